What follows belongs to an exercise in optimizing a design on an open flow for small area; a production flow would make more cautious choices. The RTL was checked by simulation tests, not by an equivalence proof against the original design. The runs stand in the order in which they began. Some may have run side by side, so a run need not build on the results above it, and the first need not be the original design. Not every run is shown, and edits may drop behaviour that the tests do not exercise. The clock cells of runs 16 to 19 come from the design's own scripts or RTL, not from TritonCTS. No driver is modelled on the clock port, so clock power and skew are understated where the tree is cut down; a real chip needs a root buffer or a tree. No activity file was given, so power comes from the tool's default toggle rates.

`flow/config.mk`:
```
export PLATFORM = sky130hd
export DESIGN_NAME = calculator
export DESIGN_NICKNAME = calculator
export VERILOG_FILES = /design/flow/design.v
export SDC_FILE = /design/flow/constraint.sdc
export NUM_CORES = 4
export LEC_CHECK = 0
export CAP_MARGIN = 20
export CORE_MARGIN = 2
export CORE_UTILIZATION = 40
export SLEW_MARGIN = 20
```
`flow/constraint.sdc`:
```
create_clock -name core_clock -period 10.0 [get_ports {clk}]
set_input_delay 2.0000 -clock core_clock [delete_from_list [all_inputs] [get_ports {clk}]]
set_output_delay 2.0000 -clock core_clock [all_outputs]
set_load 0.01 [all_outputs]
```
`flow/design.v`:
```
module hex2seg (
   input [3:0] number,            
   output reg [6:0] pattern );    
   always @ (number)
      case(number)
         4'h0:  pattern = 7'b0000001;   
         4'h1:  pattern = 7'b1001111;   
         4'h2:  pattern = 7'b0010010;
         4'h3:  pattern = 7'b0000110;
         4'h4:  pattern = 7'b1001100;
         4'h5:  pattern = 7'b0100100;
         4'h6:  pattern = 7'b0100000;
         4'h7:  pattern = 7'b0001111;
         4'h8:  pattern = 7'b0000000;
         4'h9:  pattern = 7'b0000100;
         4'hA:  pattern = 7'b0001000;
         4'hB:  pattern = 7'b1100000;
         4'hC:  pattern = 7'b0110001;
         4'hD:  pattern = 7'b1000010;
         4'hE:  pattern = 7'b0110000;
         4'hF:  pattern = 7'b0111000;   
      endcase   
endmodule 
module displayInterface (
    input clock,  
    input reset,  
    input [23:0] value,
    input [5:0] dots,
    output reg [7:0] digit,  
    output [7:0] segment     
);
    reg [2:0] count;  
    reg [3:0] hexNumber;  
    reg dot;  
    wire [6:0] pattern;  
    reg clock_slow;  
    reg [10:0] slowedCounter;  
    hex2seg hex2segModule (
        .number (hexNumber),
        .pattern (pattern)
    );
    always @ (posedge clock) begin
        if ( reset == 1'b1 ) begin  
            clock_slow <= 0;
            slowedCounter <= 0;
        end
        else begin
            slowedCounter <= slowedCounter + 11'd1;
            if (slowedCounter == 11'd1000) begin
                slowedCounter <= 0;
                clock_slow <= ~clock_slow;  
            end
        end
    end
    wire slow_tick = (slowedCounter == 11'd1000) && (clock_slow == 1'b0);
    always @ (posedge clock or posedge reset) begin
        if ( reset == 1'b1 ) begin
            count <= 3'd0;
        end
        else if (slow_tick) begin  
            count <= count + 3'd1;
            if (count == 3'd5) begin
                count <= 3'd0;
            end
        end
    end
    always @ (count, value, dots) begin
        case (count)
            3'd0 : begin
                digit <= 8'b11111110;
                hexNumber <= value[3:0];
                dot <= ~dots[0];
            end
            3'd1 : begin
                digit <= 8'b11111101;
                hexNumber <= value[7:4];
                dot <= ~dots[1];
            end
            3'd2 : begin
                digit <= 8'b11111011;
                hexNumber <= value[11:8];
                dot <= ~dots[2];
            end
            3'd3 : begin
                digit <= 8'b11110111;
                hexNumber <= value[15:12];
                dot <= ~dots[3];
            end
            3'd4 : begin
                digit <= 8'b11101111;
                hexNumber <= value[19:16];
                dot <= ~dots[4];
            end
            3'd5 : begin
                digit <= 8'b11011111;
                hexNumber <= value[23:20];
                dot <= ~dots[5];
            end
            default: begin  
                digit <= 8'b11111111;
                hexNumber <= 4'h0;
                dot <= 1'b1;
            end
        endcase
    end
    assign segment = {pattern, dot};  
endmodule
module InputProcessor (
    input new_key,  
    input [4: 0] key_code,  
    output [3: 0] code,  
    output new_value,  
    output new_op,  
    output equal_pressed  
);
localparam [4: 0] EQUAL_CODE = 5'b00001;
wire select;
wire is_op;
assign equal_pressed = (key_code == EQUAL_CODE) ? new_key : 1'b0;
assign select = (key_code[4] == 1'b1);
assign {new_value, is_op} = select ? {new_key, 1'b0} : {1'b0, new_key};
assign new_op = is_op & ~equal_pressed;
assign code = key_code[3: 0];
endmodule
module DisplayUpdate (
    input clock,
    input reset,  
    input load,  
    input [23: 0] load_val,  
    input new_digit,  
    input [3: 0] code,  
    input new_op,
    output reg [23: 0] X,  
    output reg [2: 0] digit_count  
);
wire [23: 0] new_X;
wire [23: 0] shifted_X;
wire [23: 0] proc_X;
reg [2: 0] new_digit_count;
wire max_digits;
wire value_to_add;
always @ (posedge clock or posedge reset) begin
    if (reset == 1'b1)
        X <= 0;
    else
        X <= new_X;
end
assign shifted_X = {X[19: 0], code};
assign proc_X = (new_digit == 1'b1 && max_digits == 1'b0) ? shifted_X : X;
assign new_X = (new_op == 1'b1) ? 24'd0 : (load == 1'b1) ? load_val : proc_X;
always @ (posedge clock or posedge reset) begin
    if (reset == 1'b1)
        digit_count <= 0;
    else
        digit_count <= new_digit_count;
end
always @ (load, value_to_add, digit_count) begin
    if (load == 1'b1) begin
        new_digit_count = 3'd0;
    end
    else begin
        new_digit_count = digit_count + value_to_add;
    end
end
assign max_digits = (digit_count == 3'd6);
assign value_to_add = (new_digit == 1'b1) ? (max_digits == 1'b1 ? 1'b0 : 1'b1) : 0;
endmodule
module Y_Update (
    input wire clk,              
    input wire reset,            
    input wire load,  
  input wire [23:0] X,  
  output reg [23:0] Y  
);
    always @(posedge clk or posedge reset) begin
        if (reset) begin
            Y <= 24'b0;  
        end else if (load) begin
            Y <= X;  
        end
    end
endmodule
module Operation_Update (
    input wire clk,       
    input wire reset,         
    input wire new_op,  
  input wire [3:0] code, 
  output reg [3:0] OP  
);
  wire [3:0] selected_op; 
    assign selected_op = (new_op) ? code : OP;
    always @(posedge clk or posedge reset) begin
        if (reset) begin
          OP <= 4'b00;  
        end else begin
            OP <= selected_op;  
        end
    end
endmodule
module Arithmetic_Block (
    input wire clk,    
    input wire reset,  
  input wire [23:0] X,  
  input wire [23:0] Y, 
  input wire [3:0] OP, 
  output reg [23:0] result,  
    output wire overflow  
);
  localparam [3: 0] MULTIPLY_CODE = 4'b0010;
  localparam [3: 0] PLUS_CODE = 4'b1010;
  wire [23:0] add_result, mul_result;  
  wire [23:0] selected_result; 
    assign add_result = X + Y;
    assign mul_result = X * Y;
    assign selected_result = (OP == PLUS_CODE) ? add_result : 
                             (OP == MULTIPLY_CODE) ? mul_result : 
                             24'b0;  
    always @(posedge clk or posedge reset) begin
        if (reset) begin
            result <= 24'b0;  
        end else begin
            result <= selected_result;  
        end
    end
    assign overflow = (selected_result > 24'hFFFFFF);
endmodule
module calculator (
    input         clk,       
    input         reset,     
    input         newkey,    
    input  [4:0]  keycode,   
    output [23:0] value,     
    output [7:0]  digit,     
    output [7:0]  segment    
);
    wire [3:0] code, OP;
    wire new_value, new_op, equal_pressed;
    wire [23:0] X, Y, R;
    assign value = X;
    InputProcessor inputProc (
        .new_key(newkey),
        .key_code(keycode),
        .code(code),
        .new_value(new_value),
        .new_op(new_op),
        .equal_pressed(equal_pressed)
    );
    DisplayUpdate dispUp (
        .clock(clk),
        .reset(reset),
        .load(equal_pressed),
        .load_val(R),
        .new_digit(new_value),
        .code(code),
        .new_op(new_op),
        .X(X),
        .digit_count()
    );
    Y_Update YReg (
        .clk(clk),
        .reset(reset),
        .load(new_op),
        .X(X),
        .Y(Y)
    );
    Operation_Update OpReg (
        .clk(clk),
        .reset(reset),
        .new_op(new_op),
        .code(code),
        .OP(OP)
    );
    Arithmetic_Block arithmetic (
        .clk(clk),
        .reset(reset),
        .X(X),
        .Y(Y),
        .OP(OP),
        .result(R),
        .overflow()
    );
    displayInterface disp (
        .clock(clk),
        .reset(reset),
        .value(X),
        .dots(6'b0),
        .digit(digit),
        .segment(segment)
    );
endmodule
```
`flow/run.sh`:
```
#!/bin/bash
# synth_recipe.tcl (not shown) runs the flow's synth.tcl, then flattens the netlist and writes it again
# the make line also repeats each setting of config.mk as NAME=value (left out here)
make -C /OpenROAD-flow-scripts/flow DESIGN_CONFIG=/design/flow/config.mk WORK_HOME=/design/flow/orfs CLKGATE_MAP_FILE= SYNTH_SCRIPT=/design/flow/synth_recipe.tcl finish
```
==> results.json, run 1 <==
{
  "outcome": "no timing/DRC/antenna violations",
  "layout_common_cells": "305 x sky130_fd_sc_hd__inv_1, 248 x sky130_fd_sc_hd__nand2_1, 214 x sky130_fd_sc_hd__fa_1, 166 x sky130_fd_sc_hd__and2_1, 121 x sky130_fd_sc_hd__ha_1",
  "critical_path_class": "reg2reg",
  "ys.warnings.count": 6,
  "worstPathArrival_ps": 7440,
  "die-height_um": 194,
  "core-area_um2": 35700,
  "cell_breakdown_of_the_critical_path": "ha_1 > inv_1 > fa_1 > inv_1 > fa_1 > inv_1 > fa_1 > inv_1 > ha_1 > fa_1 > fa_1 > inv_1 > fa_1 > inv_1 > ha_1 > a21o_1 > a21oi_1 > nor3b_1 > a31oi_1 > a21o_1 > o21ba_2 > xor2_1 > o21ai_0 > a21oi_1",
  "num-nets-final": 2029,
  "cp-start-kind": "flip-flop",
  "ys_ff_latch": 94,
  "floorplan.initialDensity_pct": 40.6,
  "cts.root.buffer_cell": "sky130_fd_sc_hd__clkbuf_16",
  "slew_viol_final": 0,
  "tns_ps": 0,
  "antenna-diode-count": 0,
  "dr.pass1.iters": 5,
  "clock.fmax_ghz": 0.139,
  "numCtsBuffers": 9,
  "slowest_delay_ps": 1070,
  "number_of_global_route_vias_before_repair": 11800,
  "gp_routability_congestion": 0.863,
  "async_flop_share_pct": 87.2,
  "netlist_area_um2": 14500,
  "path_delay_family": "adder cells",
  "finalHoldViolations": 0,
  "crit-reg2reg-launch": "dispUp.X[5]",
  "grt_pass1_wl_um": 66000,
  "clk_latency_ps": 360,
  "largest_driver_fanout_on_the_critical_path": 24,
  "crit_start": "dispUp.X[5]",
  "clk_slew_on_worst_s_h_paths_ps": 80,
  "ys_dominant_reg_cell": "sky130_fd_sc_hd__dfrtp_1",
  "worst-path-buf-inv": 6,
  "antenna_found_initial": 1,
  "fp-row-count": 69,
  "finalSetupViolations": 0,
  "ys_seq_area_share_pct": 15.8,
  "end_kind": "flip-flop",
  "holdCritPathClass": "reg2reg",
  "max_cap_viols": 0,
  "areaGrowthSynthToFinish_pct": 8.27,
  "antenna_violating_nets_post_route": 0,
  "drt_wl_total_um": 41000,
  "layout_commonest_cell": "sky130_fd_sc_hd__inv_1",
  "fraction_of_final_layout_cells_sized_beyond_drive_strength_1_pct": 3.78,
  "overall_global_routing_resource_usage_pct": 22.6,
  "grt_max_degree": 75,
  "synth_area_leaders": "sky130_fd_sc_hd__fa_1 30%, sky130_fd_sc_hd__dfrtp_1 14%, sky130_fd_sc_hd__ha_1 10%",
  "tritoncts_num_sinks": 94,
  "synth_edf_count": 0,
  "drcViolationCount": 0,
  "cts_htree_levels": 3,
  "postSynthCellCount": 1687,
  "worst_path_max_delay_cell": "sky130_fd_sc_hd__dfrtp_1",
  "port_buffers": 44,
  "grt_setup_unrepaired": "false",
  "dr_total_vias": 11300,
  "detail_route.iter0.violations": 921,
  "viasPerCell": 5.23,
  "synthDominantCellAreaShare_pct": 29.6,
  "ioPinCount": 48,
  "dp.final_hpwl_um": 30500,
  "worstPathRequired_ps": 10220,
  "yosys.cell_types.count": 69,
  "die_w_um": 194,
  "post_cts.repair.setup_buffers": 0,
  "cts_hold_repair.buffers": 0,
  "min_period_over_period_pct": 72.2,
  "timing.slew.headroom_pct": 27.1,
  "launch_instance_of_the_worst_min_delay_path": "arithmetic.result[1]",
  "design.die.area_um2": 37800,
  "cts_repair_resize_count": 0,
  "grt-ovfl-total": 0,
  "worst_clock_skew_ps": 8.10,
  "wire_per_inst_um": 19.0,
  "worst_pin_slew_ps": 1090,
  "timing.final.crit_period_ps": 7220,
  "clock_tree_from_tritoncts": "built",
  "post_synth.cell_area_avg_um2": 8.59,
  "max-clock-path-buffers": 2,
  "synth_area_leader_cell": "sky130_fd_sc_hd__fa_1"
}
-- routing by layer --
layer  vias up  GRT usage, %  part of all wire [%]
met3        76          2.48                   7.0
met1      5585          31.9                    44
li1       5151             -                     -
met4         0          6.55                   2.6
met5         -             0                     0
met2       446          36.7                    46
-- metrics by stage --
| step | util (%) | cell area, um^2 | worst slack (ps) | instances | hold slack, ps |
|---|---|---|---|---|---|
| final | 44.0 | 15700 | 2780 | 2152 | 485 |
| after detailed placement | 43.1 | 15400 | 2830 | 2135 | 473 |
| after floorplan | - | 14500 | 3620 | 1689 | 426 |
| after CTS | 44.0 | 15700 | 2800 | 2151 | 495 |
| after global placement | 43.1 | 15400 | 3010 | 2135 | 464 |
| after global routing | 44.0 | 15700 | 2460 | 2152 | 499 |
-- cells by family (layout without fill, tap and decap cells) --
kind of cell / after synthesis / after routing / share of synthesized area [%]
buf+inv: 387 / 389 / 10.1
other cells: 1 / 3 / 0.0259
compound gates: 196 / 196 / 8.72
mux: 15 / 15 / 1.16
fa+ha+maj: 335 / 335 / 40.0
flops: 94 / 94 / 15.8
simple gates: 569 / 569 / 18.4
xor+xnor: 90 / 90 / 5.69
-- cells in the mapped netlist (12+ instances only) --
cell / n
sky130_fd_sc_hd__fa_1: 214
sky130_fd_sc_hd__nand2_1: 248
sky130_fd_sc_hd__xnor2_1: 62
sky130_fd_sc_hd__o21ai_0: 47
sky130_fd_sc_hd__inv_1: 306
sky130_fd_sc_hd__a21oi_1: 61
sky130_fd_sc_hd__dfrtp_1: 82
sky130_fd_sc_hd__nor2_1: 103
sky130_fd_sc_hd__ha_1: 121
sky130_fd_sc_hd__and2_1: 166
sky130_fd_sc_hd__xor2_1: 24
sky130_fd_sc_hd__dfxtp_1: 12
sky130_fd_sc_hd__clkbuf_1: 71
-- area by class of cell --
cell class                 instances  area (um^2)
clock buffer                       9          225
clock inverter                     7         86.3
fill                            3489        20000
inverter                         306         1150
multi-input combinational       1208        10700
sequential                        94         2290
tap                              461          577
timing repair buffer              67          611
-- registers in the layout, indices dropped and copies added (netlist names) --
name and count:
arithmetic.result 24, dispUp.digit_count 3, disp.slowedCounter 11, disp.clock_slow 1
YReg.Y 24, OpReg.OP 4, disp.count 3, dispUp.X 24
-- worst reg2reg max path: stages (launching register included) --
cell                      delay [ps]
sky130_fd_sc_hd__dfrtp_1        1070
sky130_fd_sc_hd__ha_1            370
sky130_fd_sc_hd__inv_1            80
sky130_fd_sc_hd__fa_1            500
sky130_fd_sc_hd__inv_1            50
sky130_fd_sc_hd__fa_1            470
sky130_fd_sc_hd__inv_1            60
sky130_fd_sc_hd__fa_1            420
sky130_fd_sc_hd__inv_1            70
sky130_fd_sc_hd__ha_1            150
sky130_fd_sc_hd__fa_1            440
sky130_fd_sc_hd__fa_1            540
sky130_fd_sc_hd__inv_1            50
sky130_fd_sc_hd__fa_1            480
sky130_fd_sc_hd__inv_1            50
sky130_fd_sc_hd__ha_1            320
sky130_fd_sc_hd__a21o_1          190
sky130_fd_sc_hd__a21oi_1         280
sky130_fd_sc_hd__nor3b_1         460
sky130_fd_sc_hd__a31oi_1         220
sky130_fd_sc_hd__a21o_1          240
sky130_fd_sc_hd__o21ba_2         200
sky130_fd_sc_hd__xor2_1          140
sky130_fd_sc_hd__o21ai_0         170
sky130_fd_sc_hd__a21oi_1          60
-- final timing paths --
path                                               to  slack (ps)  cells past startpoint
worst min register to register            dispUp.X[1]         480                      2
worst max-delay path            arithmetic.result[22]        2780                     24
worst max register to register  arithmetic.result[22]        2780                     24
worst min-delay path                      dispUp.X[1]         480                      2
min in group asynchronous                  YReg.Y[21]        1890                      2
max in group asynchronous                dispUp.X[11]        6930                      3
Power of run 1 is not shown: default switching activity piles up to over one toggle a cycle in this logic, so the estimate is an artifact.
==> run 2: changes to the inputs <==
==> flow/design.v (replaced) <==
module hex2seg (
   input [3:0] number,            
   output reg [6:0] pattern );    
   always @ (number)
      case(number)
         4'h0:  pattern = 7'b0000001;   
         4'h1:  pattern = 7'b1001111;   
         4'h2:  pattern = 7'b0010010;
         4'h3:  pattern = 7'b0000110;
         4'h4:  pattern = 7'b1001100;
         4'h5:  pattern = 7'b0100100;
         4'h6:  pattern = 7'b0100000;
         4'h7:  pattern = 7'b0001111;
         4'h8:  pattern = 7'b0000000;
         4'h9:  pattern = 7'b0000100;
         4'hA:  pattern = 7'b0001000;
         4'hB:  pattern = 7'b1100000;
         4'hC:  pattern = 7'b0110001;
         4'hD:  pattern = 7'b1000010;
         4'hE:  pattern = 7'b0110000;
         4'hF:  pattern = 7'b0111000;   
      endcase   
endmodule 
module calculator (
    input         clk,       
    input         reset,     
    input         newkey,    
    input  [4:0]  keycode,   
    output [23:0] value,     
    output [7:0]  digit,     
    output [7:0]  segment    
);
    wire key_digit = newkey & keycode[4];
    wire key_eq    = newkey & (keycode == 5'h01);
    wire key_op    = newkey & ~keycode[4] & (keycode[3:0] != 4'h1);
    reg [23:0] X;        
    reg [23:0] Y;        
    reg [23:0] R;        
    reg        op_add;   
    reg        op_mul;   
    reg [2:0]  dcnt;     
    reg [4:0]  step;     
    assign value = X;
    wire full = (dcnt == 3'd6);
    always @(posedge clk or posedge reset) begin
        if (reset)
            X <= 24'd0;
        else if (key_op)
            X <= 24'd0;
        else if (key_eq)
            X <= R;
        else if (key_digit & ~full)
            X <= {X[19:0], keycode[3:0]};
    end
    always @(posedge clk or posedge reset) begin
        if (reset)
            dcnt <= 3'd0;
        else if (key_eq)
            dcnt <= 3'd0;
        else if (key_digit & ~full)
            dcnt <= dcnt + 3'd1;
    end
    always @(posedge clk or posedge reset) begin
        if (reset) begin
            op_add <= 1'b0;
            op_mul <= 1'b0;
        end else if (key_op) begin
            op_add <= (keycode[3:0] == 4'hA);
            op_mul <= (keycode[3:0] == 4'h2);
        end
    end
    always @(posedge clk)
        if (key_op)
            Y <= X;
    wire run = ~(step[4] & step[3]);
    always @(posedge clk or posedge reset) begin
        if (reset)
            step <= 5'd0;
        else if (newkey)
            step <= 5'd0;
        else if (run)
            step <= step + 5'd1;
    end
    wire ybit = Y[5'd23 - step];
    wire [23:0] opa = op_add ? Y : {R[22:0], 1'b0};
    wire [23:0] opb = (op_add | (op_mul & ybit)) ? X : 24'd0;
    always @(posedge clk)
        if (run)
            R <= opa + opb;
    reg [10:0] div;      
    reg [2:0]  dsel;     
    wire tick = (div == 11'd1000);
    always @(posedge clk or posedge reset) begin
        if (reset)
            div <= 11'd0;
        else if (div == 11'd2001)
            div <= 11'd0;
        else
            div <= div + 11'd1;
    end
    always @(posedge clk or posedge reset) begin
        if (reset)
            dsel <= 3'd0;
        else if (tick)
            dsel <= (dsel == 3'd5) ? 3'd0 : dsel + 3'd1;
    end
    reg [3:0] nib;
    reg [7:0] dig;
    always @* begin
        case (dsel)
            3'd0: begin dig = 8'b11111110; nib = X[3:0];   end
            3'd1: begin dig = 8'b11111101; nib = X[7:4];   end
            3'd2: begin dig = 8'b11111011; nib = X[11:8];  end
            3'd3: begin dig = 8'b11110111; nib = X[15:12]; end
            3'd4: begin dig = 8'b11101111; nib = X[19:16]; end
            3'd5: begin dig = 8'b11011111; nib = X[23:20]; end
            default: begin dig = 8'b11111111; nib = 4'h0; end
        endcase
    end
    assign digit = dig;
    wire [6:0] pattern;
    hex2seg h2s (.number(nib), .pattern(pattern));
    assign segment = {pattern, 1'b1};
endmodule
==> run 2 against run 1 <==
Effect of this change: largest cell class unchanged; area after synthesis is 58% lower; synthesized cell count is 67% lower; wire length is 61% lower; count of clock-buffer cells in the layout is 3 higher; setup slack better by 1700 ps.
==> results.json, run 2 <==
{
  "outcome": "no timing/DRC/antenna violations",
  "synthDominantCellAreaShare_pct": 23.8,
  "cp-start-kind": "flip-flop",
  "postSynthCellCount": 563,
  "timing.slew.headroom_pct": 26.7,
  "post_synth.cell_area_avg_um2": 10.8,
  "fill_cells": 1349,
  "clk_latency_ps": 350,
  "grt-ovfl-total": 0,
  "max-clock-path-buffers": 2,
  "dr_total_vias": 4587,
  "ys_seq_area_share_pct": 43.6,
  "yosys.cell_types.count": 69,
  "number_of_global_route_vias_before_repair": 4540,
  "core-area_um2": 14600,
  "dr.pass1.iters": 8,
  "ys_ff_latch": 96,
  "worstPathRequired_ps": 8000,
  "finalSetupViolations": 0,
  "timing.final.ws_setup_ps": 4480,
  "clk_slew_on_worst_s_h_paths_ps": 70,
  "timing.final.crit_period_ps": 5520,
  "dp.final_hpwl_um": 11100,
  "pre_cts_ws_ps": 4840,
  "biggest_regs": "R: 24 flops, X: 24 flops, Y: 24 flops",
  "areaGrowthSynthToFinish_pct": 14.4,
  "layout_common_cells": "48 x sky130_fd_sc_hd__edfxtp_1, 48 x sky130_fd_sc_hd__dfrtp_1, 44 x sky130_fd_sc_hd__clkdlybuf4s50_1, 39 x sky130_fd_sc_hd__inv_1, 37 x sky130_fd_sc_hd__ha_1",
  "slew_viol_final": 0,
  "cts_repair_resize_count": 0,
  "clock_tree_from_tritoncts": "built",
  "ioPinCount": 48,
  "hold_path_end": "X[23]",
  "design.die.area_um2": 16100,
  "drt_wl_total_um": 15900,
  "gp_routability_congestion": 0.893,
  "antenna-diode-count": 0,
  "max_cap_viols": 0,
  "holdCritPathClass": "reg2reg",
  "cts.root.buffer_cell": "sky130_fd_sc_hd__clkbuf_16",
  "reg2reg_setup_slack_ps": 5300,
  "overall_global_routing_resource_usage_pct": 20.3,
  "worst_clock_skew_ps": 8.11,
  "synth_edf_count": 48,
  "cts_htree_levels": 3,
  "design_power_total_mw": 1.31,
  "die_w_um": 127,
  "critical_path_class": "reg2out",
  "worstPathArrival_ps": 3520,
  "viasPerCell": 5.84,
  "antenna_violating_nets_post_route": 0,
  "numCtsBuffers": 9,
  "cts_hold_repair.buffers": 0,
  "min_period_over_period_pct": 55.2,
  "end_kind": "output port",
  "tns_ps": 0,
  "async_flop_share_pct": 50.0,
  "port_buffers": 44,
  "largest_driver_fanout_on_the_critical_path": 14,
  "netlist_area_um2": 6060,
  "ys_dominant_reg_cell": "sky130_fd_sc_hd__edfxtp_1",
  "fraction_of_final_layout_cells_sized_beyond_drive_strength_1_pct": 13.1,
  "floorplan.initialDensity_pct": 41.4,
  "finalHoldViolations": 0,
  "yosys-top-cells-count": "48 x sky130_fd_sc_hd__dfrtp_1, 48 x sky130_fd_sc_hd__edfxtp_1, 42 x sky130_fd_sc_hd__inv_1",
  "drcViolationCount": 0,
  "synth_area_leader_cell": "sky130_fd_sc_hd__edfxtp_1",
  "hold_depth": 2,
  "post_cts.repair.setup_buffers": 0,
  "p_leak_nw": 3.06,
  "peakVddDrop_mv": 0.112,
  "fp-row-count": 44,
  "wire_per_inst_um": 20.2,
  "dpl_cell_area_um2": 6620,
  "antenna_found_initial": 0,
  "worst_r2r_path_depth": 14,
  "power_density_nw_per_um2": 190,
  "launch_instance_of_the_worst_min_delay_path": "R[23]",
  "detail_route.iter0.violations": 415,
  "stdcell_area_um2": 6930,
  "clock.fmax_ghz": 0.181,
  "capture_instance_of_the_worst_register_to_register_path": "R[20]",
  "ys.warnings.count": 2,
  "grt_pass1_wl_um": 25200,
  "grt_setup_unrepaired": "false",
  "grt_max_degree": 49,
  "num-nets-final": 643,
  "synth_area_leaders": "sky130_fd_sc_hd__edfxtp_1 24%, sky130_fd_sc_hd__dfrtp_1 20%, sky130_fd_sc_hd__ha_1 7.6%",
  "tritoncts_num_sinks": 96,
  "die-height_um": 127,
  "crit-reg2reg-launch": "step[0]",
  "worst_pin_slew_ps": 1100
}
-- run 2: cell types whose count changed in the layout (fill, tap and decap cells not counted), sizes merged, moves of 34 or more --
cell	delta
inv	-267
xnor2	-52
fa	-213
and2	-139
dfrtp	-34
nand2	-221
edfxtp	+48
ha	-84
a21oi	-35
nor2	-69
-- run 2: cell families (layout without fill, tap and decap cells) --
group                      after synthesis  count (layout)  synth area share (%)
other                                    1               3                0.0619
and+or+nand+nor                        154             154                  14.0
muxes                                   39              39                  8.33
AOI/OAI and AO/OA                      137             137                  16.7
adders and majority gates               38              38                  7.98
buffers and inverters                   68             105                  5.00
DFF                                     96              96                  43.6
xor gates and xnor gates                30              30                  4.34
-- run 2: final cells by class --
type / count / area [um^2] / share of cell area (%)
inverters: 42 / 160 / 2.31
multi-input cells: 401 / 3120 / 45.1
well taps: 184 / 230 / 3.32
flip-flops and latches: 96 / 2640 / 38.2
repair buffers: 47 / 463 / 6.68
clock inverters: 4 / 51.3 / 0.741
clock buffers: 12 / 256 / 3.70
-- run 2: routing by layer --
metal	up-vias	share of wire [%]	GRT usage, %
met1	2273	46	28.7
met5	-	0	0
met2	144	46	31.5
met4	0	1.7	5.95
li1	2145	-	-
met3	25	6.1	4.36
-- run 2: worst max path at each step --
stage	start	depth (start not counted)	to	slack [ps]
floorplan	dsel[1]	11	segment[2]	5530
global placement	dsel[0]	10	segment[2]	4970
detailed placement	dsel[0]	10	segment[2]	4840
CTS	dsel[0]	10	segment[2]	4440
global route	dsel[0]	10	segment[1]	4150
finish	dsel[0]	10	segment[2]	4480
-- run 2: report_power, final --
group	switching [mW]	total, mW	internal [mW]
logic	0.198	0.383	0.185
registers	0.0732	0.574	0.501
clock network	0.149	0.357	0.208
total	0.420	1.31	0.894
-- run 2: per-stage QoR --
stage          instances  hold WS (ps)  utilization (%)
6_report             786           494             47.3
5_1_grt              786           514             47.3
4_1_cts              786           493             47.3
3_5_place_dp         770           471             45.2
3_3_place_gp         770           473             45.2
2_1_floorplan        565           457                -
-- run 2: critical path: stages, from the launching register on --
cell and delay [ps]:
sky130_fd_sc_hd__dfrtp_1 540, sky130_fd_sc_hd__and2_1 220, sky130_fd_sc_hd__ha_1 270, sky130_fd_sc_hd__a22o_1 260, sky130_fd_sc_hd__a211oi_1 560, sky130_fd_sc_hd__inv_1 180, sky130_fd_sc_hd__ha_1 250, sky130_fd_sc_hd__nand2b_1 110
sky130_fd_sc_hd__a21boi_0 180, sky130_fd_sc_hd__o22ai_1 100, sky130_fd_sc_hd__clkdlybuf4s50_1 490
==> run 3: changes to the inputs <==
--- a/flow/design.v
+++ b/flow/design.v
@@ -73,5 +73,14 @@
         if (key_op)
             Y <= X;
-    wire run = ~(step[4] & step[3]);
+    wire done  = step[4] & step[3];
+    wire first = (step == 5'd0);
+    wire [23:0] yrev;
+    genvar gr;
+    generate
+        for (gr = 0; gr < 24; gr = gr + 1) begin : rev
+            assign yrev[gr] = Y[23 - gr];
+        end
+    endgenerate
+    wire ybit  = yrev[step];
     always @(posedge clk or posedge reset) begin
         if (reset)
@@ -79,29 +88,41 @@
         else if (newkey)
             step <= 5'd0;
-        else if (run)
+        else if (~done)
             step <= step + 5'd1;
     end
-    wire ybit = Y[5'd23 - step];
-    wire [23:0] opa = op_add ? Y : {R[22:0], 1'b0};
-    wire [23:0] opb = (op_add | (op_mul & ybit)) ? X : 24'd0;
+    wire a_sh = ~op_add & ~first & ~done;         
+    wire a_hd = op_add ? ~first : done;           
+    wire b_x  = op_add ? first : (~done & op_mul & ybit);
+    wire b_y  = op_add & (step == 5'd1);
+    wire [23:0] opa = ({24{a_sh}} & {R[22:0], 1'b0}) | ({24{a_hd}} & R);
+    wire [23:0] opb = ({24{b_x}} & X) | ({24{b_y}} & Y);
+    wire [23:0] sum;
+    wire [24:0] cy;
+    assign cy[0] = 1'b0;
+    genvar gi;
+    generate
+        for (gi = 0; gi < 24; gi = gi + 1) begin : rca
+            assign sum[gi]  = opa[gi] ^ opb[gi] ^ cy[gi];
+            assign cy[gi+1] = (opa[gi] & opb[gi]) | (cy[gi] & (opa[gi] ^ opb[gi]));
+        end
+    endgenerate
     always @(posedge clk)
-        if (run)
-            R <= opa + opb;
-    reg [10:0] div;      
+        R <= sum;
+    localparam [10:0] DIV_RESET = 11'd298;
+    localparam [10:0] DIV_TICK  = 11'd438;
+    reg [10:0] div;
     reg [2:0]  dsel;     
-    wire tick = (div == 11'd1000);
+    wire tick = (div == DIV_TICK);
     always @(posedge clk or posedge reset) begin
         if (reset)
-            div <= 11'd0;
-        else if (div == 11'd2001)
-            div <= 11'd0;
+            div <= DIV_RESET;
         else
-            div <= div + 11'd1;
+            div <= {div[9:0], ~(div[10] ^ div[1] ^ tick)};
     end
     always @(posedge clk or posedge reset) begin
         if (reset)
-            dsel <= 3'd0;
+            dsel <= 3'b000;
         else if (tick)
-            dsel <= (dsel == 3'd5) ? 3'd0 : dsel + 3'd1;
+            dsel <= {dsel[1:0], ~dsel[2]};
     end
     reg [3:0] nib;
@@ -109,10 +130,10 @@
     always @* begin
         case (dsel)
-            3'd0: begin dig = 8'b11111110; nib = X[3:0];   end
-            3'd1: begin dig = 8'b11111101; nib = X[7:4];   end
-            3'd2: begin dig = 8'b11111011; nib = X[11:8];  end
-            3'd3: begin dig = 8'b11110111; nib = X[15:12]; end
-            3'd4: begin dig = 8'b11101111; nib = X[19:16]; end
-            3'd5: begin dig = 8'b11011111; nib = X[23:20]; end
+            3'b000: begin dig = 8'b11111110; nib = X[3:0];   end
+            3'b001: begin dig = 8'b11111101; nib = X[7:4];   end
+            3'b011: begin dig = 8'b11111011; nib = X[11:8];  end
+            3'b111: begin dig = 8'b11110111; nib = X[15:12]; end
+            3'b110: begin dig = 8'b11101111; nib = X[19:16]; end
+            3'b100: begin dig = 8'b11011111; nib = X[23:20]; end
             default: begin dig = 8'b11111111; nib = 4'h0; end
         endcase
==> run 3 against run 2 <==
Effect of this change: now fails the layout checks on negative setup slack; combinational power down 14%; die area down 12%; global-route usage up 0.30 points; cell count down 11%; power down 6.0%; maximum frequency down 45%; count of clock-buffer cells in the layout unchanged; wire length down 13%; largest power group unchanged; highest routed layer unchanged.
==> results.json, run 3 <==
{
  "outcome": "complete, but fails checks",
  "layout.failed_checks": "negative setup slack",
  "post_synth_mux_area_share_pct": 6.39,
  "met1_length_um": 6050,
  "hold_depth": 0,
  "worst-path-buf-inv": 2,
  "basic_gate_share_of_the_synthesized_area_counting_and_or_nand_and_nor_cells_pct": 7.89,
  "worst_pin_slew_ps": 990,
  "antenna_violating_nets_post_route": 0,
  "design_power_total_mw": 1.24,
  "reg2reg_setup_slack_ps": -60,
  "tritoncts_num_sinks": 96,
  "met2WireLength_um": 6980,
  "dp.final_hpwl_um": 9820,
  "cp-start-kind": "flip-flop",
  "highest-signal-layer": "met4",
  "largest_driver_fanout_on_the_critical_path": 5,
  "post_synth_fa_ha_maj_area_fraction_pct": 11.1,
  "layout_common_cells": "44 x sky130_fd_sc_hd__clkdlybuf4s50_1, 43 x sky130_fd_sc_hd__dfrtp_1, 35 x sky130_fd_sc_hd__inv_1, 30 x sky130_fd_sc_hd__a21oi_1, 29 x sky130_fd_sc_hd__buf_4",
  "drt_wl_total_um": 13900,
  "cts_htree_levels": 3,
  "biggest_regs": "R: 24 flops, X: 24 flops, Y: 24 flops",
  "antenna-diode-count": 0,
  "num-nets-final": 563,
  "number_of_global_route_vias_before_repair": 4008,
  "clk_slew_on_worst_s_h_paths_ps": 70,
  "p_leak_nw": 2.59,
  "yosys.cell_types.count": 57,
  "post_synth.cell_area_avg_um2": 11.3,
  "postSynthCellCount": 470,
  "cts.root.buffer_cell": "sky130_fd_sc_hd__clkbuf_16",
  "power_density_nw_per_um2": 193,
  "viasPerCell": 5.66,
  "port_buffers": 44,
  "timing.final.crit_period_ps": 10060,
  "detail_route.iter0.violations": 324,
  "max-clock-path-buffers": 2,
  "worst_path_max_delay_cell": "sky130_fd_sc_hd__mux4_2",
  "fraction_of_final_layout_cells_sized_beyond_drive_strength_1_pct": 21.1,
  "ys_ff_latch": 96,
  "layoutNonFillerInstCount": 702,
  "synth_compound_gate_area_share_pct": 21.8,
  "antenna_found_initial": 0,
  "finalHoldViolations": 0,
  "min_period_over_period_pct": 101,
  "ys_dominant_reg_cell": "sky130_fd_sc_hd__dfrtp_1",
  "max_cap_viols": 0,
  "worstPathArrival_ps": 10280,
  "worstPathRequired_ps": 10220,
  "ioPinCount": 48,
  "path_delay_family": "adder cells",
  "cp.depth": 30,
  "layout_commonest_cell": "sky130_fd_sc_hd__clkdlybuf4s50_1",
  "netlist_area_um2": 5330,
  "synthMostInstantiatedCell": "sky130_fd_sc_hd__dfrtp_1",
  "fp-row-count": 42,
  "grt_pass1_wl_um": 22700,
  "tns_ps": -61.6,
  "grt-ovfl-total": 0,
  "synth_area_leader_cell": "sky130_fd_sc_hd__dfrtp_1",
  "drcViolationCount": 0,
  "main_combinational_cell_family_by_area_after_synthesis": "compound AO/OA/AOI/OAI gates",
  "detailroute.wirelength.met3_um": 645,
  "areaGrowthSynthToFinish_pct": 20.2,
  "design.die.area_um2": 14300,
  "gp_routability_congestion": 0.887,
  "post-place-cells": 681,
  "die_w_um": 119,
  "timing.slew.headroom_pct": 33.6,
  "synthDominantCellAreaShare_pct": 20.7,
  "critical_path_class": "reg2reg",
  "clk_latency_ps": 340,
  "layout.core_utilization_pct": 48.7,
  "grt_setup_unrepaired": "true",
  "synth_area_leaders": "sky130_fd_sc_hd__dfrtp_1 21%, sky130_fd_sc_hd__edfxtp_1 14%, sky130_fd_sc_hd__dfxtp_1 9.0%",
  "clock.fmax_ghz": 0.0994,
  "clock_tree_from_tritoncts": "built",
  "dr.pass1.iters": 5,
  "slew_viol_final": 0,
  "synth_edf_count": 24,
  "numCtsBuffers": 9,
  "finalSetupViolations": 1,
  "yosys-top-cells-count": "44 x sky130_fd_sc_hd__dfrtp_1, 36 x sky130_fd_sc_hd__inv_1, 30 x sky130_fd_sc_hd__a21oi_1",
  "dr_total_vias": 3973,
  "worst_clock_skew_ps": 8.35,
  "core-area_um2": 13100,
  "dpl_cell_area_um2": 6050,
  "worst_r2r_path_depth": 30,
  "synth_xor_area_share_pct": 1.15,
  "stdcell_area_um2": 6400,
  "die-height_um": 119,
  "end_kind": "flip-flop",
  "slowest_delay_ps": 480,
  "overall_global_routing_resource_usage_pct": 20.6,
  "path_common_cell": "sky130_fd_sc_hd__fa_2",
  "holdCritPathClass": "reg2reg",
  "fill_cells": 1181,
  "ys_seq_area_share_pct": 45.2,
  "ys.warnings.count": 2,
  "timing.final.ws_setup_ps": -61.6,
  "async_flop_share_pct": 50.0,
  "grt_max_degree": 49,
  "peakVddDrop_mv": 0.101,
  "wire_per_inst_um": 19.7,
  "floorplan.initialDensity_pct": 40.5
}
run 3: changes by cell type after synthesis, sizes merged, moves of 18 or more:
cell and delta:
edfxtp -24, ha -25, a22oi +20, mux2 -18
and2 -24, a222oi -22, a22o +18, dfxtp +24
fa +21, a221oi +19, nor2 -25
run 3: final cells by class:
class / instances / area, um^2 / area share [%]
Timing Repair Buffer: 75 / 689 / 10.8
Clock buffer: 12 / 236 / 3.69
Tap cell: 176 / 220 / 3.44
Inverter: 36 / 135 / 2.11
Multi-Input combinational cell: 303 / 2670 / 41.7
Sequential cell: 96 / 2410 / 37.6
Clock inverter: 4 / 45.0 / 0.704
run 3: per-layer routing:
metal  up-vias  global-route usage, %
met1      2011                   27.7
met3        12                   3.30
met4         0                   5.59
met2       110                   34.6
met5         -                      0
li1       1840                      -
run 3: final timing paths:
check,startpoint,to
setup / recovery,step[0],R[23]
hold / removal,div[7],div[8]
setup reg to reg,step[0],R[23]
hold reg to reg,div[7],div[8]
max in group asynchronous,reset,step[0]
min in group asynchronous,reset,div[6]
run 3: what timing repair did:
action / CTS / global route
resized for setup: 6 / 2
buffers inserted: 1 / 4
pin swaps: 2 / 2
setup endpoints to repair: 2 / 2
gates cloned: 0 / 0
hold buffers: 0 / 0
hold endpoints to repair: 0 / 0
run 3: logic make-up (layout without fill, tap and decap cells):
logic type,Yosys count,after routing
AO/OA/AOI/OAI,154,154
XOR/XNOR,7,7
adder cells (fa/ha/maj),34,34
buffers and inverters,73,127
flip-flops,96,96
multiplexers,29,29
other,1,3
AND/OR/NAND/NOR,76,76
run 3: per-stage QoR:
stage | hold WS (ps) | setup WS [ps]
4_1_cts | 377 | -21.7
3_3_place_gp | 358 | -53.3
3_5_place_dp | 366 | -141
6_report | 375 | -61.6
5_1_grt | 386 | -249
2_1_floorplan | 347 | 24.3
run 3: report_power, final:
group	switching [mW]	leakage [nW]	internal, mW	total, mW
Sequential	0.0976	0.999	0.474	0.572
Clock	0.141	0.132	0.193	0.333
Combinational	0.165	1.46	0.165	0.330
==> run 4: changes to the inputs <==
--- a/flow/design.v
+++ b/flow/design.v
@@ -1,25 +1,12 @@
-module hex2seg (
-   input [3:0] number,            
-   output reg [6:0] pattern );    
-   always @ (number)
-      case(number)
-         4'h0:  pattern = 7'b0000001;   
-         4'h1:  pattern = 7'b1001111;   
-         4'h2:  pattern = 7'b0010010;
-         4'h3:  pattern = 7'b0000110;
-         4'h4:  pattern = 7'b1001100;
-         4'h5:  pattern = 7'b0100100;
-         4'h6:  pattern = 7'b0100000;
-         4'h7:  pattern = 7'b0001111;
-         4'h8:  pattern = 7'b0000000;
-         4'h9:  pattern = 7'b0000100;
-         4'hA:  pattern = 7'b0001000;
-         4'hB:  pattern = 7'b1100000;
-         4'hC:  pattern = 7'b0110001;
-         4'hD:  pattern = 7'b1000010;
-         4'hE:  pattern = 7'b0110000;
-         4'hF:  pattern = 7'b0111000;   
-      endcase   
-endmodule 
+module hex2seg (input [3:0] number, output [6:0] pattern);
+    wire [3:0] n = number;
+    assign pattern[6] = (n[0]&~n[1]&~n[2]&~n[3]) | (~n[0]&~n[1]&n[2]&~n[3]) | (n[0]&n[1]&~n[2]&n[3]) | (n[0]&~n[1]&n[2]&n[3]);
+    assign pattern[5] = (n[0]&~n[1]&n[2]&~n[3]) | (~n[0]&n[1]&n[2]&~n[3]) | (n[0]&n[1]&~n[2]&n[3]) | (~n[0]&~n[1]&n[2]&n[3]) | (~n[0]&n[1]&n[2]&n[3]) | (n[0]&n[1]&n[2]&n[3]);
+    assign pattern[4] = (~n[0]&n[1]&~n[2]&~n[3]) | (~n[0]&~n[1]&n[2]&n[3]) | (~n[0]&n[1]&n[2]&n[3]) | (n[0]&n[1]&n[2]&n[3]);
+    assign pattern[3] = (n[0]&~n[1]&~n[2]&~n[3]) | (~n[0]&~n[1]&n[2]&~n[3]) | (n[0]&n[1]&n[2]&~n[3]) | (~n[0]&n[1]&~n[2]&n[3]) | (n[0]&n[1]&n[2]&n[3]);
+    assign pattern[2] = (n[0]&~n[1]&~n[2]&~n[3]) | (n[0]&n[1]&~n[2]&~n[3]) | (~n[0]&~n[1]&n[2]&~n[3]) | (n[0]&~n[1]&n[2]&~n[3]) | (n[0]&n[1]&n[2]&~n[3]) | (n[0]&~n[1]&~n[2]&n[3]);
+    assign pattern[1] = (n[0]&~n[1]&~n[2]&~n[3]) | (~n[0]&n[1]&~n[2]&~n[3]) | (n[0]&n[1]&~n[2]&~n[3]) | (n[0]&n[1]&n[2]&~n[3]) | (n[0]&~n[1]&n[2]&n[3]);
+    assign pattern[0] = (~n[0]&~n[1]&~n[2]&~n[3]) | (n[0]&~n[1]&~n[2]&~n[3]) | (n[0]&n[1]&n[2]&~n[3]) | (~n[0]&~n[1]&n[2]&n[3]);
+endmodule
 module calculator (
     input         clk,       
@@ -40,5 +27,4 @@
     reg        op_mul;   
     reg [2:0]  dcnt;     
-    reg [4:0]  step;     
     assign value = X;
     wire full = (dcnt == 3'd6);
@@ -73,4 +59,6 @@
         if (key_op)
             Y <= X;
+    reg  [4:0] step;
+    reg        a_sh, a_hd, b_x, b_y;
     wire done  = step[4] & step[3];
     wire first = (step == 5'd0);
@@ -91,8 +79,10 @@
             step <= step + 5'd1;
     end
-    wire a_sh = ~op_add & ~first & ~done;         
-    wire a_hd = op_add ? ~first : done;           
-    wire b_x  = op_add ? first : (~done & op_mul & ybit);
-    wire b_y  = op_add & (step == 5'd1);
+    always @(posedge clk) begin
+        a_sh <= ~op_add & ~first & ~done;
+        a_hd <= op_add ? ~first : done;
+        b_x  <= op_add ? first : (~done & op_mul & ybit);
+        b_y  <= op_add & (step == 5'd1);
+    end
     wire [23:0] opa = ({24{a_sh}} & {R[22:0], 1'b0}) | ({24{a_hd}} & R);
     wire [23:0] opb = ({24{b_x}} & X) | ({24{b_y}} & Y);
==> run 4 against run 3 <==
Effect of this change: now clean on timing, DRC and antenna; final area down 8.0%; non-clock buffer count down 21; critical path depth down 4; setup slack better by 350 ps; sequential share of layout area up 4.6 points; first-iteration DRC count down 33%; largest cell class is now sequential cells; largest power group unchanged; highest routed layer unchanged.
==> results.json, run 4 <==
{
  "outcome": "no timing/DRC/antenna violations",
  "yosys-top-cells-count": "47 x sky130_fd_sc_hd__a22o_1, 44 x sky130_fd_sc_hd__dfrtp_1, 42 x sky130_fd_sc_hd__nand2_1",
  "port_buffers": 44,
  "cts.root.buffer_cell": "sky130_fd_sc_hd__clkbuf_16",
  "clk_latency_ps": 350,
  "tns_ps": 0,
  "dpl_cell_area_um2": 5560,
  "slew_viol_final": 0,
  "end_kind": "flip-flop",
  "drcViolationCount": 0,
  "power.share.combinational_pct": 18.9,
  "viasPerCell": 5.56,
  "postSynthCellCount": 424,
  "ioPinCount": 48,
  "drt_wl_total_um": 12600,
  "hold_depth": 0,
  "cts_hold_repair.buffers": 0,
  "cell_internal_pwr_mw": 0.736,
  "worstPathRequired_ps": 10240,
  "synth_area_leaders": "sky130_fd_sc_hd__dfrtp_1 22%, sky130_fd_sc_hd__edfxtp_1 14%, sky130_fd_sc_hd__dfxtp_1 11%",
  "worst_pin_slew_ps": 1080,
  "ys_dominant_reg_cell": "sky130_fd_sc_hd__dfrtp_1",
  "dr.pass1.iters": 4,
  "stdcell_area_um2": 5890,
  "core-area_um2": 12100,
  "timing.slew.headroom_pct": 27.8,
  "ys_seq_area_share_pct": 49.8,
  "netlist_area_um2": 4990,
  "num-nets-final": 496,
  "finalSetupViolations": 0,
  "clock.fmax_ghz": 0.103,
  "path_common_cell": "sky130_fd_sc_hd__fa_1",
  "critical_path_class": "reg2reg",
  "worst-path-buf-inv": 0,
  "dp.final_hpwl_um": 8600,
  "design.die.area_um2": 13400,
  "cts_htree_levels": 3,
  "finalHoldViolations": 0,
  "timing.final.crit_period_ps": 9720,
  "antenna_found_initial": 0,
  "worst_path_max_delay_cell": "sky130_fd_sc_hd__edfxtp_1",
  "synth_area_leader_cell": "sky130_fd_sc_hd__dfrtp_1",
  "post_synth.cell_area_avg_um2": 11.8,
  "die_w_um": 116,
  "seq_power_share_pct": 48.3,
  "fp-row-count": 40,
  "worstPathArrival_ps": 9960,
  "post_cts.repair.setup_buffers": 0,
  "number_of_global_route_vias_before_repair": 3790,
  "antenna_violating_nets_post_route": 0,
  "layout_commonest_cell": "sky130_fd_sc_hd__a22o_1",
  "grt-ovfl-total": 0,
  "sw_frac_of_total_pct": 31.1,
  "p_leak_nw": 2.32,
  "min_period_over_period_pct": 97.2,
  "gp_routability_congestion": 0.801,
  "layout_common_cells": "47 x sky130_fd_sc_hd__a22o_1, 44 x sky130_fd_sc_hd__dfrtp_1, 44 x sky130_fd_sc_hd__clkdlybuf4s50_1, 42 x sky130_fd_sc_hd__nand2_1, 28 x sky130_fd_sc_hd__dfxtp_1",
  "ys.warnings.count": 1,
  "synthDominantCellAreaShare_pct": 22.1,
  "synthMostInstantiatedCell": "sky130_fd_sc_hd__a22o_1",
  "cp.depth": 26,
  "slowest_delay_ps": 400,
  "worst_clock_skew_ps": 5.29,
  "dr_total_vias": 3522,
  "detail_route.iter0.violations": 217,
  "path_delay_family": "adder cells",
  "wire_per_inst_um": 19.9,
  "power.share.clock_pct": 32.9,
  "biggest_regs": "R: 24 flops, X: 24 flops, Y: 24 flops",
  "die-height_um": 116,
  "fraction_of_final_layout_cells_sized_beyond_drive_strength_1_pct": 11.4,
  "clock_tree_from_tritoncts": "built",
  "power_density_nw_per_um2": 181,
  "areaGrowthSynthToFinish_pct": 18.0,
  "floorplan.initialDensity_pct": 41.2,
  "tritoncts_num_sinks": 100,
  "worst_r2r_path_depth": 26,
  "grt_pass1_wl_um": 21100,
  "holdCritPathClass": "reg2reg",
  "largest_driver_fanout_on_the_critical_path": 2,
  "overall_global_routing_resource_usage_pct": 20.9,
  "peakVddDrop_mv": 0.0916,
  "yosys.cell_types.count": 59,
  "ys_ff_latch": 100,
  "cp-start-kind": "flip-flop",
  "max_cap_viols": 0,
  "power.switching_mw": 0.332,
  "antenna-diode-count": 0,
  "async_flop_share_pct": 48.0,
  "max-clock-path-buffers": 2,
  "clk_slew_on_worst_s_h_paths_ps": 70,
  "numCtsBuffers": 9,
  "grt_setup_unrepaired": "false",
  "synth_edf_count": 24,
  "grt_max_degree": 49
}
-- run 4: changes by cell type after synthesis, moves of 6 or more --
cell | previous run | this run
sky130_fd_sc_hd__o21ai_2 | 20 | 0
sky130_fd_sc_hd__a221oi_1 | 21 | 0
sky130_fd_sc_hd__inv_1 | 36 | 10
sky130_fd_sc_hd__a21oi_1 | 30 | 10
sky130_fd_sc_hd__mux2i_1 | 19 | 13
sky130_fd_sc_hd__nand3_1 | 15 | 8
sky130_fd_sc_hd__nand2_1 | 17 | 42
sky130_fd_sc_hd__o21ai_0 | 11 | 26
sky130_fd_sc_hd__buf_2 | 16 | 5
sky130_fd_sc_hd__ha_1 | 12 | 6
sky130_fd_sc_hd__clkbuf_1 | 12 | 19
sky130_fd_sc_hd__a22o_1 | 24 | 47
-- run 4: path summary, 6_finish.rpt --
kind | from | endpoint | slack, ps
worst max-delay path | Y[0] | R[23] | 280
worst min-delay path | div[7] | div[8] | 390
worst max register to register | Y[0] | R[23] | 280
worst min register to register | div[7] | div[8] | 390
max in group asynchronous | reset | X[11] | 7340
min in group asynchronous | reset | div[4] | 2130
-- run 4: worst register-to-register path: stages (launching register included) --
cell and delay (ps):
sky130_fd_sc_hd__edfxtp_1 400, sky130_fd_sc_hd__a22o_1 220, sky130_fd_sc_hd__ha_1 200, sky130_fd_sc_hd__fa_1 390
sky130_fd_sc_hd__fa_1 400, sky130_fd_sc_hd__fa_1 390, sky130_fd_sc_hd__fa_1 390, sky130_fd_sc_hd__fa_1 390
sky130_fd_sc_hd__fa_1 380, sky130_fd_sc_hd__fa_1 380, sky130_fd_sc_hd__fa_1 390, sky130_fd_sc_hd__fa_1 400
sky130_fd_sc_hd__fa_2 350, sky130_fd_sc_hd__fa_1 400, sky130_fd_sc_hd__fa_1 400, sky130_fd_sc_hd__fa_1 400
sky130_fd_sc_hd__fa_1 400, sky130_fd_sc_hd__fa_2 350, sky130_fd_sc_hd__fa_1 390, sky130_fd_sc_hd__fa_1 390
sky130_fd_sc_hd__fa_1 400, sky130_fd_sc_hd__fa_2 370, sky130_fd_sc_hd__fa_1 390, sky130_fd_sc_hd__fa_1 400
sky130_fd_sc_hd__fa_2 360, sky130_fd_sc_hd__xnor2_2 140, sky130_fd_sc_hd__xnor2_1 130
-- run 4: what timing repair did --
item / CTS / global route
hold endpoints to repair: 0 / 0
setup endpoints to repair: 0 / 1
resized for setup: 0 / 5
-- run 4: cell families (layout without fill, tap and decap cells) --
logic type               after synthesis  after routing  share of synthesized area, %
adder cells (fa/ha/maj)               29             29                          10.6
AO/OA/AOI/OAI                        133            133                          20.2
XOR/XNOR                               7              7                          1.23
AND/OR/NAND/NOR                       92             92                          8.98
buffers and inverters                 42             81                          4.04
flip-flops                           100            100                          49.8
multiplexers                          20             20                          5.09
other                                  1              3                        0.0752
-- run 4: area by class of cell --
| cell class | instances | area, um^2 |
|---|---|---|
| fillers | 1110 | 6220 |
| flip-flops and latches | 100 | 2490 |
| multi-input cells | 284 | 2330 |
| repair buffers | 54 | 515 |
| clock buffers | 9 | 225 |
| well taps | 168 | 210 |
| clock inverters | 7 | 80.1 |
| inverters | 11 | 42.5 |
-- run 4: through the flow --
| stage | cells | power, mW | worst slack, ps | hold WS, ps | utilization [%] |
|---|---|---|---|---|---|
| floorplan | 426 | 0.619 | 336 | 347 | - |
| global placement | 617 | 0.721 | 311 | 361 | 45.9 |
| detailed placement | 617 | 0.725 | 137 | 362 | 45.9 |
| CTS | 633 | 1.08 | 103 | 388 | 48.5 |
| global route | 633 | 1.12 | 33.3 | 398 | 48.6 |
| finish | 633 | 1.07 | 284 | 387 | 48.6 |
-- run 4: routing by layer --
metal  wire (um)  global-route usage (%)  vias to the layer above
met5           0                       0                        -
met4         182                    4.60                        0
met3         725                    6.12                       15
met2        6030                    33.9                       96
met1        5690                    28.0                     1771
li1            -                       -                     1640
-- run 4: power by group through the flow --
stage | sequential [mW] | clock, mW | combinational [mW]
floorplan | 0.508 | 0 | 0.111
global placement | 0.523 | 0 | 0.198
detailed placement | 0.523 | 0 | 0.202
CTS | 0.516 | 0.360 | 0.204
global route | 0.522 | 0.374 | 0.222
finish | 0.515 | 0.351 | 0.201
==> run 5: changes to the inputs <==
--- a/flow/config.mk
+++ b/flow/config.mk
@@ -9,3 +9,4 @@
 export CORE_MARGIN = 2
 export CORE_UTILIZATION = 40
+export CTS_BUF_LIST = sky130_fd_sc_hd__clkbuf_8
 export SLEW_MARGIN = 20
==> run 5 against run 4 <==
Effect of this change: largest power group unchanged; highest routed layer unchanged; non-clock buffer count did not move; still clean; critical path depth did not move; setup slack worse by 0.96 ps; first-iteration DRC count increased by 1.8%; sequential power barely moved; via count up 0.14%.
==> results.json, run 5 <==
{
  "post_cts.repair.setup_buffers": 0,
  "cp-start-kind": "flip-flop",
  "capture_instance_of_the_worst_register_to_register_path": "R[23]",
  "cts_htree_levels": 3,
  "viasPerCell": 5.57,
  "areaGrowthSynthToFinish_pct": 15.9,
  "overall_global_routing_resource_usage_pct": 20.9,
  "timing.slew.headroom_pct": 27.8,
  "die-height_um": 116,
  "peakVddDrop_mv": 0.0842,
  "synth_area_leader_cell": "sky130_fd_sc_hd__dfrtp_1",
  "clock.fmax_ghz": 0.103,
  "ys.warnings.count": 1,
  "finalSetupViolations": 0,
  "slew_viol_final": 0,
  "finalHoldViolations": 0,
  "ys_dominant_reg_cell": "sky130_fd_sc_hd__dfrtp_1",
  "min_period_over_period_pct": 97.2,
  "launch_instance_of_the_worst_min_delay_path": "div[7]",
  "detail_route.iter0.violations": 221,
  "synth_area_leaders": "sky130_fd_sc_hd__dfrtp_1 22%, sky130_fd_sc_hd__edfxtp_1 14%, sky130_fd_sc_hd__dfxtp_1 11%",
  "dpl_cell_area_um2": 5560,
  "max_cap_viols": 0,
  "dr.pass1.iters": 4,
  "synthMostInstantiatedCell": "sky130_fd_sc_hd__a22o_1",
  "drcViolationCount": 0,
  "clock_tree_from_tritoncts": "built",
  "antenna_found_initial": 0,
  "crit-reg2reg-launch": "Y[0]",
  "slowest_delay_ps": 410,
  "netlist_area_um2": 4990,
  "power.switching_mw": 0.320,
  "number_of_global_route_vias_before_repair": 3788,
  "port_buffers": 44,
  "biggest_regs": "R: 24 flops, X: 24 flops, Y: 24 flops",
  "pre_cts_ws_ps": 137,
  "end_kind": "flip-flop",
  "worst_pin_slew_ps": 1080,
  "fraction_of_final_layout_cells_sized_beyond_drive_strength_1_pct": 11.4,
  "ioPinCount": 48,
  "design_power_total_mw": 0.977,
  "worst_clock_skew_ps": 11.6,
  "core-area_um2": 12100,
  "reg2reg_setup_slack_ps": 280,
  "seq_power_share_pct": 52.7,
  "worst_r2r_path_depth": 26,
  "tns_ps": 0,
  "dp.final_hpwl_um": 8600,
  "ys_ff_latch": 100,
  "hold_depth": 0,
  "power.share.combinational_pct": 20.6,
  "dr_total_vias": 3527,
  "die_w_um": 116,
  "power.share.clock_pct": 26.7,
  "cell_internal_pwr_mw": 0.657,
  "num-nets-final": 496,
  "cts.root.buffer_cell": "sky130_fd_sc_hd__clkbuf_8",
  "yosys-top-cells-count": "47 x sky130_fd_sc_hd__a22o_1, 44 x sky130_fd_sc_hd__dfrtp_1, 42 x sky130_fd_sc_hd__nand2_1",
  "post-place-cells": 617,
  "critical_path_class": "reg2reg",
  "clk_latency_ps": 380,
  "stdcell_area_um2": 5790,
  "post_synth.cell_area_avg_um2": 11.8,
  "outcome": "no timing/DRC/antenna violations",
  "design.die.area_um2": 13400,
  "largest_driver_fanout_on_the_critical_path": 2,
  "postSynthCellCount": 424,
  "timing.final.ws_setup_ps": 283,
  "ys_seq_area_share_pct": 49.8,
  "numCtsBuffers": 9,
  "grt_pass1_wl_um": 21200,
  "worstPathArrival_ps": 9990,
  "grt-ovfl-total": 0,
  "hold_slack_ps": 393,
  "gp_routability_congestion": 0.801,
  "timing.final.crit_period_ps": 9720,
  "holdCritPathClass": "reg2reg",
  "layoutNonFillerInstCount": 633,
  "power_density_nw_per_um2": 169,
  "layout_commonest_cell": "sky130_fd_sc_hd__a22o_1",
  "max-clock-path-buffers": 2,
  "wire_per_inst_um": 19.8,
  "grt_setup_unrepaired": "false",
  "hold_path_end": "div[8]",
  "path_common_cell": "sky130_fd_sc_hd__fa_1",
  "tritoncts_num_sinks": 100,
  "clk_slew_on_worst_s_h_paths_ps": 100,
  "grt_max_degree": 49,
  "sw_frac_of_total_pct": 32.7,
  "antenna-diode-count": 0,
  "synthDominantCellAreaShare_pct": 22.1,
  "synth_edf_count": 24,
  "fp-row-count": 40,
  "async_flop_share_pct": 48.0,
  "layout.core_utilization_pct": 47.8,
  "worst_path_max_delay_cell": "sky130_fd_sc_hd__edfxtp_1",
  "floorplan.initialDensity_pct": 41.2,
  "layout_common_cells": "47 x sky130_fd_sc_hd__a22o_1, 44 x sky130_fd_sc_hd__dfrtp_1, 44 x sky130_fd_sc_hd__clkdlybuf4s50_1, 42 x sky130_fd_sc_hd__nand2_1, 28 x sky130_fd_sc_hd__dfxtp_1",
  "worstPathRequired_ps": 10270,
  "antenna_violating_nets_post_route": 0,
  "p_leak_nw": 2.28,
  "drt_wl_total_um": 12600,
  "yosys.cell_types.count": 59
}
## run 5: worst max-delay path, delay by kind of cell, from the launching register on
kind,cells,cell delay (ps)
flip-flops,1,410
AO/OA/AOI/OAI,1,220
adder cells (fa/ha/maj),23,8700
XOR/XNOR,2,270
## run 5: cell type report
cell class                      instances  area (um^2)
Tap cell                              168          210
Multi-Input combinational cell        284         2330
Fill cell                            1124         6330
Clock buffer                            9          124
Inverter                               11         42.5
Timing Repair Buffer                   54          515
Clock inverter                          7         80.1
Sequential cell                       100         2490
## run 5: routing by layer
layer	GRT usage, %	up-vias	share of wire, %
li1	-	1639	-
met1	28.0	1786	46
met2	33.8	94	48
met3	5.91	8	5.3
met4	5.00	0	0.92
met5	0	-	0
## run 5: worst max path at each step
stage / slack, ps / start / cells after the start / to
3_5_place_dp: 140 / Y[0] / 26 / R[23]
5_1_grt: 30 / Y[0] / 26 / R[23]
6_report: 280 / Y[0] / 26 / R[23]
4_1_cts: 100 / Y[0] / 26 / R[23]
3_3_place_gp: 310 / Y[0] / 26 / R[23]
2_1_floorplan: 340 / b_x / 27 / R[23]
## run 5: power by group through the flow
stage / combinational [mW] / clock (mW) / sequential [mW]
floorplan: 0.111 / 0 / 0.508
global placement: 0.198 / 0 / 0.523
detailed placement: 0.202 / 0 / 0.523
CTS: 0.204 / 0.270 / 0.516
global route: 0.222 / 0.284 / 0.522
finish: 0.201 / 0.260 / 0.515
## run 5: cell families after synthesis
family                     count (synthesis)  share of synthesized area (%)
other                                      1                         0.0752
muxes                                     20                           5.09
xor gates and xnor gates                   7                           1.23
buffers and inverters                     42                           4.04
AOI/OAI and AO/OA                        133                           20.2
adders and majority gates                 29                           10.6
and+or+nand+nor                           92                           8.98
DFF                                      100                           49.8
## run 5: what timing repair did
action	4_1_cts	5_1_grt
resized for setup	0	5
setup endpoints to repair	0	1
hold buffers	0	0
==> run 6: changes to the inputs <==
==> flow/flow/run.sh (new file) <==
#!/bin/bash
cp standard.sh standard_copy.log
export BUFFER_PORTS_ARGS="-buffer_cell sky130_fd_sc_hd__buf_1"
export RECOVER_POWER=100
bash standard.sh > standard.log 2>&1
==> flow/standard.sh (new file) <==
#!/bin/bash
# synth_recipe.tcl (not shown) runs the flow's synth.tcl, then flattens the netlist and writes it again
# the make line also repeats each setting of config.mk as NAME=value (left out here)
make -C /OpenROAD-flow-scripts/flow DESIGN_CONFIG=/design/flow/config.mk WORK_HOME=/design/flow/orfs CLKGATE_MAP_FILE= SYNTH_SCRIPT=/design/flow/synth_recipe.tcl "${@:-finish}"
removed: flow/run.sh
==> run 6 against run 5 <==
Effect of this change: wire length is 4.4% lower; combinational power is 19% lower; power is 2.4% lower; clock power is 6% higher; the layout now fails its checks (max-capacitance violations, max-slew violations).
==> results.json, run 6 <==
{
  "slowest_delay_ps": 410,
  "hold_path_end": "div[7]",
  "grt_pass1_wl_um": 19400,
  "overall_global_routing_resource_usage_pct": 19.2,
  "worstPathRequired_ps": 10270,
  "reg2reg_setup_slack_ps": 250,
  "worst-path-buf-inv": 0,
  "cts_hold_repair.buffers": 0,
  "ys_dominant_reg_cell": "sky130_fd_sc_hd__dfrtp_1",
  "hold_depth": 0,
  "floorplan.initialDensity_pct": 41.2,
  "power_density_nw_per_um2": 174,
  "max_cap_viols": 2,
  "die_w_um": 116,
  "finalSetupViolations": 0,
  "die-height_um": 116,
  "postSynthCellCount": 424,
  "fp-row-count": 40,
  "clk_slew_on_worst_s_h_paths_ps": 100,
  "netlist_area_um2": 4990,
  "ioPinCount": 48,
  "synth_area_leader_cell": "sky130_fd_sc_hd__dfrtp_1",
  "viasPerCell": 5.63,
  "launch_instance_of_the_worst_min_delay_path": "div[6]",
  "multi_input_area_um2": 2290,
  "clk_latency_ps": 370,
  "cts_repair_resize_count": 0,
  "end_kind": "flip-flop",
  "path_common_cell": "sky130_fd_sc_hd__fa_1",
  "core-area_um2": 12100,
  "worst_pin_slew_ps": 2210,
  "critical_path_class": "reg2reg",
  "drt_wl_total_um": 12000,
  "numCtsBuffers": 9,
  "post_synth.cell_area_avg_um2": 11.8,
  "capture_instance_of_the_worst_register_to_register_path": "R[23]",
  "worst_r2r_path_depth": 26,
  "num-nets-final": 496,
  "clock.fmax_ghz": 0.103,
  "synthDominantCellAreaShare_pct": 22.1,
  "port_buffers": 44,
  "holdCritPathClass": "reg2reg",
  "timing.slew.headroom_pct": -48.0,
  "wire_per_inst_um": 19.0,
  "worstPathArrival_ps": 10020,
  "antenna-diode-count": 0,
  "worst_clock_skew_ps": 11.2,
  "dr_total_vias": 3564,
  "cts_htree_levels": 3,
  "max-clock-path-buffers": 2,
  "dr.pass1.iters": 6,
  "fraction_of_final_layout_cells_sized_beyond_drive_strength_1_pct": 8.82,
  "drcViolationCount": 0,
  "yosys.cell_types.count": 59,
  "layout_commonest_cell": "sky130_fd_sc_hd__a22o_1",
  "finalHoldViolations": 0,
  "grt_setup_unrepaired": "false",
  "yosys-top-cells-count": "47 x sky130_fd_sc_hd__a22o_1, 44 x sky130_fd_sc_hd__dfrtp_1, 42 x sky130_fd_sc_hd__nand2_1",
  "timing.final.crit_period_ps": 9750,
  "synth_area_leaders": "sky130_fd_sc_hd__dfrtp_1 22%, sky130_fd_sc_hd__edfxtp_1 14%, sky130_fd_sc_hd__dfxtp_1 11%",
  "grt_max_degree": 49,
  "outcome": "complete, but fails checks",
  "grt-ovfl-total": 0,
  "largest_driver_fanout_on_the_critical_path": 2,
  "slew_viol_final": 78,
  "peakVddDrop_mv": 0.0759,
  "detail_route.iter0.violations": 239,
  "p_leak_nw": 2.15,
  "design.die.area_um2": 13400,
  "dp.final_hpwl_um": 8360,
  "fill_cells": 1172,
  "antenna_violating_nets_post_route": 0,
  "cts.root.buffer_cell": "sky130_fd_sc_hd__clkbuf_8",
  "areaGrowthSynthToFinish_pct": 9.98,
  "ys.warnings.count": 1,
  "design_power_total_mw": 0.953,
  "tritoncts_num_sinks": 100,
  "layout.failed_checks": "max-capacitance violations, max-slew violations",
  "ys_seq_area_share_pct": 49.8,
  "antenna_found_initial": 0,
  "ff_latch_area_um2": 2490,
  "async_flop_share_pct": 48.0,
  "biggest_regs": "R: 24 flops, X: 24 flops, Y: 24 flops",
  "number_of_global_route_vias_before_repair": 3536,
  "worst_path_max_delay_cell": "sky130_fd_sc_hd__edfxtp_1",
  "ys_ff_latch": 100,
  "crit-reg2reg-launch": "Y[0]",
  "path_delay_family": "adder cells",
  "post_cts.repair.setup_buffers": 0,
  "gp_routability_congestion": 0.818,
  "tns_ps": 0,
  "cp-start-kind": "flip-flop",
  "min_period_over_period_pct": 97.5,
  "layout_common_cells": "47 x sky130_fd_sc_hd__a22o_1, 44 x sky130_fd_sc_hd__dfrtp_1, 43 x sky130_fd_sc_hd__buf_1, 42 x sky130_fd_sc_hd__nand2_1, 30 x sky130_fd_sc_hd__o21ai_0",
  "synth_edf_count": 24,
  "clock_tree_from_tritoncts": "built",
  "synthMostInstantiatedCell": "sky130_fd_sc_hd__a22o_1"
}
run 6: area by class of cell:
| type | instances | share of cell area (%) |
|---|---|---|
| Sequential cell | 100 | 45.3 |
| Multi-Input combinational cell | 284 | 41.8 |
| Timing Repair Buffer | 54 | 4.31 |
| Tap cell | 168 | 3.83 |
| Clock buffer | 9 | 2.26 |
| Clock inverter | 7 | 1.69 |
| Inverter | 11 | 0.775 |
run 6: worst reg2reg max path: stages (launching register included):
cell	delay (ps)
sky130_fd_sc_hd__edfxtp_1	410
sky130_fd_sc_hd__a22o_1	220
sky130_fd_sc_hd__ha_1	210
sky130_fd_sc_hd__fa_1	390
sky130_fd_sc_hd__fa_1	400
sky130_fd_sc_hd__fa_1	390
sky130_fd_sc_hd__fa_1	390
sky130_fd_sc_hd__fa_1	390
sky130_fd_sc_hd__fa_1	380
sky130_fd_sc_hd__fa_1	390
sky130_fd_sc_hd__fa_1	380
sky130_fd_sc_hd__fa_1	400
sky130_fd_sc_hd__fa_1	400
sky130_fd_sc_hd__fa_1	390
sky130_fd_sc_hd__fa_1	390
sky130_fd_sc_hd__fa_2	360
sky130_fd_sc_hd__fa_2	350
sky130_fd_sc_hd__fa_1	390
sky130_fd_sc_hd__fa_1	390
sky130_fd_sc_hd__fa_1	390
sky130_fd_sc_hd__fa_1	410
sky130_fd_sc_hd__fa_1	390
sky130_fd_sc_hd__fa_1	390
sky130_fd_sc_hd__fa_1	390
sky130_fd_sc_hd__fa_1	390
sky130_fd_sc_hd__xnor2_1	150
sky130_fd_sc_hd__xnor2_1	130
run 6: cells by family (layout without fill, tap and decap cells):
group	after synthesis	count (layout)	share of synthesized area (%)
and+or+nand+nor	92	92	8.98
AOI/OAI and AO/OA	133	133	20.2
adders and majority gates	29	29	10.6
xor gates and xnor gates	7	7	1.23
DFF	100	100	49.8
other	1	3	0.0752
muxes	20	20	5.09
buffers and inverters	42	81	4.04
run 6: where the power goes:
group	leakage (nW)	internal, mW	switching (mW)	total, mW
logic	0.960	0.0636	0.0998	0.163
registers	1.08	0.460	0.0555	0.515
clock network	0.109	0.123	0.152	0.275
total	2.15	0.646	0.307	0.953
run 6: how the worst max path moves through the flow:
stage               slack [ps]     to  start  depth (start not counted)
floorplan                  340  R[23]    b_x                         27
global placement           280  R[23]    b_x                         26
detailed placement         170  R[23]   Y[0]                         26
CTS                        150  R[23]   Y[0]                         26
global route                 9  R[23]    b_x                         26
finish                     250  R[23]   Y[0]                         26
run 6: metrics by stage:
step / utilization (%) / hold slack (ps) / cells / instance area [um^2] / worst slack, ps
after floorplan: - / 347 / 426 / 5000 / 336
after global placement: 43.6 / 359 / 616 / 5280 / 284
after detailed placement: 43.6 / 357 / 616 / 5280 / 170
after CTS: 45.4 / 389 / 632 / 5500 / 154
after global routing: 45.3 / 402 / 633 / 5490 / 9.30
final: 45.3 / 390 / 633 / 5490 / 248
run 6: layer usage:
metal / wire length, um / track usage (%) / vias up / share of wire (%)
met3: 575 / 3.87 / 14 / 4.8
met1: 5430 / 26.3 / 1797 / 45
li1: - / - / 1639 / -
met5: 0 / 0 / - / 0
met4: 193 / 6.03 / 0 / 1.6
met2: 5800 / 30.8 / 114 / 48
==> run 7: changes to the inputs <==
==> flow/flow/run.sh (replaced) <==
#!/bin/bash
cp standard.sh standard_copy.log
export BUFFER_PORTS_ARGS="-buffer_cell sky130_fd_sc_hd__buf_1"
bash standard.sh > standard.log 2>&1
==> run 7 against run 6 <==
Effect of this change: now clean on timing, DRC and antenna; count of clock-buffer cells in the layout stayed put; first-iteration DRC count is 18% higher; final area rose by 0.55%; global-route usage is the same; critical path depth did not move; worst hold slack worse by 2.5 ps; setup slack is essentially flat; sequential power hardly changed; maximum frequency about the same; critical endpoint unchanged; highest routed layer unchanged.
==> results.json, run 7 <==
{
  "outcome": "no timing/DRC/antenna violations",
  "design.die.area_um2": 13400,
  "synth_edf_count": 24,
  "finalHoldViolations": 0,
  "tns_ps": 0,
  "antenna-diode-count": 0,
  "hold_depth": 0,
  "worst_r2r_path_depth": 26,
  "cts.root.buffer_cell": "sky130_fd_sc_hd__clkbuf_8",
  "clock.fmax_ghz": 0.103,
  "ys_ff_latch": 100,
  "slew_viol_final": 0,
  "peakVddDrop_mv": 0.0758,
  "clk_latency_ps": 370,
  "dr_total_vias": 3577,
  "yosys-top-cells-count": "47 x sky130_fd_sc_hd__a22o_1, 44 x sky130_fd_sc_hd__dfrtp_1, 42 x sky130_fd_sc_hd__nand2_1",
  "dp.final_hpwl_um": 8360,
  "viasPerCell": 5.65,
  "timing.final.ws_setup_ps": 248,
  "dr.pass1.iters": 5,
  "layout_common_cells": "47 x sky130_fd_sc_hd__a22o_1, 44 x sky130_fd_sc_hd__dfrtp_1, 44 x sky130_fd_sc_hd__buf_1, 42 x sky130_fd_sc_hd__nand2_1, 28 x sky130_fd_sc_hd__dfxtp_1",
  "antenna_violating_nets_post_route": 0,
  "capture_instance_of_the_worst_register_to_register_path": "R[23]",
  "grt-ovfl-total": 0,
  "clock_tree_from_tritoncts": "built",
  "layout_commonest_cell": "sky130_fd_sc_hd__a22o_1",
  "worst_clock_skew_ps": 10.8,
  "holdCritPathClass": "reg2reg",
  "pre_cts_ws_ps": 170,
  "ioPinCount": 48,
  "hold_path_end": "div[1]",
  "yosys.cell_types.count": 59,
  "largest_driver_fanout_on_the_critical_path": 2,
  "overall_global_routing_resource_usage_pct": 19.2,
  "layout.core_utilization_pct": 45.6,
  "antenna_found_initial": 0,
  "launch_instance_of_the_worst_min_delay_path": "div[0]",
  "crit-reg2reg-launch": "Y[0]",
  "worstPathArrival_ps": 10020,
  "worst_pin_slew_ps": 1030,
  "number_of_global_route_vias_before_repair": 3536,
  "clk_slew_on_worst_s_h_paths_ps": 100,
  "synth_area_leader_cell": "sky130_fd_sc_hd__dfrtp_1",
  "tritoncts_num_sinks": 100,
  "max_cap_viols": 0,
  "timing.slew.headroom_pct": 31.3,
  "die-height_um": 116,
  "port_buffers": 44,
  "ys.warnings.count": 1,
  "die_w_um": 116,
  "grt_setup_unrepaired": "false",
  "gp_routability_congestion": 0.818,
  "worstPathRequired_ps": 10270,
  "fraction_of_final_layout_cells_sized_beyond_drive_strength_1_pct": 10.8,
  "multi_input_area_um2": 2310,
  "wire_per_inst_um": 19.0,
  "synthDominantCellAreaShare_pct": 22.1,
  "fp-row-count": 40,
  "cp-start-kind": "flip-flop",
  "ys_dominant_reg_cell": "sky130_fd_sc_hd__dfrtp_1",
  "reg2reg_setup_slack_ps": 250,
  "drt_wl_total_um": 12000,
  "synthMostInstantiatedCell": "sky130_fd_sc_hd__a22o_1",
  "critical_path_class": "reg2reg",
  "num-nets-final": 496,
  "fill_cells": 1164,
  "grt_pass1_wl_um": 19400,
  "detail_route.iter0.violations": 282,
  "postSynthCellCount": 424,
  "floorplan.initialDensity_pct": 41.2,
  "timing.final.crit_period_ps": 9750,
  "dpl_cell_area_um2": 5280,
  "max-clock-path-buffers": 2,
  "finalSetupViolations": 0,
  "ys_seq_area_share_pct": 49.8,
  "design_power_total_mw": 0.957,
  "numCtsBuffers": 9,
  "core-area_um2": 12100,
  "async_flop_share_pct": 48.0,
  "stdcell_area_um2": 5520,
  "power_density_nw_per_um2": 173,
  "end_kind": "flip-flop",
  "post_synth.cell_area_avg_um2": 11.8,
  "grt_max_degree": 49,
  "p_leak_nw": 2.18,
  "biggest_regs": "R: 24 flops, X: 24 flops, Y: 24 flops",
  "areaGrowthSynthToFinish_pct": 10.6,
  "drcViolationCount": 0,
  "netlist_area_um2": 4990,
  "synth_area_leaders": "sky130_fd_sc_hd__dfrtp_1 22%, sky130_fd_sc_hd__edfxtp_1 14%, sky130_fd_sc_hd__dfxtp_1 11%",
  "min_period_over_period_pct": 97.5,
  "ff_latch_area_um2": 2490,
  "cts_htree_levels": 3
}
-- run 7: cell counts after synthesis --
Identical to the previous run, type by type.
-- run 7: how the worst max path moves through the flow --
stage,from,depth (start not counted),end,slack (ps)
final,Y[0],26,R[23],250
after global routing,b_x,26,R[23],9
after CTS,Y[0],26,R[23],150
after detailed placement,Y[0],26,R[23],170
after global placement,b_x,26,R[23],280
after floorplan,b_x,27,R[23],340
-- run 7: critical path: stages (launching register included) --
cell                       delay (ps)
sky130_fd_sc_hd__edfxtp_1         410
sky130_fd_sc_hd__a22o_1           220
sky130_fd_sc_hd__ha_1             200
sky130_fd_sc_hd__fa_1             390
sky130_fd_sc_hd__fa_1             400
sky130_fd_sc_hd__fa_1             390
sky130_fd_sc_hd__fa_1             390
sky130_fd_sc_hd__fa_1             390
sky130_fd_sc_hd__fa_1             380
sky130_fd_sc_hd__fa_1             390
sky130_fd_sc_hd__fa_1             380
sky130_fd_sc_hd__fa_1             400
sky130_fd_sc_hd__fa_1             400
sky130_fd_sc_hd__fa_1             390
sky130_fd_sc_hd__fa_1             390
sky130_fd_sc_hd__fa_2             360
sky130_fd_sc_hd__fa_2             350
sky130_fd_sc_hd__fa_1             390
sky130_fd_sc_hd__fa_1             390
sky130_fd_sc_hd__fa_1             390
sky130_fd_sc_hd__fa_1             410
sky130_fd_sc_hd__fa_1             390
sky130_fd_sc_hd__fa_1             390
sky130_fd_sc_hd__fa_1             390
sky130_fd_sc_hd__fa_1             390
sky130_fd_sc_hd__xnor2_1          150
sky130_fd_sc_hd__xnor2_1          130
-- run 7: final cells by class --
type / instances / share of cell area (%)
Clock buffer: 9 / 2.24
Timing Repair Buffer: 54 / 4.49
Sequential cell: 100 / 45.1
Tap cell: 168 / 3.81
Multi-Input combinational cell: 284 / 41.9
Inverter: 11 / 0.771
Clock inverter: 7 / 1.68
-- run 7: cells by family after synthesis --
| logic type | share of synthesized area [%] |
|---|---|
| buf+inv | 4.04 |
| fa+ha+maj | 10.6 |
| simple gates | 8.98 |
| mux | 5.09 |
| other cells | 0.0752 |
| xor+xnor | 1.23 |
| flops | 49.8 |
| compound gates | 20.2 |
-- run 7: layer usage --
layer	wire [um]	vias to the layer above	GRT usage [%]
met5	0	-	0
met4	195	0	6.03
met3	574	14	3.87
met2	5750	113	30.8
met1	5470	1812	26.3
li1	-	1638	-
-- run 7: power breakdown --
group	switching [mW]	leakage [nW]	total, mW	internal [mW]
Clock	0.152	0.109	0.275	0.123
Combinational	0.100	0.986	0.167	0.0667
Sequential	0.0556	1.08	0.515	0.460
-- run 7: per-stage QoR --
step                      hold slack, ps  std cells
after floorplan                      347        426
after global placement               359        616
after detailed placement             357        616
after CTS                            389        632
after global routing                 401        633
final                                387        633
-- run 7: timing repair --
| action | CTS | global route |
|---|---|---|
| hold buffers | 0 | 0 |
| setup endpoints to repair | 0 | 1 |
| gates resized for setup | 0 | 2 |
| setup buffers | 0 | 0 |
==> run 8: changes to the inputs <==
==> flow/flow/run.sh (replaced) <==
#!/bin/bash
cp standard.sh standard_copy.log
export BUFFER_PORTS_ARGS="-buffer_cell sky130_fd_sc_hd__buf_1"
export CTS_ARGS="-sink_clustering_enable -repair_clock_nets -buf_list sky130_fd_sc_hd__clkbuf_8 -dont_use_dummy_load"
bash standard.sh > standard.log 2>&1
==> run 8 against run 7 <==
Effect of this change: still clean; clock skew is 21 ps higher; utilization shrank 0.70 points; first-iteration DRC count shrank 11%; global-route usage about the same; power fell by 7.7%; maximum frequency rose by 0.20%; via count is 0.59% lower; worst hold slack unchanged; critical path depth stayed put; cell count down 0.95%; largest power group unchanged.
==> results.json, run 8 <==
{
  "ys.warnings.count": 1,
  "detailroute.wirelength.met3_um": 718,
  "post_synth.cell_area_avg_um2": 11.8,
  "power.share.combinational_pct": 18.9,
  "clock.fmax_ghz": 0.103,
  "timing.final.ws_setup_ps": 268,
  "timing.final.crit_period_ps": 9730,
  "yosys.cell_types.count": 59,
  "layout_common_cells": "47 x sky130_fd_sc_hd__a22o_1, 44 x sky130_fd_sc_hd__dfrtp_1, 44 x sky130_fd_sc_hd__buf_1, 42 x sky130_fd_sc_hd__nand2_1, 28 x sky130_fd_sc_hd__dfxtp_1",
  "ioPinCount": 48,
  "drt_wl_total_um": 12000,
  "crit_start": "b_x",
  "slew_viol_final": 0,
  "hold_depth": 0,
  "synth_area_leaders": "sky130_fd_sc_hd__dfrtp_1 22%, sky130_fd_sc_hd__edfxtp_1 14%, sky130_fd_sc_hd__dfxtp_1 11%",
  "worst_pin_slew_ps": 1000,
  "core-area_um2": 12100,
  "stdcell_area_um2": 5430,
  "fill_cells": 1175,
  "antenna-diode-count": 0,
  "holdCritPathClass": "reg2reg",
  "die_w_um": 116,
  "areaGrowthSynthToFinish_pct": 8.88,
  "min_period_over_period_pct": 97.3,
  "p_leak_nw": 2.14,
  "clk_latency_ps": 370,
  "finalSetupViolations": 0,
  "wire_per_inst_um": 19.1,
  "dpl_cell_area_um2": 5280,
  "yosys-top-cells-count": "47 x sky130_fd_sc_hd__a22o_1, 44 x sky130_fd_sc_hd__dfrtp_1, 42 x sky130_fd_sc_hd__nand2_1",
  "tritoncts_num_sinks": 100,
  "reg2reg_setup_slack_ps": 270,
  "end_kind": "flip-flop",
  "finalHoldViolations": 0,
  "ys_seq_area_share_pct": 49.8,
  "cts_hold_repair.buffers": 0,
  "overall_global_routing_resource_usage_pct": 19.1,
  "antenna_violating_nets_post_route": 0,
  "grt_max_degree": 49,
  "design.die.area_um2": 13400,
  "detail_route.iter0.violations": 250,
  "fp-row-count": 40,
  "crit-reg2reg-launch": "b_x",
  "numCtsBuffers": 9,
  "outcome": "no timing/DRC/antenna violations",
  "worst_r2r_path_depth": 26,
  "tns_ps": 0,
  "path_common_cell": "sky130_fd_sc_hd__fa_1",
  "floorplan.initialDensity_pct": 41.2,
  "cell_internal_pwr_mw": 0.608,
  "met2WireLength_um": 5760,
  "dp.final_hpwl_um": 8360,
  "clk_slew_on_worst_s_h_paths_ps": 100,
  "worst_clock_skew_ps": 31.7,
  "max_cap_viols": 0,
  "timing.slew.headroom_pct": 33.3,
  "biggest_regs": "R: 24 flops, X: 24 flops, Y: 24 flops",
  "power.switching_mw": 0.276,
  "grt_setup_unrepaired": "false",
  "synthDominantCellAreaShare_pct": 22.1,
  "ys_dominant_reg_cell": "sky130_fd_sc_hd__dfrtp_1",
  "cp-start-kind": "flip-flop",
  "grt_pass1_wl_um": 19400,
  "port_buffers": 44,
  "cts.root.buffer_cell": "sky130_fd_sc_hd__clkbuf_8",
  "power_density_nw_per_um2": 163,
  "synth_area_leader_cell": "sky130_fd_sc_hd__dfrtp_1",
  "viasPerCell": 5.67,
  "dr.pass1.iters": 4,
  "largest_driver_fanout_on_the_critical_path": 15,
  "synthMostInstantiatedCell": "sky130_fd_sc_hd__a22o_1",
  "peakVddDrop_mv": 0.0758,
  "antenna_found_initial": 0,
  "slowest_delay_ps": 410,
  "pre_cts_ws_ps": 170,
  "postSynthCellCount": 424,
  "async_flop_share_pct": 48.0,
  "worstPathRequired_ps": 10250,
  "grt-ovfl-total": 0,
  "dr_total_vias": 3556,
  "drcViolationCount": 0,
  "layout_commonest_cell": "sky130_fd_sc_hd__a22o_1",
  "worstPathArrival_ps": 9980,
  "max-clock-path-buffers": 2,
  "layout.core_utilization_pct": 44.9,
  "seq_power_share_pct": 58.3,
  "met1_length_um": 5300,
  "cts_htree_levels": 3,
  "clock_tree_from_tritoncts": "built",
  "num-nets-final": 497,
  "launch_instance_of_the_worst_min_delay_path": "div[0]",
  "fraction_of_final_layout_cells_sized_beyond_drive_strength_1_pct": 9.59,
  "worst_path_max_delay_cell": "sky130_fd_sc_hd__fa_1",
  "gp_routability_congestion": 0.818,
  "ys_ff_latch": 100,
  "die-height_um": 116,
  "netlist_area_um2": 4990,
  "synth_edf_count": 24,
  "number_of_global_route_vias_before_repair": 3522,
  "power.share.clock_pct": 22.8,
  "sw_frac_of_total_pct": 31.2,
  "critical_path_class": "reg2reg",
  "highest-signal-layer": "met4"
}
==> run 8: changes by cell type in the layout (fill, tap and decap cells not counted) <==
cell	change
sky130_fd_sc_hd__clkinv_8	-1
sky130_fd_sc_hd__inv_6	-3
sky130_fd_sc_hd__inv_8	-1
sky130_fd_sc_hd__clkinv_4	-1
sky130_fd_sc_hd__buf_4	+1
sky130_fd_sc_hd__bufinv_16	-1
==> run 8: per-layer routing <==
metal  global-route usage, %  vias to the layer above
li1                        -                     1632
met1                    26.2                     1799
met2                    30.9                      112
met3                    3.87                       13
met4                    6.03                        0
met5                       0                        -
==> run 8: final timing paths <==
| kind | endpoint |
|---|---|
| worst max-delay path | R[23] |
| worst min-delay path | div[1] |
| worst max register to register | R[23] |
| worst min register to register | div[1] |
| max in group asynchronous | X[10] |
| min in group asynchronous | div[10] |
==> run 8: cell families after synthesis <==
| family | after synthesis | share of synthesized area (%) |
|---|---|---|
| AOI/OAI and AO/OA | 133 | 20.2 |
| xor gates and xnor gates | 7 | 1.23 |
| adders and majority gates | 29 | 10.6 |
| buffers and inverters | 42 | 4.04 |
| DFF | 100 | 49.8 |
| muxes | 20 | 5.09 |
| other | 1 | 0.0752 |
| and+or+nand+nor | 92 | 8.98 |
==> run 8: stage by stage <==
| step | total power, mW | hold WS, ps | instances |
|---|---|---|---|
| after floorplan | 0.619 | 347 | 426 |
| after global placement | 0.687 | 359 | 616 |
| after detailed placement | 0.691 | 357 | 616 |
| after CTS | 0.894 | 389 | 625 |
| after global routing | 0.935 | 401 | 627 |
| final | 0.883 | 387 | 627 |
==> run 8: cell type report <==
class,count,area [um^2],share of cell area [%]
well taps,168,210,3.87
flip-flops and latches,100,2490,45.8
repair buffers,55,255,4.70
clock buffers,9,124,2.28
inverters,11,42.5,0.783
multi-input cells,284,2310,42.6
==> run 8: timing repair <==
action,4_1_cts,5_1_grt
setup buffers,0,1
endpoints found under the setup margin,0,1
gates resized for setup,0,2
==> run 8: power groups by stage <==
stage / clock network (mW) / registers, mW / logic, mW
CTS: 0.210 / 0.516 / 0.168
floorplan: 0 / 0.508 / 0.111
finish: 0.201 / 0.515 / 0.167
global route: 0.224 / 0.523 / 0.188
global placement: 0 / 0.524 / 0.164
detailed placement: 0 / 0.524 / 0.168
==> run 8: critical path, delay by kind of cell (launching register included) <==
kind	cells	cell delay (ps)
fa+ha+maj	22	8560
flops	1	330
xor+xnor	2	280
compound gates	1	260
buf+inv	1	190
==> run 9: changes to the inputs <==
--- a/flow/design.v
+++ b/flow/design.v
@@ -60,7 +60,6 @@
             Y <= X;
     reg  [4:0] step;
-    reg        a_sh, a_hd, b_x, b_y;
+    reg        a_sh, inj, b_x;
     wire done  = step[4] & step[3];
-    wire first = (step == 5'd0);
     wire [23:0] yrev;
     genvar gr;
@@ -70,5 +69,5 @@
         end
     endgenerate
-    wire ybit  = yrev[step];
+    wire yb = yrev[step];
     always @(posedge clk or posedge reset) begin
         if (reset)
@@ -80,11 +79,10 @@
     end
     always @(posedge clk) begin
-        a_sh <= ~op_add & ~first & ~done;
-        a_hd <= op_add ? ~first : done;
-        b_x  <= op_add ? first : (~done & op_mul & ybit);
-        b_y  <= op_add & (step == 5'd1);
+        a_sh <= ~done;
+        inj  <= ~done & op_add & yb;
+        b_x  <= ~done & (op_mul ? yb : (op_add & (step == 5'd23)));
     end
-    wire [23:0] opa = ({24{a_sh}} & {R[22:0], 1'b0}) | ({24{a_hd}} & R);
-    wire [23:0] opb = ({24{b_x}} & X) | ({24{b_y}} & Y);
+    wire [23:0] opa = ({24{a_sh}} & {R[22:0], inj}) | ({24{~a_sh}} & R);
+    wire [23:0] opb = {24{b_x}} & X;
     wire [23:0] sum;
     wire [24:0] cy;
==> run 9 against run 8 <==
Effect of this change: count of clock-buffer cells in the layout is the same; worst hold slack lost 11 ps; synthesized cell count shrank 7.3%; register-to-register slack is essentially flat; power grew 1.0%; global-route usage shrank 1.1 points; die area shrank 3.6%; via count shrank 9.5%; sequential power is essentially flat; utilization shrank 0.52 points; non-clock buffer count shrank 4.
==> results.json, run 9 <==
{
  "fraction_of_final_layout_cells_sized_beyond_drive_strength_1_pct": 15.3,
  "areaGrowthSynthToFinish_pct": 9.48,
  "clock_tree_from_tritoncts": "built",
  "cts.root.buffer_cell": "sky130_fd_sc_hd__clkbuf_8",
  "timing.final.crit_period_ps": 9720,
  "detail_route.iter0.violations": 279,
  "finalSetupViolations": 0,
  "cts_hold_repair.buffers": 0,
  "async_flop_share_pct": 48.5,
  "slowest_delay_ps": 400,
  "worst-path-buf-inv": 0,
  "worst_clock_skew_ps": 17.7,
  "largest_driver_fanout_on_the_critical_path": 3,
  "min_period_over_period_pct": 97.2,
  "dp.final_hpwl_um": 7410,
  "antenna_violating_nets_post_route": 0,
  "worstPathRequired_ps": 10240,
  "power.share.clock_pct": 22.6,
  "num-nets-final": 468,
  "ys_seq_area_share_pct": 51.4,
  "antenna-diode-count": 0,
  "number_of_global_route_vias_before_repair": 3290,
  "peakVddDrop_mv": 0.0818,
  "die-height_um": 114,
  "floorplan.initialDensity_pct": 40.5,
  "slew_viol_final": 0,
  "worst_r2r_path_depth": 26,
  "grt_max_degree": 49,
  "grt-ovfl-total": 0,
  "dr.pass1.iters": 5,
  "worst_pin_slew_ps": 1000,
  "critical_path_class": "reg2reg",
  "path_common_cell": "sky130_fd_sc_hd__fa_1",
  "hold_path_end": "div[7]",
  "max-clock-path-buffers": 2,
  "power.switching_mw": 0.272,
  "worst_path_max_delay_cell": "sky130_fd_sc_hd__fa_1",
  "yosys-top-cells-count": "44 x sky130_fd_sc_hd__dfrtp_1, 28 x sky130_fd_sc_hd__inv_1, 28 x sky130_fd_sc_hd__mux2_2",
  "capture_instance_of_the_worst_register_to_register_path": "R[23]",
  "layout.core_utilization_pct": 44.3,
  "fill_cells": 1123,
  "p_leak_nw": 2.32,
  "launch_instance_of_the_worst_min_delay_path": "div[6]",
  "post_synth.cell_area_avg_um2": 12.2,
  "clk_latency_ps": 360,
  "gp_routability_congestion": 0.767,
  "synthMostInstantiatedCell": "sky130_fd_sc_hd__dfrtp_1",
  "max_cap_viols": 0,
  "synth_area_leaders": "sky130_fd_sc_hd__dfrtp_1 23%, sky130_fd_sc_hd__edfxtp_1 15%, sky130_fd_sc_hd__dfxtp_1 11%",
  "antenna_found_initial": 0,
  "dr_total_vias": 3217,
  "crit-reg2reg-launch": "a_sh",
  "holdCritPathClass": "reg2reg",
  "numCtsBuffers": 9,
  "worstPathArrival_ps": 9960,
  "ioPinCount": 48,
  "viasPerCell": 5.56,
  "layout_common_cells": "44 x sky130_fd_sc_hd__dfrtp_1, 44 x sky130_fd_sc_hd__buf_1, 28 x sky130_fd_sc_hd__mux2_2, 27 x sky130_fd_sc_hd__inv_1",
  "clock.fmax_ghz": 0.103,
  "synth_edf_count": 24,
  "sw_frac_of_total_pct": 30.5,
  "yosys.cell_types.count": 58,
  "postSynthCellCount": 393,
  "cp-start-kind": "flip-flop",
  "power_density_nw_per_um2": 170,
  "design.die.area_um2": 12900,
  "grt_pass1_wl_um": 17900,
  "drcViolationCount": 0,
  "cts_htree_levels": 3,
  "seq_power_share_pct": 57.3,
  "netlist_area_um2": 4800,
  "ys_dominant_reg_cell": "sky130_fd_sc_hd__dfrtp_1",
  "tns_ps": 0,
  "hold_depth": 0,
  "core-area_um2": 11900,
  "outcome": "no timing/DRC/antenna violations",
  "clk_slew_on_worst_s_h_paths_ps": 70,
  "cell_internal_pwr_mw": 0.621,
  "ys_ff_latch": 99,
  "finalHoldViolations": 0,
  "biggest_regs": "R: 24 flops, X: 24 flops, Y: 24 flops",
  "end_kind": "flip-flop",
  "drt_wl_total_um": 10900,
  "wire_per_inst_um": 18.7,
  "overall_global_routing_resource_usage_pct": 18.0,
  "design_power_total_mw": 0.893,
  "die_w_um": 114,
  "tritoncts_num_sinks": 99,
  "port_buffers": 44,
  "timing.slew.headroom_pct": 33.1,
  "ys.warnings.count": 1,
  "path_delay_family": "adder cells",
  "power.share.combinational_pct": 20.1,
  "reg2reg_setup_slack_ps": 280,
  "synthDominantCellAreaShare_pct": 22.9,
  "synth_area_leader_cell": "sky130_fd_sc_hd__dfrtp_1",
  "grt_setup_unrepaired": "false",
  "fp-row-count": 40
}
==> run 9: cell types whose count changed in the layout (fill, tap and decap cells not counted), sizes merged, moves of 16 or more <==
cell	previous run	this run
inv	10	27
a22o	47	1
o21ai	30	7
and2	4	26
a222oi	0	21
a22oi	23	5
mux2	3	29
nand2	42	26
==> run 9: power by group through the flow <==
stage / clock [mW] / sequential [mW] / combinational (mW)
2_1_floorplan: 0 / 0.505 / 0.124
3_3_place_gp: 0 / 0.519 / 0.175
3_5_place_dp: 0 / 0.521 / 0.179
4_1_cts: 0.208 / 0.512 / 0.180
5_1_grt: 0.224 / 0.519 / 0.202
6_report: 0.201 / 0.512 / 0.179
==> run 9: cell families after synthesis <==
kind of cell | after synthesis | share of synthesized area, %
AO/OA/AOI/OAI | 65 | 10.7
AND/OR/NAND/NOR | 95 | 10.3
other | 1 | 0.0781
adder cells (fa/ha/maj) | 27 | 10.4
XOR/XNOR | 7 | 1.28
multiplexers | 48 | 11.4
buffers and inverters | 51 | 4.51
flip-flops | 99 | 51.4
==> run 9: layout make-up <==
class	instances	area, um^2	area share, %
flip-flops and latches	99	2470	46.9
multi-input cells	245	2160	41.0
repair buffers	51	218	4.14
well taps	147	184	3.50
clock buffers	9	124	2.36
inverters	28	106	2.02
==> run 9: stage by stage <==
step           setup slack, ps  instance area [um^2]  hold WS [ps]  cells
2_1_floorplan             95.6                  4820           345    395
3_3_place_gp               112                  5100           350    570
3_5_place_dp             -8.81                  5110           360    570
4_1_cts                   13.7                  5240           376    579
5_1_grt                   28.5                  5260           390    579
6_report                   276                  5260           376    579
==> run 9: routing by layer <==
layer | global-route usage, % | part of all wire, % | vias up | wire length (um)
li1 | - | - | 1486 | -
met4 | 5.12 | 1.3 | 0 | 138
met3 | 3.88 | 4.8 | 10 | 521
met2 | 28.9 | 49 | 86 | 5320
met1 | 24.9 | 45 | 1635 | 4880
met5 | 0 | 0 | - | 0
==> run 9: timing repair <==
action / CTS / global route
endpoints found under the setup margin: 1 / 2
pin swaps: 1 / 0
setup buffers: 0 / 0
gates resized for setup: 1 / 7
hold endpoints to repair: 0 / 0
==> run 9: how the worst max path moves through the flow <==
stage                        to  depth (start not counted)  from  slack, ps
after floorplan           R[23]                         28  a_sh        100
final                     R[23]                         26  a_sh        280
after CTS                 R[23]                         26  a_sh         10
after detailed placement  R[23]                         26  a_sh         -9
after global routing      R[23]                         26  a_sh         30
after global placement    R[23]                         26  a_sh        110
==> run 10: changes to the inputs <==
--- a/flow/design.v
+++ b/flow/design.v
@@ -60,6 +60,7 @@
             Y <= X;
     reg  [4:0] step;
-    reg        a_sh, inj, b_x;
+    reg        a_sh, a_hd, b_x, b_y;
     wire done  = step[4] & step[3];
+    wire first = (step == 5'd0);
     wire [23:0] yrev;
     genvar gr;
@@ -69,5 +70,5 @@
         end
     endgenerate
-    wire yb = yrev[step];
+    wire ybit  = yrev[step];
     always @(posedge clk or posedge reset) begin
         if (reset)
@@ -79,10 +80,11 @@
     end
     always @(posedge clk) begin
-        a_sh <= ~done;
-        inj  <= ~done & op_add & yb;
-        b_x  <= ~done & (op_mul ? yb : (op_add & (step == 5'd23)));
+        a_sh <= ~op_add & ~first & ~done;
+        a_hd <= op_add ? ~first : done;
+        b_x  <= op_add ? first : (~done & op_mul & ybit);
+        b_y  <= op_add & (step == 5'd1);
     end
-    wire [23:0] opa = ({24{a_sh}} & {R[22:0], inj}) | ({24{~a_sh}} & R);
-    wire [23:0] opb = {24{b_x}} & X;
+    wire [23:0] opa = ({24{a_sh}} & {R[22:0], 1'b0}) | ({24{a_hd}} & R);
+    wire [23:0] opb = ({24{b_x}} & X) | ({24{b_y}} & Y);
     wire [23:0] sum;
     wire [24:0] cy;
==> flow/flow/run.sh (replaced) <==
#!/bin/bash
cp standard.sh standard_copy.log
export BUFFER_PORTS_ARGS="-buffer_cell sky130_fd_sc_hd__buf_1"
export CTS_ARGS="-sink_clustering_enable -repair_clock_nets -buf_list sky130_fd_sc_hd__clkbuf_8 -dont_use_dummy_load -sink_clustering_size 32 -sink_clustering_max_diameter 120"
bash standard.sh > standard.log 2>&1
==> run 10 against run 9 <==
Effect of this change: utilization grew 0.52 points; final area up 3.3%; wire length up 10%; critical endpoint unchanged; highest routed layer unchanged.
==> results.json, run 10 <==
{
  "drcViolationCount": 0,
  "drt_wl_total_um": 12000,
  "postSynthCellCount": 424,
  "met1_length_um": 5300,
  "hold_path_end": "div[1]",
  "capture_instance_of_the_worst_register_to_register_path": "R[23]",
  "synthMostInstantiatedCell": "sky130_fd_sc_hd__a22o_1",
  "ff_latch_area_um2": 2490,
  "clock_tree_from_tritoncts": "built",
  "synth_area_leaders": "sky130_fd_sc_hd__dfrtp_1 22%, sky130_fd_sc_hd__edfxtp_1 14%, sky130_fd_sc_hd__dfxtp_1 11%",
  "floorplan.initialDensity_pct": 41.2,
  "antenna-diode-count": 0,
  "dr_total_vias": 3556,
  "tns_ps": 0,
  "biggest_regs": "R: 24 flops, X: 24 flops, Y: 24 flops",
  "fill_cells": 1175,
  "fraction_of_final_layout_cells_sized_beyond_drive_strength_1_pct": 9.59,
  "gp_routability_congestion": 0.818,
  "antenna_found_initial": 0,
  "post_synth.cell_area_avg_um2": 11.8,
  "ys.warnings.count": 1,
  "multi_input_area_um2": 2310,
  "holdCritPathClass": "reg2reg",
  "met2WireLength_um": 5760,
  "stdcell_area_um2": 5430,
  "yosys.cell_types.count": 59,
  "wire_per_inst_um": 19.1,
  "die-height_um": 116,
  "clk_slew_on_worst_s_h_paths_ps": 100,
  "design.die.area_um2": 13400,
  "layout_commonest_cell": "sky130_fd_sc_hd__a22o_1",
  "power_density_nw_per_um2": 163,
  "layoutNonFillerInstCount": 627,
  "yosys-top-cells-count": "47 x sky130_fd_sc_hd__a22o_1, 44 x sky130_fd_sc_hd__dfrtp_1, 42 x sky130_fd_sc_hd__nand2_1",
  "grt-ovfl-total": 0,
  "largest_driver_fanout_on_the_critical_path": 15,
  "crit-reg2reg-launch": "b_x",
  "number_of_global_route_vias_before_repair": 3522,
  "grt_pass1_wl_um": 19400,
  "outcome": "no timing/DRC/antenna violations",
  "min_period_over_period_pct": 97.3,
  "layout_common_cells": "47 x sky130_fd_sc_hd__a22o_1, 44 x sky130_fd_sc_hd__dfrtp_1, 44 x sky130_fd_sc_hd__buf_1, 42 x sky130_fd_sc_hd__nand2_1, 28 x sky130_fd_sc_hd__dfxtp_1",
  "clk_latency_ps": 370,
  "dr.pass1.iters": 4,
  "max_cap_viols": 0,
  "cp-start-kind": "flip-flop",
  "fp-row-count": 40,
  "dpl_cell_area_um2": 5280,
  "worst_r2r_path_depth": 26,
  "post-place-cells": 616,
  "synth_edf_count": 24,
  "die_w_um": 116,
  "worst_clock_skew_ps": 31.7,
  "antenna_violating_nets_post_route": 0,
  "overall_global_routing_resource_usage_pct": 19.1,
  "dp.final_hpwl_um": 8360,
  "reg2reg_setup_slack_ps": 270,
  "end_kind": "flip-flop",
  "worst_pin_slew_ps": 1000,
  "viasPerCell": 5.67,
  "ioPinCount": 48,
  "detail_route.iter0.violations": 250,
  "critical_path_class": "reg2reg",
  "tritoncts_num_sinks": 100,
  "hold_depth": 0,
  "synth_area_leader_cell": "sky130_fd_sc_hd__dfrtp_1",
  "ys_seq_area_share_pct": 49.8,
  "ys_dominant_reg_cell": "sky130_fd_sc_hd__dfrtp_1",
  "areaGrowthSynthToFinish_pct": 8.88,
  "slew_viol_final": 0,
  "core-area_um2": 12100,
  "port_buffers": 44,
  "detailroute.wirelength.met3_um": 718,
  "finalSetupViolations": 0,
  "worstPathRequired_ps": 10250,
  "num-nets-final": 497,
  "grt_setup_unrepaired": "false",
  "worstPathArrival_ps": 9980,
  "launch_instance_of_the_worst_min_delay_path": "div[0]",
  "async_flop_share_pct": 48.0,
  "max-clock-path-buffers": 2,
  "netlist_area_um2": 4990,
  "clock.fmax_ghz": 0.103,
  "timing.slew.headroom_pct": 33.3,
  "cts.root.buffer_cell": "sky130_fd_sc_hd__clkbuf_8",
  "p_leak_nw": 2.14,
  "cts_htree_levels": 3,
  "ys_ff_latch": 100,
  "grt_max_degree": 49,
  "cts_hold_repair.buffers": 0,
  "synthDominantCellAreaShare_pct": 22.1,
  "timing.final.crit_period_ps": 9730,
  "numCtsBuffers": 9,
  "finalHoldViolations": 0,
  "peakVddDrop_mv": 0.0758,
  "highest-signal-layer": "met4"
}
[run 10: changes by cell type after synthesis, moves of 4 or more]
cell,previous run,this run
sky130_fd_sc_hd__clkbuf_1,14,19
sky130_fd_sc_hd__mux2_2,28,3
sky130_fd_sc_hd__a22oi_1,5,23
sky130_fd_sc_hd__and2_1,25,2
sky130_fd_sc_hd__mux2i_1,17,13
sky130_fd_sc_hd__inv_1,28,10
sky130_fd_sc_hd__o21ai_0,6,26
sky130_fd_sc_hd__nand2_1,26,42
sky130_fd_sc_hd__a22o_1,1,47
sky130_fd_sc_hd__a222oi_1,21,0
[run 10: worst max path at each step]
| stage | start | to | cells after the start |
|---|---|---|---|
| CTS | Y[0] | R[23] | 26 |
| global placement | b_x | R[23] | 26 |
| finish | b_x | R[23] | 26 |
| detailed placement | Y[0] | R[23] | 26 |
| floorplan | b_x | R[23] | 27 |
| global route | Y[0] | R[23] | 26 |
[run 10: cell families after synthesis]
| kind of cell | Yosys count | synth area share (%) |
|---|---|---|
| fa+ha+maj | 29 | 10.6 |
| buf+inv | 42 | 4.04 |
| compound gates | 133 | 20.2 |
| flops | 100 | 49.8 |
| xor+xnor | 7 | 1.23 |
| simple gates | 92 | 8.98 |
| mux | 20 | 5.09 |
| other cells | 1 | 0.0752 |
[run 10: timing repair]
action / 4_1_cts / 5_1_grt
buffers inserted: 0 / 1
hold endpoints to repair: 0 / 0
endpoints found under the setup margin: 0 / 1
gates resized for setup: 0 / 2
[run 10: metrics by stage]
| step | util, % | total power, mW | hold slack [ps] | worst slack [ps] |
|---|---|---|---|---|
| after CTS | 44.6 | 0.894 | 389 | 163 |
| after global routing | 44.9 | 0.935 | 401 | 19.6 |
| after global placement | 43.6 | 0.687 | 359 | 284 |
| after detailed placement | 43.6 | 0.691 | 357 | 170 |
| after floorplan | - | 0.619 | 347 | 336 |
| final | 44.9 | 0.883 | 387 | 268 |
[run 10: final cells by class]
cell class | instances | area share (%)
clock buffer | 9 | 2.28
timing repair buffer | 55 | 4.70
sequential | 100 | 45.8
tap | 168 | 3.87
multi-input combinational | 284 | 42.6
inverter | 11 | 0.783
[run 10: power by group]
group | internal (mW) | total, mW | switching (mW)
clock network | 0.0810 | 0.201 | 0.120
logic | 0.0670 | 0.167 | 0.100
registers | 0.460 | 0.515 | 0.0552
[run 10: metal layers]
layer	up-vias	track usage, %
li1	1632	-
met1	1799	26.2
met2	112	30.9
met3	13	3.87
met4	0	6.03
met5	-	0
[run 10: critical path: stages (launching register included)]
cell and delay (ps):
sky130_fd_sc_hd__dfxtp_1 330, sky130_fd_sc_hd__buf_4 190, sky130_fd_sc_hd__a22o_1 260, sky130_fd_sc_hd__fa_1 410, sky130_fd_sc_hd__fa_1 390, sky130_fd_sc_hd__fa_1 390
sky130_fd_sc_hd__fa_1 390, sky130_fd_sc_hd__fa_1 390, sky130_fd_sc_hd__fa_1 390, sky130_fd_sc_hd__fa_1 390, sky130_fd_sc_hd__fa_1 380, sky130_fd_sc_hd__fa_1 400
sky130_fd_sc_hd__fa_1 400, sky130_fd_sc_hd__fa_1 390, sky130_fd_sc_hd__fa_1 390, sky130_fd_sc_hd__fa_2 360, sky130_fd_sc_hd__fa_2 350, sky130_fd_sc_hd__fa_1 390
sky130_fd_sc_hd__fa_1 390, sky130_fd_sc_hd__fa_1 390, sky130_fd_sc_hd__fa_1 410, sky130_fd_sc_hd__fa_1 390, sky130_fd_sc_hd__fa_1 390, sky130_fd_sc_hd__fa_1 390
sky130_fd_sc_hd__fa_1 390, sky130_fd_sc_hd__xnor2_1 150, sky130_fd_sc_hd__xnor2_1 130
==> run 11: changes to the inputs <==
--- a/flow/design.v
+++ b/flow/design.v
@@ -60,7 +60,6 @@
             Y <= X;
     reg  [4:0] step;
-    reg        a_sh, a_hd, b_x, b_y;
+    reg        a_sh, inj, b_x;
     wire done  = step[4] & step[3];
-    wire first = (step == 5'd0);
     wire [23:0] yrev;
     genvar gr;
@@ -70,5 +69,5 @@
         end
     endgenerate
-    wire ybit  = yrev[step];
+    wire yb = yrev[step];
     always @(posedge clk or posedge reset) begin
         if (reset)
@@ -80,11 +79,10 @@
     end
     always @(posedge clk) begin
-        a_sh <= ~op_add & ~first & ~done;
-        a_hd <= op_add ? ~first : done;
-        b_x  <= op_add ? first : (~done & op_mul & ybit);
-        b_y  <= op_add & (step == 5'd1);
+        a_sh <= ~done;
+        inj  <= ~done & op_add & yb;
+        b_x  <= ~done & (op_mul ? yb : (op_add & (step == 5'd23)));
     end
-    wire [23:0] opa = ({24{a_sh}} & {R[22:0], 1'b0}) | ({24{a_hd}} & R);
-    wire [23:0] opb = ({24{b_x}} & X) | ({24{b_y}} & Y);
+    wire [23:0] opa = ({24{a_sh}} & {R[22:0], inj}) | ({24{~a_sh}} & R);
+    wire [23:0] opb = {24{b_x}} & X;
     wire [23:0] sum;
     wire [24:0] cy;
==> flow/flow/run.sh (replaced) <==
#!/bin/bash
# The standard layout with three changes:
#  - synthesis maps the logic with an area-oriented ABC script (flow/area.abc)
#    instead of ORFS's speed script; everything else in synthesis, including
#    the flip-flop mapping, is the standard synthesis unchanged;
#  - the port buffers are made from the smallest buffer cell;
#  - the clock tree is built from clkbuf_8 without dummy balancing loads.
set -euo pipefail
here=$PWD
# ORFS synth.tcl with only the ABC script replaced
sed "s#^source \$::env(SCRIPTS_DIR)/synth_preamble.tcl#&\nset abc_args [lreplace \$abc_args 1 1 $here/flow/area.abc]#" \
    "$FLOW_HOME/scripts/synth.tcl" > "$here/area_synth.tcl"
grep -q "area.abc" "$here/area_synth.tcl"
# The standard flow's synthesis wrapper, sourcing it
sed "s#^source \$::env(SCRIPTS_DIR)/synth.tcl#source $here/area_synth.tcl#" \
    "$here/synth_recipe.tcl" > "$here/area_synth_recipe.tcl"
grep -q "area_synth.tcl" "$here/area_synth_recipe.tcl"
sed "s#SYNTH_SCRIPT=[^ ]*#SYNTH_SCRIPT=$here/area_synth_recipe.tcl#" "$here/standard.sh" > "$here/area_standard.sh"
grep -q "area_synth_recipe.tcl" "$here/area_standard.sh"
export BUFFER_PORTS_ARGS="-buffer_cell sky130_fd_sc_hd__buf_1"
export CTS_ARGS="-sink_clustering_enable -repair_clock_nets -buf_list sky130_fd_sc_hd__clkbuf_8 -dont_use_dummy_load"
bash "$here/area_standard.sh" > "$here/flow.log" 2>&1
==> flow/flow/area.abc (new file) <==
strash
&get -n
&st
&syn2
&synch2
&dch -f
&put
amap
--- a/flow/config.mk
+++ b/flow/config.mk
@@ -9,4 +9,3 @@
 export CORE_MARGIN = 2
 export CORE_UTILIZATION = 40
-export CTS_BUF_LIST = sky130_fd_sc_hd__clkbuf_8
 export SLEW_MARGIN = 20
==> run 11 against run 10 <==
Effect of this change: wire length is 7.3% lower; count of clock-buffer cells in the layout stayed put; utilization is 1.5 points higher; synthesized cell count is 3.3% lower; sequential cell count is 1 lower; non-clock buffer count is 6 lower; power is 3.6% lower; sequential share of layout area is 2.9 points higher; cell count is 3.2% lower; highest routed layer unchanged.
==> results.json, run 11 <==
{
  "cts_hold_repair.buffers": 0,
  "synth_edf_count": 24,
  "grt_max_degree": 49,
  "floorplan.initialDensity_pct": 41.5,
  "design.die.area_um2": 12200,
  "gp_routability_congestion": 0.876,
  "ys_seq_area_share_pct": 54.3,
  "clk_latency_ps": 370,
  "antenna-diode-count": 0,
  "path_delay_family": "adder cells",
  "worst_clock_skew_ps": 19.7,
  "die-height_um": 111,
  "min_period_over_period_pct": 97.1,
  "capture_instance_of_the_worst_register_to_register_path": "R[23]",
  "ioPinCount": 48,
  "ys_ff_latch": 99,
  "synth_area_leaders": "sky130_fd_sc_hd__dfrtp_1 24%, sky130_fd_sc_hd__edfxtp_1 16%, sky130_fd_sc_hd__dfxtp_1 12%",
  "outcome": "no timing/DRC/antenna violations",
  "holdCritPathClass": "reg2reg",
  "cts_repair_resize_count": 0,
  "antenna_found_initial": 0,
  "cp-start-kind": "flip-flop",
  "cts.root.buffer_cell": "sky130_fd_sc_hd__clkbuf_8",
  "slew_viol_final": 0,
  "worstPathRequired_ps": 10260,
  "power_density_nw_per_um2": 168,
  "tritoncts_num_sinks": 99,
  "port_buffers": 44,
  "critical_path_class": "reg2reg",
  "synthDominantCellAreaShare_pct": 24.2,
  "worst-path-buf-inv": 1,
  "layout_commonest_cell": "sky130_fd_sc_hd__nor2_1",
  "slowest_delay_ps": 410,
  "dr.pass1.iters": 5,
  "max_cap_viols": 0,
  "die_w_um": 111,
  "synthMostInstantiatedCell": "sky130_fd_sc_hd__nor2_1",
  "clock.fmax_ghz": 0.103,
  "fp-row-count": 38,
  "crit_start": "a_sh",
  "timing.final.crit_period_ps": 9710,
  "yosys.cell_types.count": 38,
  "viasPerCell": 5.67,
  "peakVddDrop_mv": 0.0803,
  "largest_driver_fanout_on_the_critical_path": 4,
  "layout_common_cells": "73 x sky130_fd_sc_hd__nor2_1, 49 x sky130_fd_sc_hd__clkinv_1, 44 x sky130_fd_sc_hd__dfrtp_1, 44 x sky130_fd_sc_hd__buf_1, 26 x sky130_fd_sc_hd__dfxtp_1",
  "tns_ps": 0,
  "endpoint": "R[23]",
  "worst_r2r_path_depth": 29,
  "design_power_total_mw": 0.851,
  "yosys-top-cells-count": "73 x sky130_fd_sc_hd__nor2_1, 51 x sky130_fd_sc_hd__clkinv_1, 44 x sky130_fd_sc_hd__dfrtp_1",
  "end_kind": "flip-flop",
  "grt_pass1_wl_um": 18300,
  "async_flop_share_pct": 48.5,
  "ys_dominant_reg_cell": "sky130_fd_sc_hd__dfrtp_1",
  "max-clock-path-buffers": 2,
  "clock_tree_from_tritoncts": "built",
  "fraction_of_final_layout_cells_sized_beyond_drive_strength_1_pct": 6.00,
  "reg2reg_setup_slack_ps": 290,
  "post_synth.cell_area_avg_um2": 11.1,
  "post_cts.repair.setup_buffers": 0,
  "hold_depth": 0,
  "antenna_violating_nets_post_route": 0,
  "worst_pin_slew_ps": 985,
  "drcViolationCount": 0,
  "finalHoldViolations": 0,
  "grt_setup_unrepaired": "false",
  "worstPathArrival_ps": 9960,
  "overall_global_routing_resource_usage_pct": 18.9,
  "biggest_regs": "R: 24 flops, X: 24 flops, Y: 24 flops",
  "synth_area_leader_cell": "sky130_fd_sc_hd__dfrtp_1",
  "ys.warnings.count": 1,
  "finalSetupViolations": 0,
  "core-area_um2": 10900,
  "grt-ovfl-total": 0,
  "drt_wl_total_um": 11100,
  "dp.final_hpwl_um": 8380,
  "dr_total_vias": 3442,
  "postSynthCellCount": 410,
  "netlist_area_um2": 4540,
  "wire_per_inst_um": 18.3,
  "crit-reg2reg-launch": "a_sh",
  "timing.slew.headroom_pct": 34.2,
  "detail_route.iter0.violations": 200,
  "path_common_cell": "sky130_fd_sc_hd__fa_1",
  "cts_htree_levels": 3,
  "numCtsBuffers": 9,
  "areaGrowthSynthToFinish_pct": 11.7,
  "clk_slew_on_worst_s_h_paths_ps": 80,
  "num-nets-final": 503,
  "number_of_global_route_vias_before_repair": 3495,
  "cp.depth": 29,
  "p_leak_nw": 1.96,
  "worst_path_max_delay_cell": "sky130_fd_sc_hd__fa_1"
}
## run 11: area by class of cell
type	count	area, um^2
clock buffer	9	124
fill	1060	5860
inverter	51	198
multi-input combinational	259	1900
sequential	99	2470
tap	140	175
timing repair buffer	49	203
## run 11: worst register-to-register path, delay by kind of cell (launching register included)
family          cells  cell delay [ps]
simple gates        1               50
flops               1              380
buf+inv             1               60
fa+ha+maj          23             8690
compound gates      4              410
## run 11: logic make-up (layout without fill, tap and decap cells)
| group | count (synthesis) | in the layout | share of synthesized area (%) |
|---|---|---|---|
| AOI/OAI and AO/OA | 124 | 124 | 20.3 |
| adders and majority gates | 26 | 26 | 10.8 |
| buffers and inverters | 54 | 109 | 4.71 |
| DFF | 99 | 99 | 54.3 |
| other | 1 | 3 | 0.0826 |
| and+or+nand+nor | 106 | 106 | 9.73 |
## run 11: metrics by stage
step	worst slack (ps)	cells	util [%]	hold slack (ps)	instance area (um^2)
finish	293	607	46.4	375	5070
detailed placement	71.0	598	45.0	355	4920
global placement	228	598	45.0	355	4920
global route	9.21	607	46.4	396	5070
floorplan	64.0	412	-	346	4550
CTS	54.4	607	46.1	376	5040
## run 11: how the worst min path moves through the flow
| stage | slack, ps | end | start |
|---|---|---|---|
| 3_5_place_dp | 360 | div[10] | div[9] |
| 6_report | 380 | div[10] | div[9] |
| 4_1_cts | 380 | div[10] | div[9] |
| 2_1_floorplan | 350 | div[7] | div[6] |
| 5_1_grt | 400 | div[8] | div[7] |
| 3_3_place_gp | 350 | div[1] | div[0] |
## run 11: report_power, final
group	internal (mW)	switching, mW	leakage [nW]
Combinational	0.0551	0.0935	0.816
Clock	0.0809	0.122	0.0647
Sequential	0.457	0.0424	1.08
Total	0.593	0.258	1.96
## run 11: metal layers
metal  vias to the layer above  global-route usage, %  share of wire (%)  wire length [um]
met2                        91                   30.1                 48              5330
met5                         -                      0                  0                 0
met4                         0                   6.25                1.3               140
met3                        12                   3.62                4.6               506
met1                      1702                   26.2                 46              5120
li1                       1637                      -                  -                 -
==> run 12: changes to the inputs <==
--- a/flow/design.v
+++ b/flow/design.v
@@ -35,5 +35,5 @@
             X <= 24'd0;
         else if (key_eq)
-            X <= R;
+            X <= (op_add | op_mul) ? R : 24'd0;
         else if (key_digit & ~full)
             X <= {X[19:0], keycode[3:0]};
@@ -70,8 +70,6 @@
     endgenerate
     wire yb = yrev[step];
-    always @(posedge clk or posedge reset) begin
-        if (reset)
-            step <= 5'd0;
-        else if (newkey)
+    always @(posedge clk) begin
+        if (newkey)
             step <= 5'd0;
         else if (~done)
@@ -83,5 +81,5 @@
         b_x  <= ~done & (op_mul ? yb : (op_add & (step == 5'd23)));
     end
-    wire [23:0] opa = ({24{a_sh}} & {R[22:0], inj}) | ({24{~a_sh}} & R);
+    wire [23:0] opa = {R[22:0], inj};
     wire [23:0] opb = {24{b_x}} & X;
     wire [23:0] sum;
@@ -96,5 +94,6 @@
     endgenerate
     always @(posedge clk)
-        R <= sum;
+        if (a_sh)
+            R <= sum;
     localparam [10:0] DIV_RESET = 11'd298;
     localparam [10:0] DIV_TICK  = 11'd438;
==> run 12 against run 11 <==
Effect of this change: die area up 0.55%; count of clock-buffer cells in the layout unchanged; power down 2.1%; critical path depth up 2; critical endpoint is now R[23].
==> results.json, run 12 <==
{
  "outcome": "no timing/DRC/antenna violations",
  "crit_start": "X[0]",
  "ys.warnings.count": 1,
  "number_of_global_route_vias_before_repair": 3329,
  "wire_per_inst_um": 19.5,
  "areaGrowthSynthToFinish_pct": 10.9,
  "floorplan.initialDensity_pct": 40.5,
  "fill_cells": 1066,
  "fp-row-count": 39,
  "clock_tree_from_tritoncts": "built",
  "num-nets-final": 467,
  "overall_global_routing_resource_usage_pct": 18.6,
  "slew_viol_final": 0,
  "ioPinCount": 48,
  "drt_wl_total_um": 11200,
  "finalHoldViolations": 0,
  "power_density_nw_per_um2": 165,
  "grt_setup_unrepaired": "false",
  "netlist_area_um2": 4570,
  "worstPathRequired_ps": 10100,
  "peakVddDrop_mv": 0.0695,
  "reg2reg_setup_slack_ps": 290,
  "synthDominantCellAreaShare_pct": 31.6,
  "timing.final.crit_period_ps": 9710,
  "synth_edf_count": 48,
  "async_flop_share_pct": 43.4,
  "ys_ff_latch": 99,
  "die-height_um": 111,
  "yosys.cell_types.count": 36,
  "min_period_over_period_pct": 97.1,
  "clk_latency_ps": 360,
  "antenna_violating_nets_post_route": 0,
  "dr_total_vias": 3384,
  "cts.root.buffer_cell": "sky130_fd_sc_hd__clkbuf_8",
  "cts_hold_repair.buffers": 0,
  "antenna-diode-count": 0,
  "cp-start-kind": "flip-flop",
  "synth_area_leaders": "sky130_fd_sc_hd__edfxtp_1 32%, sky130_fd_sc_hd__dfrtp_1 21%, sky130_fd_sc_hd__fa_1 9.6%",
  "ys_dominant_reg_cell": "sky130_fd_sc_hd__edfxtp_1",
  "design.die.area_um2": 12300,
  "worst-path-buf-inv": 3,
  "gp_routability_congestion": 0.863,
  "synth_area_leader_cell": "sky130_fd_sc_hd__edfxtp_1",
  "launch_instance_of_the_worst_min_delay_path": "div[0]",
  "post_synth.cell_area_avg_um2": 12.2,
  "tritoncts_num_sinks": 99,
  "largest_driver_fanout_on_the_critical_path": 3,
  "drcViolationCount": 0,
  "max_cap_viols": 0,
  "worst_path_max_delay_cell": "sky130_fd_sc_hd__dfrtp_1",
  "slowest_delay_ps": 420,
  "core-area_um2": 11300,
  "grt_pass1_wl_um": 17900,
  "die_w_um": 111,
  "layoutNonFillerInstCount": 574,
  "path_delay_family": "adder cells",
  "path_common_cell": "sky130_fd_sc_hd__fa_1",
  "synthMostInstantiatedCell": "sky130_fd_sc_hd__clkinv_1",
  "tns_ps": 0,
  "critical_path_class": "reg2reg",
  "crit-reg2reg-launch": "X[0]",
  "viasPerCell": 5.90,
  "dr.pass1.iters": 5,
  "dp.final_hpwl_um": 7890,
  "finalSetupViolations": 0,
  "end_kind": "flip-flop",
  "detail_route.iter0.violations": 342,
  "grt_max_degree": 44,
  "holdCritPathClass": "reg2reg",
  "clk_slew_on_worst_s_h_paths_ps": 90,
  "numCtsBuffers": 9,
  "p_leak_nw": 1.88,
  "layout_commonest_cell": "sky130_fd_sc_hd__clkinv_1",
  "clock.fmax_ghz": 0.103,
  "worstPathArrival_ps": 9810,
  "ys_seq_area_share_pct": 58.7,
  "port_buffers": 44,
  "grt-ovfl-total": 0,
  "yosys-top-cells-count": "51 x sky130_fd_sc_hd__clkinv_1, 48 x sky130_fd_sc_hd__edfxtp_1, 42 x sky130_fd_sc_hd__nor2_1",
  "timing.slew.headroom_pct": 28.7,
  "max-clock-path-buffers": 2,
  "fraction_of_final_layout_cells_sized_beyond_drive_strength_1_pct": 5.57,
  "worst_pin_slew_ps": 1070,
  "layout_common_cells": "50 x sky130_fd_sc_hd__clkinv_1, 48 x sky130_fd_sc_hd__edfxtp_1, 44 x sky130_fd_sc_hd__buf_1, 41 x sky130_fd_sc_hd__nor2_1, 39 x sky130_fd_sc_hd__dfrtp_1",
  "postSynthCellCount": 375,
  "worst_clock_skew_ps": 20.9,
  "cts_htree_levels": 3,
  "antenna_found_initial": 0,
  "post-place-cells": 564,
  "biggest_regs": "R: 24 flops, X: 24 flops, Y: 24 flops"
}
-- run 12: changes by cell type after synthesis, sizes merged, moves of 3 or more --
cell	change
nand2	+7
o32ai	-13
a31oi	+3
nor2	-31
edfxtp	+24
a32oi	+20
o22a	-20
dfrtp	-5
a211oi	-3
o21ai	-7
o22ai	+15
o221ai	-5
dfxtp	-19
-- run 12: what timing repair did --
item / in CTS / in global routing
buffers inserted: 0 / 1
endpoints found under the setup margin: 0 / 1
gates resized for setup: 0 / 4
-- run 12: cell families (layout without fill, tap and decap cells) --
kind of cell	count (synthesis)	after routing	synth area share (%)
flip-flops	99	99	58.7
other	1	3	0.0821
adder cells (fa/ha/maj)	26	26	10.7
AND/OR/NAND/NOR	81	81	7.62
buffers and inverters	54	108	4.68
AO/OA/AOI/OAI	114	114	18.1
-- run 12: area by class of cell --
| cell class | count | area [um^2] | area share, % |
|---|---|---|---|
| multi-input cells | 224 | 1690 | 33.4 |
| clock buffers | 9 | 124 | 2.45 |
| well taps | 143 | 179 | 3.53 |
| inverters | 51 | 191 | 3.78 |
| repair buffers | 48 | 195 | 3.85 |
| flip-flops and latches | 99 | 2680 | 53.0 |
-- run 12: report_power, final --
group | total [mW] | switching (mW) | internal [mW]
clock network | 0.203 | 0.122 | 0.0810
registers | 0.496 | 0.0330 | 0.463
logic | 0.134 | 0.0872 | 0.0463
total | 0.833 | 0.243 | 0.590
-- run 12: routing by layer --
| layer | global-route usage [%] | vias to the layer above | routed length, um |
|---|---|---|---|
| met1 | 26.3 | 1698 | 4980 |
| met5 | 0 | - | 0 |
| li1 | - | 1537 | - |
| met3 | 3.50 | 29 | 599 |
| met4 | 8.33 | 0 | 355 |
| met2 | 28.1 | 120 | 5240 |
-- run 12: worst register-to-register path: cells and delay by family (launching register included) --
kind | cells | cell delay (ps)
adder cells (fa/ha/maj) | 23 | 8480
flip-flops | 1 | 420
AND/OR/NAND/NOR | 3 | 250
buffers and inverters | 3 | 210
AO/OA/AOI/OAI | 2 | 110
-- run 12: path summary, 6_finish.rpt --
check / to / cells after the start
worst max-delay path: R[23] / 31
worst min-delay path: div[1] / 0
worst max register to register: R[23] / 31
worst min register to register: div[1] / 0
max in group asynchronous: div[4] / 2
min in group asynchronous: X[17] / 2
-- run 12: through the flow --
step	worst slack (ps)	hold slack, ps	cell area, um^2	utilization (%)	power [mW]
detailed placement	165	359	4920	43.7	0.635
global route	22.6	382	5060	44.9	0.876
floorplan	464	347	4570	-	0.584
finish	289	364	5060	44.9	0.833
global placement	331	354	4920	43.7	0.633
CTS	126	365	5040	44.8	0.838
==> run 13: changes to the inputs <==
==> flow/flow/area.abc (replaced) <==
strash
&get -n
&st
&deepsyn -I 20 -J 50
&dch -f
&put
amap
==> run 13 against run 12 <==
Effect of this change: setup slack better by 130 ps; sequential power down 4.0%; non-clock buffer count down 1; sequential cell count unchanged; area after synthesis down 2.1%; critical path type unchanged; largest cell class unchanged; largest power group unchanged.
==> results.json, run 13 <==
{
  "outcome": "no timing/DRC/antenna violations",
  "post-place-cells": 571,
  "grt_max_degree": 44,
  "ff_latch_area_um2": 2680,
  "viasPerCell": 5.43,
  "power.share.clock_pct": 26.0,
  "ys_ff_latch": 99,
  "dpl_cell_area_um2": 4820,
  "max-clock-path-buffers": 2,
  "port_buffers": 44,
  "synth_area_leaders": "sky130_fd_sc_hd__edfxtp_1 32%, sky130_fd_sc_hd__dfrtp_1 22%, sky130_fd_sc_hd__fa_1 9.9%",
  "worst_clock_skew_ps": 20.4,
  "numCtsBuffers": 9,
  "finalHoldViolations": 0,
  "slew_viol_final": 0,
  "postSynthCellCount": 385,
  "clk_latency_ps": 360,
  "seq_power_share_pct": 62.7,
  "slowest_delay_ps": 400,
  "dr_total_vias": 3151,
  "fp-row-count": 38,
  "tns_ps": 0,
  "dr.pass1.iters": 5,
  "drcViolationCount": 0,
  "post_cts.repair.setup_buffers": 0,
  "die_w_um": 110,
  "die-height_um": 110,
  "ys_seq_area_share_pct": 60.0,
  "power.switching_mw": 0.196,
  "stdcell_area_um2": 4970,
  "grt_pass1_wl_um": 16400,
  "power.share.combinational_pct": 11.3,
  "biggest_regs": "R: 24 flops, X: 24 flops, Y: 24 flops",
  "layout_commonest_cell": "sky130_fd_sc_hd__clkinv_1",
  "ys.warnings.count": 1,
  "worst_pin_slew_ps": 906,
  "design.die.area_um2": 12000,
  "worst_path_max_delay_cell": "sky130_fd_sc_hd__dfrtp_1",
  "fill_cells": 1018,
  "clk_slew_on_worst_s_h_paths_ps": 90,
  "gp_routability_congestion": 0.879,
  "antenna_violating_nets_post_route": 0,
  "grt_setup_unrepaired": "false",
  "min_period_over_period_pct": 95.8,
  "synth_edf_count": 48,
  "peakVddDrop_mv": 0.0950,
  "core-area_um2": 10900,
  "clock.fmax_ghz": 0.104,
  "overall_global_routing_resource_usage_pct": 18.4,
  "number_of_global_route_vias_before_repair": 3075,
  "num-nets-final": 476,
  "tritoncts_num_sinks": 99,
  "p_leak_nw": 1.88,
  "multi_input_area_um2": 1570,
  "ys_dominant_reg_cell": "sky130_fd_sc_hd__edfxtp_1",
  "async_flop_share_pct": 43.4,
  "cell_internal_pwr_mw": 0.563,
  "end_kind": "flip-flop",
  "synthDominantCellAreaShare_pct": 32.2,
  "grt-ovfl-total": 0,
  "detail_route.iter0.violations": 261,
  "antenna_found_initial": 0,
  "layout_common_cells": "59 x sky130_fd_sc_hd__clkinv_1, 50 x sky130_fd_sc_hd__nor2_1, 48 x sky130_fd_sc_hd__edfxtp_1, 44 x sky130_fd_sc_hd__buf_1, 39 x sky130_fd_sc_hd__dfrtp_1",
  "path_common_cell": "sky130_fd_sc_hd__fa_1",
  "cts.root.buffer_cell": "sky130_fd_sc_hd__clkbuf_8",
  "floorplan.initialDensity_pct": 41.1,
  "post_synth.cell_area_avg_um2": 11.6,
  "netlist_area_um2": 4470,
  "antenna-diode-count": 0,
  "areaGrowthSynthToFinish_pct": 11.1,
  "sw_frac_of_total_pct": 25.9,
  "drt_wl_total_um": 10200,
  "ioPinCount": 48,
  "power_density_nw_per_um2": 153,
  "wire_per_inst_um": 17.7,
  "cp-start-kind": "flip-flop",
  "critical_path_class": "reg2reg",
  "finalSetupViolations": 0,
  "cts_htree_levels": 3,
  "holdCritPathClass": "reg2reg",
  "worstPathRequired_ps": 10110,
  "synth_area_leader_cell": "sky130_fd_sc_hd__edfxtp_1",
  "largest_driver_fanout_on_the_critical_path": 4,
  "yosys-top-cells-count": "60 x sky130_fd_sc_hd__clkinv_1, 50 x sky130_fd_sc_hd__nor2_1, 48 x sky130_fd_sc_hd__edfxtp_1",
  "timing.slew.headroom_pct": 39.5,
  "worstPathArrival_ps": 9690,
  "yosys.cell_types.count": 31,
  "design_power_total_mw": 0.759,
  "timing.final.crit_period_ps": 9580,
  "layoutNonFillerInstCount": 580,
  "max_cap_viols": 0,
  "dp.final_hpwl_um": 7620,
  "fraction_of_final_layout_cells_sized_beyond_drive_strength_1_pct": 5.91,
  "clock_tree_from_tritoncts": "built",
  "synthMostInstantiatedCell": "sky130_fd_sc_hd__clkinv_1"
}
==> run 13: cell types whose count changed in the layout (fill, tap and decap cells not counted), sizes merged, moves of 9 or more <==
cell,delta
o221ai,+22
a32oi,-18
nand2,+18
o22ai,-15
a221oi,-10
clkinv,+9
==> run 13: power groups by stage <==
| stage | clock network [mW] | logic (mW) | registers, mW |
|---|---|---|---|
| global route | 0.222 | 0.0962 | 0.480 |
| global placement | 0 | 0.0836 | 0.484 |
| detailed placement | 0 | 0.0847 | 0.484 |
| floorplan | 0 | 0.0550 | 0.481 |
| CTS | 0.204 | 0.0858 | 0.476 |
| finish | 0.197 | 0.0861 | 0.476 |
==> run 13: cell type report <==
class | count | share of cell area (%)
multi-input cells | 225 | 31.6
well taps | 140 | 3.53
inverters | 60 | 4.54
repair buffers | 47 | 3.78
flip-flops and latches | 99 | 54.0
clock buffers | 9 | 2.49
==> run 13: logic make-up after synthesis <==
kind of cell / after synthesis / share of synthesized area [%]
buf+inv: 63 / 5.54
fa+ha+maj: 26 / 11.0
compound gates: 79 / 12.3
flops: 99 / 60.0
other cells: 1 / 0.0839
simple gates: 117 / 11.1
==> run 13: through the flow <==
step	hold slack (ps)	setup slack, ps	utilization (%)
4_1_cts	376	112	45.4
5_1_grt	394	34.2	45.6
3_5_place_dp	361	110	44.3
3_3_place_gp	355	325	44.3
6_report	375	423	45.6
2_1_floorplan	345	464	-
==> run 13: timing repair <==
item / 4_1_cts / 5_1_grt
gates resized for setup: 0 / 8
hold buffers: 0 / 0
setup endpoints to repair: 0 / 1
==> run 13: final timing paths <==
path	startpoint	endpoint	slack [ps]	cells after the start
max	X[0]	R[23]	420	31
min	div[6]	div[7]	380	0
max reg2reg	X[0]	R[23]	420	31
min reg2reg	div[6]	div[7]	380	0
max in group asynchronous	reset	X[14]	7850	3
min in group asynchronous	reset	div[9]	1750	3
==> run 13: routing by layer <==
metal / track usage, % / share of wire [%] / vias to the layer above
met2: 28.2 / 47 / 124
met4: 4.16 / 1.7 / 0
met1: 26.7 / 46 / 1536
met5: 0 / 0 / -
met3: 4.39 / 5.8 / 20
li1: - / - / 1471
==> run 13: critical path, delay by kind of cell, from the launching register on <==
family	cells	cell delay (ps)
AND/OR/NAND/NOR	3	280
buffers and inverters	3	210
adder cells (fa/ha/maj)	23	8310
AO/OA/AOI/OAI	2	110
flip-flops	1	400
==> run 14: changes to the inputs <==
--- a/flow/design.v
+++ b/flow/design.v
@@ -59,25 +59,49 @@
         if (key_op)
             Y <= X;
+    localparam [4:0] STEP_LAST = 5'd26;     
+    localparam [4:0] STEP_DONE = 5'd20;     
     reg  [4:0] step;
     reg        a_sh, inj, b_x;
-    wire done  = step[4] & step[3];
-    wire [23:0] yrev;
-    genvar gr;
-    generate
-        for (gr = 0; gr < 24; gr = gr + 1) begin : rev
-            assign yrev[gr] = Y[23 - gr];
-        end
-    endgenerate
-    wire yb = yrev[step];
+    wire done = (step == STEP_DONE);
+    reg  yb;
+    always @* begin
+        case (step)
+            5'd0: yb = Y[23];
+            5'd1: yb = Y[22];
+            5'd3: yb = Y[21];
+            5'd7: yb = Y[20];
+            5'd14: yb = Y[19];
+            5'd28: yb = Y[18];
+            5'd25: yb = Y[17];
+            5'd18: yb = Y[16];
+            5'd4: yb = Y[15];
+            5'd8: yb = Y[14];
+            5'd17: yb = Y[13];
+            5'd2: yb = Y[12];
+            5'd5: yb = Y[11];
+            5'd10: yb = Y[10];
+            5'd21: yb = Y[9];
+            5'd11: yb = Y[8];
+            5'd23: yb = Y[7];
+            5'd15: yb = Y[6];
+            5'd30: yb = Y[5];
+            5'd29: yb = Y[4];
+            5'd27: yb = Y[3];
+            5'd22: yb = Y[2];
+            5'd13: yb = Y[1];
+            5'd26: yb = Y[0];
+            default: yb = 1'b0;
+        endcase
+    end
     always @(posedge clk) begin
         if (newkey)
             step <= 5'd0;
         else if (~done)
-            step <= step + 5'd1;
+            step <= {step[3:0], ~(step[4] ^ step[2])};
     end
     always @(posedge clk) begin
         a_sh <= ~done;
         inj  <= ~done & op_add & yb;
-        b_x  <= ~done & (op_mul ? yb : (op_add & (step == 5'd23)));
+        b_x  <= ~done & (op_mul ? yb : (op_add & (step == STEP_LAST)));
     end
     wire [23:0] opa = {R[22:0], inj};
==> run 14 against run 13 <==
Effect of this change: sequential power up 2%; largest cell class unchanged; wire length shrank 1.9%; first-iteration DRC count shrank 14%; maximum frequency shrank 0.30%; worst hold slack better by 5.5 ps; cell count decreased by 2.4%; non-clock buffer count unchanged; power increased by 4.1%; critical path depth unchanged.
==> results.json, run 14 <==
{
  "holdCritPathClass": "reg2reg",
  "slowest_delay_ps": 400,
  "floorplan.initialDensity_pct": 40.8,
  "p_leak_nw": 1.87,
  "yosys.cell_types.count": 34,
  "ys_dominant_reg_cell": "sky130_fd_sc_hd__edfxtp_1",
  "biggest_regs": "R: 24 flops, X: 24 flops, Y: 24 flops",
  "synthDominantCellAreaShare_pct": 32.6,
  "path_delay_family": "adder cells",
  "pre_cts_ws_ps": 225,
  "max_cap_viols": 0,
  "num-nets-final": 461,
  "basic_gate_share_of_the_synthesized_area_counting_and_or_nand_and_nor_cells_pct": 10.1,
  "max-clock-path-buffers": 2,
  "ys.warnings.count": 1,
  "worst_path_max_delay_cell": "sky130_fd_sc_hd__dfrtp_1",
  "dpl_cell_area_um2": 4780,
  "dr.pass1.iters": 4,
  "areaGrowthSynthToFinish_pct": 11.0,
  "worst_pin_slew_ps": 841,
  "cts_htree_levels": 3,
  "slew_viol_final": 0,
  "dp.final_hpwl_um": 7540,
  "synth_area_leader_cell": "sky130_fd_sc_hd__edfxtp_1",
  "ys_seq_area_share_pct": 60.6,
  "antenna-diode-count": 0,
  "tritoncts_num_sinks": 99,
  "grt_max_degree": 44,
  "synth_xor_area_share_pct": 0,
  "main_combinational_cell_family_by_area_after_synthesis": "compound AO/OA/AOI/OAI gates",
  "grt_setup_unrepaired": "false",
  "core-area_um2": 10800,
  "numCtsBuffers": 9,
  "overall_global_routing_resource_usage_pct": 18.2,
  "power_density_nw_per_um2": 161,
  "cts_repair_resize_count": 0,
  "clock.fmax_ghz": 0.104,
  "cts.root.buffer_cell": "sky130_fd_sc_hd__clkbuf_8",
  "finalSetupViolations": 0,
  "synthMostInstantiatedCell": "sky130_fd_sc_hd__clkinv_1",
  "detail_route.iter0.violations": 225,
  "post_cts.repair.setup_buffers": 0,
  "fill_cells": 1003,
  "design_power_total_mw": 0.791,
  "post_synth_mux_area_share_pct": 0,
  "fp-row-count": 38,
  "ioPinCount": 48,
  "layout_commonest_cell": "sky130_fd_sc_hd__clkinv_1",
  "cts_hold_repair.buffers": 0,
  "clk_latency_ps": 360,
  "min_period_over_period_pct": 96.1,
  "worst_clock_skew_ps": 18.9,
  "peakVddDrop_mv": 0.0628,
  "finalHoldViolations": 0,
  "critical_path_class": "reg2reg",
  "synth_compound_gate_area_share_pct": 13.1,
  "dr_total_vias": 3050,
  "post_synth.cell_area_avg_um2": 11.9,
  "cp-start-kind": "flip-flop",
  "drcViolationCount": 0,
  "worstPathArrival_ps": 9720,
  "number_of_global_route_vias_before_repair": 3004,
  "gp_routability_congestion": 0.825,
  "design.die.area_um2": 11900,
  "netlist_area_um2": 4430,
  "wire_per_inst_um": 17.7,
  "path_common_cell": "sky130_fd_sc_hd__fa_1",
  "post_synth_fa_ha_maj_area_fraction_pct": 10.8,
  "timing.final.crit_period_ps": 9610,
  "tns_ps": 0,
  "largest_driver_fanout_on_the_critical_path": 4,
  "layout_common_cells": "57 x sky130_fd_sc_hd__clkinv_1, 48 x sky130_fd_sc_hd__edfxtp_1, 47 x sky130_fd_sc_hd__nor2_1, 44 x sky130_fd_sc_hd__buf_1",
  "grt_pass1_wl_um": 16100,
  "antenna_violating_nets_post_route": 0,
  "worst-path-buf-inv": 3,
  "clock_tree_from_tritoncts": "built",
  "clk_slew_on_worst_s_h_paths_ps": 100,
  "grt-ovfl-total": 0,
  "port_buffers": 44,
  "layout.core_utilization_pct": 45.3,
  "synth_edf_count": 48,
  "fraction_of_final_layout_cells_sized_beyond_drive_strength_1_pct": 4.93,
  "drt_wl_total_um": 10000,
  "end_kind": "flip-flop",
  "worstPathRequired_ps": 10110,
  "timing.slew.headroom_pct": 43.8,
  "antenna_found_initial": 0,
  "ys_ff_latch": 99,
  "synth_area_leaders": "sky130_fd_sc_hd__edfxtp_1 33%, sky130_fd_sc_hd__dfrtp_1 22%, sky130_fd_sc_hd__fa_1 10%",
  "stdcell_area_um2": 4910,
  "viasPerCell": 5.39,
  "outcome": "no timing/DRC/antenna violations",
  "yosys-top-cells-count": "57 x sky130_fd_sc_hd__clkinv_1, 48 x sky130_fd_sc_hd__edfxtp_1, 47 x sky130_fd_sc_hd__nor2_1",
  "async_flop_share_pct": 43.4,
  "die-height_um": 109,
  "postSynthCellCount": 371,
  "timing.final.ws_setup_ps": 394,
  "die_w_um": 109
}
[run 14: worst register-to-register path, delay by kind of cell, from the launching register on]
family / cells / cell delay [ps]
compound gates: 2 / 100
fa+ha+maj: 23 / 8440
buf+inv: 3 / 210
flops: 1 / 400
simple gates: 3 / 260
[run 14: logic make-up after synthesis]
family                     Yosys count
adders and majority gates           25
and+or+nand+nor                    108
buffers and inverters               60
AOI/OAI and AO/OA                   78
DFF                                 99
other                                1
[run 14: path summary, 6_finish.rpt]
kind	startpoint	endpoint	slack, ps	cells after the start
worst max-delay path	X[0]	R[23]	390	31
worst min-delay path	div[6]	div[7]	380	0
worst max register to register	X[0]	R[23]	390	31
worst min register to register	div[6]	div[7]	380	0
max in group asynchronous	reset	X[3]	7850	3
min in group asynchronous	reset	div[7]	1720	3
[run 14: metal layers]
layer / vias up / track usage, % / part of all wire [%]
met5: - / 0 / 0
met4: 0 / 8.14 / 2.7
met3: 19 / 3.41 / 4.0
met2: 87 / 26.3 / 45
met1: 1506 / 26.6 / 48
li1: 1438 / - / -
[run 14: power by group]
group	total, mW	switching (mW)	internal (mW)
Sequential	0.486	0.0243	0.461
Clock	0.203	0.122	0.0810
Combinational	0.102	0.0685	0.0335
Total	0.791	0.215	0.576
[run 14: metrics by stage]
step                      instances  hold WS (ps)
after floorplan                 373           345
after global placement          557           355
after detailed placement        557           354
after CTS                       566           380
after global routing            566           394
final                           566           381
[run 14: layout make-up]
cell class                 instances  area (um^2)  area share (%)
sequential                        99         2680            54.6
tap                              140          175            3.57
inverter                          57          214            4.36
clock buffer                       9          124            2.52
multi-input combinational        214         1530            31.1
timing repair buffer              47          188            3.82
==> run 15: changes to the inputs <==
--- a/flow/design.v
+++ b/flow/design.v
@@ -56,7 +56,4 @@
         end
     end
-    always @(posedge clk)
-        if (key_op)
-            Y <= X;
     localparam [4:0] STEP_LAST = 5'd26;     
     localparam [4:0] STEP_DONE = 5'd20;     
@@ -64,34 +61,10 @@
     reg        a_sh, inj, b_x;
     wire done = (step == STEP_DONE);
-    reg  yb;
-    always @* begin
-        case (step)
-            5'd0: yb = Y[23];
-            5'd1: yb = Y[22];
-            5'd3: yb = Y[21];
-            5'd7: yb = Y[20];
-            5'd14: yb = Y[19];
-            5'd28: yb = Y[18];
-            5'd25: yb = Y[17];
-            5'd18: yb = Y[16];
-            5'd4: yb = Y[15];
-            5'd8: yb = Y[14];
-            5'd17: yb = Y[13];
-            5'd2: yb = Y[12];
-            5'd5: yb = Y[11];
-            5'd10: yb = Y[10];
-            5'd21: yb = Y[9];
-            5'd11: yb = Y[8];
-            5'd23: yb = Y[7];
-            5'd15: yb = Y[6];
-            5'd30: yb = Y[5];
-            5'd29: yb = Y[4];
-            5'd27: yb = Y[3];
-            5'd22: yb = Y[2];
-            5'd13: yb = Y[1];
-            5'd26: yb = Y[0];
-            default: yb = 1'b0;
-        endcase
-    end
+    wire yb = Y[23];
+    wire y_ld  = key_op;
+    wire y_rot = ~key_op & ~done;
+    wire y_hd  = ~key_op & done;
+    always @(posedge clk)
+        Y <= ({24{y_ld}} & X) | ({24{y_rot}} & {Y[22:0], Y[23]}) | ({24{y_hd}} & Y);
     always @(posedge clk) begin
         if (newkey)
==> run 15 against run 14 <==
Effect of this change: cell count grew 3.4%; combinational power increased by 44%; die area is 2.1% lower; power increased by 5.0%; count of clock-buffer cells in the layout unchanged; synthesized cell count rose by 5.7%; non-clock buffer count is 2 higher; area after synthesis fell by 2.1%; utilization is 1.0 points higher; global-route usage increased by 0.99 points; critical path depth decreased by 2; critical path type unchanged; largest cell class unchanged.
==> results.json, run 15 <==
{
  "critical_path_class": "reg2reg",
  "pre_cts_ws_ps": 234,
  "dr.pass1.iters": 5,
  "p_leak_nw": 1.86,
  "synth_edf_count": 24,
  "post_synth_fa_ha_maj_area_fraction_pct": 11.0,
  "gp_routability_congestion": 0.836,
  "design_power_total_mw": 0.830,
  "synth_xor_area_share_pct": 0,
  "wire_per_inst_um": 17.8,
  "viasPerCell": 5.58,
  "worstPathArrival_ps": 9780,
  "synth_compound_gate_area_share_pct": 18.2,
  "floorplan.initialDensity_pct": 41.6,
  "ys_dominant_reg_cell": "sky130_fd_sc_hd__dfrtp_1",
  "clk_slew_on_worst_s_h_paths_ps": 100,
  "hold_slack_ps": 372,
  "post_synth_mux_area_share_pct": 0,
  "areaGrowthSynthToFinish_pct": 11.4,
  "min_period_over_period_pct": 96.8,
  "clock_tree_from_tritoncts": "built",
  "postSynthCellCount": 392,
  "antenna_violating_nets_post_route": 0,
  "max_cap_viols": 0,
  "clk_latency_ps": 360,
  "async_flop_share_pct": 43.4,
  "dr_total_vias": 3263,
  "timing.final.ws_setup_ps": 322,
  "power_density_nw_per_um2": 172,
  "stdcell_area_um2": 4830,
  "end_kind": "flip-flop",
  "layout_commonest_cell": "sky130_fd_sc_hd__clkinv_1",
  "timing.slew.headroom_pct": 34.0,
  "numCtsBuffers": 9,
  "post-place-cells": 575,
  "yosys.cell_types.count": 29,
  "grt_pass1_wl_um": 16700,
  "synth_area_leaders": "sky130_fd_sc_hd__dfrtp_1 23%, sky130_fd_sc_hd__edfxtp_1 17%, sky130_fd_sc_hd__dfxtp_1 15%",
  "slew_viol_final": 0,
  "die_w_um": 108,
  "drt_wl_total_um": 10400,
  "drcViolationCount": 0,
  "overall_global_routing_resource_usage_pct": 19.2,
  "max-clock-path-buffers": 2,
  "netlist_area_um2": 4330,
  "dp.final_hpwl_um": 7350,
  "die-height_um": 108,
  "grt_max_degree": 44,
  "ys.warnings.count": 1,
  "finalHoldViolations": 0,
  "cts.root.buffer_cell": "sky130_fd_sc_hd__clkbuf_8",
  "synthMostInstantiatedCell": "sky130_fd_sc_hd__clkinv_1",
  "synth_area_leader_cell": "sky130_fd_sc_hd__dfrtp_1",
  "worst_path_max_delay_cell": "sky130_fd_sc_hd__dfrtp_1",
  "design.die.area_um2": 11700,
  "layoutNonFillerInstCount": 585,
  "worst_pin_slew_ps": 990,
  "cts_hold_repair.buffers": 0,
  "largest_driver_fanout_on_the_critical_path": 3,
  "antenna-diode-count": 0,
  "finalSetupViolations": 0,
  "peakVddDrop_mv": 0.0823,
  "timing.final.crit_period_ps": 9680,
  "main_combinational_cell_family_by_area_after_synthesis": "compound AO/OA/AOI/OAI gates",
  "layout.core_utilization_pct": 46.3,
  "grt_setup_unrepaired": "false",
  "cts_htree_levels": 3,
  "num-nets-final": 484,
  "core-area_um2": 10400,
  "port_buffers": 44,
  "yosys-top-cells-count": "65 x sky130_fd_sc_hd__clkinv_1, 42 x sky130_fd_sc_hd__nor2_1, 41 x sky130_fd_sc_hd__o21ai_0",
  "clock.fmax_ghz": 0.103,
  "cp-start-kind": "flip-flop",
  "ys_ff_latch": 99,
  "detail_route.iter0.violations": 325,
  "outcome": "no timing/DRC/antenna violations",
  "fraction_of_final_layout_cells_sized_beyond_drive_strength_1_pct": 5.57,
  "fp-row-count": 37,
  "number_of_global_route_vias_before_repair": 3125,
  "tns_ps": 0,
  "grt-ovfl-total": 0,
  "holdCritPathClass": "reg2reg",
  "ioPinCount": 48,
  "biggest_regs": "R: 24 flops, X: 24 flops, Y: 24 flops",
  "slowest_delay_ps": 420,
  "ys_seq_area_share_pct": 56.4,
  "dpl_cell_area_um2": 4680,
  "antenna_found_initial": 0,
  "worst_clock_skew_ps": 27.2,
  "layout_common_cells": "64 x sky130_fd_sc_hd__clkinv_1, 44 x sky130_fd_sc_hd__buf_1, 42 x sky130_fd_sc_hd__nor2_1, 41 x sky130_fd_sc_hd__o21ai_0, 39 x sky130_fd_sc_hd__dfrtp_1",
  "synthDominantCellAreaShare_pct": 22.5,
  "basic_gate_share_of_the_synthesized_area_counting_and_or_nand_and_nor_cells_pct": 8.12,
  "path_common_cell": "sky130_fd_sc_hd__fa_1",
  "post_synth.cell_area_avg_um2": 11.0,
  "worstPathRequired_ps": 10100,
  "tritoncts_num_sinks": 99
}
==> run 15: cell count changes in the layout (fill, tap and decap cells not counted), moves of 3 or more <==
cell and change:
sky130_fd_sc_hd__nor3_1 +5, sky130_fd_sc_hd__a311oi_1 -3, sky130_fd_sc_hd__nand2_1 -28, sky130_fd_sc_hd__dfxtp_1 +24, sky130_fd_sc_hd__a21oi_1 -6, sky130_fd_sc_hd__nor2_1 -5
sky130_fd_sc_hd__o221ai_1 -23, sky130_fd_sc_hd__a22oi_1 +33, sky130_fd_sc_hd__edfxtp_1 -24, sky130_fd_sc_hd__a222oi_1 +11, sky130_fd_sc_hd__o32ai_1 -5, sky130_fd_sc_hd__clkinv_1 +7
sky130_fd_sc_hd__o21ai_0 +37
==> run 15: metal layers <==
metal  part of all wire [%]  GRT usage [%]  vias up  wire, um
li1                       -              -     1506         -
met1                     44           26.6     1608      4620
met2                     46           29.6      139      4830
met3                    7.8           4.58       10       811
met4                    1.3           6.59        0       131
met5                      0              0        -         0
==> run 15: area by class of cell <==
class,instances,area [um^2]
clock buffer,9,124
fill,999,5590
inverter,65,244
multi-input combinational,227,1640
sequential,99,2440
tap,136,170
timing repair buffer,49,203
==> run 15: logic make-up after synthesis <==
logic type / count (synthesis)
buffers and inverters: 68
DFF: 99
and+or+nand+nor: 80
other: 1
AOI/OAI and AO/OA: 119
adders and majority gates: 25
==> run 15: worst max-delay path: cells and delay by family, from the launching register on <==
family / cells / cell delay [ps]
simple gates: 1 / 50
compound gates: 2 / 300
flops: 1 / 420
buf+inv: 3 / 220
fa+ha+maj: 23 / 8440
==> run 15: final timing paths <==
kind	startpoint	to	slack [ps]	depth (start not counted)
max	X[0]	R[23]	320	29
min	div[9]	div[10]	370	0
max reg2reg	X[0]	R[23]	320	29
min reg2reg	div[9]	div[10]	370	0
max in group asynchronous	reset	X[13]	7580	2
min in group asynchronous	reset	div[4]	1810	2
==> run 15: what timing repair did <==
| item | in CTS | in global routing |
|---|---|---|
| gates resized for setup | 0 | 5 |
| buffers inserted | 0 | 1 |
| endpoints found under the setup margin | 0 | 1 |
==> run 15: power by group <==
part	internal [mW]	total (mW)	switching, mW
logic	0.0484	0.147	0.0983
registers	0.450	0.481	0.0315
clock network	0.0810	0.202	0.121
total	0.579	0.830	0.251
==> run 16: changes to the inputs <==
--- a/flow/flow/run.sh
+++ b/flow/flow/run.sh
@@ -5,5 +5,6 @@
 #    the flip-flop mapping, is the standard synthesis unchanged;
 #  - the port buffers are made from the smallest buffer cell;
-#  - the clock tree is built from clkbuf_8 without dummy balancing loads.
+#  - the clock tree is built by flow/clock_tree.tcl: six clkbuf_8, each
+#    driving an equal share of the flip-flops, under one clkbuf_4 root.
 set -euo pipefail
 here=$PWD
@@ -19,4 +20,4 @@
 grep -q "area_synth_recipe.tcl" "$here/area_standard.sh"
 export BUFFER_PORTS_ARGS="-buffer_cell sky130_fd_sc_hd__buf_1"
-export CTS_ARGS="-sink_clustering_enable -repair_clock_nets -buf_list sky130_fd_sc_hd__clkbuf_8 -dont_use_dummy_load"
+export PRE_CTS_TCL="$here/flow/clock_tree.tcl"
 bash "$here/area_standard.sh" > "$here/flow.log" 2>&1
==> flow/flow/clock_tree.tcl (new file) <==
# Balanced manual clock tree: split the clock sinks into NCOL columns by x
# and each column into NROW groups by y, all of (nearly) equal size; one
# leaf buffer per group at its centroid, and one root buffer driving the
# leaves, placed at their centroid.
proc bal_cts { ncol nrow leafcell rootcell } {
  set block [ord::get_db_block]
  set net [$block findNet clk]
  set sinks {}
  foreach it [$net getITerms] {
    if { [$it isInputSignal] } {
      set inst [$it getInst]
      set bb [$inst getBBox]
      lappend sinks [list "[$inst getName]/[[$it getMTerm] getName]" \
        [expr ([$bb xMin] + [$bb xMax]) / 2.0] [expr ([$bb yMin] + [$bb yMax]) / 2.0]]
    }
  }
  set n [llength $sinks]
  set byx [lsort -real -index 1 $sinks]
  set groups {}
  for {set c 0} {$c < $ncol} {incr c} {
    set col [lrange $byx [expr $c * $n / $ncol] [expr ($c + 1) * $n / $ncol - 1]]
    set m [llength $col]
    set byy [lsort -real -index 2 $col]
    for {set r 0} {$r < $nrow} {incr r} {
      lappend groups [lrange $byy [expr $r * $m / $nrow] [expr ($r + 1) * $m / $nrow - 1]]
    }
  }
  set dbu [$block getDbUnitsPerMicron]
  set k 0
  set lx 0; set ly 0
  foreach g $groups {
    set sx 0; set sy 0; set pins {}
    foreach s $g { set sx [expr $sx + [lindex $s 1]]; set sy [expr $sy + [lindex $s 2]]; lappend pins [get_pins [lindex $s 0]] }
    set x [expr $sx / [llength $g] / $dbu]; set y [expr $sy / [llength $g] / $dbu]
    set lx [expr $lx + $x]; set ly [expr $ly + $y]
    insert_buffer -buffer_cell $leafcell -net clk -load_pins $pins -location [list $x $y] \
      -buffer_name clkbuf_leaf_$k -net_name clknet_leaf_$k
    incr k
  }
  if { $rootcell == "none" } { return }
  set pins {}
  foreach it [$net getITerms] {
    if { [$it isInputSignal] } { lappend pins [get_pins "[[$it getInst] getName]/[[$it getMTerm] getName]"] }
  }
  insert_buffer -buffer_cell $rootcell -net clk -load_pins $pins \
    -location [list [expr $lx / $k] [expr $ly / $k]] -buffer_name clkbuf_root -net_name clknet_root
}

# Used as ORFS's PRE_CTS_TCL hook: build the tree here, then make the
# clock_tree_synthesis call that follows in cts.tcl do nothing. The rest of
# cts.tcl (placement legalisation, timing repair) runs as usual.
bal_cts 2 3 sky130_fd_sc_hd__clkbuf_8 sky130_fd_sc_hd__clkbuf_4
set_propagated_clock [all_clocks]
proc clock_tree_synthesis { args } {
  puts "clock tree already built by [info script]"
}
==> run 16 against run 15 <==
Effect of this change: clock power down 13%; critical endpoint unchanged; sequential share of layout area is 0.33 points higher; wire length fell by 0.59%; largest cell class unchanged; first-iteration DRC count decreased by 12%; power is 3.2% lower; sequential power is essentially flat; critical path type unchanged.
==> results.json, run 16 <==
{
  "outcome": "no timing/DRC/antenna violations",
  "path_common_cell": "sky130_fd_sc_hd__fa_1",
  "number_of_global_route_vias_before_repair": 3088,
  "dp.final_hpwl_um": 7350,
  "yosys.cell_types.count": 29,
  "overall_global_routing_resource_usage_pct": 18.0,
  "cp-start-kind": "flip-flop",
  "detail_route.iter0.violations": 285,
  "dr.pass1.iters": 7,
  "ys.warnings.count": 1,
  "ys_dominant_reg_cell": "sky130_fd_sc_hd__dfrtp_1",
  "grt_pass1_wl_um": 16500,
  "min_period_over_period_pct": 96.5,
  "post-place-cells": 575,
  "timing.slew.headroom_pct": 32.4,
  "fraction_of_final_layout_cells_sized_beyond_drive_strength_1_pct": 5.15,
  "async_flop_share_pct": 43.4,
  "netlist_area_um2": 4330,
  "die_w_um": 108,
  "floorplan.initialDensity_pct": 41.6,
  "num-nets-final": 482,
  "p_leak_nw": 1.85,
  "synth_edf_count": 24,
  "design.die.area_um2": 11700,
  "holdCritPathClass": "reg2reg",
  "synthDominantCellAreaShare_pct": 22.5,
  "layout_common_cells": "64 x sky130_fd_sc_hd__clkinv_1, 44 x sky130_fd_sc_hd__buf_1, 42 x sky130_fd_sc_hd__nor2_1, 41 x sky130_fd_sc_hd__o21ai_0, 39 x sky130_fd_sc_hd__dfrtp_1",
  "clk_latency_ps": 430,
  "drt_wl_total_um": 10300,
  "grt_setup_unrepaired": "false",
  "antenna_violating_nets_post_route": 0,
  "ioPinCount": 48,
  "power_density_nw_per_um2": 167,
  "antenna_found_initial": 0,
  "tns_ps": 0,
  "crit_start": "X[0]",
  "fp-row-count": 37,
  "cts_hold_repair.buffers": 0,
  "peakVddDrop_mv": 0.0685,
  "worstPathRequired_ps": 10190,
  "crit-reg2reg-launch": "X[0]",
  "areaGrowthSynthToFinish_pct": 10.7,
  "worstPathArrival_ps": 9840,
  "grt_max_degree": 44,
  "max_cap_viols": 0,
  "synth_area_leader_cell": "sky130_fd_sc_hd__dfrtp_1",
  "finalHoldViolations": 0,
  "largest_driver_fanout_on_the_critical_path": 3,
  "grt-ovfl-total": 0,
  "clk_slew_on_worst_s_h_paths_ps": 110,
  "synth_area_leaders": "sky130_fd_sc_hd__dfrtp_1 23%, sky130_fd_sc_hd__edfxtp_1 17%, sky130_fd_sc_hd__dfxtp_1 15%",
  "worst_path_max_delay_cell": "sky130_fd_sc_hd__dfrtp_1",
  "slowest_delay_ps": 420,
  "postSynthCellCount": 392,
  "wire_per_inst_um": 17.7,
  "worst_clock_skew_ps": 13.0,
  "ys_ff_latch": 99,
  "critical_path_class": "reg2reg",
  "core-area_um2": 10400,
  "finalSetupViolations": 0,
  "design_power_total_mw": 0.803,
  "drcViolationCount": 0,
  "post_synth.cell_area_avg_um2": 11.0,
  "viasPerCell": 5.57,
  "worst_pin_slew_ps": 1010,
  "clock.fmax_ghz": 0.104,
  "port_buffers": 44,
  "ys_seq_area_share_pct": 56.4,
  "biggest_regs": "R: 24 flops, X: 24 flops, Y: 24 flops",
  "layoutNonFillerInstCount": 584,
  "dr_total_vias": 3254,
  "die-height_um": 108,
  "synthMostInstantiatedCell": "sky130_fd_sc_hd__clkinv_1",
  "yosys-top-cells-count": "65 x sky130_fd_sc_hd__clkinv_1, 42 x sky130_fd_sc_hd__nor2_1, 41 x sky130_fd_sc_hd__o21ai_0",
  "layout_commonest_cell": "sky130_fd_sc_hd__clkinv_1",
  "end_kind": "flip-flop",
  "launch_instance_of_the_worst_min_delay_path": "div[6]",
  "gp_routability_congestion": 0.836,
  "timing.final.crit_period_ps": 9650,
  "slew_viol_final": 0
}
## run 16: what timing repair did
action                     4_1_cts  5_1_grt
gates resized for setup          0        5
setup endpoints to repair        0        1
hold endpoints to repair         0        0
setup buffers                    0        1
## run 16: cell families after synthesis
family | synth area share [%]
AND/OR/NAND/NOR | 8.12
flip-flops | 56.4
AO/OA/AOI/OAI | 18.2
buffers and inverters | 6.15
other | 0.0866
adder cells (fa/ha/maj) | 11.0
## run 16: cell type report, clock buffers not listed
type                            instances  area, um^2
Antenna cell                            1        2.50
Timing Repair Buffer                   49         203
Inverter                               65         244
Tap cell                              136         170
Sequential cell                        99        2440
Multi-Input combinational cell        227        1640
Fill cell                            1005        5620
## run 16: routing by layer
metal  part of all wire (%)  track usage [%]
met5                      0                0
met4                    1.4             2.84
met3                    7.2             2.23
met2                     46             28.9
met1                     45             26.7
## run 16: worst paths after layout
kind,to,slack (ps),cells past startpoint
worst min-delay path,div[7],380,0
worst min register to register,div[7],380,0
max in group asynchronous,X[17],7660,2
worst max-delay path,R[23],350,29
min in group asynchronous,dsel[2],1750,2
worst max register to register,R[23],350,29
## run 16: critical path, delay by kind of cell (launching register included)
kind,cells,cell delay [ps]
AOI/OAI and AO/OA,2,290
buffers and inverters,3,220
adders and majority gates,23,8430
DFF,1,420
and+or+nand+nor,1,50
## run 16: report_power, final
| group | internal (mW) | switching [mW] |
|---|---|---|
| Sequential | 0.449 | 0.0319 |
| Combinational | 0.0484 | 0.0976 |
| Clock | 0.0588 | 0.117 |
## run 16: stage by stage
| stage | utilization (%) | setup slack, ps | hold WS (ps) | cell area, um^2 |
|---|---|---|---|---|
| 2_1_floorplan | - | 464 | 345 | 4340 |
| 5_1_grt | 46.0 | 44.1 | 398 | 4790 |
| 3_3_place_gp | 44.9 | 314 | 353 | 4680 |
| 3_5_place_dp | 44.9 | 234 | 360 | 4680 |
| 6_report | 46.0 | 349 | 381 | 4790 |
| 4_1_cts | 45.8 | 180 | 383 | 4770 |
==> run 17: changes to the inputs <==
--- a/flow/config.mk
+++ b/flow/config.mk
@@ -8,4 +8,4 @@
 export CAP_MARGIN = 20
 export CORE_MARGIN = 2
-export CORE_UTILIZATION = 40
+export CORE_UTILIZATION = 65
 export SLEW_MARGIN = 20
==> run 17 against run 16 <==
Effect of this change: worst hold slack lost 3.3 ps; still clean; sequential share of layout area grew 0.80 points; clock power is essentially flat; final area is 1.5% lower; critical path type unchanged; largest cell class unchanged; via count increased by 4.3%; maximum frequency decreased by 0.70%; power is 0.20% lower; combinational power is essentially flat; sequential power hardly changed.
==> results.json, run 17 <==
{
  "outcome": "no timing/DRC/antenna violations",
  "finalHoldViolations": 0,
  "dp.final_hpwl_um": 7310,
  "ys_seq_area_share_pct": 56.4,
  "wire_per_inst_um": 19.4,
  "stdcell_area_um2": 4720,
  "synth_compound_gate_area_share_pct": 18.2,
  "clk_latency_ps": 430,
  "netlist_area_um2": 4330,
  "antenna_found_initial": 0,
  "peakVddDrop_mv": 0.115,
  "finalSetupViolations": 0,
  "min_period_over_period_pct": 97.2,
  "worstPathArrival_ps": 9910,
  "main_combinational_cell_family_by_area_after_synthesis": "compound AO/OA/AOI/OAI gates",
  "launch_instance_of_the_worst_min_delay_path": "div[6]",
  "design.die.area_um2": 7330,
  "reg2reg_setup_slack_ps": 280,
  "grt_setup_unrepaired": "false",
  "crit_start": "X[0]",
  "grt_max_degree": 44,
  "grt-ovfl-total": 0,
  "die_w_um": 85.6,
  "design_power_total_mw": 0.801,
  "cts_hold_repair.buffers": 0,
  "p_leak_nw": 1.85,
  "end_kind": "flip-flop",
  "yosys.cell_types.count": 29,
  "antenna_violating_nets_post_route": 0,
  "drt_wl_total_um": 10200,
  "number_of_global_route_vias_before_repair": 3223,
  "layoutNonFillerInstCount": 525,
  "ys.warnings.count": 1,
  "worst_pin_slew_ps": 986,
  "timing.final.crit_period_ps": 9720,
  "post_synth_mux_area_share_pct": 0,
  "path_common_cell": "sky130_fd_sc_hd__fa_1",
  "biggest_regs": "R: 24 flops, X: 24 flops, Y: 24 flops",
  "clock.fmax_ghz": 0.103,
  "fraction_of_final_layout_cells_sized_beyond_drive_strength_1_pct": 4.69,
  "synth_xor_area_share_pct": 0,
  "layout_common_cells": "65 x sky130_fd_sc_hd__clkinv_1, 44 x sky130_fd_sc_hd__buf_1, 42 x sky130_fd_sc_hd__nor2_1, 41 x sky130_fd_sc_hd__o21ai_0, 39 x sky130_fd_sc_hd__dfrtp_1",
  "worst_clock_skew_ps": 15.0,
  "post_synth.cell_area_avg_um2": 11.0,
  "async_flop_share_pct": 43.4,
  "drcViolationCount": 0,
  "viasPerCell": 6.46,
  "largest_driver_fanout_on_the_critical_path": 3,
  "timing.slew.headroom_pct": 34.3,
  "antenna-diode-count": 0,
  "max_cap_viols": 0,
  "ff_latch_area_um2": 2440,
  "holdCritPathClass": "reg2reg",
  "tns_ps": 0,
  "post-place-cells": 517,
  "synthMostInstantiatedCell": "sky130_fd_sc_hd__clkinv_1",
  "fill_cells": 483,
  "areaGrowthSynthToFinish_pct": 9.01,
  "dpl_cell_area_um2": 4610,
  "ys_dominant_reg_cell": "sky130_fd_sc_hd__dfrtp_1",
  "multi_input_area_um2": 1640,
  "detail_route.iter0.violations": 353,
  "synthDominantCellAreaShare_pct": 22.5,
  "gp_routability_congestion": 0.847,
  "port_buffers": 44,
  "layout_commonest_cell": "sky130_fd_sc_hd__clkinv_1",
  "cp-start-kind": "flip-flop",
  "num-nets-final": 483,
  "post_synth_fa_ha_maj_area_fraction_pct": 11.0,
  "yosys-top-cells-count": "65 x sky130_fd_sc_hd__clkinv_1, 42 x sky130_fd_sc_hd__nor2_1, 41 x sky130_fd_sc_hd__o21ai_0",
  "synth_edf_count": 24,
  "worstPathRequired_ps": 10190,
  "overall_global_routing_resource_usage_pct": 28.8,
  "worst_path_max_delay_cell": "sky130_fd_sc_hd__fa_1",
  "synth_area_leaders": "sky130_fd_sc_hd__dfrtp_1 23%, sky130_fd_sc_hd__edfxtp_1 17%, sky130_fd_sc_hd__dfxtp_1 15%",
  "dr.pass1.iters": 5,
  "slowest_delay_ps": 410,
  "basic_gate_share_of_the_synthesized_area_counting_and_or_nand_and_nor_cells_pct": 8.12,
  "ys_ff_latch": 99,
  "critical_path_class": "reg2reg",
  "slew_viol_final": 0,
  "power_density_nw_per_um2": 170,
  "grt_pass1_wl_um": 16700,
  "synth_area_leader_cell": "sky130_fd_sc_hd__dfrtp_1",
  "ioPinCount": 48,
  "postSynthCellCount": 392,
  "path_delay_family": "adder cells",
  "dr_total_vias": 3394,
  "core-area_um2": 6390,
  "clk_slew_on_worst_s_h_paths_ps": 100,
  "worst-path-buf-inv": 3,
  "die-height_um": 85.6,
  "floorplan.initialDensity_pct": 67.8,
  "fp-row-count": 29,
  "crit-reg2reg-launch": "X[0]"
}
-- run 17: worst paths after layout --
check,end,depth (start not counted)
setup / recovery,R[23],31
hold / removal,div[7],0
setup reg to reg,R[23],31
hold reg to reg,div[7],0
max in group asynchronous,div[1],3
min in group asynchronous,X[14],3
-- run 17: timing repair --
action                                  in CTS  in global routing
resized for setup                            0                  3
buffers inserted                             0                  1
endpoints found under the setup margin       0                  1
-- run 17: layout make-up, clock buffers not listed --
type                            instances  area share (%)
Sequential cell                        99            51.8
Tap cell                               77            2.04
Multi-Input combinational cell        227            34.7
Timing Repair Buffer                   50            4.45
Inverter                               65            5.17
-- run 17: layer usage --
| metal | track usage (%) | up-vias | routed length, um |
|---|---|---|---|
| met5 | 0 | - | 0 |
| met4 | 5.48 | 0 | 227 |
| met3 | 3.56 | 24 | 849 |
| met2 | 45.2 | 180 | 4810 |
| met1 | 44.4 | 1686 | 4290 |
| li1 | - | 1504 | - |
-- run 17: through the flow --
step           worst slack, ps  hold WS, ps  utilization [%]
2_1_floorplan              464          345                -
3_3_place_gp               390          352             72.3
3_5_place_dp               171          358             72.3
4_1_cts                    167          382             73.7
5_1_grt                   41.0          390             73.9
6_report                   280          377             73.9
-- run 17: cells by family (layout without fill, tap and decap cells) --
kind of cell,count (synthesis),in the layout
other,1,3
buffers and inverters,68,122
adders and majority gates,25,25
AOI/OAI and AO/OA,119,119
and+or+nand+nor,80,80
DFF,99,99
-- run 17: where the power goes --
group	leakage [nW]	switching [mW]	internal, mW	total, mW
clock	0.0477	0.114	0.0587	0.173
combinational	0.691	0.0983	0.0489	0.147
sequential	1.11	0.0318	0.449	0.481
total	1.85	0.244	0.557	0.801
==> run 18: changes to the inputs <==
--- a/flow/design.v
+++ b/flow/design.v
@@ -39,8 +39,6 @@
             X <= {X[19:0], keycode[3:0]};
     end
-    always @(posedge clk or posedge reset) begin
-        if (reset)
-            dcnt <= 3'd0;
-        else if (key_eq)
+    always @(posedge clk) begin
+        if (reset | key_eq)
             dcnt <= 3'd0;
         else if (key_digit & ~full)
--- a/flow/config.mk
+++ b/flow/config.mk
@@ -8,4 +8,4 @@
 export CAP_MARGIN = 20
 export CORE_MARGIN = 2
-export CORE_UTILIZATION = 65
+export CORE_UTILIZATION = 40
 export SLEW_MARGIN = 20
==> run 18 against run 17 <==
Effect of this change: clock power about the same; final area rose by 1.4%; setup slack better by 78 ps; clock skew fell by 2.0 ps; area after synthesis fell by 0.26%; via count down 4.7%; combinational power decreased by 47%; cell count rose by 11%; power fell by 12%; synthesized cell count unchanged; wire length up 1.7%; sequential cell count stayed put; highest routed layer unchanged.
==> results.json, run 18 <==
{
  "drcViolationCount": 0,
  "max_cap_viols": 0,
  "synth_xor_area_share_pct": 0,
  "design_power_total_mw": 0.703,
  "design.die.area_um2": 11600,
  "biggest_regs": "R: 24 flops, X: 24 flops, Y: 24 flops",
  "overall_global_routing_resource_usage_pct": 18.3,
  "ys_seq_area_share_pct": 56.2,
  "min_period_over_period_pct": 96.4,
  "multi_input_area_um2": 1650,
  "path_common_cell": "sky130_fd_sc_hd__fa_1",
  "drt_wl_total_um": 10300,
  "grt_max_degree": 41,
  "cts_hold_repair.buffers": 0,
  "dp.final_hpwl_um": 7280,
  "fraction_of_final_layout_cells_sized_beyond_drive_strength_1_pct": 5.13,
  "gp_routability_congestion": 0.878,
  "power_density_nw_per_um2": 147,
  "async_flop_share_pct": 40.4,
  "slowest_delay_ps": 410,
  "antenna_found_initial": 0,
  "die_w_um": 108,
  "post_synth_mux_area_share_pct": 0,
  "dr_total_vias": 3233,
  "floorplan.initialDensity_pct": 41.5,
  "clk_slew_on_worst_s_h_paths_ps": 110,
  "end_kind": "flip-flop",
  "peakVddDrop_mv": 0.0809,
  "post_synth_fa_ha_maj_area_fraction_pct": 11.1,
  "yosys.cell_types.count": 28,
  "dr.pass1.iters": 6,
  "detail_route.iter0.violations": 265,
  "synthDominantCellAreaShare_pct": 20.9,
  "clk_latency_ps": 430,
  "worst-path-buf-inv": 3,
  "netlist_area_um2": 4320,
  "grt_setup_unrepaired": "false",
  "areaGrowthSynthToFinish_pct": 10.9,
  "worstPathArrival_ps": 9840,
  "worst_path_max_delay_cell": "sky130_fd_sc_hd__fa_1",
  "synth_edf_count": 24,
  "worst_clock_skew_ps": 12.9,
  "antenna_violating_nets_post_route": 0,
  "main_combinational_cell_family_by_area_after_synthesis": "compound AO/OA/AOI/OAI gates",
  "critical_path_class": "reg2reg",
  "fill_cells": 1025,
  "ys_dominant_reg_cell": "sky130_fd_sc_hd__dfrtp_1",
  "worst_pin_slew_ps": 954,
  "postSynthCellCount": 392,
  "grt_pass1_wl_um": 16900,
  "basic_gate_share_of_the_synthesized_area_counting_and_or_nand_and_nor_cells_pct": 8.20,
  "path_delay_family": "adder cells",
  "synth_area_leaders": "sky130_fd_sc_hd__dfrtp_1 21%, sky130_fd_sc_hd__edfxtp_1 17%, sky130_fd_sc_hd__dfxtp_1 16%",
  "grt-ovfl-total": 0,
  "outcome": "no timing/DRC/antenna violations",
  "timing.final.crit_period_ps": 9640,
  "layout_commonest_cell": "sky130_fd_sc_hd__clkinv_1",
  "timing.slew.headroom_pct": 36.4,
  "synth_area_leader_cell": "sky130_fd_sc_hd__dfrtp_1",
  "largest_driver_fanout_on_the_critical_path": 3,
  "finalSetupViolations": 0,
  "ioPinCount": 48,
  "finalHoldViolations": 0,
  "synthMostInstantiatedCell": "sky130_fd_sc_hd__clkinv_1",
  "die-height_um": 108,
  "wire_per_inst_um": 17.7,
  "number_of_global_route_vias_before_repair": 3177,
  "synth_compound_gate_area_share_pct": 18.3,
  "core-area_um2": 10400,
  "slew_viol_final": 0,
  "post_synth.cell_area_avg_um2": 11.0,
  "yosys-top-cells-count": "65 x sky130_fd_sc_hd__clkinv_1, 43 x sky130_fd_sc_hd__nor2_1, 40 x sky130_fd_sc_hd__o21ai_0",
  "ff_latch_area_um2": 2430,
  "num-nets-final": 483,
  "ys_ff_latch": 99,
  "clock.fmax_ghz": 0.104,
  "worstPathRequired_ps": 10190,
  "p_leak_nw": 1.84,
  "layout_common_cells": "65 x sky130_fd_sc_hd__clkinv_1, 44 x sky130_fd_sc_hd__buf_1, 43 x sky130_fd_sc_hd__nor2_1, 40 x sky130_fd_sc_hd__o21ai_0, 36 x sky130_fd_sc_hd__dfrtp_1",
  "viasPerCell": 5.54,
  "cp-start-kind": "flip-flop",
  "holdCritPathClass": "reg2reg",
  "tns_ps": 0,
  "antenna-diode-count": 0,
  "fp-row-count": 37,
  "ys.warnings.count": 1,
  "port_buffers": 44
}
[run 18: worst paths after layout]
| check | startpoint | to | slack [ps] | cells past startpoint |
|---|---|---|---|---|
| min | div[6] | div[7] | 380 | 0 |
| min reg2reg | div[6] | div[7] | 380 | 0 |
| min in group asynchronous | reset | op_mul | 1710 | 3 |
| max in group asynchronous | reset | div[8] | 7880 | 3 |
| max | X[0] | R[23] | 360 | 31 |
| max reg2reg | X[0] | R[23] | 360 | 31 |
[run 18: layout make-up, clock buffers not listed]
cell class	count	area share (%)
multi-input combinational	227	34.4
sequential	99	50.7
inverter	65	5.10
timing repair buffer	50	4.39
tap	136	3.55
[run 18: cells by family (layout without fill, tap and decap cells)]
family                   after synthesis  count (layout)
AO/OA/AOI/OAI                        118             118
other                                  1               3
adder cells (fa/ha/maj)               25              25
buffers and inverters                 68             122
AND/OR/NAND/NOR                       81              81
flip-flops                            99              99
[run 18: report_power, final]
| part | internal [mW] | total, mW | switching, mW |
|---|---|---|---|
| clock network | 0.0587 | 0.174 | 0.115 |
| registers | 0.433 | 0.451 | 0.0175 |
| logic | 0.0256 | 0.0784 | 0.0529 |
[run 18: metal layers]
layer / global-route usage, % / part of all wire, %
met5: 0 / 0
met1: 27.6 / 46
met4: 3.66 / 1.6
met2: 29.2 / 46
met3: 1.57 / 6.4
[run 18: what timing repair did]
| action | 4_1_cts | 5_1_grt |
|---|---|---|
| buffers inserted | 0 | 1 |
| endpoints found under the setup margin | 0 | 1 |
| resized for setup | 0 | 5 |
[run 18: metrics by stage]
step / instance area, um^2 / worst slack (ps) / hold WS [ps] / instances / utilization (%)
after CTS: 4770 / 81.5 / 386 / 583 / 45.8
after global routing: 4790 / 32.0 / 396 / 584 / 46.0
after floorplan: 4330 / 464 / 345 / 394 / -
after global placement: 4680 / 277 / 360 / 576 / 44.9
final: 4790 / 358 / 382 / 584 / 46.0
after detailed placement: 4680 / 95.1 / 360 / 576 / 44.9
[run 18: worst register-to-register path: cells and delay by family (launching register included)]
| family | cells | cell delay (ps) |
|---|---|---|
| AND/OR/NAND/NOR | 3 | 260 |
| buffers and inverters | 3 | 210 |
| adder cells (fa/ha/maj) | 23 | 8420 |
| flip-flops | 1 | 400 |
| AO/OA/AOI/OAI | 2 | 110 |
==> run 19: changes to the inputs <==
--- a/flow/design.v
+++ b/flow/design.v
@@ -45,5 +45,5 @@
             dcnt <= dcnt + 3'd1;
     end
-    always @(posedge clk or posedge reset) begin
+    always @(posedge clk) begin
         if (reset) begin
             op_add <= 1'b0;
@@ -96,5 +96,5 @@
     reg [2:0]  dsel;     
     wire tick = (div == DIV_TICK);
-    always @(posedge clk or posedge reset) begin
+    always @(posedge clk) begin
         if (reset)
             div <= DIV_RESET;
==> run 19 against run 18 <==
Effect of this change: global-route usage shrank 0.30 points; largest power group unchanged; final area shrank 0.37%; setup slack gained 1.5 ps; maximum frequency is essentially flat; cell count grew 2.2%; power shrank 5.3%; area after synthesis shrank 0.23%; via count grew 1.2%; critical path type unchanged.
==> results.json, run 19 <==
{
  "synth_compound_gate_area_share_pct": 17.1,
  "max_cap_viols": 0,
  "antenna_violating_nets_post_route": 0,
  "slew_viol_final": 0,
  "ys.warnings.count": 1,
  "end_kind": "flip-flop",
  "grt_max_degree": 27,
  "drcViolationCount": 0,
  "layout_common_cells": "54 x sky130_fd_sc_hd__clkinv_1, 49 x sky130_fd_sc_hd__nor2_1, 47 x sky130_fd_sc_hd__dfxtp_1, 44 x sky130_fd_sc_hd__buf_1, 29 x sky130_fd_sc_hd__nand2_1",
  "num-nets-final": 496,
  "fraction_of_final_layout_cells_sized_beyond_drive_strength_1_pct": 4.12,
  "dr_total_vias": 3273,
  "worst_pin_slew_ps": 889,
  "post_synth_mux_area_share_pct": 0,
  "ys_seq_area_share_pct": 54.7,
  "post-place-cells": 590,
  "clock.fmax_ghz": 0.104,
  "layoutNonFillerInstCount": 597,
  "worstPathArrival_ps": 9830,
  "critical_path_class": "reg2reg",
  "detail_route.iter0.violations": 224,
  "yosys.cell_types.count": 32,
  "worst_path_max_delay_cell": "sky130_fd_sc_hd__dfrtp_1",
  "antenna_found_initial": 0,
  "peakVddDrop_mv": 0.0863,
  "finalSetupViolations": 0,
  "ys_dominant_reg_cell": "sky130_fd_sc_hd__dfxtp_1",
  "overall_global_routing_resource_usage_pct": 18.0,
  "postSynthCellCount": 406,
  "grt_pass1_wl_um": 16700,
  "path_common_cell": "sky130_fd_sc_hd__fa_1",
  "main_combinational_cell_family_by_area_after_synthesis": "compound AO/OA/AOI/OAI gates",
  "finalHoldViolations": 0,
  "fill_cells": 1021,
  "post_synth.cell_area_avg_um2": 10.6,
  "power_density_nw_per_um2": 140,
  "path_delay_family": "adder cells",
  "async_flop_share_pct": 27.3,
  "wire_per_inst_um": 17.0,
  "timing.final.ws_setup_ps": 359,
  "synthDominantCellAreaShare_pct": 22.3,
  "layout_commonest_cell": "sky130_fd_sc_hd__clkinv_1",
  "antenna-diode-count": 0,
  "holdCritPathClass": "reg2reg",
  "tns_ps": 0,
  "fp-row-count": 37,
  "outcome": "no timing/DRC/antenna violations",
  "netlist_area_um2": 4310,
  "die_w_um": 108,
  "post_cts.repair.setup_buffers": 0,
  "hold_slack_ps": 426,
  "min_period_over_period_pct": 96.4,
  "core-area_um2": 10400,
  "timing.slew.headroom_pct": 40.7,
  "biggest_regs": "R: 24 flops, X: 24 flops, Y: 24 flops",
  "design.die.area_um2": 11600,
  "worstPathRequired_ps": 10190,
  "synth_area_leader_cell": "sky130_fd_sc_hd__dfxtp_1",
  "timing.final.crit_period_ps": 9640,
  "pre_cts_ws_ps": 221,
  "basic_gate_share_of_the_synthesized_area_counting_and_or_nand_and_nor_cells_pct": 11.7,
  "worst-path-buf-inv": 3,
  "p_leak_nw": 1.80,
  "slowest_delay_ps": 400,
  "areaGrowthSynthToFinish_pct": 10.7,
  "largest_driver_fanout_on_the_critical_path": 5,
  "grt-ovfl-total": 0,
  "ioPinCount": 48,
  "drt_wl_total_um": 10200,
  "yosys-top-cells-count": "55 x sky130_fd_sc_hd__clkinv_1, 49 x sky130_fd_sc_hd__nor2_1, 48 x sky130_fd_sc_hd__dfxtp_1",
  "synth_xor_area_share_pct": 0,
  "clk_latency_ps": 430,
  "dr.pass1.iters": 6,
  "viasPerCell": 5.48,
  "port_buffers": 44,
  "synthMostInstantiatedCell": "sky130_fd_sc_hd__clkinv_1",
  "post_synth_fa_ha_maj_area_fraction_pct": 11.1,
  "number_of_global_route_vias_before_repair": 3278,
  "die-height_um": 108,
  "synth_edf_count": 24,
  "grt_setup_unrepaired": "false",
  "floorplan.initialDensity_pct": 41.6,
  "synth_area_leaders": "sky130_fd_sc_hd__dfxtp_1 22%, sky130_fd_sc_hd__edfxtp_1 17%, sky130_fd_sc_hd__dfrtp_1 16%",
  "ys_ff_latch": 99,
  "dp.final_hpwl_um": 7450,
  "gp_routability_congestion": 0.902,
  "clk_slew_on_worst_s_h_paths_ps": 110,
  "worst_clock_skew_ps": 15.2,
  "cp-start-kind": "flip-flop"
}
## run 19: cell count changes in the layout (fill, tap and decap cells not counted), sizes merged, moves of 4 or more
cell / change
o221ai: +19
nand2: +18
o21ai: -14
dfxtp: +13
a222oi: -12
clkinv: -11
a22oi: -9
dfrtp: -9
or2: +8
nor2: +6
dfstp: -4
## run 19: repair_timing
| action | 4_1_cts | 5_1_grt |
|---|---|---|
| resized for setup | 0 | 6 |
| setup endpoints to repair | 0 | 1 |
| hold buffers | 0 | 0 |
| endpoints found under the hold margin | 0 | 0 |
## run 19: cells by family (layout without fill, tap and decap cells)
logic type | after synthesis | count (layout)
simple gates | 116 | 116
compound gates | 107 | 107
flops | 99 | 99
buf+inv | 58 | 111
fa+ha+maj | 25 | 25
other cells | 1 | 3
## run 19: layout make-up, clock buffers not listed
cell class | instances | area, um^2 | share of cell area (%)
inverters | 55 | 206 | 4.33
multi-input cells | 251 | 1740 | 36.5
flip-flops and latches | 99 | 2360 | 49.4
well taps | 136 | 170 | 3.57
repair buffers | 49 | 203 | 4.25
## run 19: path summary, 6_finish.rpt
check	startpoint	to	slack, ps	cells after the start
max	X[0]	R[23]	360	31
min	div[6]	div[7]	430	2
max reg2reg	X[0]	R[23]	360	31
min reg2reg	div[6]	div[7]	430	2
max in group asynchronous	reset	dsel[2]	7790	3
min in group asynchronous	reset	X[0]	1640	2
## run 19: routing by layer
metal	wire, um	global-route usage (%)	share of wire (%)
met5	0	0	0
met4	277	5.13	2.7
met1	4700	26.4	46
met2	4610	28.8	45
met3	573	1.27	5.6
## run 19: through the flow
step	utilization (%)	power, mW	area (um^2)
3_5_place_dp	45.0	0.499	4670
2_1_floorplan	-	0.478	4320
4_1_cts	45.9	0.671	4760
5_1_grt	46.0	0.694	4770
3_3_place_gp	45.0	0.498	4670
6_report	46.0	0.666	4770
## run 19: worst min-delay path: cells and delay by family, from the launching register on
kind | cells | cell delay [ps]
and+or+nand+nor | 1 | 40
DFF | 1 | 310
buffers and inverters | 1 | 50
## run 19: power breakdown
part           switching [mW]  internal [mW]
Clock                   0.117         0.0588
Combinational          0.0389         0.0172
Sequential            0.00902          0.425
Total                   0.165          0.501

==> afterwards: timing with drivers on the ports <==
No port has a modelled driver above. Below, the same layouts with a new extraction and two added sets of constraints. Step 1 assumes that a clkbuf_16 drives the clock port and a buf_2 every other input. Step 2 times the ports against the registers' clock, not the clock port: input delays grow and output delays shrink by t, the midpoint of the rising clock arrivals with the driver on. Slacks: ideal ports / drivers / drivers and shift; pairs: ideal ports / drivers.
run | shift t [ns] | setup WS [ns] | slew at the worst register clock pin (ns) | worst slew at a driven data input, ns
run 1 | 0.399 | 2.782 / 2.782 / 2.782 | 0.08 / 0.08 | 0.03
run 2 | 0.388 | 4.483 / 4.444 / 4.831 | 0.07 / 0.07 | 0.03
run 3 | 0.374 | -0.062 / -0.062 / -0.062 | 0.07 / 0.07 | 0.03
run 4 | 0.389 | 0.284 / 0.284 / 0.284 | 0.07 / 0.07 | 0.04
run 5 | 0.410 | 0.283 / 0.283 / 0.283 | 0.11 / 0.11 | 0.04
run 6 | 0.401 | 0.248 / 0.248 / 0.248 | 0.11 / 0.11 | 0.03
run 7 | 0.401 | 0.248 / 0.248 / 0.248 | 0.11 / 0.11 | 0.03
run 8 | 0.390 | 0.268 / 0.268 / 0.268 | 0.10 / 0.10 | 0.03
run 9 | 0.387 | 0.276 / 0.276 / 0.276 | 0.09 / 0.09 | 0.03
run 10 | 0.390 | 0.268 / 0.268 / 0.268 | 0.10 / 0.10 | 0.03
run 11 | 0.397 | 0.293 / 0.293 / 0.293 | 0.09 / 0.09 | 0.03
run 12 | 0.382 | 0.289 / 0.289 / 0.289 | 0.09 / 0.09 | 0.03
run 13 | 0.377 | 0.423 / 0.423 / 0.423 | 0.09 / 0.09 | 0.03
run 14 | 0.386 | 0.394 / 0.394 / 0.394 | 0.10 / 0.10 | 0.03
run 15 | 0.384 | 0.322 / 0.322 / 0.322 | 0.10 / 0.10 | 0.03
run 16 | 0.452 | 0.349 / 0.349 / 0.349 | 0.11 / 0.11 | 0.03
run 17 | 0.454 | 0.280 / 0.280 / 0.280 | 0.11 / 0.11 | 0.03
run 18 | 0.452 | 0.358 / 0.358 / 0.358 | 0.11 / 0.11 | 0.03
run 19 | 0.454 | 0.359 / 0.359 / 0.359 | 0.11 / 0.11 | 0.03
